Source: an optimization exercise on an open RTL-to-GDS flow (aim: small area). Production flows keep margins and buffers that such runs may drop.
Where RTL was checked, it was by simulation tests only, not by an equivalence proof against the original.
Runs are listed by start time; runs that overlapped did not see each other's results, and the first one shown may already differ from the original design.
Some runs may be left out. An edit can pass the tests and still lose a function that they never use.
No functional check of the RTL was part of runs 6 to 8.
Power is estimated from default activity; no workload was simulated.

File: design/flow/design.v
`timescale 1ns / 1ps
module tick_clock #(
    parameter CLOCK_FREQ = 100_000_000,  
    parameter TARGET_FREQ = 9600         
)
(
    input clk, reset,
    output reg tick
);
    localparam COUNTER_MAX = CLOCK_FREQ / TARGET_FREQ - 1;
    reg [$clog2(COUNTER_MAX):0] r_counter;
    always @(posedge clk or posedge reset) begin
        if (reset) begin
            tick <= 0;
            r_counter <= 0;
        end else begin
            if (r_counter == COUNTER_MAX) begin
                r_counter <= 0;
                tick <= 1;
            end else begin
                r_counter <= r_counter + 1;
                tick <= 0;
            end
        end
    end
endmodule
module UART_rx (
    input clk,
    input baud_rate_tick,
    input reset,
    input RX,
    output [7:0] o_rx_data,
    output o_rx_done,
    output o_rx_done_stop_watch,
    output o_rx_busy
);
    reg [1:0] state, next_state;
    reg [7:0] r_rx_data, r_rx_data_next;
    reg [4:0] trigger_counter, trigger_counter_next;
    reg [2:0] bit_counter, bit_counter_next;
    reg r_rx_done, r_rx_done_next;
    reg r_rx_busy, r_rx_busy_next;
    localparam IDLE = 2'b00, START = 2'b01, RECEIVE = 2'b10, STOP = 2'b11;
    assign o_rx_data = r_rx_data;
    assign o_rx_done = r_rx_done;
    assign o_rx_busy = r_rx_busy;
    assign o_rx_done_stop_watch = r_rx_done;
    always @(posedge clk, posedge reset) begin
        if (reset) begin
            state <= IDLE;
            trigger_counter <= 0;
            bit_counter     <= 0;
            r_rx_data       <= 0;
            r_rx_done       <= 0;
            r_rx_busy       <= 0;
        end else begin
            state           <= next_state;
            trigger_counter <= trigger_counter_next;
            bit_counter     <= bit_counter_next;
            r_rx_data       <= r_rx_data_next;
            r_rx_done       <= r_rx_done_next;
            r_rx_busy       <= r_rx_busy_next;
        end
    end
    always @(*) begin
        next_state = state;
        trigger_counter_next = trigger_counter;
        bit_counter_next     = bit_counter;
        case (state)
            IDLE: begin
                if(baud_rate_tick)begin
                    if (!RX) begin
                        next_state           = START;
                        trigger_counter_next = 0;
                        bit_counter_next     = 0;
                    end else begin
                        next_state = IDLE;
                    end
                end
            end
            START: begin
                if (baud_rate_tick) begin
                    if (trigger_counter == (16 - 1)) begin
                        next_state           = RECEIVE;
                        trigger_counter_next = 0;
                        bit_counter_next     = 0;
                    end else begin
                        next_state = START;
                        trigger_counter_next = trigger_counter + 1;
                    end
                end
            end
            RECEIVE: begin
                if (baud_rate_tick) begin
                    if (trigger_counter == (16 - 1)) begin
                        trigger_counter_next = 0;
                        if (bit_counter == (8 - 1)) begin
                            next_state           = STOP;
                            trigger_counter_next = 0;
                            bit_counter_next     = 0;
                        end else begin
                            next_state = RECEIVE;
                            bit_counter_next = bit_counter + 1;
                        end
                    end else begin
                        trigger_counter_next = trigger_counter + 1;
                    end
                end
            end
            STOP: begin
                if (baud_rate_tick) begin
                    if (trigger_counter == (16 - 1)) begin
                        next_state           = IDLE;
                        trigger_counter_next = 0;
                        bit_counter_next     = 0;
                    end else begin
                        next_state = STOP;
                        trigger_counter_next = trigger_counter + 1;
                    end
                end
            end
            default: next_state = IDLE;
        endcase
    end
    always @(*) begin
        r_rx_done_next = r_rx_done;
        r_rx_busy_next = r_rx_busy;
        r_rx_data_next = r_rx_data;
        case (state)
            IDLE: begin
                r_rx_busy_next = 1'b0;
                r_rx_done_next = 1'b0;
            end
            START: begin
                r_rx_busy_next = 1'b1;
                r_rx_done_next = 1'b0;
            end
            RECEIVE: begin
                if (trigger_counter == (8 - 1)) begin
                    r_rx_data_next[bit_counter] = RX;
                end   
                r_rx_busy_next = 1'b1;
                r_rx_done_next = 1'b0;
            end
            STOP: begin
                r_rx_busy_next = 1'b0;
                r_rx_done_next = 1'b1;
            end
        endcase
    end
endmodule
`timescale 1ns/1ps
module UART_tx (
    input clk,
    input baud_rate_tick,
    input reset,
    input start,
    input [7:0] i_tx_data,
    output o_tx_data,
    output tx_done,
    output tx_busy
);
    reg [1:0] state, next_state;
    reg r_tx_data, r_tx_data_next;
    reg [4:0] trigger_counter, trigger_counter_next;
    reg [2:0] bit_counter, bit_counter_next;
    reg r_tx_busy, r_tx_busy_next;
    reg r_tx_done, r_tx_done_next;
    localparam IDLE = 2'b00, START = 2'b01, SEND = 2'b10, STOP = 2'b11;
    assign o_tx_data = r_tx_data;
    assign tx_busy   = r_tx_busy;
    assign tx_done   = r_tx_done;
    always @(posedge clk, posedge reset) begin
        if (reset) begin
            state           <= IDLE;
            trigger_counter <= 0;
            bit_counter     <= 0;
            r_tx_data       <= 1;
            r_tx_done       <= 0;
            r_tx_busy       <= 0;
        end else begin
            state           <= next_state;
            trigger_counter <= trigger_counter_next;
            bit_counter     <= bit_counter_next;
            r_tx_data       <= r_tx_data_next;
            r_tx_done       <= r_tx_done_next;
            r_tx_busy       <= r_tx_busy_next;
        end
    end
    always @(*) begin
        next_state           = state;
        trigger_counter_next = trigger_counter;
        bit_counter_next     = bit_counter;
        r_tx_data_next       = r_tx_data;     
        r_tx_done_next       = r_tx_done;     
        r_tx_busy_next       = r_tx_busy;     
        case (state)
            IDLE: begin
                if (start) begin
                    next_state           = START;
                    trigger_counter_next = 0;
                    bit_counter_next     = 0;
                end else begin
                    next_state           = IDLE;
            end
            end
            START: begin
                if (baud_rate_tick) begin
                    if (trigger_counter == (16 - 1)) begin
                        next_state           = SEND;
                        trigger_counter_next = 0;
                        bit_counter_next     = 0;
                    end else begin
                        next_state = START;
                        trigger_counter_next = trigger_counter + 1;
                    end
                end 
            end
            SEND: begin
                if (baud_rate_tick) begin
                    if (trigger_counter == (16 - 1)) begin
                        trigger_counter_next = 0;
                        if (bit_counter == (8 - 1)) begin
                            next_state           = STOP;
                            trigger_counter_next = 0;
                            bit_counter_next     = 0;
                        end else begin
                            next_state           = SEND;
                            bit_counter_next     = bit_counter + 1;
                        end
                    end else begin
                        trigger_counter_next = trigger_counter + 1;
                    end
                end
            end
            STOP: begin
                if (baud_rate_tick) begin
                    if (trigger_counter == (16 - 1)) begin
                        next_state           = IDLE;
                        trigger_counter_next = 0;
                    end else begin
                        next_state = STOP;
                        trigger_counter_next = trigger_counter + 1;
                    end
                end
            end
            default: next_state = IDLE;
        endcase
        case (state)
            IDLE: begin
                r_tx_data_next = 1'b1;
                r_tx_busy_next = 1'b0; 
                r_tx_done_next = 1'b0;
            end
            START: begin
                r_tx_data_next = 1'b0;
                r_tx_busy_next = 1'b1;
                r_tx_done_next = 1'b0;
            end
            SEND: begin
                r_tx_data_next = i_tx_data[bit_counter];
                r_tx_busy_next = 1'b1;
                r_tx_done_next = 1'b0;
            end
            STOP: begin
                r_tx_data_next = 1'b1;
                r_tx_busy_next = 1'b0;
                r_tx_done_next = 1'b1;
            end
            default: begin
                r_tx_data_next = 1'b0;
                r_tx_busy_next = 1'b0;
                r_tx_done_next = 1'b0;
            end
        endcase
    end
endmodule
`timescale 1ns / 1ps
module top_uart(
    input clk, reset, 
    input RX,
    output TX, tx_busy,
    output [7:0] RX_8BIT,
    output rx_done_stop_watch
    );
wire baud_rate_tick, w_tx_start;
wire w_tx_done, w_tx_busy;
wire [7:0] w_rx_data;
assign RX_8BIT = w_rx_data;
assign tx_busy = w_tx_busy;
UART_tx U_TRANSMITTER(
    .clk(clk), 
    .baud_rate_tick(baud_rate_tick), 
    .reset(reset), 
    .start(w_tx_start),
    .i_tx_data(w_rx_data),
    .o_tx_data(TX),
    .tx_done(w_tx_done),
    .tx_busy(w_tx_busy) 
    );
UART_rx U_RECEIVER(
    .clk(clk),
    .baud_rate_tick(baud_rate_tick),
    .reset(reset),
    .RX(RX),
    .o_rx_data(w_rx_data),
    .o_rx_done(w_tx_start),
    .o_rx_done_stop_watch(rx_done_stop_watch),
    .o_rx_busy(w_rx_busy)
);
tick_clock #(
    .CLOCK_FREQ(64),   
    .TARGET_FREQ(16)
)   U_9600_16_BAUD_RATE_TICK
(
    .clk(clk), .reset(reset),
    .tick(baud_rate_tick)
);
endmodule
`timescale 1ns / 1ps
module uart_stop_watch_control (
    input  clk,
    reset,
    RX,
    output TX,
    run_stop_flag,
    clear_flag,
    mode_flag,
    tx_busy
);
    localparam CLOCK_HM = 3'b000;
    localparam CLOCK_SMS = 3'b001;
    localparam RUN = 3'b011;
    localparam STOP = 3'b010;
    localparam CLEAR = 3'b100;
    wire [7:0] RX_8BIT;
    wire rx_done_stop_watch; 
    reg [2:0] state, next_state;
    reg r_mode, r_run_stop, r_clear;
    reg done_flag;
    reg prev_flag;
    top_uart U_UART_MODULE (
        .clk(clk),
        .reset(reset),
        .RX(RX),
        .TX(TX),
        .tx_busy(tx_busy),
        .RX_8BIT(RX_8BIT),
        .rx_done_stop_watch(rx_done_stop_watch)
    );
    always@(posedge clk, posedge reset)begin
        if(reset)begin
            done_flag <= 0;
            prev_flag <= 0;
        end
        else begin
            if(rx_done_stop_watch)begin
                prev_flag <= 1;
            end else begin
                if(prev_flag == 1)begin
                    done_flag <= 1;
                    prev_flag <= 0;
                end else begin
                    done_flag <= 0;
                    prev_flag <= 0;
                end
            end
        end
    end
    always @(posedge clk, posedge reset) begin
        if (reset) begin
            state <= CLOCK_HM;
        end else begin
            state <= next_state;
        end
    end
    always @(*) begin
        next_state = state;
        if(done_flag)begin
            case (state)
                CLOCK_HM:
                if (RX_8BIT == 8'h72) begin
                    next_state = CLOCK_SMS;
                end else if (RX_8BIT == 8'h6d) begin
                    next_state = STOP;
                end else begin
                    next_state = state;
                end
                CLOCK_SMS:
                if (RX_8BIT == 8'h72) begin
                    next_state = CLOCK_HM;
                end else begin
                    next_state = state;
                end
                RUN:
                if (RX_8BIT == 8'h72) begin
                    next_state = STOP;
                end else begin
                    next_state = state;
                end
                STOP:
                if (RX_8BIT == 8'h6d) begin
                    next_state = CLOCK_HM;
                end else if (RX_8BIT == 8'h63) begin
                    next_state = CLEAR;
                end else if (RX_8BIT == 8'h72) begin
                    next_state = RUN;
                end else begin
                    next_state = state;
                end
                CLEAR: next_state = STOP;
                default: next_state = CLOCK_HM;
            endcase
        end
    end
    always @(*) begin
        case (state)
            CLOCK_HM: begin
                r_mode = 0;
                r_run_stop = 0;
                r_clear = 0;
            end
            CLOCK_SMS: begin
                r_mode = 0;
                r_run_stop = 1;
                r_clear = 0;
            end
            RUN: begin
                r_mode = 1;
                r_run_stop = 1;
                r_clear = 0;
            end
            STOP: begin
                r_mode = 1;
                r_run_stop = 0;
                r_clear = 0;
            end
            CLEAR: begin
                r_mode = 1;
                r_run_stop = 0;
                r_clear = 1;
            end
            default: begin
                r_mode = 0;
                r_run_stop = 0;
                r_clear = 0;
            end
        endcase
    end
    assign mode_flag = r_mode;
    assign run_stop_flag = r_run_stop;
    assign clear_flag = r_clear;
endmodule
`timescale 1ns / 1ps
module debounce (
    input  clk,
    reset,
    i_btn,
    output o_btn
);
    reg [3:0] r_debounce;
    reg r_d_ff;
    reg w_debounce_clk;
    reg [$clog2(5) - 1 : 0] counter;   
    wire w_debounce;
    always @(posedge clk, posedge reset) begin
        if (reset) begin
            counter <= 0;
            w_debounce_clk <= 0;
        end else if (counter == 5) begin
            counter <= 0;
            w_debounce_clk <= 1;
        end else begin
            counter <= counter + 1;
            w_debounce_clk <= 0;
        end
    end
    always @(posedge clk, posedge reset) begin   
        if (reset) begin
            r_debounce <= 0;
        end else if (w_debounce_clk) begin
            r_debounce <= {i_btn, r_debounce[3:1]};
        end
    end
    assign w_debounce = &r_debounce;
    always @(posedge clk, posedge reset) begin
        if (reset) begin
            r_d_ff <= 0;
        end else begin
            r_d_ff <= w_debounce;
        end
    end
    assign o_btn = w_debounce & ~r_d_ff;
endmodule
`timescale 1ns / 1ps
module button_control (
    input  clk,
    reset,
    btn_run_stop,
    btn_clear,
    btn_mode,
    output run_stop_flag,
    clear_flag,
    mode_flag
);
    localparam CLOCK_HM = 3'b000;
    localparam CLOCK_SMS = 3'b001;
    localparam RUN = 3'b011;
    localparam STOP = 3'b010;
    localparam CLEAR = 3'b100;
    reg [2:0] state, next_state;
    reg r_mode, r_run_stop, r_clear;
    wire debounced_run_stop, debounced_clear, debounced_mode;
    debounce DEBOUNCE_BUTTON_MODE (
        .clk  (clk),
        .reset(reset),
        .i_btn(btn_mode),
        .o_btn(debounced_mode)
    );
    debounce DEBOUNCE_BUTTON_RUN_STOP (
        .clk  (clk),
        .reset(reset),
        .i_btn(btn_run_stop),
        .o_btn(debounced_run_stop)
    );
    debounce DEBOUNCE_BUTTON_CLEAR (
        .clk  (clk),
        .reset(reset),
        .i_btn(btn_clear),
        .o_btn(debounced_clear)
    );
    always @(posedge clk, posedge reset) begin
        if (reset) begin
            state <= CLOCK_HM;
        end else begin
            state <= next_state;
        end
    end
    always @(*) begin
        case (state)
            CLOCK_HM:
            if (debounced_run_stop) begin
                next_state = CLOCK_SMS;
            end else if (debounced_mode) begin
                next_state = STOP;
            end else begin
                next_state = state;
            end
            CLOCK_SMS:
            if (debounced_run_stop) begin
                next_state = CLOCK_HM;
            end else begin
                next_state = state;
            end
            RUN:
            if (debounced_run_stop) begin
                next_state = STOP;
            end else begin
                next_state = state;
            end
            STOP:
            if(debounced_mode) begin
                next_state = CLOCK_HM;
            end
            else if (debounced_clear) begin
                next_state = CLEAR;
            end else if (debounced_run_stop) begin
                next_state = RUN;
            end else begin
                next_state = state;
            end
            CLEAR: next_state = STOP;
            default: next_state = state;
        endcase
    end
    always @(*) begin
        case (state)
            CLOCK_HM: begin
                r_mode = 0;
                r_run_stop = 0;
                r_clear = 0;
            end
            CLOCK_SMS: begin
                r_mode = 0;
                r_run_stop = 1;
                r_clear = 0;
            end
            RUN: begin
                r_mode = 1;
                r_run_stop = 1;
                r_clear = 0;
            end
            STOP: begin
                r_mode = 1;
                r_run_stop = 0;
                r_clear = 0;
            end
            CLEAR: begin
                r_mode = 1;
                r_run_stop = 0;
                r_clear = 1;
            end
            default: begin
                r_mode = 0;
                r_run_stop = 0;
                r_clear = 0;
            end
        endcase
    end
    assign mode_flag = r_mode;
    assign run_stop_flag = r_run_stop;
    assign clear_flag = r_clear;
endmodule
`timescale 1ns / 1ps
module counter_6000_stop_watch (
    input                       clk,
    input                       i_tick,
    input                       reset,
    input                       clear_flag,
    input                       mode_flag,
    output [$clog2(6_000)-1:0] o_bcd
);
    reg [$clog2(6_000)-1:0] count, count_next;
    always @(posedge clk, posedge reset) begin
        if (reset) begin
            count <= 0;
        end else begin
            count <= count_next;
        end
    end
    always @(*) begin
        count_next = count;
        if (clear_flag && mode_flag) begin
            count_next = 0;
        end else if (i_tick == 1'b1) begin
            if (count == 6_000) begin
                count_next = 0;
            end else begin
                count_next = count + 1;
            end
        end
    end
    assign o_bcd = count;
endmodule
module tick_10ms_stop_watch (
    input clk,
    input reset,
    input run_stop_flag,
    input mode_flag,
    output reg tick_100hz
);
    reg [$clog2(
10   
)-1:0] r_counter;   
    always @(posedge clk, posedge reset) begin
        if (reset) begin
            r_counter  <= 0;
            tick_100hz <= 0;
        end else if (run_stop_flag && mode_flag) begin
            if (r_counter == 10) begin
                r_counter  <= 0;
                tick_100hz <= 1'b1;
            end else begin
                r_counter  <= r_counter + 1;
                tick_100hz <= 1'b0;
            end
        end else begin
            r_counter <= r_counter;
            tick_100hz <= 1'b0;   
        end
    end
endmodule
`timescale 1ns / 1ps
module counter_6000_clock (
    input                       clk,
    input                       i_tick,
    input                       reset,
    output [$clog2(6_000)-1:0] o_bcd
);
    reg [$clog2(6_000)-1:0] count, count_next;
    always @(posedge clk, posedge reset) begin
        if (reset) begin
            count <= 0;
        end else begin
            count <= count_next;
        end
    end
    always @(*) begin
        count_next = count;
        if (i_tick) begin
            if (count == 6_000) begin
                count_next = 0;
            end else begin
                count_next = count + 1;
            end
        end
    end
    assign o_bcd = count;
endmodule
module tick_10ms_clock (
    input clk,
    input reset,
    output reg tick_100hz
);
    reg [$clog2(
10   
)-1:0] r_counter;   
    always @(posedge clk, posedge reset) begin
        if (reset) begin
            r_counter  <= 0;
            tick_100hz <= 0;
        end else begin
            if (r_counter == 10) begin
                r_counter  <= 0;
                tick_100hz <= 1'b1;
            end else begin
                r_counter  <= r_counter + 1;
                tick_100hz <= 1'b0;
            end
        end
    end
endmodule
module counter_minute_count_clock (
    input clk,
    input i_tick,
    input reset,
    output [$clog2(60)-1:0] o_bcd
);
    reg [$clog2(60)-1:0] count, count_next;
    reg [$clog2(1_000)-1:0] minute_counter, minute_counter_next;
    always @(posedge clk, posedge reset) begin
        if (reset) begin
            count <= 0;
            minute_counter <= 0;
        end else begin
            count <= count_next;
            minute_counter <= minute_counter_next;
        end
    end
    always @(*) begin
        count_next = count;
        minute_counter_next = minute_counter;
        if (i_tick) begin
            if (count == 59) begin
                count_next = 0;
                minute_counter_next = minute_counter + 1;
                if(minute_counter == 1_000) begin
                    minute_counter_next = 0;
                end
            end else begin
                count_next = count + 1;
            end
        end
    end
    assign o_bcd = minute_counter;
endmodule
module tick_1Hz_clock (
    input clk,
    input reset,
    output reg tick_1hz
);
    reg [$clog2(
30   
)-1:0] r_counter;   
    always @(posedge clk, posedge reset) begin
        if (reset) begin
            r_counter  <= 0;
            tick_1hz <= 0;
        end else begin
            if (r_counter == 30) begin
                r_counter  <= 0;
                tick_1hz <= 1'b1;
            end else begin
                r_counter  <= r_counter + 1;
                tick_1hz <= 1'b0;
            end
        end
    end
endmodule
`timescale 1ns / 1ps
module fnd_controller (
    input         clk,
    input         reset,
    input  [13:0] seg_data,
    output [ 3:0] fnd_com,
    output [ 7:0] fnd_font
);
    wire [3:0] w_digit_1, w_digit_10, w_digit_100, w_digit_1000;
    wire [1:0] w_sel;
    wire [3:0] w_bcd_data;
    wire w_tic_1Khz;
    tick_gen U_Tick_Gen (
        .clk(clk),
        .reset(reset),
        .tic_1Khz(w_tic_1Khz)
    );
    counter_4 U_Counter_4 (
        .clk  (clk),
        .en   (w_tic_1Khz),
        .reset(reset),
        .o_sel(w_sel)
    );
    decoder_2x4 U_Decoder_2x4 (
        .btn(w_sel),
        .fnd_com(fnd_com)
    );
    watch_splitter U_Digit_Splitter (
        .seg_data(seg_data),
        .digit_sec_10ms(w_digit_1),
        .digit_sec_100ms(w_digit_10),
        .digit_sec_1s(w_digit_100),
        .digit_sec_10s(w_digit_1000)
    );
    mux_4x1 U_Mux_4x1 (
        .digit_sel(w_sel),
        .digit_1(w_digit_1),
        .digit_10(w_digit_10),
        .digit_100(w_digit_100),
        .digit_1000(w_digit_1000),
        .bcd_data(w_bcd_data)
    );
    bcd_decoder U_Bcd_Decoder (
        .bcd_data(w_bcd_data),
        .sel(w_sel),
        .fnd_font(fnd_font)
    );
endmodule
module tick_gen (
    input clk,
    input reset,
    output reg tic_1Khz
);
    reg [$clog2(5)-1:0] r_tick_counter;   
    always @(posedge clk, posedge reset) begin
        if (reset) begin
            r_tick_counter <= 0;
            tic_1Khz <= 1'b0;
        end else begin
            if (r_tick_counter == 5) begin
                r_tick_counter <= 0;
                tic_1Khz <= 1'b1;
            end else begin
                r_tick_counter <= r_tick_counter + 1;
                tic_1Khz <= 1'b0;
            end
        end
    end
endmodule
module counter_4 (
    input        clk,
    input        en,
    input        reset,
    output [1:0] o_sel
);
    reg [1:0] r_counter;
    assign o_sel = r_counter;
    always @(posedge clk, posedge reset) begin
        if (reset) begin   
            r_counter <= 2'b00;
        end else if (en) begin
            r_counter <= r_counter + 1;
        end
    end
endmodule
module watch_splitter (
    input [$clog2(10_000) - 1 : 0] seg_data,
    output [3:0] digit_sec_10ms,
    digit_sec_100ms,
    digit_sec_1s,
    digit_sec_10s
);
    assign digit_sec_10ms = seg_data % 10;
    assign digit_sec_100ms = (seg_data / 10) % 10;
    assign digit_sec_1s = (seg_data / 100) % 10;
    assign digit_sec_10s = (seg_data / 1000) % 6;
endmodule
module mux_4x1 (
    input      [1:0] digit_sel,
    input      [3:0] digit_1,
    input      [3:0] digit_10,
    input      [3:0] digit_100,
    input      [3:0] digit_1000,
    output reg [3:0] bcd_data
);
    always @(*) begin
        case (digit_sel)
            2'b00:   bcd_data = digit_1;
            2'b01:   bcd_data = digit_10;
            2'b10:   bcd_data = digit_100;
            2'b11:   bcd_data = digit_1000;
            default: bcd_data = digit_1;
        endcase
    end
endmodule
module bcd_decoder (
    input [3:0] bcd_data,
    input [1:0] sel,
    output reg [7:0] fnd_font
);
    always @(*) begin
        case (sel)
            2'b00:
            case (bcd_data)
                4'h0: fnd_font = 8'hc0;
                4'h1: fnd_font = 8'hf9;
                4'h2: fnd_font = 8'ha4;
                4'h3: fnd_font = 8'hb0;
                4'h4: fnd_font = 8'h99;
                4'h5: fnd_font = 8'h92;
                4'h6: fnd_font = 8'h82;
                4'h7: fnd_font = 8'hf8;
                4'h8: fnd_font = 8'h80;
                4'h9: fnd_font = 8'h90;
                4'ha: fnd_font = 8'h88;
                4'hb: fnd_font = 8'h83;
                4'hc: fnd_font = 8'hc6;
                4'hd: fnd_font = 8'ha1;
                4'he: fnd_font = 8'h86;
                4'hf: fnd_font = 8'h8e;
                default: fnd_font = 8'hc0;
            endcase
            2'b01:
            case (bcd_data)
                4'h0: fnd_font = 8'hc0;
                4'h1: fnd_font = 8'hf9;
                4'h2: fnd_font = 8'ha4;
                4'h3: fnd_font = 8'hb0;
                4'h4: fnd_font = 8'h99;
                4'h5: fnd_font = 8'h92;
                4'h6: fnd_font = 8'h82;
                4'h7: fnd_font = 8'hf8;
                4'h8: fnd_font = 8'h80;
                4'h9: fnd_font = 8'h90;
                4'ha: fnd_font = 8'h88;
                4'hb: fnd_font = 8'h83;
                4'hc: fnd_font = 8'hc6;
                4'hd: fnd_font = 8'ha1;
                4'he: fnd_font = 8'h86;
                4'hf: fnd_font = 8'h8e;
                default: fnd_font = 8'hc0;
            endcase
            2'b10:
            case (bcd_data)
                4'h0: fnd_font = 8'hc0 - 8'h80;
                4'h1: fnd_font = 8'hf9 - 8'h80;
                4'h2: fnd_font = 8'ha4 - 8'h80;
                4'h3: fnd_font = 8'hb0 - 8'h80;
                4'h4: fnd_font = 8'h99 - 8'h80;
                4'h5: fnd_font = 8'h92 - 8'h80;
                4'h6: fnd_font = 8'h82 - 8'h80;
                4'h7: fnd_font = 8'hf8 - 8'h80;
                4'h8: fnd_font = 8'h80 - 8'h80;
                4'h9: fnd_font = 8'h90 - 8'h80;
                4'ha: fnd_font = 8'h88 - 8'h80;
                4'hb: fnd_font = 8'h83 - 8'h80;
                4'hc: fnd_font = 8'hc6 - 8'h80;
                4'hd: fnd_font = 8'ha1 - 8'h80;
                4'he: fnd_font = 8'h86 - 8'h80;
                4'hf: fnd_font = 8'h8e - 8'h80;
                default: fnd_font = 8'hc0 - 8'h80;
            endcase
            2'b11:
            case (bcd_data)
                4'h0: fnd_font = 8'hc0;
                4'h1: fnd_font = 8'hf9;
                4'h2: fnd_font = 8'ha4;
                4'h3: fnd_font = 8'hb0;
                4'h4: fnd_font = 8'h99;
                4'h5: fnd_font = 8'h92;
                4'h6: fnd_font = 8'h82;
                4'h7: fnd_font = 8'hf8;
                4'h8: fnd_font = 8'h80;
                4'h9: fnd_font = 8'h90;
                4'ha: fnd_font = 8'h88;
                4'hb: fnd_font = 8'h83;
                4'hc: fnd_font = 8'hc6;
                4'hd: fnd_font = 8'ha1;
                4'he: fnd_font = 8'h86;
                4'hf: fnd_font = 8'h8e;
                default: fnd_font = 8'hc0;
            endcase
        endcase
    end
endmodule
module decoder_2x4 (
    input [1:0] btn,
    output reg [3:0] fnd_com
);
    always @(*) begin
        case (btn)
            2'b00:   fnd_com = 4'b1110;
            2'b01:   fnd_com = 4'b1101;
            2'b10:   fnd_com = 4'b1011;
            2'b11:   fnd_com = 4'b0111;
            default: fnd_com = 4'b1111;
        endcase
    end
endmodule
`timescale 1ns / 1ps
module TOP_WATCH_STOP_WATCH(
    input clk,
    input reset,
    input RX,
    input btn_run_stop, btn_clear, btn_mode,
    output TX,
    output [3:0] fnd_com,
    output [7:0] fnd_font,
    output tx_busy
);
    wire [13:0] w_seg_data_stop_watch;
    wire [13:0] w_seg_data_clock_hm;
    wire [13:0] w_seg_data_clock_sms;
    reg [13:0] w_seg_data;
    wire w_tick_100hz_STOP_WATCH;
    wire w_tick_1hz_CLOCK;
    wire w_tick_100hz_CLOCK_SMS;
    wire w_mode, w_run_stop, w_clear;
    wire w_mode_BUTTON, w_mode_UART;
    wire w_run_stop_BUTTON, w_run_stop_UART;
    wire w_clear_BUTTON, w_clear_UART;
    assign w_run_stop = (w_run_stop_BUTTON || w_run_stop_UART);
    assign w_mode = (w_mode_BUTTON || w_mode_UART);
    assign w_clear = (w_clear_BUTTON || w_clear_UART);
    uart_stop_watch_control U_UART_CONTROL(
    .clk(clk), .reset(reset), .TX(TX), .RX(RX),
    .run_stop_flag(w_run_stop_UART), .clear_flag(w_clear_UART), .mode_flag(w_mode_UART), .tx_busy(tx_busy)
    );
    button_control U_BUTTON_CONTROL (
        .clk(clk),
        .reset(reset),
        .btn_run_stop(btn_run_stop),
        .btn_clear(btn_clear),
        .btn_mode(btn_mode),
        .run_stop_flag(w_run_stop_BUTTON),
        .clear_flag(w_clear_BUTTON),
        .mode_flag(w_mode_BUTTON)
    );
    tick_10ms_stop_watch U_Clk_Div_100hz_STOP_WATCH (
        .clk(clk),
        .reset(reset),
        .mode_flag(w_mode),
        .run_stop_flag(w_run_stop),
        .tick_100hz(w_tick_100hz_STOP_WATCH)
    );
    counter_6000_stop_watch U_Counter_6000_STOP_WATCH (
        .clk(clk),
        .i_tick(w_tick_100hz_STOP_WATCH),
        .clear_flag(w_clear),
        .mode_flag(w_mode),
        .reset(reset),
        .o_bcd(w_seg_data_stop_watch)
    );
    tick_1Hz_clock U_TICK_1S_CLOCK_HM (
        .clk(clk),
        .reset(reset),
        .tick_1hz(w_tick_1hz_CLOCK)
    );
    counter_minute_count_clock U_HM (
        .clk(clk),
        .i_tick(w_tick_1hz_CLOCK),
        .reset(reset),
        .o_bcd(w_seg_data_clock_hm)
    );
    tick_10ms_clock U_TICK_10MS_CLOCK_SMS (
        .clk(clk),
        .reset(reset),
        .tick_100hz(w_tick_100hz_CLOCK_SMS)
    );
    counter_6000_clock U_Counter_6000_CLOCK_SMS (
        .clk(clk),
        .i_tick(w_tick_100hz_CLOCK_SMS),
        .reset(reset),
        .o_bcd(w_seg_data_clock_sms)
    );
    always @(*) begin
        if(w_mode)begin
        w_seg_data = w_seg_data_stop_watch;
        end else begin   
            if(w_run_stop) begin
            w_seg_data = w_seg_data_clock_sms;
            end else begin
            w_seg_data = w_seg_data_clock_hm;
            end
        end
    end
    fnd_controller U_FND_Controller (
        .clk(clk),
        .reset(reset),
        .seg_data(w_seg_data),
        .fnd_com(fnd_com),
        .fnd_font(fnd_font)
    );
endmodule
File: design/flow/run.sh
#!/bin/bash
# synth_recipe.tcl (not shown) runs the flow's synth.tcl, then flattens the netlist and writes it again
# the make line also repeats each setting of config.mk as NAME=value (left out here)
make -C /OpenROAD-flow-scripts/flow DESIGN_CONFIG=/design/flow/config.mk WORK_HOME=/design/flow/orfs CLKGATE_MAP_FILE= SYNTH_SCRIPT=/design/flow/synth_recipe.tcl finish
File: design/flow/config.mk
export PLATFORM = sky130hd
export DESIGN_NAME = TOP_WATCH_STOP_WATCH
export DESIGN_NICKNAME = TOP_WATCH_STOP_WATCH
export VERILOG_FILES = /design/flow/design.v
export SDC_FILE = /design/flow/constraint.sdc
export NUM_CORES = 4
export LEC_CHECK = 0
export CAP_MARGIN = 20
export CORE_MARGIN = 2
export CORE_UTILIZATION = 40
export SLEW_MARGIN = 20
File: design/flow/constraint.sdc
create_clock -name core_clock -period 200.0 [get_ports {clk}]
set_input_delay 40.0000 -clock core_clock [delete_from_list [all_inputs] [get_ports {clk}]]
set_output_delay 40.0000 -clock core_clock [all_outputs]
set_load 0.01 [all_outputs]
==> impl_metrics.tcl, run 1 <==
set metrics [dict create \
    numCtsBuffers 17 \
    hold_buffers 0 \
    multi_input_area_um2 10600 \
    start_util_pct 40.7 \
    wire_per_inst_um 16.4 \
    design.core.area_um2 35700 \
    postRouteAntennaNets 0 \
    wl_mm 37.8 \
    syn_inst 1824 \
    finalSetupTns_ns 0 \
    arrival_ns 29.86 \
    grt_max_degree 69 \
    synth_cell_type_count 119 \
    ys.warnings.count 22 \
    drc 0 \
    drt_iter0_drc 906 \
    syn_to_final_growth_pct 8.19 \
    cts_buffer_depth 2 \
    synth_flop_cell "dfrtp_1" \
    ys_ff_latch 134 \
    hp-class "reg -> reg" \
    synth.yosys.seq_area_share_pct 23.1 \
    cts_setup_buffers 0 \
    timing.fmax_ghz 0.0143 \
    slew_headroom_pct 35.1 \
    cap_violations 0 \
    worst_pin_slew_ns 0.963 \
    clock_sinks 134 \
    drt_pre_antenna_iters 6 \
    synth_top_area_share_pct 22.9 \
    path_max_fanout 19 \
    cts_tree "done" \
    clk_latency_ns 0.43 \
    fill_cells 3526 \
    setup_viol 0 \
    status "complete, no violations" \
    crit_top_cell "ha_1" \
    rsz0062_at_grt "no" \
    die_area_um2 37800 \
    slowest_stage "nor3_2" \
    grt-ovfl-total 0 \
    criticalPathCategory "reg -> out" \
    slowest_delay_ns 0.70 \
    cts_root_buffer "clkbuf_16" \
    grt_pass1_vias 12874 \
    track_usage_pct 19.8 \
    io_pins 20 \
    gp_congestion 0.916 \
    fin_skew_ns 0.00829 \
    io_buffers 19 \
    core.rowCount 69 \
    yosys.area.top_type "dfrtp_1" \
    crit_family "compound AO/OA/AOI/OAI gates" \
    cts_max_level 4 \
    clkTransAtPathRegs_ns 0.06 \
    drv_slew 0 \
    finalCritPeriodShare_pct 34.9 \
    drive_gt1_share_pct 9.28 \
    finalCriticalPeriod_ns 69.86 \
    async_reset_ff_share_pct 100 \
    end_kind "primary output" \
    vias 13650 \
    yosysMostFrequentCell "nor2_1" \
    cp_num_buf_inv 6 \
    start_kind "flip-flop" \
    die_w_um 195 \
    syn-cell-area_um2 14500 \
    required_ns 160.00 \
    synthTopCellsByCount "192 x nor2_1, 173 x nand2_1, 133 x dfrtp_1, 123 x o21ai_0, 111 x a21oi_1" \
    grt_pass1_wl_mm 63.1 \
    syn-mean-instance-area_um2 7.96 \
    antenna_found_initial 0 \
    synth-edff-count 0 \
    hold_viol_final 0 \
    insertedDiodeCount 0 \
    cts_resized 0 \
    synthTopCellsByArea "dfrtp_1 23%, ha_1 8.2%, nor2_1 5.0%" \
    viasPerCell 5.93 \
    dpl.hpwl_mm 29.2 \
    final-seq-area_um2 3350 \
    dieHeight_um 195 \
    nets 1930 \
]
final cells by class:
cell class              instances  area share, %
well taps                     461           3.67
clock buffers                  17           2.71
repair buffers                 28           1.64
inverters                      87           2.11
multi-input cells            1561           67.7
flip-flops and latches        134           21.3
clock inverters                15          0.852
layer usage:
metal  share of wire (%)  wire length, um  track usage, %  vias to the layer above
met3                 4.1             1550            1.77                       66
li1                    -                -               -                     6785
met5                   0                0               0                        -
met1                  46            17500            26.4                     6441
met2                  47            17800            33.4                      358
met4                 2.6              981            7.35                        0
placed cells by master, fill, tap and decap left out, types with 38 or more instances in the layout:
cell / n
ha_1: 95
a21oi_1: 111
nor3_1: 68
nor2_1: 192
inv_1: 84
dfrtp_1: 133
o21ai_0: 123
xnor2_1: 66
nand2_1: 173
mux2_2: 38
nand3_1: 59
worst reg2reg max path, delay by kind of cell, from the launching register on:
kind	cells	cell delay (ns)
and+or+nand+nor	5	1.15
DFF	1	0.46
AOI/OAI and AO/OA	2	0.44
buffers and inverters	1	0.20
sequential cells by signal, indices dropped and copies added (netlist names), 3 cells and up, named ones only:
signal / flops
U_FND_Controller.U_Tick_Gen.r_tick_counter: 3
U_BUTTON_CONTROL.state: 3
U_Counter_6000_STOP_WATCH.count: 13
U_TICK_10MS_CLOCK_SMS.r_counter: 4
U_UART_CONTROL.state: 3
U_Counter_6000_CLOCK_SMS.count: 13
U_BUTTON_CONTROL.DEBOUNCE_BUTTON_CLEAR.counter: 3
U_UART_CONTROL.U_UART_MODULE.U_RECEIVER.bit_counter: 3
U_TICK_1S_CLOCK_HM.r_counter: 5
U_UART_CONTROL.U_UART_MODULE.U_TRANSMITTER.trigger_counter: 5
U_BUTTON_CONTROL.DEBOUNCE_BUTTON_MODE.r_debounce: 4
U_Clk_Div_100hz_STOP_WATCH.r_counter: 4
U_UART_CONTROL.U_UART_MODULE.U_RECEIVER.trigger_counter: 5
U_BUTTON_CONTROL.DEBOUNCE_BUTTON_CLEAR.r_debounce: 4
U_BUTTON_CONTROL.DEBOUNCE_BUTTON_RUN_STOP.counter: 3
U_HM.minute_counter: 10
U_HM.count: 6
U_UART_CONTROL.U_UART_MODULE.U_TRANSMITTER.bit_counter: 3
U_UART_CONTROL.U_UART_MODULE.U_RECEIVER.r_rx_data: 8
U_BUTTON_CONTROL.DEBOUNCE_BUTTON_RUN_STOP.r_debounce: 4
U_BUTTON_CONTROL.DEBOUNCE_BUTTON_MODE.counter: 3
path summary, 6_finish.rpt:
check / start / endpoint / slack (ns) / cells past startpoint
max in group asynchronous: reset / asynchronous set/reset pin / 158.73 / 3
worst min-delay path: flip-flop / flip-flop / 0.43 / 1
worst min register to register: flip-flop / flip-flop / 0.43 / 1
worst max register to register: U_BUTTON_CONTROL.state[0] / U_Clk_Div_100hz_STOP_WATCH.r_counter[3] / 197.69 / 8
worst max-delay path: U_BUTTON_CONTROL.state[0] / fnd_font[6] / 130.14 / 117
min in group asynchronous: reset / asynchronous set/reset pin / 40.01 / 2
per-stage QoR:
step / setup slack (ns) / util (%) / instances / cell area [um2] / hold WS, ns
finish: 130.14 / 44.1 / 2303 / 15700 / 0.435
global placement: 132.12 / 42.5 / 2271 / 15200 / 0.432
floorplan: 135.70 / - / 1826 / 14500 / 0.395
CTS: 130.48 / 44.1 / 2303 / 15700 / 0.440
global route: 127.64 / 44.1 / 2303 / 15700 / 0.455
detailed placement: 131.07 / 42.5 / 2271 / 15200 / 0.430
cell families (layout without fill, tap and decap cells):
family | Yosys count | in the layout | share of synthesized area (%)
simple gates | 737 | 737 | 25.7
compound gates | 536 | 536 | 26.2
flops | 134 | 134 | 23.1
buf+inv | 131 | 147 | 3.78
fa+ha+maj | 105 | 105 | 8.87
xor+xnor | 102 | 102 | 6.15
mux | 78 | 78 | 6.15
other cells | 1 | 3 | 0.0258
Power of run 1 is left out: the tool's default activity adds up to more than one toggle a clock period on the data nets, which glitch-free logic cannot reach.
==> run 2: changes to the inputs <==
==> design/flow/design.v (replaced) <==
`timescale 1ns / 1ps
module TOP_WATCH_STOP_WATCH(
    input clk,
    input reset,
    input RX,
    input btn_run_stop, btn_clear, btn_mode,
    output TX,
    output [3:0] fnd_com,
    output [7:0] fnd_font,
    output tx_busy
);
    reg [1:0] ph4;       
    reg [1:0] ph3;       
    reg [1:0] sel;       
    reg [3:0] c11;       
    reg [4:0] c31;       
    wire t0        = (c11 == 4'd0);
    wire baud_tick = (ph4 == 2'd0) && !t0;
    wire scan_tick = !ph4[0] && (ph3 == 2'd0) && !t0;
    wire scan_next = ph4[0] && (ph3 == 2'd1);       
    wire tick_10ms = (c11 == 4'd11);
    wire tick_1s   = (c31 == 5'd31);
    always @(posedge clk, posedge reset) begin
        if (reset) begin
            ph4 <= 0;
            ph3 <= 0;
            sel <= 0;
            c11 <= 0;
            c31 <= 0;
        end else begin
            ph4 <= ph4 + 1;
            ph3 <= (ph3 == 2'd2) ? 2'd0 : ph3 + 1;
            if (scan_tick) sel <= sel + 1;
            c11 <= tick_10ms ? 4'd1 : c11 + 1;
            c31 <= tick_1s ? 5'd1 : c31 + 1;
        end
    end
    reg [2:0] db_rs, db_cl, db_md;
    function [2:0] db_next(input [2:0] s, input b);
        if (!b) db_next = 3'd0;
        else if (s >= 3'd4) db_next = 3'd5;
        else db_next = s + 1;
    endfunction
    always @(posedge clk, posedge reset) begin
        if (reset) begin
            db_rs <= 0;
            db_cl <= 0;
            db_md <= 0;
        end else if (scan_tick) begin
            db_rs <= db_next(db_rs, btn_run_stop);
            db_cl <= db_next(db_cl, btn_clear);
            db_md <= db_next(db_md, btn_mode);
        end
    end
    wire p_rs = scan_next && (db_rs == 3'd4);
    wire p_cl = scan_next && (db_cl == 3'd4);
    wire p_md = scan_next && (db_md == 3'd4);
    localparam CLOCK_HM = 3'b000, CLOCK_SMS = 3'b010, RUN = 3'b110,
               STOP = 3'b100, CLEAR = 3'b101;
    reg [2:0] bst, ust;
    always @(posedge clk, posedge reset) begin
        if (reset) bst <= CLOCK_HM;
        else case (bst)
            CLOCK_HM:  if (p_rs) bst <= CLOCK_SMS; else if (p_md) bst <= STOP;
            CLOCK_SMS: if (p_rs) bst <= CLOCK_HM;
            RUN:       if (p_rs) bst <= STOP;
            STOP:      if (p_md) bst <= CLOCK_HM; else if (p_cl) bst <= CLEAR;
                       else if (p_rs) bst <= RUN;
            default:   bst <= STOP;
        endcase
    end
    reg [3:0] rp, rt;
    reg [7:0] rx_data;
    reg [3:0] tp, tt;
    reg       tx_q, busy_q;
    wire r_idle = (rp == 4'b1001);
    wire r_stop = (rp == 4'b1000);
    wire r_recv = !rp[3];
    wire r_fresh = r_idle && (rt == 4'd0);
    wire first_q = (ph4 == 2'd1) && (rt == 4'd0);
    wire rx_done = (r_stop && !first_q) || (r_fresh && first_q);
    wire cmd     = r_fresh && (ph4 == 2'd3);
    always @(posedge clk, posedge reset) begin
        if (reset) begin
            rp <= 4'b1001;
            rt <= 4'd1;
        end else if (baud_tick) begin
            if (r_idle) begin
                if (!RX) {rp, rt} <= 8'hf0;
                else rt <= 4'd1;
            end else begin
                {rp, rt} <= {rp, rt} + 1;
            end
        end
    end
    always @(posedge clk) begin
        if (r_recv && rt == 4'd7) rx_data[rp[2:0]] <= RX;
    end
    wire t_idle = (tp == 4'b1001);
    wire t_start = (tp == 4'b1111);
    wire t_send = !tp[3];
    always @(posedge clk, posedge reset) begin
        if (reset) begin
            tp <= 4'b1001;
        end else if (t_idle) begin
            if (rx_done) tp <= 4'b1111;
        end else if (baud_tick && tt == 4'd15) begin
            tp <= tp + 1;
        end
    end
    always @(posedge clk) begin
        if (t_idle) tt <= 4'd0;
        else if (baud_tick) tt <= tt + 1;
    end
    always @(posedge clk, posedge reset) begin
        if (reset) begin
            tx_q <= 1'b1;
            busy_q <= 1'b0;
        end else begin
            tx_q <= t_send ? rx_data[tp[2:0]] : !t_start;
            busy_q <= t_send || t_start;
        end
    end
    assign TX = tx_q;
    assign tx_busy = busy_q;
    wire u_r = cmd && (rx_data == 8'h72);
    wire u_m = cmd && (rx_data == 8'h6d);
    wire u_c = cmd && (rx_data == 8'h63);
    always @(posedge clk, posedge reset) begin
        if (reset) ust <= CLOCK_HM;
        else case (ust)
            CLOCK_HM:  if (u_r) ust <= CLOCK_SMS; else if (u_m) ust <= STOP;
            CLOCK_SMS: if (u_r) ust <= CLOCK_HM;
            RUN:       if (u_r) ust <= STOP;
            STOP:      if (u_m) ust <= CLOCK_HM; else if (u_c) ust <= CLEAR;
                       else if (u_r) ust <= RUN;
            default:   if (cmd) ust <= STOP;    
        endcase
    end
    wire f_mode = bst[2] | ust[2];
    wire f_run  = bst[1] | ust[1];
    wire f_clear = bst[0] | ust[0];
    reg [3:0] sw_div;
    wire sw_run = f_run && f_mode;
    wire sw_tick = (sw_div == 4'd11);
    always @(posedge clk, posedge reset) begin
        if (reset) sw_div <= 0;
        else if (sw_run) sw_div <= sw_tick ? 4'd1 : sw_div + 1;
        else if (sw_tick) sw_div <= 0;
    end
    reg [2:0] sw3;
    reg [3:0] sw2, sw1, sw0;
    reg [2:0] ck3;
    reg [3:0] ck2, ck1, ck0;
    always @(posedge clk, posedge reset) begin
        if (reset) begin
            {sw3, sw2, sw1, sw0} <= 0;
        end else if (f_clear) begin
            {sw3, sw2, sw1, sw0} <= 0;
        end else if (sw_tick) begin
            if (sw3 == 3'd6) {sw3, sw2, sw1, sw0} <= 0;
            else if (sw0 != 4'd9) sw0 <= sw0 + 1;
            else begin
                sw0 <= 0;
                if (sw1 != 4'd9) sw1 <= sw1 + 1;
                else begin
                    sw1 <= 0;
                    if (sw2 != 4'd9) sw2 <= sw2 + 1;
                    else begin
                        sw2 <= 0;
                        sw3 <= sw3 + 1;
                    end
                end
            end
        end
    end
    always @(posedge clk, posedge reset) begin
        if (reset) begin
            {ck3, ck2, ck1, ck0} <= 0;
        end else if (tick_10ms) begin
            if (ck3 == 3'd6) {ck3, ck2, ck1, ck0} <= 0;
            else if (ck0 != 4'd9) ck0 <= ck0 + 1;
            else begin
                ck0 <= 0;
                if (ck1 != 4'd9) ck1 <= ck1 + 1;
                else begin
                    ck1 <= 0;
                    if (ck2 != 4'd9) ck2 <= ck2 + 1;
                    else begin
                        ck2 <= 0;
                        ck3 <= ck3 + 1;
                    end
                end
            end
        end
    end
    reg [5:0] sec;
    reg [3:0] mq;
    reg [2:0] mt;
    reg [3:0] mo;
    always @(posedge clk, posedge reset) begin
        if (reset) begin
            sec <= 0;
            {mq, mt, mo} <= 0;
        end else if (tick_1s) begin
            if (sec != 6'd59) sec <= sec + 1;
            else begin
                sec <= 0;
                if (mq == 4'd15 && mt == 3'd4 && mo == 4'd0) {mq, mt, mo} <= 0;
                else if (mt == 3'd6 && mo == 4'd3) begin
                    mt <= 0;
                    mo <= 0;
                    mq <= mq + 1;
                end else if (mo == 4'd9) begin
                    mo <= 0;
                    mt <= mt + 1;
                end else mo <= mo + 1;
            end
        end
    end
    reg [3:0] digit;
    always @(*) begin
        if (f_mode) begin
            case (sel)
                2'd0: digit = sw0;
                2'd1: digit = sw1;
                2'd2: digit = sw2;
                default: digit = (sw3 == 3'd6) ? 4'd0 : {1'b0, sw3};
            endcase
        end else if (f_run) begin
            case (sel)
                2'd0: digit = ck0;
                2'd1: digit = ck1;
                2'd2: digit = ck2;
                default: digit = (ck3 == 3'd6) ? 4'd0 : {1'b0, ck3};
            endcase
        end else begin
            case (sel)
                2'd0: digit = mo;
                2'd1: digit = {1'b0, mt};
                default: digit = 4'd0;
            endcase
        end
    end
    reg [6:0] seg;
    always @(*) begin
        if (digit[3]) seg = digit[0] ? 7'h10 : 7'h00;
        else case (digit[2:0])
            3'd0: seg = 7'h40;
            3'd1: seg = 7'h79;
            3'd2: seg = 7'h24;
            3'd3: seg = 7'h30;
            3'd4: seg = 7'h19;
            3'd5: seg = 7'h12;
            3'd6: seg = 7'h02;
            default: seg = 7'h78;
        endcase
    end
    assign fnd_font = {sel != 2'd2, seg};
    assign fnd_com = ~(4'b0001 << sel);
endmodule
==> run 2 against run 1 <==
First-iteration DRC count decreased by 60%. Via count is 66% lower. Flip-flop and latch count shrank 27. Utilization rose by 1.1 points. Area after synthesis is 58% lower. Synthesized cell count decreased by 65%. Critical path depth decreased by 108. Register-to-register slack gained 0.07 ns. Count of clock-buffer cells in the layout decreased by 6. Global-route usage decreased by 3.5 points. Non-clock buffer count down 8. Critical path type unchanged.
==> impl_metrics.tcl, run 2 <==
set metrics [dict create \
    required_ns 160.00 \
    drt_pre_antenna_iters 6 \
    grt-ovfl-total 0 \
    clkTransAtPathRegs_ns 0.08 \
    nets 720 \
    syn-cell-area_um2 6130 \
    syn_inst 647 \
    cts_tree "done" \
    criticalPathCategory "reg -> out" \
    drv_slew 0 \
    viasPerCell 5.47 \
    cts_root_buffer "clkbuf_16" \
    drt_iter0_drc 362 \
    gp_congestion 0.824 \
    grt_pass1_wl_mm 21.5 \
    insertedDiodeCount 0 \
    wl_met2_mm 5.68 \
    start_util_pct 40.6 \
    r2r_cells 7 \
    synth_top_area_share_pct 36.3 \
    r2r-start "c31[0]" \
    slowest_stage "clkdlybuf4s50_1" \
    clk_latency_ns 0.36 \
    synth-edff-count 8 \
    postRouteAntennaNets 0 \
    wire_per_inst_um 14.4 \
    yosysMostFrequentCell "dfrtp_1" \
    synth_cell_type_count 67 \
    drive_gt1_share_pct 6.72 \
    track_usage_pct 16.3 \
    arrival_ns 3.15 \
    core.rowCount 45 \
    die_w_um 128 \
    fill_cells 1439 \
    largest_register_ffs 8 \
    fin_cells 858 \
    finalSetupTns_ns 0 \
    dpl.hpwl_mm 9.08 \
    yosys.area.top_type "dfrtp_1" \
    timing.fmax_ghz 0.0232 \
    finalCritPeriodShare_pct 21.6 \
    hp-class "reg -> reg" \
    worst_pin_slew_ns 0.879 \
    start_kind "flip-flop" \
    cts_setup_buffers 0 \
    hold_viol_final 0 \
    met1_length_mm 6.00 \
    syn-mean-instance-area_um2 9.47 \
    cp-startpoint "sel[0]" \
    rsz0062_at_grt "no" \
    cap_violations 0 \
    io_buffers 19 \
    setup_viol 0 \
    slowest_delay_ns 0.57 \
    ir_worst_vdd_uv 4.08 \
    whs_path_depth 1 \
    reg2reg_slack_ns 197.76 \
    dp.cells 842 \
    p_leak_nw 2.94 \
    slew_headroom_pct 41.3 \
    cp_num_buf_inv 2 \
    syn_to_final_growth_pct 11.1 \
    io_pins 20 \
    ys_ff_latch 107 \
    clock_sinks 107 \
    status "complete, no violations" \
    hold_path_end "ph3[0]" \
    fin_skew_ns 0.00929 \
    die_area_um2 16300 \
    drc 0 \
    synth_flop_cell "dfrtp_1" \
    cp_cell_sequence "inv_1 -> ha_1 -> a222oi_1 -> a211oi_1 -> a311oi_4 -> nor3_2 -> nand2_1 -> o2111a_1 -> clkdlybuf4s50_1" \
    crit_family "compound AO/OA/AOI/OAI gates" \
    cts_max_level 3 \
    async_reset_ff_share_pct 88.8 \
    grt_pass1_vias 4554 \
    design.core.area_um2 15100 \
    reg2reg_to "mt[2]" \
    layout_commonest_cell "dfrtp_1" \
    hp-start "ph3[1]" \
    hold_buffers 0 \
    wl_met3_um 459 \
    synthTopCellsByArea "dfrtp_1 36%, ha_1 10%, nand2_1 5.4%" \
    final_cell_mix "89 x dfrtp_1, 88 x nand2_1, 64 x o21ai_0" \
    synth.yosys.seq_area_share_pct 44.1 \
    synthTopCellsByCount "89 x dfrtp_1, 88 x nand2_1, 64 x o21ai_0, 49 x ha_1, 45 x nor2_1" \
    vias 4695 \
    ys.warnings.count 1 \
    wl_mm 12.4 \
    finalCriticalPeriod_ns 43.15 \
    grt_max_degree 51 \
    end_kind "primary output" \
    path_max_fanout 9 \
    cts_buffer_depth 2 \
    p_per_area_nw_per_um2 7.61 \
    numCtsBuffers 9 \
    antenna_found_initial 0 \
    cts_resized 0 \
    dieHeight_um 128 \
    top_layer_used "met4" \
]
run 2: worst register-to-register path, stage by stage, from the launching register on:
cell and delay (ns):
dfrtp_1 0.37, ha_1 0.19, and3_1 0.17, ha_1 0.40, and2_1 0.42, and2_1 0.33, nand2_1 0.10, mux2i_1 0.13
run 2: cell families after synthesis:
logic type                 Yosys count  share of synthesized area, %
and+or+nand+nor                    258                          21.2
AOI/OAI and AO/OA                  142                          14.7
DFF                                107                          44.1
buffers and inverters               53                          3.59
adders and majority gates           49                          10.0
xor gates and xnor gates            23                          3.29
muxes                               15                          3.00
run 2: routing by layer:
layer | vias up | GRT usage, %
met4 | 0 | 6.27
li1 | 2331 | -
met5 | - | 0
met3 | 18 | 3.80
met1 | 2256 | 21.5
met2 | 90 | 26.0
run 2: worst max path at each step:
stage	end	slack (ns)	depth (start not counted)
CTS	fnd_font[3]	156.80	9
global route	fnd_font[3]	156.62	9
detailed placement	fnd_font[3]	157.20	9
finish	fnd_font[3]	156.85	9
global placement	fnd_font[3]	157.28	9
floorplan	bst[0]	157.53	1
run 2: stage by stage:
stage               power, mW  hold WS (ns)  setup WS [ns]  utilization, %  cell area, um2
global placement       0.0333         0.427         157.28            43.0            6490
detailed placement     0.0337         0.436         157.20            43.0            6490
floorplan              0.0310         0.411         157.53               -            6130
global route           0.0549         0.494         156.62            45.1            6810
finish                 0.0518         0.448         156.85            45.1            6810
CTS                    0.0527         0.450         156.80            45.1            6810
run 2: area by class of cell:
cell class | count | area, um2 | area share, %
clock buffer | 11 | 264 | 3.88
clock inverter | 5 | 50.0 | 0.735
inverter | 40 | 151 | 2.22
multi-input combinational | 487 | 3210 | 47.1
sequential | 107 | 2710 | 39.7
tap | 188 | 235 | 3.45
timing repair buffer | 20 | 198 | 2.90
run 2: report_power, final:
| part | total [mW] | internal [mW] | switching, mW |
|---|---|---|---|
| clock | 0.0186 | 0.00984 | 0.00872 |
| sequential | 0.0248 | 0.0232 | 0.00159 |
| combinational | 0.00846 | 0.00356 | 0.00489 |
| total | 0.0518 | 0.0366 | 0.0152 |
==> run 3: changes to the inputs <==
==> design/flow/design.v (replaced) <==
`timescale 1ns / 1ps
module TOP_WATCH_STOP_WATCH(
    input clk,
    input reset,
    input RX,
    input btn_run_stop, btn_clear, btn_mode,
    output TX,
    output [3:0] fnd_com,
    output [7:0] fnd_font,
    output tx_busy
);
    wire t0, baud_tick, ph1, ph3, scan_tick, scan_next, tick_10ms, tick_min;
    wire [1:0] sel;
    time_base U_TIME (
        .clk(clk), .reset(reset), .t0(t0), .baud_tick(baud_tick), .ph1(ph1), .ph3(ph3),
        .scan_tick(scan_tick), .scan_next(scan_next), .sel(sel)
    );
    div11 U_DIV11 (.clk(clk), .reset(reset), .t0(t0), .tick(tick_10ms));
    div1860 U_DIV1860 (.clk(clk), .reset(reset), .t0(t0), .tick(tick_min));
    wire p_rs, p_cl, p_md;
    debounce U_DB_RS (.clk(clk), .reset(reset), .en(scan_tick), .show(scan_next), .i_btn(btn_run_stop), .o_btn(p_rs));
    debounce U_DB_CL (.clk(clk), .reset(reset), .en(scan_tick), .show(scan_next), .i_btn(btn_clear), .o_btn(p_cl));
    debounce U_DB_MD (.clk(clk), .reset(reset), .en(scan_tick), .show(scan_next), .i_btn(btn_mode), .o_btn(p_md));
    wire [2:0] bst, ust;
    mode_fsm U_BTN_FSM (.clk(clk), .reset(reset), .ev(1'b1), .r(p_rs), .m(p_md), .c(p_cl), .st(bst));
    wire cmd;
    wire [7:0] rx_data;
    wire rx_done;
    uart_rx_lite U_RX (.clk(clk), .reset(reset), .baud_tick(baud_tick), .ph1(ph1), .ph3(ph3),
        .RX(RX), .data(rx_data), .done(rx_done), .cmd(cmd));
    uart_tx_lite U_TX (.clk(clk), .reset(reset), .baud_tick(baud_tick), .start(rx_done),
        .data(rx_data), .TX(TX), .busy(tx_busy));
    wire u_r = (rx_data == 8'h72);
    wire u_m = (rx_data == 8'h6d);
    wire u_c = (rx_data == 8'h63);
    mode_fsm U_UART_FSM (.clk(clk), .reset(reset), .ev(cmd), .r(cmd & u_r), .m(cmd & u_m), .c(cmd & u_c), .st(ust));
    wire f_mode = bst[2] | ust[2];
    wire f_run  = bst[1] | ust[1];
    wire f_clear = bst[0] | ust[0];
    wire sw_tick;
    sw_div U_SW_DIV (.clk(clk), .reset(reset), .run(f_run & f_mode), .tick(sw_tick));
    wire [14:0] sw_v, ck_v;
    bcd6000 U_SW (.clk(clk), .reset(reset), .clr(f_clear), .inc(sw_tick), .v(sw_v));
    bcd6000 U_CK (.clk(clk), .reset(reset), .clr(1'b0), .inc(tick_10ms), .v(ck_v));
    wire [6:0] mn_v;
    minutes U_MIN (.clk(clk), .reset(reset), .inc(tick_min), .v(mn_v));
    display U_DISP (.sel(sel), .f_mode(f_mode), .f_run(f_run), .sw(sw_v), .ck(ck_v), .mn(mn_v),
        .fnd_com(fnd_com), .fnd_font(fnd_font));
endmodule
module time_base (
    input clk, input reset,
    output t0, output baud_tick, output ph1, output ph3,
    output scan_tick, output scan_next, output reg [1:0] sel
);
    reg [1:0] j4, m3;
    assign t0 = m3[1] & m3[0];
    wire even = ~(j4[1] ^ j4[0]);
    assign baud_tick = ~j4[1] & ~j4[0] & ~t0;
    assign ph1 = ~j4[1] & j4[0];
    assign ph3 = j4[1] & ~j4[0];
    assign scan_tick = ~m3[1] & m3[0] & even;
    assign scan_next = m3[1] & ~m3[0] & ~even;
    always @(posedge clk, posedge reset) begin
        if (reset) begin
            j4 <= 2'b00;
            m3 <= 2'b11;
            sel <= 2'b00;
        end else begin
            j4 <= {j4[0], ~j4[1]};
            m3 <= {m3[0], ~(m3[1] | m3[0])};
            if (scan_tick) sel <= {sel[0], ~sel[1]};
        end
    end
endmodule
module div11 (input clk, input reset, input t0, output tick);
    reg [3:0] s;
    wire at = (s == 4'b1001);
    assign tick = at & ~t0;
    always @(posedge clk, posedge reset) begin
        if (reset) s <= 4'b1001;
        else s <= {s[2:0], s[3] ^ s[0] ^ at};
    end
endmodule
module div1860 (input clk, input reset, input t0, output tick);
    localparam [10:0] S = 11'b01101101010;
    reg [10:0] s;
    wire at = (s == S);
    assign tick = at & ~t0;
    always @(posedge clk, posedge reset) begin
        if (reset) s <= S;
        else s <= {s[9:0], s[10] ^ s[1] ^ at};
    end
endmodule
module sw_div (input clk, input reset, input run, output tick);
    reg [3:0] s;
    assign tick = (s == 4'b1001);
    always @(posedge clk, posedge reset) begin
        if (reset) s <= 4'b0001;
        else if (run) s <= {s[2:0], s[3] ^ s[0] ^ tick};
        else if (tick) s[3] <= 1'b0;
    end
endmodule
module debounce (input clk, input reset, input en, input show, input i_btn, output o_btn);
    reg [2:0] s;
    assign o_btn = show & s[1] & ~s[0];
    always @(posedge clk, posedge reset) begin
        if (reset) s <= 3'b000;
        else if (en) s <= i_btn ? {s[1] | s[2], s[0], ~s[2]} : 3'b000;
    end
endmodule
module mode_fsm (input clk, input reset, input ev, input r, input m, input c, output reg [2:0] st);
    localparam CLOCK_HM = 3'b000, CLOCK_SMS = 3'b010, RUN = 3'b110,
               STOP = 3'b100, CLEAR = 3'b101;
    always @(posedge clk, posedge reset) begin
        if (reset) st <= CLOCK_HM;
        else case (st)
            CLOCK_HM:  if (r) st <= CLOCK_SMS; else if (m) st <= STOP;
            CLOCK_SMS: if (r) st <= CLOCK_HM;
            RUN:       if (r) st <= STOP;
            STOP:      if (m) st <= CLOCK_HM; else if (c) st <= CLEAR; else if (r) st <= RUN;
            default:   if (ev) st <= STOP;
        endcase
    end
endmodule
module uart_rx_lite (
    input clk, input reset, input baud_tick, input ph1, input ph3, input RX,
    output reg [7:0] data, output done, output cmd
);
    reg [3:0] p, t;
    wire idle = p[3] & ~p[2] & p[0];
    wire fresh = idle & ~p[1];
    wire stop = p[3] & ~p[2] & ~p[1] & ~p[0];
    wire tz = (t == 4'd0);
    assign done = (stop & ~(ph1 & tz)) | (fresh & ph1);
    assign cmd = fresh & ph3;
    always @(posedge clk, posedge reset) begin
        if (reset) p <= 4'b1011;
        else if (baud_tick) begin
            if (idle) begin
                if (!RX) p <= 4'b1111;
                else p[1] <= 1'b1;
            end else if (t == 4'd15) p <= p + 1;
        end
    end
    always @(posedge clk) begin
        if (baud_tick) begin
            if (idle) t <= 4'd0;
            else t <= t + 1;
        end
    end
    always @(posedge clk) begin
        if (~p[3] && t == 4'd7) data[p[2:0]] <= RX;
    end
endmodule
module uart_tx_lite (
    input clk, input reset, input baud_tick, input start, input [7:0] data,
    output reg TX, output reg busy
);
    reg [3:0] p, t;
    wire idle = p[3] & ~p[1] & p[0];
    wire st = p[3] & p[1];
    wire send = ~p[3];
    always @(posedge clk, posedge reset) begin
        if (reset) p <= 4'b1001;
        else if (idle) begin
            if (start) p <= 4'b1111;
        end else if (baud_tick && t == 4'd15) p <= p + 1;
    end
    always @(posedge clk) begin
        if (idle) t <= 4'd0;
        else if (baud_tick) t <= t + 1;
    end
    always @(posedge clk, posedge reset) begin
        if (reset) begin
            TX <= 1'b1;
            busy <= 1'b0;
        end else begin
            TX <= send ? data[p[2:0]] : ~st;
            busy <= send | st;
        end
    end
endmodule
module bcd6000 (input clk, input reset, input clr, input inc, output [14:0] v);
    reg [2:0] d3;
    reg [3:0] d2, d1, d0;
    assign v = {d3, d2, d1, d0};
    wire wrap = d3[2] & d3[1];           
    wire c0 = inc & ~wrap;
    wire c1 = c0 & d0[3] & d0[0];        
    wire c2 = c1 & d1[3] & d1[0];
    wire c3 = c2 & d2[3] & d2[0];
    function [3:0] dnext(input [3:0] d, input e);
        dnext = {d[3] ^ (e & d[0] & (d[3] | (d[2] & d[1]))),
                 d[2] ^ (e & d[0] & d[1]),
                 d[1] ^ (e & d[0] & ~d[3]),
                 d[0] ^ e};
    endfunction
    always @(posedge clk, posedge reset) begin
        if (reset) {d3, d2, d1, d0} <= 0;
        else if (clr | (inc & wrap)) {d3, d2, d1, d0} <= 0;
        else begin
            d0 <= dnext(d0, c0);
            d1 <= dnext(d1, c1);
            d2 <= dnext(d2, c2);
            d3 <= {d3[2] ^ (c3 & d3[1] & d3[0]), d3[1] ^ (c3 & d3[0]), d3[0] ^ c3};
        end
    end
endmodule
module minutes (input clk, input reset, input inc, output [6:0] v);
    reg [3:0] q;
    reg [2:0] tens;
    reg [3:0] ones;
    assign v = {tens, ones};
    wire w63 = tens[2] & tens[1] & ones[1] & ones[0];
    wire w1000 = q[3] & q[2] & q[1] & q[0] & tens[2] & ~tens[1] & ~tens[0] & ~ones[3] & ~ones[2] & ~ones[1] & ~ones[0];
    wire e1 = inc & ones[3] & ones[0];
    wire eq = inc & w63;
    always @(posedge clk, posedge reset) begin
        if (reset) {q, tens, ones} <= 0;
        else if (inc & w1000) {q, tens, ones} <= 0;
        else begin
            if (eq) {tens, ones} <= 0;
            else begin
                ones <= {ones[3] ^ (inc & ones[0] & (ones[3] | (ones[2] & ones[1]))),
                         ones[2] ^ (inc & ones[0] & ones[1]),
                         ones[1] ^ (inc & ones[0] & ~ones[3]),
                         ones[0] ^ inc};
                tens <= {tens[2] ^ (e1 & tens[1] & tens[0]), tens[1] ^ (e1 & tens[0]), tens[0] ^ e1};
            end
            q <= q ^ {eq & q[2] & q[1] & q[0], eq & q[1] & q[0], eq & q[0], eq};
        end
    end
endmodule
module display (
    input [1:0] sel, input f_mode, input f_run,
    input [14:0] sw, input [14:0] ck, input [6:0] mn,
    output [3:0] fnd_com, output [7:0] fnd_font
);
    wire [14:0] src = f_mode ? sw : ck;
    reg [3:0] digit;
    always @(*) begin
        if (f_mode | f_run) begin
            case (sel)
                2'b00: digit = src[3:0];
                2'b01: digit = src[7:4];
                2'b11: digit = src[11:8];
                default: digit = (src[14:12] == 3'd6) ? 4'd0 : {1'b0, src[14:12]};
            endcase
        end else begin
            case (sel)
                2'b00: digit = mn[3:0];
                2'b01: digit = {1'b0, mn[6:4]};
                default: digit = 4'd0;
            endcase
        end
    end
    reg [6:0] seg;
    always @(*) begin
        if (digit[3]) seg = digit[0] ? 7'h10 : 7'h00;
        else case (digit[2:0])
            3'd0: seg = 7'h40;
            3'd1: seg = 7'h79;
            3'd2: seg = 7'h24;
            3'd3: seg = 7'h30;
            3'd4: seg = 7'h19;
            3'd5: seg = 7'h12;
            3'd6: seg = 7'h02;
            default: seg = 7'h78;
        endcase
    end
    assign fnd_font = {sel != 2'b11, seg};
    assign fnd_com = {sel != 2'b10, sel != 2'b11, sel != 2'b01, sel != 2'b00};
endmodule
==> run 3 against run 2 <==
Synthesized cell count shrank 18%. Utilization rose by 0.86 points. Power down 11%. Routed wire length decreased by 15%. Combinational power fell by 45%. Register-to-register slack lost 0.09 ns. Worst setup slack worse by 0.056 ns. Worst hold slack lost 0.089 ns.
==> impl_metrics.tcl, run 3 <==
set metrics [dict create \
    status "complete, no violations" \
    p_leak_nw 2.63 \
    drt_pre_antenna_iters 4 \
    layout_commonest_cell "dfrtp_1" \
    cts_max_level 3 \
    dieHeight_um 121 \
    synth_top_area_share_pct 33.8 \
    finalCriticalPeriod_ns 43.21 \
    die_w_um 121 \
    syn_inst 532 \
    crit_family "flip-flops" \
    hold_viol_final 0 \
    p_per_area_nw_per_um2 7.56 \
    syn-cell-area_um2 5480 \
    synthTopCellsByCount "74 x dfrtp_1, 69 x nor2_1, 56 x nand2_1, 25 x nor2b_1, 23 x nand3_1" \
    syn_to_final_growth_pct 11.6 \
    wire_per_inst_um 14.4 \
    finalInstanceArea_um2 6110 \
    io_pins 20 \
    yosysMostFrequentCell "dfrtp_1" \
    fin_skew_ns 0.0114 \
    cts_buffer_depth 2 \
    dpl_cell_area_um2 5800 \
    synthTopCellsByArea "dfrtp_1 34%, dfstp_2 8.2%, edfxtp_1 6.6%" \
    synth_cell_type_count 68 \
    core.rowCount 42 \
    r2r_cells 7 \
    gp_congestion 0.832 \
    grt_pass1_wl_mm 17.9 \
    design.core.area_um2 13300 \
    final_cell_mix "74 x dfrtp_1, 69 x nor2_1, 56 x nand2_1" \
    io_buffers 19 \
    finalCritPeriodShare_pct 21.6 \
    clk_latency_ns 0.36 \
    fin_util_pct 46.0 \
    fill_cells 1231 \
    ys.warnings.count 11 \
    grt-ovfl-total 0 \
    ir_worst_vdd_uv 4.60 \
    drt_iter0_drc 308 \
    wl_mm 10.5 \
    fin_hold_ws_ns 0.359 \
    cts_setup_buffers 0 \
    grt_max_degree 74 \
    finalSetupTns_ns 0 \
    end_kind "primary output" \
    largest_register_ffs 11 \
    drc 0 \
    cap_violations 0 \
    path_max_fanout 27 \
    numCtsBuffers 9 \
    start_util_pct 41.2 \
    postRouteAntennaNets 0 \
    antenna_found_initial 0 \
    drive_gt1_share_pct 11.2 \
    cp_cell_sequence "nor2_1 -> a21oi_1 -> a21oi_1 -> o311a_4 -> or3_1 -> o22ai_1 -> clkdlybuf4s50_1" \
    synth.yosys.seq_area_share_pct 50.0 \
    fin_cells 729 \
    worst_pin_slew_ns 0.951 \
    cts_tree "done" \
    yosys.area.top_type "dfrtp_1" \
    grt_pass1_vias 3696 \
    required_ns 160.00 \
    cp_num_buf_inv 1 \
    timing.fmax_ghz 0.0231 \
    clkTransAtPathRegs_ns 0.08 \
    synth_flop_cell "dfrtp_1" \
    slowest_stage "dfrtp_1" \
    cts_root_buffer "clkbuf_16" \
    dp_slack_ns 157.16 \
    slew_headroom_pct 36.4 \
    start_kind "flip-flop" \
    track_usage_pct 15.5 \
    die_area_um2 14600 \
    arrival_ns 3.21 \
    final.setup.worst_slack_ns 156.80 \
    clock_sinks 107 \
    setup_viol 0 \
    rsz0062_at_grt "no" \
    ys_ff_latch 107 \
    nets 576 \
    async_reset_ff_share_pct 85.0 \
    drv_slew 0 \
    fin_total_pwr_mw 0.0462 \
    cts_resized 0 \
    insertedDiodeCount 0 \
    dp.cells 713 \
    crit_top_cell "a21oi_1" \
    dpl.hpwl_mm 7.41 \
    viasPerCell 5.18 \
    syn-mean-instance-area_um2 10.3 \
    criticalPathCategory "reg -> out" \
    whs_path_depth 0 \
    hp-class "reg -> reg" \
    vias 3775 \
    synth-edff-count 12 \
    slowest_delay_ns 0.92 \
    worst-path-stages 7 \
    hold_buffers 0 \
]
run 3: cell types whose count changed in the layout (fill, tap and decap cells not counted), moves of 16 or more:
cell	change
inv_1	-27
nor2_1	+24
nand2_1	-32
nor2b_1	+16
o21ai_0	-44
ha_1	-27
run 3: worst paths after layout:
check / end / slack, ns / from
min: U_DIV1860.s[9] / 0.36 / U_DIV1860.s[8]
min in group asynchronous: U_CK.d0[0] / 39.92 / reset
max: fnd_font[3] / 156.80 / U_TIME.sel[0]
max in group asynchronous: U_SW_DIV.s[3] / 158.87 / reset
min reg2reg: U_DIV1860.s[9] / 0.36 / U_DIV1860.s[8]
max reg2reg: U_TX.p[2] / 197.67 / U_TIME.j4[1]
run 3: kinds of logic after synthesis:
group	Yosys count	synth area share, %
AOI/OAI and AO/OA	78	9.69
xor gates and xnor gates	32	5.12
adders and majority gates	23	5.23
buffers and inverters	28	2.81
DFF	107	50.0
muxes	20	4.39
and+or+nand+nor	244	22.8
run 3: power breakdown:
| part | internal (mW) | switching [mW] | total, mW |
|---|---|---|---|
| registers | 0.0222 | 0.000336 | 0.0225 |
| logic | 0.00213 | 0.00252 | 0.00465 |
| clock network | 0.0106 | 0.00850 | 0.0191 |
| total | 0.0349 | 0.0114 | 0.0462 |
run 3: final cells by class:
| class | instances | area (um2) | share of cell area (%) |
|---|---|---|---|
| Clock inverter | 6 | 67.6 | 1.10 |
| Inverter | 13 | 50.0 | 0.818 |
| Tap cell | 176 | 220 | 3.60 |
| Sequential cell | 107 | 2740 | 44.8 |
| Timing Repair Buffer | 20 | 198 | 3.23 |
| Clock buffer | 10 | 250 | 4.09 |
| Multi-Input combinational cell | 397 | 2590 | 42.4 |
run 3: metal layers:
metal	global-route usage [%]	vias to the layer above	part of all wire, %
li1	-	1885	-
met1	20.8	1843	49
met2	24.3	34	47
met3	3.43	13	2.6
met4	6.40	0	1.8
met5	0	-	0
==> run 4: changes to the inputs <==
==> design/flow/flow/run.sh (new file) <==
#!/bin/bash
# Standard ORFS layout with two changes: synthesis maps the logic with an
# area-oriented ABC script (registers are mapped before ABC, as in the standard
# synthesis, so they are the same), and ports are buffered with buf_1.
set -euo pipefail
W=$(pwd)
F=$W/flow
export MY_ABC_SCRIPT=$F/area.abc
bash "$W/standard.sh" "SYNTH_SCRIPT=$F/synth.tcl" "ADDER_MAP_FILE=" \
  "BUFFER_PORTS_ARGS=-buffer_cell sky130_fd_sc_hd__buf_1" finish > "$W/flow_make.log" 2>&1
==> design/flow/flow/area.abc (new file) <==
strash; &get -n; &deepsyn -T 30; &put; dch; amap
==> design/flow/flow/synth.tcl (new file) <==
proc synth {args} { yosys synth -nofsm -noshare {*}$args }
proc abc {args} {
  set i [lsearch -exact $args -script]
  if {$i >= 0 && [info exists ::env(MY_ABC_SCRIPT)] && $::env(MY_ABC_SCRIPT) ne ""} {
    set args [lreplace $args [expr {$i + 1}] [expr {$i + 1}] $::env(MY_ABC_SCRIPT)]
  }
  yosys abc {*}$args
}
source $::env(SCRIPTS_DIR)/synth.tcl
# left out here: clear keep_hierarchy, flatten, clean up, hide names made inside functions, write 1_2_yosys.v
==> design/flow/standard.sh (new file) <==
#!/bin/bash
# synth_recipe.tcl (not shown) runs the flow's synth.tcl, then flattens the netlist and writes it again
# the make line also repeats each setting of config.mk as NAME=value (left out here)
make -C /OpenROAD-flow-scripts/flow DESIGN_CONFIG=/design/flow/config.mk WORK_HOME=/design/flow/orfs CLKGATE_MAP_FILE= SYNTH_SCRIPT=/design/flow/synth_recipe.tcl "${@:-finish}"
removed: design/flow/run.sh
==> run 4 against run 3 <==
Register-to-register slack worse by 0.53 ns. Combinational power rose by 47%. Fmax increased by 0.35%. Cell count is 3.8% lower. Sequential power is 5% higher. Sequential share of layout area grew 6.2 points. Worst setup slack improved by 0.15 ns. Global-route usage rose by 0.66 points. Non-clock buffer count is 3 higher. Cell area down 12%. First-iteration DRC count is 31% lower.
==> impl_metrics.tcl, run 4 <==
set metrics [dict create \
    grt_pass1_wl_mm 16.7 \
    synth_flop_cell "dfrtp_1" \
    grt.busiest_layer "met2" \
    async_reset_ff_share_pct 85.0 \
    syn_to_final_growth_pct 12.6 \
    hold_buffers 0 \
    core.rowCount 39 \
    largest_register_ffs 11 \
    end_kind "primary output" \
    power_frac_seq_pct 47.9 \
    synth.yosys.seq_area_share_pct 57.4 \
    gp_congestion 0.898 \
    cts_root_buffer "clkbuf_16" \
    cts_setup_buffers 0 \
    finalSetupTns_ns 0 \
    finalInstanceArea_um2 5370 \
    yosys.area.top_type "dfrtp_1" \
    timing.fmax_ghz 0.0232 \
    clock_sinks 107 \
    wire_per_inst_um 13.7 \
    syn_inst 520 \
    die_w_um 113 \
    wl_mm 9.57 \
    viasPerCell 5.30 \
    drt_pre_antenna_iters 15 \
    ir_worst_vdd_uv 4.39 \
    cts_max_level 3 \
    drv_slew 0 \
    fin_hold_ws_ns 0.368 \
    finalCriticalPeriod_ns 43.05 \
    r2r_cells 11 \
    p_int_mw 0.0362 \
    final_cell_mix "113 x nor2_1, 74 x dfrtp_1, 70 x clkinv_1" \
    status "complete, no violations" \
    fin_total_pwr_mw 0.0494 \
    p_clk_share_pct 38.2 \
    io_pins 20 \
    p_per_area_nw_per_um2 9.19 \
    comb_power_share_pct 13.9 \
    drt_iter0_drc 214 \
    synth_cell_type_count 40 \
    cts_buffer_depth 2 \
    postRouteAntennaNets 0 \
    fin_skew_ns 0.00521 \
    vias 3713 \
    p_switching_mw 0.0131 \
    hp-start "U_DIV1860.s[8]" \
    synth-edff-count 12 \
    ys_ff_latch 107 \
    met2_usage_pct 26.1 \
    drive_gt1_share_pct 6.99 \
    start_kind "flip-flop" \
    io_buffers 19 \
    insertedDiodeCount 0 \
    path_max_fanout 6 \
    track_usage_pct 16.2 \
    slew_headroom_pct 42.3 \
    worst_pin_slew_ns 0.866 \
    finalCritPeriodShare_pct 21.5 \
    design.core.area_um2 11500 \
    cts_resized 0 \
    hold_path_end "U_DIV1860.s[9]" \
    whs_path_depth 0 \
    grt_max_degree 72 \
    synthTopCellsByArea "dfrtp_1 39%, dfstp_2 9.4%, nor2_1 8.9%" \
    hp-class "reg -> reg" \
    syn-mean-instance-area_um2 9.17 \
    cap_violations 0 \
    dieHeight_um 113 \
    layout_commonest_cell "nor2_1" \
    yosysMostFrequentCell "nor2_1" \
    synth_top_area_share_pct 38.8 \
    numCtsBuffers 9 \
    reg2reg_to "U_MIN.q[3]" \
    required_ns 160.00 \
    rsz0062_at_grt "no" \
    hold_viol_final 0 \
    cts_tree "done" \
    dpl_cell_area_um2 5040 \
    synthTopCellsByCount "113 x nor2_1, 74 x dfrtp_1, 71 x clkinv_1, 49 x nor3_1" \
    drc 0 \
    nets 559 \
    r2r-start "U_DIV1860.s[1]" \
    grt_pass1_vias 3614 \
    antenna_found_initial 0 \
    grt_use_met1_pct 21.5 \
    clkTransAtPathRegs_ns 0.07 \
    start_util_pct 41.4 \
    reg2reg_slack_ns 197.14 \
    grtUsageMet3_pct 4.61 \
    arrival_ns 3.05 \
    clk_latency_ns 0.35 \
    syn-cell-area_um2 4770 \
    die_area_um2 12800 \
    p_leak_nw 2.06 \
    grt-ovfl-total 0 \
    fin_cells 701 \
    dpl.hpwl_mm 7.07 \
    dp.cells 685 \
    swShare_pct 26.6 \
    setup_viol 0 \
    criticalPathCategory "reg -> out" \
    ys.warnings.count 11 \
]
[run 4: cell count changes in the layout (fill, tap and decap cells not counted), moves of 19 or more]
cell,delta
buf_1,+19
ha_1,-22
xnor2_1,-19
clkdlybuf4s50_1,-19
nor2b_1,-19
nor2_1,+44
clkinv_1,+70
nand2_1,-29
nor3_1,+41
[run 4: critical path: stages (launching register included)]
cell	delay [ns]
dfrtp_1	0.41
nor2_1	0.36
clkinv_1	0.23
nor2_1	0.27
o21ai_0	0.13
a2111oi_0	0.33
nor2_1	0.08
o21ai_0	0.24
nand2_1	0.10
nor2_1	0.21
nor2_1	0.08
nor2_1	0.10
buf_1	0.15
[run 4: through the flow]
step	worst slack [ns]	util, %
4_1_cts	156.99	46.6
3_3_place_gp	157.51	43.8
2_1_floorplan	157.79	-
6_report	156.95	46.6
5_1_grt	156.71	46.6
3_5_place_dp	157.38	43.8
[run 4: cell families (layout without fill, tap and decap cells)]
kind of cell | Yosys count | after routing | share of synthesized area (%)
flip-flops | 107 | 107 | 57.4
AO/OA/AOI/OAI | 107 | 107 | 14.9
buffers and inverters | 72 | 110 | 5.75
AND/OR/NAND/NOR | 234 | 234 | 21.9
[run 4: layout make-up]
class                      count  area [um2]
clock buffer                  12         267
clock inverter                 4        55.1
fill                        1134        6150
inverter                      71         268
multi-input combinational    341        1760
sequential                   107        2740
tap                          143         179
timing repair buffer          23         101
[run 4: layer usage]
layer | part of all wire [%] | vias up
li1 | - | 1890
met1 | 47 | 1751
met2 | 49 | 63
met3 | 3.5 | 9
met4 | 1.1 | 0
met5 | 0 | -
[run 4: worst max path at each step]
stage / startpoint / endpoint / slack [ns] / cells after the start
floorplan: U_BTN_FSM.st[2] / fnd_font[3] / 157.79 / 10
global placement: U_BTN_FSM.st[2] / fnd_font[5] / 157.51 / 12
detailed placement: U_BTN_FSM.st[2] / fnd_font[6] / 157.38 / 12
CTS: U_BTN_FSM.st[2] / fnd_font[6] / 156.99 / 12
global route: U_BTN_FSM.st[2] / fnd_font[6] / 156.71 / 12
finish: U_BTN_FSM.st[2] / fnd_font[6] / 156.95 / 12
[run 4: power by group through the flow]
| stage | sequential, mW | clock [mW] | combinational (mW) |
|---|---|---|---|
| floorplan | 0.0239 | 0 | 0.00516 |
| detailed placement | 0.0241 | 0 | 0.00685 |
| global route | 0.0238 | 0.0201 | 0.00770 |
| global placement | 0.0240 | 0 | 0.00667 |
| finish | 0.0236 | 0.0189 | 0.00685 |
| CTS | 0.0236 | 0.0193 | 0.00686 |
==> run 5: changes to the inputs <==
--- a/design/flow/config.mk
+++ b/design/flow/config.mk
@@ -9,3 +9,4 @@
 export CORE_MARGIN = 2
 export CORE_UTILIZATION = 40
+export CTS_BUF_LIST = sky130_fd_sc_hd__clkbuf_8
 export SLEW_MARGIN = 20
==> run 5 against run 4 <==
Cell area is 1.9% lower. Sequential share of layout area rose by 0.98 points. Sequential power is essentially flat. Routed wire length fell by 0.10%. Flip-flop and latch count did not move. Global-route usage is 0.059 points higher.
==> impl_metrics.tcl, run 5 <==
set metrics [dict create \
    synth_cell_type_count 40 \
    path_max_fanout 6 \
    grt_max_degree 72 \
    io_buffers 19 \
    cts_setup_buffers 0 \
    finalInstanceArea_um2 5270 \
    cap_violations 0 \
    drt_iter0_drc 183 \
    synth_top_area_share_pct 38.8 \
    synth-edff-count 12 \
    wl_mm 9.56 \
    synthTopCellsByCount "113 x nor2_1, 74 x dfrtp_1, 71 x clkinv_1, 49 x nor3_1" \
    ys.warnings.count 11 \
    ir_worst_vdd_uv 3.48 \
    hold_buffers 0 \
    die_w_um 113 \
    fill_cells 1150 \
    insertedDiodeCount 0 \
    criticalPathCategory "reg -> out" \
    antenna_found_initial 0 \
    start_kind "flip-flop" \
    largest_register_ffs 11 \
    drc 0 \
    dpl_cell_area_um2 5040 \
    status "complete, no violations" \
    finalCriticalPeriod_ns 43.07 \
    setup_viol 0 \
    viasPerCell 5.26 \
    arrival_ns 3.07 \
    core.rowCount 39 \
    start_util_pct 41.4 \
    fin_skew_ns 0.00672 \
    worst_pin_slew_ns 0.873 \
    gp_congestion 0.898 \
    clock_sinks 107 \
    finalCritPeriodShare_pct 21.5 \
    cts_tree "done" \
    swShare_pct 28.1 \
    rsz0062_at_grt "no" \
    dieHeight_um 113 \
    comb_power_share_pct 15.2 \
    syn-mean-instance-area_um2 9.17 \
    crit_family "simple AND/OR/NAND/NOR gates" \
    drt_pre_antenna_iters 16 \
    layout_commonest_cell "nor2_1" \
    track_usage_pct 16.2 \
    required_ns 160.00 \
    vias 3690 \
    syn-cell-area_um2 4770 \
    finalSetupTns_ns 0 \
    die_area_um2 12800 \
    wire_per_inst_um 13.6 \
    grt-ovfl-total 0 \
    cts_root_buffer "clkbuf_8" \
    io_pins 20 \
    fin_total_pwr_mw 0.0449 \
    cts_resized 0 \
    numCtsBuffers 9 \
    grt_pass1_wl_mm 16.6 \
    synth_flop_cell "dfrtp_1" \
    drive_gt1_share_pct 6.99 \
    hp-class "reg -> reg" \
    async_reset_ff_share_pct 85.0 \
    cts_buffer_depth 2 \
    cts_max_level 3 \
    clkTransAtPathRegs_ns 0.10 \
    cp_cell_sequence "nor2_1 -> clkinv_1 -> nor2_1 -> o21ai_0 -> a2111oi_0 -> nor2_1 -> o21ai_0 -> nand2_1 -> nor2_1 -> nor2_1 -> nor2_1 -> buf_1" \
    yosysMostFrequentCell "nor2_1" \
    nets 559 \
    postRouteAntennaNets 0 \
    p_int_mw 0.0323 \
    hold_viol_final 0 \
    drv_slew 0 \
    cp_num_buf_inv 2 \
    crit_top_cell "nor2_1" \
    syn_inst 520 \
    p_per_area_nw_per_um2 8.53 \
    synthTopCellsByArea "dfrtp_1 39%, dfstp_2 9.4%, nor2_1 8.9%" \
    grt_pass1_vias 3619 \
    p_switching_mw 0.0126 \
    clk_latency_ns 0.37 \
    design.core.area_um2 11500 \
    syn_to_final_growth_pct 10.5 \
    timing.fmax_ghz 0.0232 \
    p_leak_nw 2.01 \
    yosys.area.top_type "dfrtp_1" \
    ys_ff_latch 107 \
    slowest_delay_ns 0.42 \
    fin_hold_ws_ns 0.372 \
    dpl.hpwl_mm 7.07 \
    power_frac_seq_pct 52.6 \
    slew_headroom_pct 41.8 \
    synth.yosys.seq_area_share_pct 57.4 \
    reg2reg_slack_ns 197.12 \
    slowest_stage "dfrtp_1" \
    end_kind "primary output" \
    p_clk_share_pct 32.2 \
    final_cell_mix "113 x nor2_1, 74 x dfrtp_1, 70 x clkinv_1" \
]
[run 5: logic make-up after synthesis]
group                  Yosys count  share of synthesized area, %
flip-flops                     107                          57.4
AND/OR/NAND/NOR                234                          21.9
AO/OA/AOI/OAI                  107                          14.9
buffers and inverters           72                          5.75
[run 5: cell type report]
class                   instances  area (um2)  area share (%)
clock buffers                  12         165            3.14
clock inverters                 4        55.1            1.05
inverters                      71         268            5.08
multi-input cells             341        1760            33.4
flip-flops and latches        107        2740            52.0
well taps                     143         179            3.40
repair buffers                 23         101            1.92
[run 5: per-stage QoR]
step	std cells	worst slack, ns	utilization [%]
3_5_place_dp	685	157.38	43.8
5_1_grt	701	156.64	45.7
4_1_cts	701	156.94	45.7
6_report	701	156.93	45.7
2_1_floorplan	520	157.79	-
3_3_place_gp	685	157.51	43.8
[run 5: path summary, 6_finish.rpt]
kind                            depth (start not counted)              to             from
worst max-delay path                                   12     fnd_font[6]  U_BTN_FSM.st[2]
worst min-delay path                                    0  U_DIV1860.s[9]   U_DIV1860.s[8]
worst max register to register                         11      U_MIN.q[3]   U_DIV1860.s[1]
worst min register to register                          0  U_DIV1860.s[9]   U_DIV1860.s[8]
max in group asynchronous                               3      U_CK.d1[0]            reset
min in group asynchronous                               2  U_DIV1860.s[7]            reset
[run 5: per-layer routing]
| layer | wire length [um] | track usage [%] | vias up |
|---|---|---|---|
| met5 | 0 | 0 | - |
| met4 | 106 | 4.31 | 0 |
| met3 | 356 | 4.93 | 7 |
| met2 | 4600 | 26.3 | 58 |
| met1 | 4500 | 21.2 | 1742 |
| li1 | - | - | 1883 |
[run 5: power groups by stage]
stage	clock, mW	combinational (mW)	sequential (mW)
global route	0.0158	0.00769	0.0238
detailed placement	0	0.00685	0.0241
finish	0.0145	0.00684	0.0236
CTS	0.0149	0.00686	0.0236
global placement	0	0.00667	0.0240
floorplan	0	0.00516	0.0239
==> run 6: changes to the inputs <==
--- a/design/flow/design.v
+++ b/design/flow/design.v
@@ -61,14 +61,16 @@
     assign scan_tick = ~m3[1] & m3[0] & even;
     assign scan_next = m3[1] & ~m3[0] & ~even;
-    always @(posedge clk, posedge reset) begin
+    always @(posedge clk) begin
         if (reset) begin
             j4 <= 2'b00;
             m3 <= 2'b11;
-            sel <= 2'b00;
         end else begin
             j4 <= {j4[0], ~j4[1]};
             m3 <= {m3[0], ~(m3[1] | m3[0])};
-            if (scan_tick) sel <= {sel[0], ~sel[1]};
-        end
+        end
+    end
+    always @(posedge clk, posedge reset) begin
+        if (reset) sel <= 2'b00;
+        else if (scan_tick) sel <= {sel[0], ~sel[1]};
     end
 endmodule
@@ -77,5 +79,5 @@
     wire at = (s == 4'b1001);
     assign tick = at & ~t0;
-    always @(posedge clk, posedge reset) begin
+    always @(posedge clk) begin
         if (reset) s <= 4'b1001;
         else s <= {s[2:0], s[3] ^ s[0] ^ at};
@@ -87,5 +89,5 @@
     wire at = (s == S);
     assign tick = at & ~t0;
-    always @(posedge clk, posedge reset) begin
+    always @(posedge clk) begin
         if (reset) s <= S;
         else s <= {s[9:0], s[10] ^ s[1] ^ at};
@@ -95,5 +97,5 @@
     reg [3:0] s;
     assign tick = (s == 4'b1001);
-    always @(posedge clk, posedge reset) begin
+    always @(posedge clk) begin
         if (reset) s <= 4'b0001;
         else if (run) s <= {s[2:0], s[3] ^ s[0] ^ tick};
@@ -104,5 +106,5 @@
     reg [2:0] s;
     assign o_btn = show & s[1] & ~s[0];
-    always @(posedge clk, posedge reset) begin
+    always @(posedge clk) begin
         if (reset) s <= 3'b000;
         else if (en) s <= i_btn ? {s[1] | s[2], s[0], ~s[2]} : 3'b000;
@@ -134,5 +136,5 @@
     assign done = (stop & ~(ph1 & tz)) | (fresh & ph1);
     assign cmd = fresh & ph3;
-    always @(posedge clk, posedge reset) begin
+    always @(posedge clk) begin
         if (reset) p <= 4'b1011;
         else if (baud_tick) begin
@@ -161,5 +163,5 @@
     wire st = p[3] & p[1];
     wire send = ~p[3];
-    always @(posedge clk, posedge reset) begin
+    always @(posedge clk) begin
         if (reset) p <= 4'b1001;
         else if (idle) begin
@@ -196,5 +198,5 @@
                  d[0] ^ e};
     endfunction
-    always @(posedge clk, posedge reset) begin
+    always @(posedge clk) begin
         if (reset) {d3, d2, d1, d0} <= 0;
         else if (clr | (inc & wrap)) {d3, d2, d1, d0} <= 0;
@@ -213,10 +215,14 @@
     assign v = {tens, ones};
     wire w63 = tens[2] & tens[1] & ones[1] & ones[0];
-    wire w1000 = q[3] & q[2] & q[1] & q[0] & tens[2] & ~tens[1] & ~tens[0] & ~ones[3] & ~ones[2] & ~ones[1] & ~ones[0];
+    wire w1000 = q[3] & q[2] & q[1] & q[0] & tens[2];    
     wire e1 = inc & ones[3] & ones[0];
     wire eq = inc & w63;
-    always @(posedge clk, posedge reset) begin
-        if (reset) {q, tens, ones} <= 0;
-        else if (inc & w1000) {q, tens, ones} <= 0;
+    always @(posedge clk) begin
+        if (reset | (inc & w1000)) q <= 0;
+        else q <= q ^ {eq & q[2] & q[1] & q[0], eq & q[1] & q[0], eq & q[0], eq};
+    end
+    always @(posedge clk, posedge reset) begin
+        if (reset) {tens, ones} <= 0;
+        else if (inc & w1000) {tens, ones} <= 0;
         else begin
             if (eq) {tens, ones} <= 0;
@@ -228,5 +234,4 @@
                 tens <= {tens[2] ^ (e1 & tens[1] & tens[0]), tens[1] ^ (e1 & tens[0]), tens[0] ^ e1};
             end
-            q <= q ^ {eq & q[2] & q[1] & q[0], eq & q[1] & q[0], eq & q[0], eq};
         end
     end
@@ -237,37 +242,29 @@
     output [3:0] fnd_com, output [7:0] fnd_font
 );
-    wire [14:0] src = f_mode ? sw : ck;
-    reg [3:0] digit;
+    wire k0 = ~sel[1] & ~sel[0];
+    wire k1 = ~sel[1] & sel[0];
+    wire k2 = sel[1] & sel[0];
+    wire k3 = sel[1] & ~sel[0];
+    reg [3:0] dsw, dck, dmn;
     always @(*) begin
-        if (f_mode | f_run) begin
-            case (sel)
-                2'b00: digit = src[3:0];
-                2'b01: digit = src[7:4];
-                2'b11: digit = src[11:8];
-                default: digit = (src[14:12] == 3'd6) ? 4'd0 : {1'b0, src[14:12]};
-            endcase
-        end else begin
-            case (sel)
-                2'b00: digit = mn[3:0];
-                2'b01: digit = {1'b0, mn[6:4]};
-                default: digit = 4'd0;
-            endcase
-        end
-    end
-    reg [6:0] seg;
-    always @(*) begin
-        if (digit[3]) seg = digit[0] ? 7'h10 : 7'h00;
-        else case (digit[2:0])
-            3'd0: seg = 7'h40;
-            3'd1: seg = 7'h79;
-            3'd2: seg = 7'h24;
-            3'd3: seg = 7'h30;
-            3'd4: seg = 7'h19;
-            3'd5: seg = 7'h12;
-            3'd6: seg = 7'h02;
-            default: seg = 7'h78;
+        case (sel)
+            2'b00: begin dsw = sw[3:0]; dck = ck[3:0]; dmn = mn[3:0]; end
+            2'b01: begin dsw = sw[7:4]; dck = ck[7:4]; dmn = {1'b0, mn[6:4]}; end
+            2'b11: begin dsw = sw[11:8]; dck = ck[11:8]; dmn = 4'd0; end
+            default: begin dsw = {1'b0, sw[14:12]}; dck = {1'b0, ck[14:12]}; dmn = 4'd0; end
         endcase
     end
-    assign fnd_font = {sel != 2'b11, seg};
-    assign fnd_com = {sel != 2'b10, sel != 2'b11, sel != 2'b01, sel != 2'b00};
-endmodule
+    wire [3:0] d = f_mode ? dsw : f_run ? dck : dmn;
+    wire [3:0] digit = {d[3], d[2] & ~(k3 & d[1]), d[1] & ~(k3 & d[2]), d[0]};
+    wire [3:0] d_ = digit;
+    wire [6:0] seg;
+    assign seg[0] = (~d_[3] & ~d_[2] & ~d_[1] & d_[0]) | (d_[2] & ~d_[1] & ~d_[0]);
+    assign seg[1] = (d_[2] & ~d_[1] & d_[0]) | (d_[2] & d_[1] & ~d_[0]);
+    assign seg[2] = (~d_[2] & d_[1] & ~d_[0]);
+    assign seg[3] = (~d_[3] & ~d_[2] & ~d_[1] & d_[0]) | (d_[2] & ~d_[1] & ~d_[0]) | (d_[2] & d_[1] & d_[0]);
+    assign seg[4] = (d_[2] & ~d_[1]) | d_[0];
+    assign seg[5] = (~d_[3] & ~d_[2] & d_[0]) | (~d_[2] & d_[1]) | (d_[1] & d_[0]);
+    assign seg[6] = (~d_[3] & ~d_[2] & ~d_[1]) | (d_[2] & d_[1] & d_[0]);
+    assign fnd_font = {~k2, seg};
+    assign fnd_com = {~k3, ~k2, ~k1, ~k0};
+endmodule
==> design/flow/flow/run.sh (replaced) <==
#!/bin/bash
# Standard ORFS layout with two changes: synthesis maps the logic with several
# area-oriented ABC scripts and keeps the smallest result (registers are mapped
# before ABC runs, as in the standard synthesis, so they are the same), and
# ports are buffered with buf_1. make's full output goes to flow_make.log; each
# ORFS step also keeps its own log under orfs/logs.
set -euo pipefail
W=$(pwd)
F=$W/flow
export MY_ABC_SCRIPTS="$F/ds1.abc $F/ds2.abc $F/ds3.abc $F/ds4.abc $F/ds5.abc $F/ds6.abc"
bash "$W/standard.sh" "SYNTH_SCRIPT=$F/synth.tcl" "ADDER_MAP_FILE=" \
  "BUFFER_PORTS_ARGS=-buffer_cell sky130_fd_sc_hd__buf_1" finish > "$W/flow_make.log" 2>&1
==> design/flow/flow/ds1.abc (new file) <==
strash; &get -n; &deepsyn -S 1 -T 15; &put; dch; amap
==> design/flow/flow/ds2.abc (new file) <==
strash; &get -n; &deepsyn -S 2 -T 15; &put; dch; amap
==> design/flow/flow/ds3.abc (new file) <==
strash; &get -n; &deepsyn -S 3 -T 15; &put; dch; amap
==> design/flow/flow/ds4.abc (new file) <==
strash; &get -n; &deepsyn -S 4 -T 15; &put; dch; amap
==> design/flow/flow/ds5.abc (new file) <==
strash; &get -n; &deepsyn -S 5 -T 15; &put; dch; amap
==> design/flow/flow/ds6.abc (new file) <==
strash; &get -n; &deepsyn -S 6 -T 15; &put; dch; amap
==> design/flow/flow/synth.tcl (replaced) <==
proc synth {args} { yosys synth -nofsm -noshare {*}$args }
# Map the logic with each ABC script in MY_ABC_SCRIPTS and keep the smallest
# result. Registers are mapped before ABC runs, so every try has the same ones.
proc abc {args} {
  set i [lsearch -exact $args -script]
  if {$i < 0 || ![info exists ::env(MY_ABC_SCRIPTS)] || $::env(MY_ABC_SCRIPTS) eq ""} {
    yosys abc {*}$args
    return
  }
  design -save pre_abc
  set best_area -1
  set n 0
  foreach scr $::env(MY_ABC_SCRIPTS) {
    incr n
    design -load pre_abc
    yosys abc {*}[lreplace $args [expr {$i + 1}] [expr {$i + 1}] $scr]
    set f [file join $::env(OBJECTS_DIR) abc_try_$n.txt]
    tee -q -o $f stat {*}$::lib_args
    set fh [open $f r]
    set txt [read $fh]
    close $fh
    if {[regexp {Chip area for module '[^']*': ([0-9.]+)} $txt -> area]} {
      puts "ABC try $n ($scr): area $area"
      if {$best_area < 0 || $area < $best_area} {
        set best_area $area
        design -save best_abc
      }
    }
  }
  design -load best_abc
  puts "ABC best area $best_area"
}
source $::env(SCRIPTS_DIR)/synth.tcl
# left out here: clear keep_hierarchy, flatten, clean up, hide names made inside functions, write 1_2_yosys.v
--- a/design/flow/config.mk
+++ b/design/flow/config.mk
@@ -8,5 +8,7 @@
 export CAP_MARGIN = 20
 export CORE_MARGIN = 2
-export CORE_UTILIZATION = 40
+export CORE_UTILIZATION = 65
 export CTS_BUF_LIST = sky130_fd_sc_hd__clkbuf_8
+export CTS_CLUSTER_DIAMETER = 60
+export CTS_CLUSTER_SIZE = 24
 export SLEW_MARGIN = 20
removed: design/flow/flow/area.abc
==> run 6 against run 5 <==
Still clean. Cell area down 6.6%. Utilization is 27 points higher. Clock skew is essentially flat. Worst setup slack got worse by 0.47 ns. First-iteration DRC count rose by 18%. Largest power group unchanged.
==> impl_metrics.tcl, run 6 <==
set metrics [dict create \
    status "complete, no violations" \
    fin_skew_ns 0.00673 \
    ir_worst_vdd_uv 5.70 \
    design.core.area_um2 6720 \
    finalCritPeriodShare_pct 21.8 \
    drive_gt1_share_pct 3.65 \
    drc 0 \
    cts_setup_buffers 0 \
    fin_util_pct 73.2 \
    synth_flop_cell "dfxtp_1" \
    synthTopCellsByCount "109 x nor2_1, 78 x dfxtp_1, 69 x clkinv_1, 49 x nor3_1, 31 x a21oi_1" \
    dpl.hpwl_mm 6.93 \
    slew_headroom_pct 27.7 \
    timing.fmax_ghz 0.0230 \
    start_kind "flip-flop" \
    p_per_area_nw_per_um2 8.98 \
    crit_family "simple AND/OR/NAND/NOR gates" \
    io_buffers 19 \
    syn_to_final_growth_pct 9.68 \
    synth.yosys.seq_area_share_pct 52.3 \
    die_w_um 87.1 \
    largest_register_ffs 11 \
    clk_latency_ns 0.39 \
    io_pins 20 \
    die_area_um2 7580 \
    wire_per_inst_um 14.8 \
    rsz0062_at_grt "no" \
    cts_resized 0 \
    required_ns 160.00 \
    gp_congestion 0.883 \
    hp-class "reg -> reg" \
    path_max_fanout 6 \
    drt_pre_antenna_iters 5 \
    hold_buffers 0 \
    finalSetupTns_ns 0 \
    grt_pass1_wl_mm 16.4 \
    synth-edff-count 12 \
    syn-cell-area_um2 4490 \
    criticalPathCategory "reg -> out" \
    fin_cells 655 \
    clkTransAtPathRegs_ns 0.11 \
    async_reset_ff_share_pct 15.9 \
    nets 576 \
    end_kind "primary output" \
    synth_cell_type_count 43 \
    antenna_found_initial 0 \
    dp.cells 639 \
    syn_inst 537 \
    syn-mean-instance-area_um2 8.36 \
    synth_top_area_share_pct 34.8 \
    vias 3859 \
    setup_viol 0 \
    cts_root_buffer "clkbuf_8" \
    drv_slew 0 \
    grt-ovfl-total 0 \
    ys_ff_latch 107 \
    slowest_delay_ns 0.42 \
    cp_cell_sequence "nor2_1 -> clkinv_1 -> nor2_1 -> clkinv_1 -> nor4_1 -> nor2_1 -> o21ai_0 -> clkinv_1 -> nor2_1 -> nor2_1 -> o21ai_0 -> clkinv_1 -> buf_1" \
    cts_max_level 3 \
    ys.warnings.count 11 \
    p_leak_nw 1.74 \
    synthTopCellsByArea "dfxtp_1 35%, nor2_1 9.1%, dfrtp_1 8.9%" \
    grt_max_degree 28 \
    finalCriticalPeriod_ns 43.54 \
    hold_viol_final 0 \
    insertedDiodeCount 0 \
    dieHeight_um 87.1 \
    track_usage_pct 27.6 \
    postRouteAntennaNets 0 \
    cts_buffer_depth 2 \
    arrival_ns 3.54 \
    worst_pin_slew_ns 1.08 \
    clock_sinks 107 \
    cts_tree "done" \
    start_util_pct 66.8 \
    fin_hold_ws_ns 0.439 \
    drt_iter0_drc 216 \
    wl_mm 9.72 \
    grt_pass1_vias 3566 \
    viasPerCell 5.89 \
    cp_num_buf_inv 5 \
    slowest_stage "dfrtp_1" \
    final-seq-area_um2 2350 \
    final.setup.worst_slack_ns 156.46 \
    layout_commonest_cell "nor2_1" \
    final_cell_mix "109 x nor2_1, 78 x dfxtp_1, 69 x clkinv_1" \
    yosys.area.top_type "dfxtp_1" \
    multi_input_area_um2 1870 \
    yosysMostFrequentCell "nor2_1" \
    core.rowCount 30 \
    fill_cells 532 \
    cap_violations 0 \
    dp_slack_ns 157.01 \
    crit_top_cell "nor2_1" \
    numCtsBuffers 9 \
]
## run 6: cell types whose count changed after synthesis, sizes merged, moves of 5 or more
cell / change
a221oi: +6
dfrtp: -58
dfstp: -16
dfxtp: +74
nor4: +5
o21ai: +5
or2: +5
## run 6: where the power goes
group | leakage (nW) | total [mW] | internal (mW) | switching (mW)
logic | 0.644 | 0.00560 | 0.00172 | 0.00388
registers | 0.975 | 0.0230 | 0.0224 | 0.000622
clock network | 0.121 | 0.0156 | 0.00742 | 0.00818
## run 6: final timing paths
check / start / endpoint / slack [ns] / depth (start not counted)
hold / removal: U_DIV1860.s[6] / U_DIV1860.s[7] / 0.44 / 2
max in group asynchronous: reset / U_MIN.tens[0] / 159.67 / 4
setup reg to reg: U_DIV1860.s[5] / U_MIN.tens[2] / 196.93 / 12
min in group asynchronous: reset / U_BTN_FSM.st[1] / 39.79 / 3
setup / recovery: U_BTN_FSM.st[2] / fnd_font[3] / 156.46 / 13
hold reg to reg: U_DIV1860.s[6] / U_DIV1860.s[7] / 0.44 / 2
## run 6: worst min-delay path: stages (launching register included)
cell      delay [ns]
dfxtp_1         0.32
clkinv_1        0.05
nor2_1          0.03
## run 6: through the flow
stage	instance area [um2]	power [mW]
2_1_floorplan	4490	0.0272
3_3_place_gp	4680	0.0288
3_5_place_dp	4680	0.0290
4_1_cts	4920	0.0443
5_1_grt	4920	0.0460
6_report	4920	0.0442
## run 6: area by class of cell
type | instances | area share, %
clock buffers | 9 | 2.52
well taps | 80 | 2.03
repair buffers | 23 | 2.06
multi-input cells | 360 | 38.0
flip-flops and latches | 107 | 47.7
clock inverters | 7 | 2.36
inverters | 69 | 5.26
## run 6: cells by family (layout without fill, tap and decap cells)
| family | after synthesis | count (layout) | share of synthesized area [%] |
|---|---|---|---|
| AND/OR/NAND/NOR | 246 | 246 | 25.4 |
| AO/OA/AOI/OAI | 114 | 114 | 16.3 |
| buffers and inverters | 70 | 108 | 5.94 |
| flip-flops | 107 | 107 | 52.3 |
## run 6: routing by layer
layer / global-route usage (%) / up-vias / share of wire (%)
li1: - / 1955 / -
met1: 36.5 / 1800 / 46
met2: 45.2 / 88 / 48
met3: 5.50 / 16 / 4.1
met4: 9.94 / 0 / 2.0
met5: 0 / - / 0
==> run 7: changes to the inputs <==
--- a/design/flow/config.mk
+++ b/design/flow/config.mk
@@ -8,7 +8,5 @@
 export CAP_MARGIN = 20
 export CORE_MARGIN = 2
-export CORE_UTILIZATION = 65
+export CORE_UTILIZATION = 40
 export CTS_BUF_LIST = sky130_fd_sc_hd__clkbuf_8
-export CTS_CLUSTER_DIAMETER = 60
-export CTS_CLUSTER_SIZE = 24
 export SLEW_MARGIN = 20
==> run 7 against run 6 <==
Still clean on timing, DRC and antenna. Sequential power hardly changed. Die area is 59% higher. Combinational power is 1% higher. Count of clock-buffer cells in the layout stayed put. Flip-flop and latch count stayed put. Clock power is 4% lower. Largest cell class unchanged.
==> impl_metrics.tcl, run 7 <==
set metrics [dict create \
    status "complete, no violations" \
    drt_iter0_drc 266 \
    cts_resized 0 \
    fin_cells 715 \
    yosysMostFrequentCell "nor2_1" \
    drt_pre_antenna_iters 5 \
    layout_commonest_cell "nor2_1" \
    insertedDiodeCount 0 \
    cts_setup_buffers 0 \
    hp-class "reg -> reg" \
    drv_slew 0 \
    timing.fmax_ghz 0.0230 \
    gp_congestion 0.924 \
    synthTopCellsByArea "dfxtp_1 35%, nor2_1 9.1%, dfrtp_1 8.9%" \
    synth_cell_type_count 43 \
    setup_viol 0 \
    grt_max_degree 28 \
    antenna_found_initial 0 \
    numCtsBuffers 9 \
    finalCritPeriodShare_pct 21.7 \
    wire_per_inst_um 13.9 \
    start_util_pct 41.2 \
    cts_buffer_depth 2 \
    vias 3778 \
    grt_pass1_vias 3431 \
    die_area_um2 12100 \
    ys_ff_latch 107 \
    die_w_um 110 \
    postRouteAntennaNets 0 \
    syn_to_final_growth_pct 11.1 \
    cts_root_buffer "clkbuf_8" \
    swShare_pct 28.3 \
    synth.yosys.seq_area_share_pct 52.3 \
    dieHeight_um 110 \
    final_cell_mix "109 x nor2_1, 78 x dfxtp_1, 70 x clkinv_1" \
    p_leak_nw 1.73 \
    finalSetupTns_ns 0 \
    clk_latency_ns 0.40 \
    cts_tree "done" \
    end_kind "primary output" \
    syn_inst 537 \
    synth_flop_cell "dfxtp_1" \
    dpl.hpwl_mm 7.28 \
    synth_top_area_share_pct 34.8 \
    p_clk_share_pct 34.3 \
    hold_viol_final 0 \
    p_switching_mw 0.0123 \
    grt-ovfl-total 0 \
    largest_register_ffs 11 \
    clkTransAtPathRegs_ns 0.09 \
    criticalPathCategory "reg -> out" \
    dp_slack_ns 157.05 \
    rsz0062_at_grt "no" \
    fin_skew_ns 0.0156 \
    cap_violations 0 \
    dp.cells 699 \
    syn-mean-instance-area_um2 8.36 \
    ys.warnings.count 11 \
    required_ns 160.00 \
    fill_cells 1047 \
    clock_sinks 107 \
    worst_pin_slew_ns 0.981 \
    viasPerCell 5.28 \
    io_pins 20 \
    async_reset_ff_share_pct 15.9 \
    io_buffers 19 \
    final.setup.worst_slack_ns 156.56 \
    power_frac_seq_pct 52.7 \
    hold_buffers 0 \
    drc 0 \
    design.core.area_um2 10900 \
    synth-edff-count 12 \
    yosys.area.top_type "dfxtp_1" \
    finalCriticalPeriod_ns 43.44 \
    grt_pass1_wl_mm 16.2 \
    core.rowCount 38 \
    p_int_mw 0.0313 \
    wl_mm 9.90 \
    path_max_fanout 6 \
    p_per_area_nw_per_um2 8.75 \
    comb_power_share_pct 13.0 \
    syn-cell-area_um2 4490 \
    start_kind "flip-flop" \
    synthTopCellsByCount "109 x nor2_1, 78 x dfxtp_1, 69 x clkinv_1, 49 x nor3_1, 31 x a21oi_1" \
    cts_max_level 3 \
    track_usage_pct 17.5 \
    final-seq-area_um2 2350 \
    multi_input_area_um2 1880 \
    nets 576 \
    drive_gt1_share_pct 3.65 \
    arrival_ns 3.44 \
    slew_headroom_pct 34.1 \
    ir_worst_vdd_uv 5.06 \
]
[run 7: cell count changes in the layout (fill, tap and decap cells not counted)]
cell	delta
clkinvlp_4	+1
inv_6	-1
clkinv_4	+1
inv_8	-1
nor3_1	-1
clkinv_8	-1
clkinv_1	+1
nor3_2	+1
[run 7: worst paths after layout]
path,startpoint,to,slack (ns),cells after the start
min reg2reg,U_DIV1860.s[6],U_DIV1860.s[7],0.42,2
min in group asynchronous,reset,U_TX.busy,39.82,3
min,U_DIV1860.s[6],U_DIV1860.s[7],0.42,2
max,U_BTN_FSM.st[2],fnd_font[0],156.56,14
max in group asynchronous,reset,U_TX.TX,159.55,4
max reg2reg,U_DIV1860.s[5],U_MIN.tens[2],196.93,12
[run 7: metrics by stage]
step / util, % / total power [mW] / area, um2 / hold slack (ns)
after CTS: 45.7 / 0.0440 / 4980 / 0.424
after detailed placement: 43.7 / 0.0291 / 4760 / 0.411
after floorplan: - / 0.0272 / 4490 / 0.393
after global placement: 43.7 / 0.0289 / 4760 / 0.401
final: 45.8 / 0.0436 / 4980 / 0.423
after global routing: 45.8 / 0.0457 / 4980 / 0.442
[run 7: layout make-up]
cell class / count / share of cell area (%)
clock buffers: 9 / 2.48
clock inverters: 7 / 2.01
inverters: 69 / 5.20
multi-input cells: 360 / 37.7
flip-flops and latches: 107 / 47.1
well taps: 140 / 3.51
repair buffers: 23 / 2.03
[run 7: routing by layer]
layer  routed length [um]  track usage, %  vias up
met2                 4400            26.6       63
li1                     -               -     1959
met5                    0               0        -
met4                  207            7.41        0
met1                 4920            22.8     1738
met3                  378            5.63       18
[run 7: cell families (layout without fill, tap and decap cells)]
kind of cell | after synthesis | count (layout) | share of synthesized area (%)
buffers and inverters | 70 | 108 | 5.94
DFF | 107 | 107 | 52.3
and+or+nand+nor | 246 | 246 | 25.4
AOI/OAI and AO/OA | 114 | 114 | 16.3
[run 7: worst max-delay path: stages (launching register included)]
cell and delay, ns:
dfrtp_1 0.41, nor2_1 0.36, clkinv_1 0.22, nor2_1 0.23, clkinv_1 0.17, nor4_1 0.34, nor2_1 0.08, o21ai_0 0.15
clkinv_1 0.19, nand2_1 0.14, o41ai_1 0.13, nor2_1 0.12, o21ai_0 0.13, nor2_1 0.21, buf_1 0.19
[run 7: power by group through the flow]
stage / Combinational, mW / Clock, mW / Sequential [mW]
2_1_floorplan: 0.00388 / 0 / 0.0233
3_3_place_gp: 0.00550 / 0 / 0.0234
3_5_place_dp: 0.00560 / 0 / 0.0235
4_1_cts: 0.00562 / 0.0154 / 0.0230
5_1_grt: 0.00636 / 0.0162 / 0.0231
6_report: 0.00567 / 0.0149 / 0.0230
==> run 8: changes to the inputs <==
==> design/flow/flow/run.sh (replaced) <==
#!/bin/bash
# Standard ORFS layout with three changes: synthesis maps the logic with several
# area-oriented ABC scripts and keeps the smallest result (registers are mapped
# before ABC runs, as in the standard synthesis, so they are the same); ports
# are buffered with buf_1; and clock tree synthesis uses clkbuf_8 without
# dummy loads. make's full output goes to flow_make.log; each
# ORFS step also keeps its own log under orfs/logs.
set -euo pipefail
W=$(pwd)
F=$W/flow
export MY_ABC_SCRIPTS="$F/ds1.abc $F/ds2.abc $F/ds3.abc $F/ds4.abc $F/ds5.abc $F/ds6.abc"
bash "$W/standard.sh" "SYNTH_SCRIPT=$F/synth.tcl" "ADDER_MAP_FILE=" \
  "BUFFER_PORTS_ARGS=-buffer_cell sky130_fd_sc_hd__buf_1" \
  "CTS_ARGS=-sink_clustering_enable -repair_clock_nets -buf_list sky130_fd_sc_hd__clkbuf_8 -dont_use_dummy_load" \
  finish > "$W/flow_make.log" 2>&1
--- a/design/flow/config.mk
+++ b/design/flow/config.mk
@@ -9,4 +9,3 @@
 export CORE_MARGIN = 2
 export CORE_UTILIZATION = 40
-export CTS_BUF_LIST = sky130_fd_sc_hd__clkbuf_8
 export SLEW_MARGIN = 20
==> run 8 against run 7 <==
Non-clock buffer count fell by 1. Via count fell by 1.2%. Flip-flop and latch count did not move. Worst setup slack got worse by 0.19 ns. Synthesized cell count fell by 0.37%. Count of clock-buffer cells in the layout did not move. Sequential share of layout area rose by 1.2 points. Sequential power barely moved. Critical path depth fell by 3. Cell area fell by 2.5%. Clock skew rose by 0.014 ns. Highest routed layer unchanged.
==> impl_metrics.tcl, run 8 <==
set metrics [dict create \
    r2r-start "U_DIV1860.s[1]" \
    cts_buffer_depth 2 \
    ir_worst_vdd_uv 5.23 \
    syn-cell-area_um2 4480 \
    synth-edff-count 12 \
    synthTopCellsByArea "dfxtp_1 35%, dfrtp_1 8.9%, nor2_1 8.4%" \
    finalSetupTns_ns 0 \
    drc 0 \
    yosys.area.top_type "dfxtp_1" \
    io_pins 20 \
    criticalPathCategory "reg -> out" \
    reg2reg_slack_ns 197.16 \
    synth.yosys.seq_area_share_pct 52.5 \
    numCtsBuffers 9 \
    p_leak_nw 1.66 \
    synth_cell_type_count 40 \
    hold_viol_final 0 \
    grt-ovfl-total 0 \
    hp-class "reg -> reg" \
    fin_hold_ws_ns 0.420 \
    syn_to_final_growth_pct 8.61 \
    final.setup.worst_slack_ns 156.38 \
    r2r_cells 11 \
    viasPerCell 5.29 \
    drv_slew 0 \
    path_max_fanout 6 \
    dieHeight_um 110 \
    fin_cells 705 \
    drt_iter0_drc 158 \
    gp_congestion 0.916 \
    start_kind "flip-flop" \
    end_kind "primary output" \
    status "complete, no violations" \
    start_util_pct 41.1 \
    finalCriticalPeriod_ns 43.62 \
    synth_flop_cell "dfxtp_1" \
    die_w_um 110 \
    die_area_um2 12100 \
    core.rowCount 38 \
    dpl.hpwl_mm 7.01 \
    p_per_area_nw_per_um2 7.93 \
    fin_total_pwr_mw 0.0386 \
    ys_ff_latch 107 \
    hold_path_end "U_DIV1860.s[7]" \
    hp-start "U_DIV1860.s[6]" \
    syn-mean-instance-area_um2 8.37 \
    drt_pre_antenna_iters 6 \
    wl_mm 9.34 \
    design.core.area_um2 10900 \
    arrival_ns 3.62 \
    whs_path_depth 2 \
    required_ns 160.00 \
    dp_slack_ns 156.89 \
    timing.fmax_ghz 0.0229 \
    io_buffers 19 \
    async_reset_ff_share_pct 15.9 \
    cts_tree "done" \
    grt_max_degree 27 \
    grt_pass1_wl_mm 16.1 \
    syn_inst 535 \
    cts_max_level 3 \
    fin_skew_ns 0.0292 \
    reg2reg_to "U_MIN.tens[2]" \
    clk_latency_ns 0.37 \
    vias 3731 \
    antenna_found_initial 0 \
    cap_violations 0 \
    clkTransAtPathRegs_ns 0.09 \
    wire_per_inst_um 13.3 \
    insertedDiodeCount 0 \
    synth_top_area_share_pct 34.9 \
    final_cell_mix "100 x nor2_1, 78 x dfxtp_1, 69 x clkinv_1" \
    worst_pin_slew_ns 1.01 \
    drive_gt1_share_pct 2.30 \
    layout_commonest_cell "nor2_1" \
    finalCritPeriodShare_pct 21.8 \
    nets 573 \
    largest_register_ffs 11 \
    grt_pass1_vias 3549 \
    cts_resized 0 \
    synthTopCellsByCount "100 x nor2_1, 78 x dfxtp_1, 69 x clkinv_1, 43 x nor3_1, 40 x nand2_1" \
    ys.warnings.count 11 \
    rsz0062_at_grt "no" \
    dp.cells 696 \
    cts_setup_buffers 0 \
    yosysMostFrequentCell "nor2_1" \
    clock_sinks 107 \
    hold_buffers 0 \
    track_usage_pct 16.9 \
    cts_root_buffer "clkbuf_8" \
    postRouteAntennaNets 0 \
    slew_headroom_pct 32.2 \
    setup_viol 0 \
]
run 8: cell types whose count changed after synthesis, sizes merged, moves of 5 or more:
| cell | before | now |
|---|---|---|
| o21ai | 21 | 29 |
| a21oi | 31 | 26 |
| nor2 | 109 | 100 |
| nor3 | 49 | 43 |
| nand2 | 30 | 40 |
run 8: layer usage:
layer | part of all wire (%) | vias to the layer above | track usage [%]
met5 | 0 | - | 0
met4 | 2.0 | 0 | 5.88
met3 | 2.9 | 17 | 4.15
met2 | 46 | 47 | 28.2
met1 | 49 | 1717 | 21.3
li1 | - | 1950 | -
run 8: power breakdown:
group	internal, mW	switching, mW
Sequential	0.0225	0.000486
Clock	0.00406	0.00634
Combinational	0.00152	0.00370
run 8: how the worst max path moves through the flow:
stage | from | end
after floorplan | U_TIME.sel[0] | fnd_font[3]
after global placement | U_TIME.sel[0] | fnd_font[5]
after detailed placement | U_TIME.sel[1] | fnd_font[5]
after CTS | U_TIME.sel[1] | fnd_font[5]
after global routing | U_TIME.sel[1] | fnd_font[5]
final | U_TIME.sel[1] | fnd_font[5]
run 8: worst max-delay path: stages, from the launching register on:
cell and delay (ns):
dfrtp_1 0.39, clkinv_1 0.11, nor2_1 0.36, clkinv_1 0.26, o22ai_1 0.17, nor4_1 0.07, o41ai_1 0.66, nor2_1 0.12
a2111oi_0 0.63, nor2_1 0.14, o21ai_0 0.18, buf_1 0.17
run 8: through the flow:
stage / util [%] / instance area, um2
4_1_cts: 44.6 / 4860
5_1_grt: 44.6 / 4860
3_3_place_gp: 43.5 / 4740
6_report: 44.6 / 4860
3_5_place_dp: 43.5 / 4740
2_1_floorplan: - / 4480
run 8: layout make-up:
cell class                      instances  area, um2
Fill cell                            1069       6030
Tap cell                              140        175
Timing Repair Buffer                   22       93.8
Clock buffer                            9        124
Inverter                               69        259
Multi-Input combinational cell        358       1860
Sequential cell                       107       2350
run 8: logic make-up after synthesis:
logic type,share of synthesized area (%)
buffers and inverters,5.95
flip-flops,52.5
AO/OA/AOI/OAI,17.1
AND/OR/NAND/NOR,24.5
==> run 9: changes to the inputs <==
--- a/design/flow/design.v
+++ b/design/flow/design.v
@@ -10,12 +10,12 @@
     output tx_busy
 );
-    wire t0, baud_tick, ph1, ph3, scan_tick, scan_next, tick_10ms, tick_min;
+    wire t0, q12, baud_tick, ph1, ph3, scan_tick, scan_next, tick_10ms, tick_min;
     wire [1:0] sel;
     time_base U_TIME (
-        .clk(clk), .reset(reset), .t0(t0), .baud_tick(baud_tick), .ph1(ph1), .ph3(ph3),
+        .clk(clk), .reset(reset), .t0(t0), .q12(q12), .baud_tick(baud_tick), .ph1(ph1), .ph3(ph3),
         .scan_tick(scan_tick), .scan_next(scan_next), .sel(sel)
     );
     div11 U_DIV11 (.clk(clk), .reset(reset), .t0(t0), .tick(tick_10ms));
-    div1860 U_DIV1860 (.clk(clk), .reset(reset), .t0(t0), .tick(tick_min));
+    div1860 U_DIV1860 (.clk(clk), .reset(reset), .q12(q12), .tick(tick_min));
     wire p_rs, p_cl, p_md;
     debounce U_DB_RS (.clk(clk), .reset(reset), .en(scan_tick), .show(scan_next), .i_btn(btn_run_stop), .o_btn(p_rs));
@@ -50,5 +50,5 @@
 module time_base (
     input clk, input reset,
-    output t0, output baud_tick, output ph1, output ph3,
+    output t0, output q12, output baud_tick, output ph1, output ph3,
     output scan_tick, output scan_next, output reg [1:0] sel
 );
@@ -57,4 +57,5 @@
     wire even = ~(j4[1] ^ j4[0]);
     assign baud_tick = ~j4[1] & ~j4[0] & ~t0;
+    assign q12 = ~j4[1] & ~j4[0] & ~m3[1] & m3[0];    
     assign ph1 = ~j4[1] & j4[0];
     assign ph3 = j4[1] & ~j4[0];
@@ -84,12 +85,16 @@
     end
 endmodule
-module div1860 (input clk, input reset, input t0, output tick);
-    localparam [10:0] S = 11'b01101101010;
-    reg [10:0] s;
-    wire at = (s == S);
-    assign tick = at & ~t0;
-    always @(posedge clk) begin
-        if (reset) s <= S;
-        else s <= {s[9:0], s[10] ^ s[1] ^ at};
+module div1860 (input clk, input reset, input q12, output tick);
+    reg [2:0] m5;
+    reg [4:0] l31;
+    assign tick = q12 & (m5 == 3'b000) & (l31 == 5'b00001);
+    always @(posedge clk) begin
+        if (reset) begin
+            m5 <= 3'b000;
+            l31 <= 5'b00001;
+        end else begin
+            m5 <= {m5[1], m5[0], ~(m5[2] | m5[1])};
+            l31 <= {l31[3:0], l31[4] ^ l31[2]};
+        end
     end
 endmodule
==> run 9 against run 8 <==
Still clean on timing, DRC and antenna. Worst setup slack improved by 0.49 ns. Fmax increased by 1.1%. Cell count unchanged. Clock power about the same. Worst hold slack got worse by 0.014 ns. Largest cell class unchanged. Largest power group unchanged. Highest routed layer unchanged.
==> impl_metrics.tcl, run 9 <==
set metrics [dict create \
    status "complete, no violations" \
    synth_top_area_share_pct 34.1 \
    gp_congestion 0.883 \
    yosys.area.top_type "dfxtp_1" \
    grt-ovfl-total 0 \
    synthTopCellsByCount "120 x nor2_1, 75 x dfxtp_1, 74 x clkinv_1, 48 x nor3_1, 31 x a21oi_1" \
    syn-cell-area_um2 4410 \
    criticalPathCategory "reg -> out" \
    fin_cells 705 \
    largest_register_ffs 8 \
    cts_root_buffer "clkbuf_8" \
    io_pins 20 \
    grt_pass1_vias 3471 \
    antenna_found_initial 0 \
    reg2reg_to "U_TX.p[2]" \
    die_w_um 109 \
    hp-start "U_DIV1860.m5[0]" \
    cp-startpoint "U_TIME.sel[0]" \
    finalCritPeriodShare_pct 21.6 \
    drt_pre_antenna_iters 4 \
    whs_path_depth 2 \
    ys_ff_latch 104 \
    hp-class "reg -> reg" \
    r2r_cells 13 \
    crit_family "simple AND/OR/NAND/NOR gates" \
    synthTopCellsByArea "dfxtp_1 34%, nor2_1 10%, dfrtp_1 9.1%" \
    dp.cells 696 \
    clkTransAtPathRegs_ns 0.09 \
    clock_sinks 104 \
    syn_to_final_growth_pct 8.85 \
    cap_violations 0 \
    synth-edff-count 12 \
    grt_max_degree 24 \
    rsz0062_at_grt "no" \
    ys.warnings.count 11 \
    reg2reg_slack_ns 197.30 \
    layout_commonest_cell "nor2_1" \
    async_reset_ff_share_pct 16.3 \
    vias 3650 \
    slowest_stage "nor4_1" \
    syn_inst 535 \
    end_kind "primary output" \
    insertedDiodeCount 0 \
    setup_viol 0 \
    track_usage_pct 16.7 \
    drt_iter0_drc 162 \
    cp_num_buf_inv 3 \
    path_max_fanout 7 \
    drive_gt1_share_pct 2.48 \
    syn-mean-instance-area_um2 8.24 \
    cp_cell_sequence "clkinv_1 -> nor2_1 -> clkinv_1 -> o22ai_1 -> nor4_1 -> nor3_1 -> nor2_1 -> nor4_1 -> nor2_1 -> o21ai_0 -> buf_1" \
    cts_max_level 3 \
    p_per_area_nw_per_um2 7.78 \
    finalSetupTns_ns 0 \
    clk_latency_ns 0.36 \
    start_kind "flip-flop" \
    synth.yosys.seq_area_share_pct 51.9 \
    arrival_ns 3.13 \
    hold_viol_final 0 \
    die_area_um2 11900 \
    r2r-start "U_TIME.j4[1]" \
    nets 573 \
    ir_worst_vdd_uv 4.37 \
    wl_mm 9.19 \
    hold_buffers 0 \
    p_leak_nw 1.67 \
    required_ns 160.00 \
    synth_flop_cell "dfxtp_1" \
    design.core.area_um2 10800 \
    worst-path-stages 11 \
    synth_cell_type_count 42 \
    grt_pass1_wl_mm 15.6 \
    viasPerCell 5.18 \
    core.rowCount 38 \
    cts_resized 0 \
    crit_top_cell "nor2_1" \
    drv_slew 0 \
    slowest_delay_ns 0.44 \
    cts_buffer_depth 2 \
    drc 0 \
    worst_pin_slew_ns 0.675 \
    yosysMostFrequentCell "nor2_1" \
    fill_cells 1069 \
    wire_per_inst_um 13.0 \
    fin_skew_ns 0.0170 \
    finalCriticalPeriod_ns 43.13 \
    numCtsBuffers 9 \
    final_cell_mix "120 x nor2_1, 75 x dfxtp_1, 74 x clkinv_1" \
    dpl.hpwl_mm 6.85 \
    cts_setup_buffers 0 \
    cts_tree "done" \
    io_buffers 19 \
    start_util_pct 40.9 \
    timing.fmax_ghz 0.0232 \
    postRouteAntennaNets 0 \
    dieHeight_um 109 \
    hold_path_end "U_DIV1860.m5[1]" \
    slew_headroom_pct 54.6 \
]
-- run 9: cell types whose count changed in the layout (fill, tap and decap cells not counted), sizes merged, moves of 5 or more --
cell / previous run / this run
a21oi: 26 / 31
clkinv: 69 / 74
nand2: 40 / 24
nand3: 11 / 5
nor2: 100 / 120
nor3: 43 / 48
o21ai: 29 / 20
-- run 9: per-layer routing --
metal / GRT usage, % / share of wire [%] / vias up / wire length, um
met5: 0 / 0 / - / 0
met4: 5.22 / 1.8 / 0 / 164
met3: 4.78 / 3.4 / 12 / 308
met2: 28.2 / 47 / 44 / 4290
met1: 20.7 / 48 / 1661 / 4420
li1: - / - / 1933 / -
-- run 9: worst max path at each step --
stage / to
after floorplan: fnd_font[3]
after global placement: fnd_font[5]
after detailed placement: fnd_font[5]
after CTS: fnd_font[5]
after global routing: fnd_font[3]
final: fnd_font[5]
-- run 9: power breakdown --
part	internal (mW)	leakage, nW	switching (mW)	total (mW)
registers	0.0217	0.949	0.000436	0.0221
logic	0.00149	0.654	0.00352	0.00501
clock network	0.00405	0.0647	0.00613	0.0102
total	0.0272	1.67	0.0101	0.0373
-- run 9: kinds of logic after synthesis --
kind of cell	synth area share (%)
AO/OA/AOI/OAI	16.2
buffers and inverters	6.47
AND/OR/NAND/NOR	25.5
flip-flops	51.9
-- run 9: final cells by class --
| class | count | area [um2] | share of cell area (%) |
|---|---|---|---|
| Sequential cell | 104 | 2290 | 47.7 |
| Multi-Input combinational cell | 356 | 1840 | 38.3 |
| Inverter | 74 | 278 | 5.79 |
| Tap cell | 140 | 175 | 3.65 |
| Clock buffer | 9 | 124 | 2.58 |
| Timing Repair Buffer | 22 | 93.8 | 1.96 |
-- run 9: worst reg2reg max path, cell delays in order, from the launching register on --
cell      delay (ns)
dfxtp_1         0.34
or2_0           0.22
nor2_1          0.48
clkinv_1        0.19
nor2b_1         0.22
and3_1          0.23
nand2_1         0.09
nor3_1          0.19
or2_0           0.19
nand2_1         0.09
nor2_1          0.17
a21oi_1         0.07
nor2_1          0.09
nor2_1          0.04
-- run 9: through the flow --
stage | hold slack (ns) | utilization (%) | cell area, um2 | worst slack [ns] | total power, mW
final | 0.405 | 44.5 | 4800 | 156.87 | 0.0373
after global routing | 0.419 | 44.5 | 4800 | 156.51 | 0.0394
after CTS | 0.403 | 44.4 | 4790 | 156.86 | 0.0379
after detailed placement | 0.408 | 43.3 | 4670 | 157.27 | 0.0276
after global placement | 0.412 | 43.3 | 4670 | 157.52 | 0.0274
after floorplan | 0.397 | - | 4410 | 157.68 | 0.0261
==> run 10: changes to the inputs <==
--- a/design/flow/design.v
+++ b/design/flow/design.v
@@ -35,6 +35,6 @@
     wire u_c = (rx_data == 8'h63);
     mode_fsm U_UART_FSM (.clk(clk), .reset(reset), .ev(cmd), .r(cmd & u_r), .m(cmd & u_m), .c(cmd & u_c), .st(ust));
-    wire f_mode = bst[2] | ust[2];
-    wire f_run  = bst[1] | ust[1];
+    wire f_mode = (bst[2] | ust[2]) & ~reset;
+    wire f_run  = (bst[1] | ust[1]) & ~reset;
     wire f_clear = bst[0] | ust[0];
     wire sw_tick;
@@ -45,5 +45,5 @@
     wire [6:0] mn_v;
     minutes U_MIN (.clk(clk), .reset(reset), .inc(tick_min), .v(mn_v));
-    display U_DISP (.sel(sel), .f_mode(f_mode), .f_run(f_run), .sw(sw_v), .ck(ck_v), .mn(mn_v),
+    display U_DISP (.reset(reset), .sel(sel), .f_mode(f_mode), .f_run(f_run), .sw(sw_v), .ck(ck_v), .mn(mn_v),
         .fnd_com(fnd_com), .fnd_font(fnd_font));
 endmodule
@@ -119,5 +119,5 @@
     localparam CLOCK_HM = 3'b000, CLOCK_SMS = 3'b010, RUN = 3'b110,
                STOP = 3'b100, CLEAR = 3'b101;
-    always @(posedge clk, posedge reset) begin
+    always @(posedge clk) begin
         if (reset) st <= CLOCK_HM;
         else case (st)
@@ -150,9 +150,7 @@
         end
     end
-    always @(posedge clk) begin
-        if (baud_tick) begin
-            if (idle) t <= 4'd0;
-            else t <= t + 1;
-        end
+    wire [3:0] t_tog = {4{baud_tick}} & {t[2] & t[1] & t[0], t[1] & t[0], t[0], 1'b1};
+    always @(posedge clk) begin
+        t <= (t ^ t_tog) & ~{4{baud_tick & idle}};
     end
     always @(posedge clk) begin
@@ -227,7 +225,6 @@
         else q <= q ^ {eq & q[2] & q[1] & q[0], eq & q[1] & q[0], eq & q[0], eq};
     end
-    always @(posedge clk, posedge reset) begin
-        if (reset) {tens, ones} <= 0;
-        else if (inc & w1000) {tens, ones} <= 0;
+    always @(posedge clk) begin
+        if (reset | (inc & w1000)) {tens, ones} <= 0;
         else begin
             if (eq) {tens, ones} <= 0;
@@ -243,5 +240,5 @@
 endmodule
 module display (
-    input [1:0] sel, input f_mode, input f_run,
+    input reset, input [1:0] sel, input f_mode, input f_run,
     input [14:0] sw, input [14:0] ck, input [6:0] mn,
     output [3:0] fnd_com, output [7:0] fnd_font
@@ -260,5 +257,5 @@
         endcase
     end
-    wire [3:0] d = f_mode ? dsw : f_run ? dck : dmn;
+    wire [3:0] d = f_mode ? dsw : f_run ? dck : reset ? 4'd0 : dmn;
     wire [3:0] digit = {d[3], d[2] & ~(k3 & d[1]), d[1] & ~(k3 & d[2]), d[0]};
     wire [3:0] d_ = digit;
==> design/flow/flow/run.sh (replaced) <==
#!/bin/bash
# Standard ORFS layout with three changes:
# - synthesis maps the logic with an area-oriented ABC script (deepsyn, then
#   dch and amap) under 16 random seeds and keeps the smallest result; the
#   registers are mapped before ABC runs, as in the standard synthesis, so
#   they are the same;
# - ports are buffered with buf_1;
# - clock tree synthesis uses clkbuf_8 without dummy loads.
# make's full output goes to flow_make.log; each ORFS step also keeps its own
# log under orfs/logs.
set -euo pipefail
W=$(pwd)
F=$W/flow
mkdir -p "$W/abc"
S=""
for k in $(seq 1 16); do
  echo "strash; &get -n; &deepsyn -S $k -T 10; &put; dch; amap" > "$W/abc/ds$k.abc"
  S="$S $W/abc/ds$k.abc"
done
export MY_ABC_SCRIPTS="$S"
bash "$W/standard.sh" "SYNTH_SCRIPT=$F/synth.tcl" "ADDER_MAP_FILE=" \
  "BUFFER_PORTS_ARGS=-buffer_cell sky130_fd_sc_hd__buf_1" \
  "CTS_ARGS=-sink_clustering_enable -repair_clock_nets -buf_list sky130_fd_sc_hd__clkbuf_8 -dont_use_dummy_load" \
  finish > "$W/flow_make.log" 2>&1
removed: design/flow/flow/ds1.abc
removed: design/flow/flow/ds2.abc
removed: design/flow/flow/ds3.abc
removed: design/flow/flow/ds4.abc
removed: design/flow/flow/ds5.abc
removed: design/flow/flow/ds6.abc
==> run 10 against run 9 <==
Sequential share of layout area is 1.1 points lower. Critical path depth is 3 lower. Worst setup slack worse by 39 ns. Utilization is 0.54 points higher. Cell count shrank 1.8%. Worst hold slack better by 0.019 ns. Cell area decreased by 2.3%. Clock skew increased by 0.0028 ns. Largest power group unchanged.
==> impl_metrics.tcl, run 10 <==
set metrics [dict create \
    drt_pre_antenna_iters 6 \
    path_max_fanout 33 \
    rsz0062_at_grt "no" \
    synth_flop_cell "dfxtp_1" \
    cts_resized 0 \
    wl_mm 9.32 \
    async_reset_ff_share_pct 3.85 \
    cts_max_level 3 \
    numCtsBuffers 9 \
    end_kind "primary output" \
    clk_latency_ns 0.37 \
    wl_met2_mm 4.52 \
    fin_total_pwr_mw 0.0366 \
    grt_pass1_vias 3439 \
    clock_sinks 104 \
    finalSetupTns_ns 0 \
    syn_inst 527 \
    core.rowCount 37 \
    grt_pass1_wl_mm 15.9 \
    fin_skew_ns 0.0198 \
    top_layer_used "met4" \
    criticalPathCategory "in -> out" \
    fill_cells 1085 \
    syn-cell-area_um2 4320 \
    crit_top_cell "buf_1" \
    cap_violations 0 \
    insertedDiodeCount 0 \
    cts_root_buffer "clkbuf_8" \
    cts_buffer_depth 2 \
    syn_to_final_growth_pct 8.58 \
    yosysMostFrequentCell "nor2_1" \
    status "complete, no violations" \
    postRouteAntennaNets 0 \
    synth_top_area_share_pct 42.7 \
    start_kind "input port" \
    grt_max_degree 34 \
    io_pins 20 \
    slew_headroom_pct 50.7 \
    p_leak_nw 1.56 \
    arrival_ns 42.11 \
    slowest_stage "clkinv_1" \
    cts_tree "done" \
    dieHeight_um 108 \
    hp-class "reg -> reg" \
    worst_pin_slew_ns 0.732 \
    hold_viol_final 0 \
    synth_cell_type_count 46 \
    met1_length_mm 4.37 \
    yosys.area.top_type "dfxtp_1" \
    vias 3631 \
    layout_commonest_cell "nor2_1" \
    setup_viol 0 \
    die_area_um2 11600 \
    design.core.area_um2 10400 \
    slowest_delay_ns 0.53 \
    drive_gt1_share_pct 2.16 \
    fin_hold_ws_ns 0.425 \
    die_w_um 108 \
    final_cell_mix "109 x nor2_1, 92 x dfxtp_1, 67 x clkinv_1" \
    timing.fmax_ghz 0.0122 \
    wl_met3_um 259 \
    antenna_found_initial 0 \
    synth.yosys.seq_area_share_pct 50.6 \
    drv_slew 0 \
    syn-mean-instance-area_um2 8.19 \
    gp_congestion 0.817 \
    finalCritPeriodShare_pct 41.1 \
    fin_util_pct 45.0 \
    viasPerCell 5.25 \
    wire_per_inst_um 13.5 \
    start_util_pct 41.5 \
    io_buffers 19 \
    track_usage_pct 17.2 \
    drc 0 \
    synthTopCellsByCount "109 x nor2_1, 92 x dfxtp_1, 67 x clkinv_1, 50 x nor3_1, 27 x nand2_1" \
    drt_iter0_drc 132 \
    clkTransAtPathRegs_ns 0.09 \
    synth-edff-count 8 \
    cp_num_buf_inv 4 \
    cts_setup_buffers 0 \
    ir_worst_vdd_uv 4.28 \
    p_per_area_nw_per_um2 7.81 \
    ys_ff_latch 104 \
    largest_register_ffs 8 \
    crit_family "buffers and inverters" \
    dpl.hpwl_mm 6.99 \
    required_ns 160.00 \
    finalCriticalPeriod_ns 82.11 \
    nets 564 \
    synthTopCellsByArea "dfxtp_1 43%, nor2_1 9.5%, clkinv_1 5.8%" \
    cp_cell_sequence "buf_1 -> buf_4 -> clkinv_1 -> nand3_1 -> nor4bb_1 -> nor2_1 -> o21ai_0 -> buf_1" \
    ys.warnings.count 11 \
    hold_buffers 0 \
    grt-ovfl-total 0 \
]
==> run 10: final cells by class <==
| class | count | area, um2 | area share (%) |
|---|---|---|---|
| clock buffers | 9 | 124 | 2.64 |
| inverters | 67 | 251 | 5.36 |
| multi-input cells | 355 | 1880 | 40.0 |
| flip-flops and latches | 104 | 2180 | 46.6 |
| well taps | 136 | 170 | 3.63 |
| repair buffers | 21 | 83.8 | 1.79 |
==> run 10: per-stage QoR <==
step / instances / cell area (um2) / setup WS, ns
global route: 692 / 4690 / 117.59
finish: 692 / 4690 / 117.89
global placement: 682 / 4560 / 117.96
detailed placement: 683 / 4560 / 117.85
CTS: 692 / 4690 / 117.84
floorplan: 527 / 4320 / 118.81
==> run 10: worst paths after layout <==
path / from / to / slack (ns) / depth (start not counted)
setup / recovery: reset / fnd_font[5] / 117.89 / 8
hold / removal: U_DIV1860.l31[1] / U_DIV1860.l31[2] / 0.42 / 2
setup reg to reg: U_TIME.j4[1] / U_MIN.q[3] / 197.17 / 12
hold reg to reg: U_DIV1860.l31[1] / U_DIV1860.l31[2] / 0.42 / 2
max in group asynchronous: reset / U_TX.TX / 159.83 / 3
min in group asynchronous: reset / U_TIME.sel[0] / 39.86 / 3
==> run 10: cell families (layout without fill, tap and decap cells) <==
kind of cell | count (synthesis) | in the layout | synth area share, %
simple gates | 253 | 253 | 27.4
compound gates | 102 | 102 | 16.0
flops | 104 | 104 | 50.6
buf+inv | 68 | 97 | 6.00
==> run 10: where the power goes <==
group / internal, mW / leakage [nW] / switching [mW] / total, mW
Clock: 0.00405 / 0.0647 / 0.00638 / 0.0104
Combinational: 0.00115 / 0.632 / 0.00289 / 0.00405
Sequential: 0.0215 / 0.867 / 0.000613 / 0.0221
Total: 0.0267 / 1.56 / 0.00989 / 0.0366
==> run 10: metal layers <==
metal | global-route usage (%) | up-vias
met5 | 0 | -
met4 | 6.78 | 0
met3 | 3.87 | 13
met2 | 29.9 | 45
met1 | 20.6 | 1650
li1 | - | 1923
==> run 10: worst register-to-register path, delay by kind of cell (launching register included) <==
family / cells / cell delay (ns)
buf+inv: 1 / 0.09
flops: 1 / 0.34
simple gates: 11 / 2.37
==> run 11: changes to the inputs <==
--- a/design/flow/design.v
+++ b/design/flow/design.v
@@ -35,6 +35,6 @@
     wire u_c = (rx_data == 8'h63);
     mode_fsm U_UART_FSM (.clk(clk), .reset(reset), .ev(cmd), .r(cmd & u_r), .m(cmd & u_m), .c(cmd & u_c), .st(ust));
-    wire f_mode = (bst[2] | ust[2]) & ~reset;
-    wire f_run  = (bst[1] | ust[1]) & ~reset;
+    wire f_mode = bst[2] | ust[2];
+    wire f_run  = bst[1] | ust[1];
     wire f_clear = bst[0] | ust[0];
     wire sw_tick;
@@ -45,5 +45,5 @@
     wire [6:0] mn_v;
     minutes U_MIN (.clk(clk), .reset(reset), .inc(tick_min), .v(mn_v));
-    display U_DISP (.reset(reset), .sel(sel), .f_mode(f_mode), .f_run(f_run), .sw(sw_v), .ck(ck_v), .mn(mn_v),
+    display U_DISP (.sel(sel), .f_mode(f_mode), .f_run(f_run), .sw(sw_v), .ck(ck_v), .mn(mn_v),
         .fnd_com(fnd_com), .fnd_font(fnd_font));
 endmodule
@@ -62,5 +62,5 @@
     assign scan_tick = ~m3[1] & m3[0] & even;
     assign scan_next = m3[1] & ~m3[0] & ~even;
-    always @(posedge clk) begin
+    always @(posedge clk, posedge reset) begin
         if (reset) begin
             j4 <= 2'b00;
@@ -80,5 +80,5 @@
     wire at = (s == 4'b1001);
     assign tick = at & ~t0;
-    always @(posedge clk) begin
+    always @(posedge clk, posedge reset) begin
         if (reset) s <= 4'b1001;
         else s <= {s[2:0], s[3] ^ s[0] ^ at};
@@ -89,5 +89,5 @@
     reg [4:0] l31;
     assign tick = q12 & (m5 == 3'b000) & (l31 == 5'b00001);
-    always @(posedge clk) begin
+    always @(posedge clk, posedge reset) begin
         if (reset) begin
             m5 <= 3'b000;
@@ -102,5 +102,5 @@
     reg [3:0] s;
     assign tick = (s == 4'b1001);
-    always @(posedge clk) begin
+    always @(posedge clk, posedge reset) begin
         if (reset) s <= 4'b0001;
         else if (run) s <= {s[2:0], s[3] ^ s[0] ^ tick};
@@ -111,5 +111,5 @@
     reg [2:0] s;
     assign o_btn = show & s[1] & ~s[0];
-    always @(posedge clk) begin
+    always @(posedge clk, posedge reset) begin
         if (reset) s <= 3'b000;
         else if (en) s <= i_btn ? {s[1] | s[2], s[0], ~s[2]} : 3'b000;
@@ -119,5 +119,5 @@
     localparam CLOCK_HM = 3'b000, CLOCK_SMS = 3'b010, RUN = 3'b110,
                STOP = 3'b100, CLEAR = 3'b101;
-    always @(posedge clk) begin
+    always @(posedge clk, posedge reset) begin
         if (reset) st <= CLOCK_HM;
         else case (st)
@@ -141,5 +141,5 @@
     assign done = (stop & ~(ph1 & tz)) | (fresh & ph1);
     assign cmd = fresh & ph3;
-    always @(posedge clk) begin
+    always @(posedge clk, posedge reset) begin
         if (reset) p <= 4'b1011;
         else if (baud_tick) begin
@@ -166,5 +166,5 @@
     wire st = p[3] & p[1];
     wire send = ~p[3];
-    always @(posedge clk) begin
+    always @(posedge clk, posedge reset) begin
         if (reset) p <= 4'b1001;
         else if (idle) begin
@@ -201,5 +201,5 @@
                  d[0] ^ e};
     endfunction
-    always @(posedge clk) begin
+    always @(posedge clk, posedge reset) begin
         if (reset) {d3, d2, d1, d0} <= 0;
         else if (clr | (inc & wrap)) {d3, d2, d1, d0} <= 0;
@@ -221,10 +221,12 @@
     wire e1 = inc & ones[3] & ones[0];
     wire eq = inc & w63;
-    always @(posedge clk) begin
-        if (reset | (inc & w1000)) q <= 0;
+    always @(posedge clk, posedge reset) begin
+        if (reset) q <= 0;
+        else if (inc & w1000) q <= 0;
         else q <= q ^ {eq & q[2] & q[1] & q[0], eq & q[1] & q[0], eq & q[0], eq};
     end
-    always @(posedge clk) begin
-        if (reset | (inc & w1000)) {tens, ones} <= 0;
+    always @(posedge clk, posedge reset) begin
+        if (reset) {tens, ones} <= 0;
+        else if (inc & w1000) {tens, ones} <= 0;
         else begin
             if (eq) {tens, ones} <= 0;
@@ -240,5 +242,5 @@
 endmodule
 module display (
-    input reset, input [1:0] sel, input f_mode, input f_run,
+    input [1:0] sel, input f_mode, input f_run,
     input [14:0] sw, input [14:0] ck, input [6:0] mn,
     output [3:0] fnd_com, output [7:0] fnd_font
@@ -257,5 +259,5 @@
         endcase
     end
-    wire [3:0] d = f_mode ? dsw : f_run ? dck : reset ? 4'd0 : dmn;
+    wire [3:0] d = f_mode ? dsw : f_run ? dck : dmn;
     wire [3:0] digit = {d[3], d[2] & ~(k3 & d[1]), d[1] & ~(k3 & d[2]), d[0]};
     wire [3:0] d_ = digit;
==> run 11 against run 10 <==
Power increased by 11%. Clock power about the same. Cell area increased by 6.7%. First-iteration DRC count increased by 18%. Sequential share of layout area increased by 5.8 points. Global-route usage decreased by 0.50 points. Utilization decreased by 0.83 points. Worst hold slack got worse by 0.043 ns. Critical path type is now reg -> out.
==> impl_metrics.tcl, run 11 <==
set metrics [dict create \
    synthTopCellsByCount "108 x nor2_1, 76 x dfrtp_1, 73 x clkinv_1, 40 x nand2_1, 31 x o21ai_0" \
    finalCriticalPeriod_ns 43.48 \
    synth_flop_cell "dfrtp_1" \
    wl_mm 9.48 \
    grt.busiest_layer "met2" \
    crit_top_cell "nor2_1" \
    power_frac_seq_pct 56.4 \
    ys_ff_latch 104 \
    antenna_found_initial 0 \
    ir_worst_vdd_uv 4.18 \
    numCtsBuffers 9 \
    p_leak_nw 1.95 \
    grtUsageMet3_pct 3.86 \
    synth_cell_type_count 40 \
    grt_pass1_vias 3550 \
    cts_max_level 3 \
    drive_gt1_share_pct 4.70 \
    cts_tree "done" \
    grt_max_degree 76 \
    hold_buffers 0 \
    comb_power_share_pct 17.8 \
    yosys.area.top_type "dfrtp_1" \
    largest_register_ffs 8 \
    yosysMostFrequentCell "nor2_1" \
    grt_use_met1_pct 23.7 \
    slowest_stage "a2111oi_0" \
    hold_viol_final 0 \
    die_w_um 111 \
    setup_viol 0 \
    cts_resized 0 \
    viasPerCell 5.35 \
    vias 3611 \
    cp_cell_sequence "clkinv_1 -> nor2_1 -> clkinv_1 -> o21ai_0 -> nand2_1 -> o22ai_1 -> nor2_1 -> a2111oi_0 -> nor2_1 -> o21ai_0 -> buf_1" \
    p_per_area_nw_per_um2 8.09 \
    start_kind "flip-flop" \
    slew_headroom_pct 37.8 \
    gp_congestion 0.849 \
    clk_latency_ns 0.38 \
    crit_family "compound AO/OA/AOI/OAI gates" \
    design.core.area_um2 11300 \
    grt_pass1_wl_mm 16.8 \
    cts_buffer_depth 2 \
    wire_per_inst_um 14.0 \
    arrival_ns 3.48 \
    syn-mean-instance-area_um2 9.17 \
    finalCritPeriodShare_pct 21.7 \
    required_ns 160.00 \
    drt_pre_antenna_iters 4 \
    cap_violations 0 \
    insertedDiodeCount 0 \
    reg2reg_slack_ns 197.24 \
    rsz0062_at_grt "no" \
    clkTransAtPathRegs_ns 0.09 \
    nets 540 \
    fill_cells 1103 \
    swShare_pct 28.9 \
    slowest_delay_ns 0.58 \
    p_int_mw 0.0288 \
    dp_slack_ns 156.95 \
    p_clk_share_pct 25.7 \
    fin_skew_ns 0.0239 \
    ys.warnings.count 11 \
    syn-cell-area_um2 4610 \
    met2_usage_pct 25.3 \
    drc 0 \
    grt-ovfl-total 0 \
    cts_setup_buffers 0 \
    drt_iter0_drc 156 \
    drv_slew 0 \
    r2r-start "U_SW_DIV.s[0]" \
    dpl.hpwl_mm 7.04 \
    dieHeight_um 111 \
    synth-edff-count 8 \
    start_util_pct 40.7 \
    synth_top_area_share_pct 41.2 \
    io_buffers 19 \
    final_cell_mix "108 x nor2_1, 76 x dfrtp_1, 72 x clkinv_1" \
    die_area_um2 12400 \
    hp-class "reg -> reg" \
    worst_pin_slew_ns 0.932 \
    syn_inst 503 \
    timing.fmax_ghz 0.0230 \
    synthTopCellsByArea "dfrtp_1 41%, nor2_1 8.8%, dfstp_2 6.8%" \
    cts_root_buffer "clkbuf_8" \
    status "complete, no violations" \
    end_kind "primary output" \
    core.rowCount 39 \
    cp-startpoint "U_TIME.sel[0]" \
    clock_sinks 104 \
    dpl_cell_area_um2 4880 \
    postRouteAntennaNets 0 \
    hp-start "U_DIV1860.l31[3]" \
    finalInstanceArea_um2 5000 \
    async_reset_ff_share_pct 84.6 \
    layout_commonest_cell "nor2_1" \
    finalSetupTns_ns 0 \
    final.setup.worst_slack_ns 156.52 \
    path_max_fanout 7 \
    cp_num_buf_inv 3 \
    io_pins 20 \
    p_switching_mw 0.0117 \
    synth.yosys.seq_area_share_pct 56.8 \
    track_usage_pct 16.7 \
    syn_to_final_growth_pct 8.44 \
    criticalPathCategory "reg -> out" \
]
run 11: per-stage QoR:
| stage | power, mW | hold slack, ns | cells | util [%] |
|---|---|---|---|---|
| 2_1_floorplan | 0.0283 | 0.345 | 503 | - |
| 3_3_place_gp | 0.0302 | 0.361 | 666 | 43.1 |
| 3_5_place_dp | 0.0305 | 0.366 | 666 | 43.1 |
| 4_1_cts | 0.0409 | 0.387 | 675 | 44.2 |
| 5_1_grt | 0.0429 | 0.395 | 675 | 44.2 |
| 6_report | 0.0405 | 0.382 | 675 | 44.2 |
run 11: cell type report:
type                            count  area (um2)  area share, %
Clock buffer                        9         124           2.48
Inverter                           73         275           5.50
Timing Repair Buffer               21        86.3           1.73
Sequential cell                   104        2620           52.3
Multi-Input combinational cell    325        1720           34.4
Tap cell                          143         179           3.58
run 11: metal layers:
| metal | part of all wire, % | wire length (um) |
|---|---|---|
| met1 | 50 | 4740 |
| met2 | 45 | 4310 |
| met3 | 2.7 | 253 |
| met4 | 1.8 | 170 |
| met5 | 0 | 0 |
run 11: path summary, 6_finish.rpt:
| path | endpoint | cells after the start |
|---|---|---|
| max reg2reg | U_SW.d3[2] | 13 |
| max in group asynchronous | U_SW.d1[0] | 3 |
| min reg2reg | U_DIV1860.l31[4] | 0 |
| min | U_DIV1860.l31[4] | 0 |
| min in group asynchronous | U_TX.p[2] | 2 |
| max | fnd_font[5] | 11 |
run 11: logic make-up (layout without fill, tap and decap cells):
kind of cell	after synthesis	in the layout	share of synthesized area (%)
compound gates	126	126	18.4
flops	104	104	56.8
buf+inv	74	103	6.10
simple gates	199	199	18.7
run 11: power groups by stage:
| stage | Combinational [mW] | Clock, mW | Sequential, mW |
|---|---|---|---|
| after floorplan | 0.00524 | 0 | 0.0231 |
| after global placement | 0.00693 | 0 | 0.0232 |
| after detailed placement | 0.00723 | 0 | 0.0233 |
| after CTS | 0.00723 | 0.0108 | 0.0228 |
| after global routing | 0.00817 | 0.0118 | 0.0230 |
| final | 0.00721 | 0.0104 | 0.0228 |
==> run 12: changes to the inputs <==
==> design/flow/design.v: back to that of run 10 <==
--- a/design/flow/flow/run.sh
+++ b/design/flow/flow/run.sh
@@ -1,6 +1,7 @@
 #!/bin/bash
 # Standard ORFS layout with three changes:
-# - synthesis maps the logic with an area-oriented ABC script (deepsyn, then
-#   dch and amap) under 16 random seeds and keeps the smallest result; the
+# - synthesis maps the logic with area-oriented ABC scripts (deepsyn, then
+#   dch and amap, once under 16 random seeds and twice in a row under 8 more)
+#   and keeps the smallest result; the
 #   registers are mapped before ABC runs, as in the standard synthesis, so
 #   they are the same;
@@ -18,4 +19,9 @@
   S="$S $W/abc/ds$k.abc"
 done
+# a second round of deepsyn on the mapped result of a first round
+for k in $(seq 1 8); do
+  echo "strash; &get -n; &deepsyn -S $k -T 10; &put; dch; amap; strash; &get -n; &deepsyn -S $((k + 20)) -T 10; &put; dch; amap" > "$W/abc/dd$k.abc"
+  S="$S $W/abc/dd$k.abc"
+done
 export MY_ABC_SCRIPTS="$S"
 bash "$W/standard.sh" "SYNTH_SCRIPT=$F/synth.tcl" "ADDER_MAP_FILE=" \
==> run 12 against run 11 <==
Area after synthesis is 6.5% lower. Fmax shrank 48%. Non-clock buffer count stayed put. Critical endpoint unchanged.
==> impl_metrics.tcl, run 12 <==
set metrics [dict create \
    cts_setup_buffers 0 \
    comb_power_share_pct 11.8 \
    synthTopCellsByArea "dfxtp_1 43%, nor2_1 9.7%, nor3_1 6.0%" \
    track_usage_pct 17.2 \
    grt_pass1_wl_mm 15.8 \
    hp-start "U_DIV1860.l31[1]" \
    cts_resized 0 \
    hold_viol_final 0 \
    r2r_cells 11 \
    drc 0 \
    finalInstanceArea_um2 4690 \
    hp-class "reg -> reg" \
    synth_top_family_by_area "simple AND/OR/NAND/NOR gates" \
    criticalPathCategory "in -> out" \
    yosys.area.top_type "dfxtp_1" \
    rsz0062_at_grt "no" \
    fin_cells 700 \
    cts_root_buffer "clkbuf_8" \
    synth_cell_type_count 39 \
    syn-mean-instance-area_um2 8.06 \
    grt_pass1_vias 3407 \
    yosysMostFrequentCell "nor2_1" \
    synth_compound_area_share_pct 14.9 \
    io_pins 20 \
    fin_skew_ns 0.0372 \
    viasPerCell 5.36 \
    end_kind "primary output" \
    cts_max_level 3 \
    endpoint "fnd_font[5]" \
    p_per_area_nw_per_um2 7.87 \
    numCtsBuffers 9 \
    dp_slack_ns 116.88 \
    p_leak_nw 1.54 \
    swShare_pct 27.3 \
    io_buffers 19 \
    finalCritPeriodShare_pct 41.6 \
    yosys.area_share.simple_pct 28.6 \
    synth_flop_cell "dfxtp_1" \
    dp.cells 691 \
    async_reset_ff_share_pct 3.85 \
    p_int_mw 0.0269 \
    drive_gt1_share_pct 2.30 \
    finalCriticalPeriod_ns 83.13 \
    gp_congestion 0.874 \
    worst_pin_slew_ns 0.640 \
    fin_total_pwr_mw 0.0369 \
    cts_buffer_depth 2 \
    cp-startpoint "reset" \
    dpl_cell_area_um2 4560 \
    antenna_found_initial 0 \
    largest_register_ffs 8 \
    drt_pre_antenna_iters 4 \
    synth_xor_area_share_pct 0 \
    final.setup.worst_slack_ns 116.87 \
    p_clk_share_pct 28.2 \
    synthTopCellsByCount "111 x nor2_1, 92 x dfxtp_1, 65 x clkinv_1, 52 x nor3_1, 34 x nand2_1" \
    synth-edff-count 8 \
    synth.yosys.seq_area_share_pct 50.6 \
    cap_violations 0 \
    syn_to_final_growth_pct 8.76 \
    finalSetupTns_ns 0 \
    fin_util_pct 45.0 \
    die_area_um2 11600 \
    p_switching_mw 0.0101 \
    dpl.hpwl_mm 7.05 \
    wl_mm 9.46 \
    status "complete, no violations" \
    setup_viol 0 \
    clock_sinks 104 \
    slew_headroom_pct 56.3 \
    die_w_um 108 \
    ys.warnings.count 11 \
    wire_per_inst_um 13.5 \
    ys_ff_latch 104 \
    ir_worst_vdd_uv 4.05 \
    drt_iter0_drc 205 \
    arrival_ns 43.13 \
    fin_hold_ws_ns 0.425 \
    reg2reg_to "U_CK.d3[2]" \
    vias 3752 \
    cts_tree "done" \
    syn-cell-area_um2 4310 \
    design.core.area_um2 10400 \
    start_util_pct 41.4 \
    r2r-start "U_TIME.m3[0]" \
    timing.fmax_ghz 0.0120 \
    grt-ovfl-total 0 \
    clkTransAtPathRegs_ns 0.10 \
    synthMuxAreaShare_pct 0 \
    synth_adder_area_share_pct 0 \
    nets 572 \
    path_max_fanout 23 \
    core.rowCount 37 \
    drv_slew 0 \
    clk_latency_ns 0.37 \
    synth_top_area_share_pct 42.7 \
    dieHeight_um 108 \
    layout_commonest_cell "nor2_1" \
    syn_inst 535 \
    start_kind "input port" \
    insertedDiodeCount 0 \
    postRouteAntennaNets 0 \
    final_cell_mix "111 x nor2_1, 92 x dfxtp_1, 65 x clkinv_1" \
    reg2reg_slack_ns 197.49 \
    hold_buffers 0 \
    power_frac_seq_pct 60.0 \
    grt_max_degree 24 \
    required_ns 160.00 \
]
-- run 12: cells by family (layout without fill, tap and decap cells) --
| group | count (synthesis) | count (layout) |
|---|---|---|
| AOI/OAI and AO/OA | 99 | 99 |
| buffers and inverters | 66 | 95 |
| DFF | 104 | 104 |
| and+or+nand+nor | 266 | 266 |
-- run 12: final cells by class --
cell class | instances | area, um2
Fill cell | 1064 | 5730
Clock buffer | 9 | 124
Timing Repair Buffer | 21 | 86.3
Multi-Input combinational cell | 365 | 1880
Sequential cell | 104 | 2180
Tap cell | 136 | 170
Inverter | 65 | 244
-- run 12: power groups by stage --
stage | logic, mW | registers [mW] | clock network [mW]
detailed placement | 0.00433 | 0.0226 | 0
finish | 0.00436 | 0.0221 | 0.0104
CTS | 0.00435 | 0.0221 | 0.0108
floorplan | 0.00295 | 0.0224 | 0
global route | 0.00480 | 0.0222 | 0.0115
global placement | 0.00451 | 0.0226 | 0
-- run 12: how the worst min path moves through the flow --
stage | slack (ns) | end | cells after the start
after detailed placement | 0.42 | U_DIV1860.l31[2] | 2
after global placement | 0.42 | U_DIV1860.l31[2] | 2
after global routing | 0.46 | U_DIV1860.l31[2] | 2
final | 0.43 | U_DIV1860.l31[2] | 2
after CTS | 0.43 | U_DIV1860.l31[2] | 2
after floorplan | 0.40 | U_DIV1860.l31[2] | 2
-- run 12: per-layer routing --
layer | up-vias | routed length [um] | track usage [%] | part of all wire (%)
met5 | - | 0 | 0 | 0
met1 | 1754 | 4740 | 23.3 | 50
met2 | 55 | 4290 | 27.0 | 45
met3 | 13 | 276 | 4.12 | 2.9
li1 | 1930 | - | - | -
met4 | 0 | 153 | 5.31 | 1.6
-- run 12: critical path: stages --
cell	delay, ns
buf_1	0.07
buf_4	0.25
clkinv_1	0.55
o21ai_0	0.47
a2111oi_0	0.16
nor3_1	0.49
nor2_1	0.12
a2111oi_0	0.56
nor2_1	0.13
o21ai_0	0.16
buf_1	0.17
==> run 13: changes to the inputs <==
--- a/design/flow/flow/run.sh
+++ b/design/flow/flow/run.sh
@@ -1,7 +1,6 @@
 #!/bin/bash
 # Standard ORFS layout with three changes:
-# - synthesis maps the logic with area-oriented ABC scripts (deepsyn, then
-#   dch and amap, once under 16 random seeds and twice in a row under 8 more)
-#   and keeps the smallest result; the
+# - synthesis maps the logic with an area-oriented ABC script (deepsyn, then
+#   dch and amap) under 16 random seeds and keeps the smallest result; the
 #   registers are mapped before ABC runs, as in the standard synthesis, so
 #   they are the same;
@@ -19,9 +18,4 @@
   S="$S $W/abc/ds$k.abc"
 done
-# a second round of deepsyn on the mapped result of a first round
-for k in $(seq 1 8); do
-  echo "strash; &get -n; &deepsyn -S $k -T 10; &put; dch; amap; strash; &get -n; &deepsyn -S $((k + 20)) -T 10; &put; dch; amap" > "$W/abc/dd$k.abc"
-  S="$S $W/abc/dd$k.abc"
-done
 export MY_ABC_SCRIPTS="$S"
 bash "$W/standard.sh" "SYNTH_SCRIPT=$F/synth.tcl" "ADDER_MAP_FILE=" \
--- a/design/flow/config.mk
+++ b/design/flow/config.mk
@@ -6,6 +6,6 @@
 export NUM_CORES = 4
 export LEC_CHECK = 0
-export CAP_MARGIN = 20
+export CAP_MARGIN = 0
 export CORE_MARGIN = 2
 export CORE_UTILIZATION = 40
-export SLEW_MARGIN = 20
+export SLEW_MARGIN = 0
==> run 13 against run 12 <==
Highest routed layer unchanged. Critical path type unchanged. Cell area is 0.13% lower. Sequential power barely moved. Flip-flop and latch count is the same.
==> impl_metrics.tcl, run 13 <==
set metrics [dict create \
    final_cell_mix "109 x nor2_1, 92 x dfxtp_1, 67 x clkinv_1" \
    dp_slack_ns 117.83 \
    final.setup.worst_slack_ns 117.83 \
    ys.warnings.count 11 \
    dpl.hpwl_mm 6.97 \
    fin_util_pct 45.0 \
    slew_headroom_pct 24.0 \
    rsz0062_at_grt "no" \
    clkTransAtPathRegs_ns 0.09 \
    wire_per_inst_um 13.4 \
    arrival_ns 42.17 \
    worst_pin_slew_ns 1.13 \
    synth_top_area_share_pct 42.7 \
    cts_root_buffer "clkbuf_8" \
    hold_viol_final 0 \
    cts_resized 0 \
    ys_ff_latch 104 \
    clk_latency_ns 0.37 \
    finalCriticalPeriod_ns 82.17 \
    drt_pre_antenna_iters 8 \
    io_buffers 19 \
    clock_sinks 104 \
    end_kind "primary output" \
    design.core.area_um2 10400 \
    drv_slew 0 \
    async_reset_ff_share_pct 3.85 \
    path_max_fanout 33 \
    yosysMostFrequentCell "nor2_1" \
    layout_commonest_cell "nor2_1" \
    grt_max_degree 34 \
    grt_pass1_wl_mm 15.9 \
    setup_viol 0 \
    cap_violations 0 \
    vias 3625 \
    status "complete, no violations" \
    numCtsBuffers 9 \
    syn-mean-instance-area_um2 8.19 \
    largest_register_ffs 8 \
    fin_hold_ws_ns 0.423 \
    syn-cell-area_um2 4320 \
    antenna_found_initial 0 \
    p_per_area_nw_per_um2 7.80 \
    grt_pass1_vias 3477 \
    fin_cells 691 \
    synth_cell_type_count 46 \
    cts_tree "done" \
    finalSetupTns_ns 0 \
    start_util_pct 41.5 \
    hold_buffers 0 \
    finalInstanceArea_um2 4680 \
    core.rowCount 37 \
    hp-class "reg -> reg" \
    ir_worst_vdd_uv 3.85 \
    gp_congestion 0.817 \
    dp.cells 682 \
    nets 563 \
    drc 0 \
    yosys.area.top_type "dfxtp_1" \
    fin_skew_ns 0.0224 \
    dpl_cell_area_um2 4560 \
    io_pins 20 \
    syn_to_final_growth_pct 8.46 \
    syn_inst 527 \
    grt-ovfl-total 0 \
    timing.fmax_ghz 0.0122 \
    track_usage_pct 17.2 \
    dieHeight_um 108 \
    fin_total_pwr_mw 0.0365 \
    die_w_um 108 \
    required_ns 160.00 \
    postRouteAntennaNets 0 \
    synth.yosys.seq_area_share_pct 50.6 \
    insertedDiodeCount 0 \
    synth_flop_cell "dfxtp_1" \
    cts_buffer_depth 2 \
    viasPerCell 5.25 \
    start_kind "input port" \
    synthTopCellsByCount "109 x nor2_1, 92 x dfxtp_1, 67 x clkinv_1, 50 x nor3_1, 27 x nand2_1" \
    wl_mm 9.29 \
    drive_gt1_share_pct 1.98 \
    synth-edff-count 8 \
    die_area_um2 11600 \
    p_leak_nw 1.56 \
    drt_iter0_drc 210 \
    finalCritPeriodShare_pct 41.1 \
    cts_setup_buffers 0 \
    synthTopCellsByArea "dfxtp_1 43%, nor2_1 9.5%, clkinv_1 5.8%" \
    criticalPathCategory "in -> out" \
    cts_max_level 3 \
]
==> run 13: cell types whose count changed after synthesis, moves of 4 or more <==
cell / change
nand2_1: -7
o21ai_0: -4
nor4_1: +5
o22ai_1: -5
a21oi_1: +5
nor2b_1: -4
==> run 13: cell type report <==
| cell class | instances | area, um2 |
|---|---|---|
| Sequential cell | 104 | 2180 |
| Clock buffer | 9 | 124 |
| Tap cell | 136 | 170 |
| Inverter | 67 | 251 |
| Timing Repair Buffer | 20 | 78.8 |
| Fill cell | 1049 | 5730 |
| Multi-Input combinational cell | 355 | 1880 |
==> run 13: critical path: stages <==
cell and delay, ns:
buf_1 0.07, buf_4 0.33, clkinv_1 0.57, nand3_1 0.29, nor4bb_1 0.43, nor2_1 0.13
o21ai_0 0.15, buf_1 0.17
==> run 13: where the power goes <==
part / switching [mW] / internal (mW)
Combinational: 0.00294 / 0.00116
Clock: 0.00625 / 0.00405
Sequential: 0.000619 / 0.0215
==> run 13: per-layer routing <==
layer	routed length (um)	global-route usage, %
met2	4380	29.2
met1	4450	21.1
met5	0	0
met4	189	6.68
met3	269	3.81
==> run 13: path summary, 6_finish.rpt <==
path                                       start          endpoint  slack (ns)  cells past startpoint
worst max-delay path                       reset       fnd_font[5]      117.83                      8
worst min-delay path            U_DIV1860.l31[1]  U_DIV1860.l31[2]        0.42                      2
worst max register to register      U_TIME.j4[1]        U_MIN.q[3]      197.17                     12
worst min register to register  U_DIV1860.l31[1]  U_DIV1860.l31[2]        0.42                      2
max in group asynchronous                  reset           U_TX.TX      159.80                      3
min in group asynchronous                  reset         U_TX.busy       39.89                      3
==> run 13: cells by family (layout without fill, tap and decap cells) <==
logic type             Yosys count  count (layout)  synth area share (%)
AND/OR/NAND/NOR                253             253                  27.4
flip-flops                     104             104                  50.6
AO/OA/AOI/OAI                  102             102                  16.0
buffers and inverters           68              96                  6.00
==> run 14: changes to the inputs <==
--- a/design/flow/config.mk
+++ b/design/flow/config.mk
@@ -6,6 +6,6 @@
 export NUM_CORES = 4
 export LEC_CHECK = 0
-export CAP_MARGIN = 0
+export CAP_MARGIN = 20
 export CORE_MARGIN = 2
-export CORE_UTILIZATION = 40
-export SLEW_MARGIN = 0
+export CORE_UTILIZATION = 25
+export SLEW_MARGIN = 20
==> run 14 against run 13 <==
Combinational power about the same. Critical path depth is the same. Sequential power about the same. Register-to-register slack worse by 0.03 ns. Power down 0.19%. Utilization down 17 points. Worst hold slack worse by 0.012 ns. Synthesized cell count did not move. Clock skew rose by 0.0081 ns. Global-route usage shrank 6.4 points. Cell count rose by 13%. Non-clock buffer count is the same. Critical path type unchanged. Largest cell class unchanged.
==> impl_metrics.tcl, run 14 <==
set metrics [dict create \
    arrival_ns 42.09 \
    drive_gt1_share_pct 2.16 \
    die_w_um 135 \
    required_ns 160.00 \
    rsz0062_at_grt "no" \
    hp-class "reg -> reg" \
    start_util_pct 25.2 \
    cts_max_level 3 \
    p_clk_share_pct 28.1 \
    ys.warnings.count 11 \
    fill_cells 1872 \
    syn_to_final_growth_pct 11.2 \
    yosysMostFrequentCell "nor2_1" \
    cts_setup_buffers 0 \
    slowest_stage "clkinv_1" \
    dp.cells 771 \
    dpl.hpwl_mm 6.77 \
    synthTopCellsByArea "dfxtp_1 43%, nor2_1 9.5%, clkinv_1 5.8%" \
    swShare_pct 26.7 \
    core.rowCount 48 \
    syn-mean-instance-area_um2 8.19 \
    postRouteAntennaNets 0 \
    start_kind "input port" \
    cap_violations 0 \
    crit_top_cell "buf_1" \
    criticalPathCategory "in -> out" \
    hold_viol_final 0 \
    ir_worst_vdd_uv 3.15 \
    yosys.area.top_type "dfxtp_1" \
    comb_power_share_pct 11.2 \
    cts_buffer_depth 2 \
    drt_iter0_drc 196 \
    wire_per_inst_um 11.7 \
    clock_sinks 104 \
    worst_pin_slew_ns 0.840 \
    layout_commonest_cell "nor2_1" \
    r2r-start "U_TIME.j4[1]" \
    met1_length_mm 4.57 \
    vias 3607 \
    timing.fmax_ghz 0.0122 \
    fin_skew_ns 0.0305 \
    grt-ovfl-total 0 \
    viasPerCell 4.62 \
    die_area_um2 18300 \
    end_kind "primary output" \
    design.core.area_um2 17100 \
    largest_register_ffs 8 \
    final_cell_mix "109 x nor2_1, 92 x dfxtp_1, 67 x clkinv_1" \
    p_int_mw 0.0267 \
    gp_congestion 0.772 \
    insertedDiodeCount 0 \
    antenna_found_initial 0 \
    wl_met2_mm 4.02 \
    cts_root_buffer "clkbuf_8" \
    clk_latency_ns 0.37 \
    dieHeight_um 135 \
    top_layer_used "met4" \
    fin_cells 780 \
    slowest_delay_ns 0.52 \
    cts_tree "done" \
    fin_total_pwr_mw 0.0365 \
    p_switching_mw 0.00974 \
    hp-start "U_DIV1860.l31[1]" \
    synth_top_area_share_pct 42.7 \
    track_usage_pct 10.7 \
    nets 563 \
    syn-cell-area_um2 4320 \
    cts_resized 0 \
    synth.yosys.seq_area_share_pct 50.6 \
    finalCritPeriodShare_pct 41.0 \
    grt_max_degree 34 \
    reg2reg_slack_ns 197.14 \
    async_reset_ff_share_pct 3.85 \
    grt_pass1_wl_mm 15.9 \
    p_per_area_nw_per_um2 7.60 \
    cp_cell_sequence "buf_1 -> buf_4 -> clkinv_1 -> nand3_1 -> nor4bb_1 -> nor2_1 -> o21ai_0 -> buf_1" \
    drc 0 \
    drt_pre_antenna_iters 5 \
    grt_pass1_vias 3286 \
    path_max_fanout 33 \
    synthTopCellsByCount "109 x nor2_1, 92 x dfxtp_1, 67 x clkinv_1, 50 x nor3_1, 27 x nand2_1" \
    syn_inst 527 \
    clkTransAtPathRegs_ns 0.08 \
    slew_headroom_pct 43.5 \
    synth-edff-count 8 \
    ys_ff_latch 104 \
    numCtsBuffers 9 \
    wl_mm 9.13 \
    hold_buffers 0 \
    io_pins 20 \
    finalSetupTns_ns 0 \
    finalCriticalPeriod_ns 82.09 \
    cp-startpoint "reset" \
    p_leak_nw 1.56 \
    drv_slew 0 \
    status "complete, no violations" \
    synth_flop_cell "dfxtp_1" \
    setup_viol 0 \
    io_buffers 19 \
    power_frac_seq_pct 60.7 \
    wl_met3_um 410 \
    synth_cell_type_count 46 \
]
-- run 14: final cells by class --
cell class | count | area [um2] | area share, %
flip-flops and latches | 104 | 2180 | 45.5
multi-input cells | 355 | 1880 | 39.2
well taps | 225 | 282 | 5.87
inverters | 67 | 251 | 5.24
clock buffers | 9 | 124 | 2.58
repair buffers | 20 | 78.8 | 1.64
-- run 14: worst max-delay path: cells and delay by family --
kind                   cells  cell delay (ns)
AOI/OAI and AO/OA          1             0.15
buffers and inverters      4             1.08
and+or+nand+nor            3             0.83
-- run 14: cell families after synthesis --
family	count (synthesis)	share of synthesized area, %
DFF	104	50.6
AOI/OAI and AO/OA	102	16.0
buffers and inverters	68	6.00
and+or+nand+nor	253	27.4
-- run 14: power groups by stage --
| stage | Sequential, mW | Clock, mW | Combinational (mW) |
|---|---|---|---|
| 4_1_cts | 0.0221 | 0.0108 | 0.00410 |
| 6_report | 0.0221 | 0.0102 | 0.00409 |
| 2_1_floorplan | 0.0224 | 0 | 0.00285 |
| 5_1_grt | 0.0222 | 0.0117 | 0.00465 |
| 3_3_place_gp | 0.0226 | 0 | 0.00408 |
| 3_5_place_dp | 0.0226 | 0 | 0.00409 |
-- run 14: worst paths after layout --
kind                                     to  cells after the start
max                             fnd_font[5]                      8
min in group asynchronous     U_TIME.sel[1]                      3
min reg2reg                U_DIV1860.l31[2]                      2
max reg2reg                      U_MIN.q[3]                     12
max in group asynchronous           U_TX.TX                      3
min                        U_DIV1860.l31[2]                      2
-- run 14: layer usage --
metal	up-vias	GRT usage [%]
met5	-	0
li1	1922	-
met3	10	3.44
met2	52	16.6
met1	1623	14.2
met4	0	3.53
-- run 14: stage by stage --
stage | util, % | setup WS, ns | area (um2) | hold WS, ns
2_1_floorplan | - | 118.81 | 4320 | 0.398
3_3_place_gp | 27.3 | 117.95 | 4670 | 0.409
3_5_place_dp | 27.3 | 117.90 | 4670 | 0.413
4_1_cts | 28.0 | 117.90 | 4790 | 0.419
5_1_grt | 28.0 | 117.64 | 4800 | 0.427
6_report | 28.0 | 117.92 | 4800 | 0.412
==> run 15: changes to the inputs <==
--- a/design/flow/config.mk
+++ b/design/flow/config.mk
@@ -8,4 +8,4 @@
 export CAP_MARGIN = 20
 export CORE_MARGIN = 2
-export CORE_UTILIZATION = 25
+export CORE_UTILIZATION = 60
 export SLEW_MARGIN = 20
==> run 15 against run 14 <==
Largest cell class unchanged. Via count grew 2.8%. Synthesized cell count unchanged. Critical endpoint unchanged. Worst setup slack gained 0.041 ns. Highest routed layer unchanged.
==> impl_metrics.tcl, run 15 <==
set metrics [dict create \
    finalSetupTns_ns 0 \
    start_util_pct 62.9 \
    drt_iter0_drc 217 \
    gp_congestion 0.907 \
    cts_max_level 3 \
    numCtsBuffers 9 \
    finalCritPeriodShare_pct 41.0 \
    grt_use_met1_pct 32.1 \
    syn_inst 527 \
    cts_buffer_depth 2 \
    yosys.area.top_type "dfxtp_1" \
    hp-class "reg -> reg" \
    cts_tree "done" \
    required_ns 160.00 \
    wire_per_inst_um 13.9 \
    hold_viol_final 0 \
    cp_cell_sequence "buf_1 -> buf_4 -> clkinv_1 -> nand3_1 -> nor4bb_1 -> nor2_1 -> o21ai_0 -> buf_1" \
    core.rowCount 30 \
    rsz0062_at_grt "no" \
    clock_sinks 104 \
    drt_pre_antenna_iters 5 \
    synthTopCellsByCount "109 x nor2_1, 92 x dfxtp_1, 67 x clkinv_1, 50 x nor3_1, 27 x nand2_1" \
    antenna_found_initial 0 \
    grtUsageMet3_pct 6.72 \
    syn-cell-area_um2 4320 \
    clk_latency_ns 0.36 \
    fin_total_pwr_mw 0.0363 \
    setup_viol 0 \
    status "complete, no violations" \
    cp_num_buf_inv 4 \
    drv_slew 0 \
    synth_top_area_share_pct 42.7 \
    slowest_stage "clkinv_1" \
    met2_usage_pct 41.2 \
    finalCriticalPeriod_ns 82.04 \
    p_leak_nw 1.56 \
    slowest_delay_ns 0.52 \
    die_w_um 88.8 \
    dp.cells 642 \
    grt_pass1_vias 3378 \
    fin_skew_ns 0.0257 \
    path_max_fanout 33 \
    io_buffers 19 \
    async_reset_ff_share_pct 3.85 \
    final_cell_mix "109 x nor2_1, 92 x dfxtp_1, 67 x clkinv_1" \
    criticalPathCategory "in -> out" \
    crit_family "buffers and inverters" \
    layout_commonest_cell "nor2_1" \
    syn-mean-instance-area_um2 8.19 \
    track_usage_pct 24.9 \
    viasPerCell 5.70 \
    postRouteAntennaNets 0 \
    insertedDiodeCount 0 \
    vias 3709 \
    wl_mm 9.04 \
    cap_violations 0 \
    slew_headroom_pct 51.6 \
    design.core.area_um2 6870 \
    grt-ovfl-total 0 \
    dieHeight_um 88.8 \
    grt.busiest_layer "met2" \
    cts_resized 0 \
    clkTransAtPathRegs_ns 0.07 \
    end_kind "primary output" \
    syn_to_final_growth_pct 7.42 \
    cts_root_buffer "clkbuf_8" \
    p_per_area_nw_per_um2 7.82 \
    synth-edff-count 8 \
    fin_util_pct 67.5 \
    dpl.hpwl_mm 6.86 \
    grt_max_degree 34 \
    die_area_um2 7890 \
    reg2reg_slack_ns 197.13 \
    io_pins 20 \
    start_kind "input port" \
    hold_buffers 0 \
    timing.fmax_ghz 0.0122 \
    synthTopCellsByArea "dfxtp_1 43%, nor2_1 9.5%, clkinv_1 5.8%" \
    arrival_ns 42.04 \
    ys_ff_latch 104 \
    ir_worst_vdd_uv 5.42 \
    synth.yosys.seq_area_share_pct 50.6 \
    yosysMostFrequentCell "nor2_1" \
    cts_setup_buffers 0 \
    nets 563 \
    ys.warnings.count 11 \
    worst_pin_slew_ns 0.721 \
    fin_cells 651 \
    largest_register_ffs 8 \
    crit_top_cell "buf_1" \
    grt_pass1_wl_mm 15.4 \
    synth_flop_cell "dfxtp_1" \
    drive_gt1_share_pct 2.16 \
    drc 0 \
    synth_cell_type_count 46 \
]
## run 15: cell counts after synthesis
Identical to the previous run, type by type.
## run 15: cell type report
| type | instances | area [um2] |
|---|---|---|
| fillers | 600 | 2230 |
| flip-flops and latches | 104 | 2180 |
| multi-input cells | 355 | 1880 |
| inverters | 67 | 251 |
| clock buffers | 9 | 124 |
| well taps | 96 | 120 |
| repair buffers | 20 | 78.8 |
## run 15: power by group
part / switching (mW) / internal [mW] / total [mW]
registers: 0.000636 / 0.0215 / 0.0221
logic: 0.00292 / 0.00115 / 0.00407
clock network: 0.00602 / 0.00405 / 0.0101
total: 0.00957 / 0.0267 / 0.0363
## run 15: cell families (layout without fill, tap and decap cells)
group	Yosys count	in the layout	synth area share (%)
flip-flops	104	104	50.6
AO/OA/AOI/OAI	102	102	16.0
buffers and inverters	68	96	6.00
AND/OR/NAND/NOR	253	253	27.4
## run 15: metrics by stage
stage / instance area [um2] / setup slack (ns) / hold slack, ns
floorplan: 4320 / 118.81 / 0.398
global placement: 4510 / 118.06 / 0.414
detailed placement: 4510 / 117.91 / 0.417
CTS: 4630 / 117.91 / 0.429
global route: 4640 / 117.72 / 0.437
finish: 4640 / 117.96 / 0.429
## run 15: routing by layer
metal	vias up	part of all wire, %
met5	-	0
met4	0	1.6
met3	17	5.0
met2	74	48
met1	1701	46
li1	1917	-
## run 15: path summary, 6_finish.rpt
| path | from | endpoint | cells past startpoint |
|---|---|---|---|
| max in group asynchronous | reset | U_TX.TX | 3 |
| hold reg to reg | U_DIV1860.l31[1] | U_DIV1860.l31[2] | 2 |
| hold / removal | U_DIV1860.l31[1] | U_DIV1860.l31[2] | 2 |
| setup reg to reg | U_TIME.j4[1] | U_MIN.q[3] | 12 |
| min in group asynchronous | reset | U_TIME.sel[1] | 3 |
| setup / recovery | reset | fnd_font[5] | 8 |
## run 15: tightest hold or removal path, cell delays in order, from the launching register on
cell      delay [ns]
dfxtp_1         0.31
clkinv_1        0.05
nor2_1          0.04
==> run 16: changes to the inputs <==
--- a/design/flow/flow/run.sh
+++ b/design/flow/flow/run.sh
@@ -2,5 +2,5 @@
 # Standard ORFS layout with three changes:
 # - synthesis maps the logic with an area-oriented ABC script (deepsyn, then
-#   dch and amap) under 16 random seeds and keeps the smallest result; the
+#   dch and amap) under 48 random seeds and keeps the smallest result; the
 #   registers are mapped before ABC runs, as in the standard synthesis, so
 #   they are the same;
@@ -14,5 +14,5 @@
 mkdir -p "$W/abc"
 S=""
-for k in $(seq 1 16); do
+for k in $(seq 1 48); do
   echo "strash; &get -n; &deepsyn -S $k -T 10; &put; dch; amap" > "$W/abc/ds$k.abc"
   S="$S $W/abc/ds$k.abc"
--- a/design/flow/config.mk
+++ b/design/flow/config.mk
@@ -8,4 +8,4 @@
 export CAP_MARGIN = 20
 export CORE_MARGIN = 2
-export CORE_UTILIZATION = 60
+export CORE_UTILIZATION = 40
 export SLEW_MARGIN = 20
==> run 16 against run 15 <==
Synthesized cell count increased by 0.76%. Count of clock-buffer cells in the layout unchanged. Routed wire length increased by 1.7%. Cell area increased by 0.86%. Critical path type unchanged. Still clean. Sequential power about the same. Sequential share of layout area decreased by 0.40 points. Via count decreased by 1.9%.
==> impl_metrics.tcl, run 16 <==
set metrics [dict create \
    synth_cell_type_count 40 \
    clkTransAtPathRegs_ns 0.09 \
    cp_cell_sequence "buf_1 -> buf_4 -> clkinv_1 -> o21ai_0 -> a21oi_1 -> a21oi_1 -> or2_0 -> nand2_1 -> nor3_1 -> nor2_1 -> o21ai_0 -> buf_1" \
    synth.yosys.seq_area_share_pct 50.8 \
    worst-path-stages 12 \
    die_area_um2 11600 \
    yosysMostFrequentCell "nor2_1" \
    finalCritPeriodShare_pct 41.3 \
    reg2reg_slack_ns 197.22 \
    dp_slack_ns 117.32 \
    viasPerCell 5.23 \
    start_kind "input port" \
    grt_max_degree 24 \
    r2r-start "U_DIV1860.m5[1]" \
    syn-mean-instance-area_um2 8.10 \
    start_util_pct 41.5 \
    insertedDiodeCount 0 \
    hold_buffers 0 \
    drt_pre_antenna_iters 7 \
    path_max_fanout 23 \
    status "complete, no violations" \
    arrival_ns 42.67 \
    cts_setup_buffers 0 \
    synth_top_area_share_pct 42.8 \
    cts_resized 0 \
    wire_per_inst_um 13.2 \
    numCtsBuffers 9 \
    required_ns 160.00 \
    reg2reg_to "U_MIN.q[3]" \
    grt_pass1_wl_mm 15.6 \
    final.setup.worst_slack_ns 117.33 \
    syn_inst 531 \
    end_kind "primary output" \
    cap_violations 0 \
    io_pins 20 \
    vias 3639 \
    fin_skew_ns 0.0295 \
    final_cell_mix "111 x nor2_1, 92 x dfxtp_1, 74 x clkinv_1" \
    ir_worst_vdd_uv 3.92 \
    syn-cell-area_um2 4300 \
    rsz0062_at_grt "no" \
    timing.fmax_ghz 0.0121 \
    r2r_cells 12 \
    drc 0 \
    criticalPathCategory "in -> out" \
    drive_gt1_share_pct 2.32 \
    cts_root_buffer "clkbuf_8" \
    clock_sinks 104 \
    gp_congestion 0.820 \
    design.core.area_um2 10400 \
    track_usage_pct 16.8 \
    io_buffers 19 \
    clk_latency_ns 0.37 \
    syn_to_final_growth_pct 8.79 \
    hp-class "reg -> reg" \
    cp-startpoint "reset" \
    synth_flop_cell "dfxtp_1" \
    synthTopCellsByCount "111 x nor2_1, 92 x dfxtp_1, 74 x clkinv_1, 51 x nor3_1, 35 x nand2_1" \
    wl_mm 9.19 \
    core.rowCount 37 \
    p_leak_nw 1.56 \
    drv_slew 0 \
    dpl.hpwl_mm 6.80 \
    finalCriticalPeriod_ns 82.67 \
    layout_commonest_cell "nor2_1" \
    p_per_area_nw_per_um2 7.75 \
    crit_family "buffers and inverters" \
    dieHeight_um 108 \
    drt_iter0_drc 195 \
    hold_viol_final 0 \
    grt_pass1_vias 3457 \
    synthTopCellsByArea "dfxtp_1 43%, nor2_1 9.7%, clkinv_1 6.5%" \
    setup_viol 0 \
    cts_buffer_depth 2 \
    die_w_um 108 \
    slew_headroom_pct 56.2 \
    worst_pin_slew_ns 0.652 \
    largest_register_ffs 8 \
    slowest_delay_ns 0.59 \
    endpoint "fnd_font[5]" \
    cp_num_buf_inv 4 \
    finalSetupTns_ns 0 \
    yosys.area.top_type "dfxtp_1" \
    fin_util_pct 45.1 \
    cts_tree "done" \
    grt-ovfl-total 0 \
    synth-edff-count 8 \
    async_reset_ff_share_pct 3.85 \
    antenna_found_initial 0 \
    ys_ff_latch 104 \
    cts_max_level 3 \
    ys.warnings.count 11 \
    slowest_stage "clkinv_1" \
    nets 568 \
    postRouteAntennaNets 0 \
    fill_cells 1054 \
]
==> run 16: changes by cell type after synthesis, sizes merged, moves of 4 or more <==
cell | before | now
a211oi | 10 | 15
a21oi | 25 | 20
nand2 | 27 | 35
clkinv | 67 | 74
or3 | 4 | 0
a222oi | 0 | 4
==> run 16: where the power goes <==
part           internal (mW)  total, mW  switching [mW]  leakage, nW
Combinational        0.00115    0.00403         0.00288        0.635
Sequential            0.0215     0.0219        0.000432        0.860
Clock                0.00406     0.0103         0.00625       0.0647
Total                 0.0267     0.0363         0.00956         1.56
==> run 16: area by class of cell <==
type,count,area [um2],area share (%)
sequential,104,2180,46.7
tap,136,170,3.64
timing repair buffer,21,86.3,1.85
clock buffer,9,124,2.65
inverter,74,278,5.94
multi-input combinational,352,1840,39.3
==> run 16: logic make-up after synthesis <==
kind of cell / synth area share (%)
AND/OR/NAND/NOR: 26.3
buffers and inverters: 6.63
AO/OA/AOI/OAI: 16.3
flip-flops: 50.8
==> run 16: worst min path at each step <==
stage	slack [ns]	to	depth (start not counted)	start
6_report	0.43	U_DIV1860.l31[2]	2	U_DIV1860.l31[1]
5_1_grt	0.44	U_DIV1860.l31[2]	2	U_DIV1860.l31[1]
4_1_cts	0.43	U_DIV1860.l31[2]	2	U_DIV1860.l31[1]
3_5_place_dp	0.42	U_DIV1860.l31[2]	2	U_DIV1860.l31[1]
3_3_place_gp	0.40	U_DIV1860.l31[2]	2	U_DIV1860.l31[1]
2_1_floorplan	0.40	U_DIV1860.l31[2]	2	U_DIV1860.l31[1]
==> run 16: through the flow <==
stage	instance area, um2	power (mW)	instances	hold slack, ns
finish	4680	0.0363	696	0.434
global route	4680	0.0379	696	0.438
CTS	4670	0.0368	696	0.432
detailed placement	4550	0.0264	687	0.419
global placement	4550	0.0264	687	0.404
floorplan	4300	0.0252	531	0.398
==> run 16: layer usage <==
metal	vias to the layer above	track usage (%)	routed length [um]
met2	50	27.6	4220
met4	0	4.49	121
met5	-	0	0
li1	1923	-	-
met1	1656	22.2	4510
met3	10	4.06	335
==> run 16: worst reg2reg max path, cell delays in order (launching register included) <==
cell and delay (ns):
dfxtp_1 0.31, or2_0 0.25, or4b_1 0.48, nor4_1 0.42, nand2_1 0.18, clkinv_1 0.09, nand2_1 0.10, nor3_1 0.28
nand2_1 0.14, nor2_1 0.17, and2_0 0.18, nor2_1 0.05, nor2_1 0.08

==> static timing again, ports no longer ideal <==
In the flow no input, the clock included, has a driving cell. The finished layouts below were timed again as built, in two steps.
Step 1: set_driving_cell puts a clkbuf_16 on clk and a buf_2 on each other input, an assumption about the parent block.
Step 2 times the ports against the registers' clock, not the clock port: input delays grow and output delays shrink by t, the midpoint of the rising clock arrivals with the driver on.
Slacks: ideal ports / drivers / drivers and shift; pairs: ideal ports / drivers.
| run | t (ns) | slack for setup (ns) | hold slack, ns | latest minus earliest clock arrival (ns) |
|---|---|---|---|---|
| run 1 | 0.465 | 130.139 / 130.095 / 130.560 | 0.435 / 0.435 / 0.435 | 0.009 / 0.009 |
| run 2 | 0.401 | 156.851 / 156.807 / 157.208 | 0.448 / 0.448 / 0.448 | 0.010 / 0.009 |
| run 3 | 0.395 | 156.795 / 156.752 / 157.146 | 0.359 / 0.359 / 0.359 | 0.011 / 0.011 |
| run 4 | 0.383 | 156.947 / 156.909 / 157.291 | 0.368 / 0.368 / 0.368 | 0.005 / 0.005 |
| run 5 | 0.404 | 156.929 / 156.893 / 157.297 | 0.372 / 0.372 / 0.372 | 0.007 / 0.008 |
| run 6 | 0.415 | 156.458 / 156.427 / 156.842 | 0.439 / 0.439 / 0.439 | 0.008 / 0.008 |
| run 7 | 0.426 | 156.563 / 156.525 / 156.951 | 0.423 / 0.423 / 0.423 | 0.017 / 0.017 |
| run 8 | 0.384 | 156.378 / 156.346 / 156.729 | 0.420 / 0.420 / 0.420 | 0.030 / 0.031 |
| run 9 | 0.386 | 156.872 / 156.841 / 157.227 | 0.405 / 0.405 / 0.405 | 0.020 / 0.020 |
| run 10 | 0.395 | 117.888 / 117.866 / 117.866 | 0.425 / 0.425 / 0.425 | 0.020 / 0.020 |
| run 11 | 0.399 | 156.520 / 156.487 / 156.886 | 0.382 / 0.382 / 0.382 | 0.028 / 0.028 |
| run 12 | 0.388 | 116.873 / 116.852 / 116.852 | 0.425 / 0.425 / 0.425 | 0.037 / 0.037 |
| run 13 | 0.390 | 117.831 / 117.808 / 117.808 | 0.423 / 0.423 / 0.423 | 0.022 / 0.023 |
| run 14 | 0.395 | 117.915 / 117.892 / 117.892 | 0.412 / 0.412 / 0.412 | 0.031 / 0.031 |
| run 15 | 0.374 | 117.956 / 117.932 / 117.932 | 0.429 / 0.429 / 0.429 | 0.026 / 0.026 |
| run 16 | 0.387 | 117.331 / 117.310 / 117.310 | 0.434 / 0.434 / 0.434 | 0.030 / 0.030 |
After both steps setup and hold are still met in every run listed. The setup slack of run 15, which loses most, moves by -0.024 ns with the drivers and by -0.024 ns with both steps.
